This design comes from an exercise in tuning for small area and few clock cycles per item on the open sky130 flow, not from production work. At most, simulation tests tie the RTL to the original design; equivalence was not proved. Runs are listed by start time; runs that overlapped did not see each other's results, and the first one shown may already differ from the original design. Some runs may be left out. An edit can pass the tests and still lose a function that they never use. Function not checked in runs 1 to 7: the RTL went through the layout flow alone.

==> flow/design.v <==
module ascon_enc(
	input [127:0] i_data,
	input [127:0] i_n,
	input [127:0] i_k,
	input clk,
	input i_rst,
	input i_start,
	input [15:0] i_a_len,
	input [15:0] i_m_len,
	output reg o_nxt_data,
	output reg o_c,
	output reg [127:0]o_data,
	output reg o_fin
	);
	reg [319:0] data,data_nxt;
	reg [3:0] ctr,ctr_nxt; 
	reg [15:0] b_ctr,b_ctr_nxt;  
	wire [319:0] p_out;
	reg [319:0] p_in;
	reg [7:0] p_c;
	reg [3:0] state, state_nxt;
	reg [127:0] key,key_nxt;
	reg [15:0] a_len,a_len_nxt,m_len,m_len_nxt;
	localparam IV = 64'h80800c0800000000;
	localparam P_A = 12;
	localparam P_B = 8;
	localparam S_IDLE = 0;
	localparam S_INIT = 1;
	localparam S_AD1 = 2;
	localparam S_P1 = 3;
	localparam S_F = 4;
	localparam S_FIN = 5;
	permutation p(p_in,p_out,p_c);
	always @(*) begin
		if((state==S_F)||(state==S_INIT)) begin
			case(ctr)
				1 : p_c = 8'hf0;
				2 : p_c = 8'he1;
				3 : p_c = 8'hd2;
				4 : p_c = 8'hc3;
				5 : p_c = 8'hb4;
				6 : p_c = 8'ha5;
				7 : p_c = 8'h96;
				8 : p_c = 8'h87;
				9 : p_c = 8'h78;
				10: p_c = 8'h69;
				11: p_c = 8'h5a;
				12: p_c = 8'h4b;
				default: p_c = 0;
			endcase
		end
		else begin
			case(ctr)
				1 : p_c = 8'hb4;
				2 : p_c = 8'ha5;
				3 : p_c = 8'h96;
				4 : p_c = 8'h87;
				5 : p_c = 8'h78;
				6 : p_c = 8'h69;
				7 : p_c = 8'h5a;
				8 : p_c = 8'h4b;
				default: p_c = 0;
			endcase
		end
	end
	always @(*) begin
		state_nxt = state;
		data_nxt = data;
		ctr_nxt = ctr;
		b_ctr_nxt = b_ctr;
		key_nxt = key;
		a_len_nxt = a_len;
		m_len_nxt = m_len;
		o_nxt_data = 0;
		o_data = 0;
		o_c = 0;
		o_fin = 0;
		p_in = 0;
		case(state)
			S_IDLE: begin
				if(i_start) begin
					state_nxt = S_INIT;
					data_nxt = {IV,i_k,i_n};
					ctr_nxt = 1;
					key_nxt = i_k;
					a_len_nxt = i_a_len;
					m_len_nxt = i_m_len;
				end
			end
			S_INIT: begin
				if(ctr<P_A) begin
					p_in = data;
					data_nxt = p_out; 
					ctr_nxt = ctr + 1;
				end
				else begin
					p_in = data;
					data_nxt = p_out ^ {192'd0,key};
					state_nxt = S_AD1;
					ctr_nxt = 1;
					b_ctr_nxt = 1;
					o_nxt_data = 1;
				end
			end
			S_AD1: begin
				if(ctr<P_B) begin
					p_in = (ctr==1)? {data[319:192]^i_data,data[191:0]}:data;
					data_nxt = p_out; 
					ctr_nxt = ctr + 1;
				end
				else begin
					p_in = data;
					ctr_nxt = 1;
					o_nxt_data = 1;
					if(b_ctr==a_len) begin
						data_nxt = p_out ^ 320'd1;
						b_ctr_nxt = 1;
						state_nxt = S_P1;
					end 
					else begin
						data_nxt = p_out;
						b_ctr_nxt = b_ctr + 1;
					end
				end
			end
			S_P1: begin
				if(ctr<P_B) begin
					o_data = (ctr==1)? data[319:192]^i_data:0;
					o_c = (ctr==1)? 1:0;
					p_in = (ctr==1)? {data[319:192]^i_data,data[191:0]}:data;
					data_nxt = p_out; 
					ctr_nxt = ctr + 1;
				end
				else begin
					p_in = data;
					if(b_ctr==m_len) begin
						o_c = 1;
						o_data = data[319:192]^i_data;
						data_nxt = {data[319:192]^i_data,data[191:0]};
						b_ctr_nxt = 0;
						ctr_nxt = 1;
						state_nxt = S_F;
					end
					else if(b_ctr==m_len-1) begin
						data_nxt = p_out;
						b_ctr_nxt = b_ctr + 1;
						o_nxt_data = 1;
					end 
					else begin
						data_nxt = p_out;
						b_ctr_nxt = b_ctr + 1;
						ctr_nxt = 1;
						o_nxt_data = 1;
					end
				end
			end
			S_F: begin
				if(ctr<P_A) begin
					p_in = (ctr==1)? data^{128'd0,key,64'd0}:data;
					data_nxt = p_out; 
					ctr_nxt = ctr + 1;
				end
				else begin
					p_in = data;
					data_nxt = p_out^{192'd0,key};
					state_nxt = S_FIN;
					ctr_nxt = 0;
				end
			end
			S_FIN: begin
				o_data = data[127:0];
				o_fin = 1;
				state_nxt = S_IDLE;
			end
		endcase
	end
	always @(posedge clk or negedge i_rst) begin
		if(~i_rst) begin
			state <= S_IDLE;
			data <= 320'd0;
			ctr <= 0; 
			b_ctr <= 0; 
			key <= 0;
			a_len <= 0;
			m_len <= 0;
		end 
		else begin
			state <= state_nxt;
			data <= data_nxt;
			ctr <= ctr_nxt;
			b_ctr <= b_ctr_nxt; 
			key <= key_nxt;
			a_len <= a_len_nxt;
			m_len <= m_len_nxt;
		end
	end
endmodule
module permutation(in,out,round_c);  
	input [319:0] in;
	input [7:0] round_c;
	output [319:0] out;
	reg [63:0] x  [0:4];
	reg [63:0] x1 [0:4];
	reg [63:0] x2 [0:4];
	reg [63:0] x3 [0:4];
	reg [63:0] x4 [0:4];
	integer i; 
	assign out = {x4[0],x4[1],x4[2],x4[3],x4[4]};
	always@(*) begin
		x[0] = in[319:256];
		x[1] = in[255:192];
		x[2] = in[191:128]^{56'b0,round_c};
		x[3] = in[127:64];
		x[4] = in[63:0];
		x1[0] = x[0] ^ x[4];
		x1[1] = x[1];
		x1[2] = x[2] ^ x[1];
		x1[3] = x[3];
		x1[4] = x[4] ^ x[3];
		x2[0] = x1[0] ^ (~x1[1]&x1[2]);
		x2[1] = x1[1] ^ (~x1[2]&x1[3]);
		x2[2] = x1[2] ^ (~x1[3]&x1[4]);
		x2[3] = x1[3] ^ (~x1[4]&x1[0]);
		x2[4] = x1[4] ^ (~x1[0]&x1[1]);
		x3[0] = x2[0] ^ x2[4];
		x3[1] = x2[1] ^ x2[0];
		x3[2] = ~x2[2];
		x3[3] = x2[3] ^ x2[2];
		x3[4] = x2[4];
		x4[0] = x3[0] ^ {x3[0][18:0],x3[0][63:19]} ^ {x3[0][27:0],x3[0][63:28]};
		x4[1] = x3[1] ^ {x3[1][60:0],x3[1][63:61]} ^ {x3[1][38:0],x3[1][63:39]};
		x4[2] = x3[2] ^ {x3[2][ 1:0],x3[2][63: 1]} ^ {x3[2][ 5:0],x3[2][63: 6]};
		x4[3] = x3[3] ^ {x3[3][ 9:0],x3[3][63:10]} ^ {x3[3][16:0],x3[3][63:17]};
		x4[4] = x3[4] ^ {x3[4][ 6:0],x3[4][63: 7]} ^ {x3[4][40:0],x3[4][63:41]};
	end
endmodule
==> flow/run.sh <==
#!/bin/bash
# synth_recipe.tcl (not shown) runs the flow's synth.tcl, then flattens the netlist and writes it again
# the make line also repeats each setting of config.mk as NAME=value (left out here)
make -C /OpenROAD-flow-scripts/flow DESIGN_CONFIG=/design/flow/config.mk WORK_HOME=/design/flow/orfs CLKGATE_MAP_FILE= SYNTH_SCRIPT=/design/flow/synth_recipe.tcl finish
==> flow/config.mk <==
export PLATFORM = sky130hd
export DESIGN_NAME = ascon_enc
export DESIGN_NICKNAME = ascon_enc
export VERILOG_FILES = /design/flow/design.v
export SDC_FILE = /design/flow/constraint.sdc
export NUM_CORES = 4
export LEC_CHECK = 0
export CAP_MARGIN = 40
export CORE_MARGIN = 2
export CORE_UTILIZATION = 40
export SLEW_MARGIN = 40
==> flow/constraint.sdc <==
create_clock -name core_clock -period 10.0 [get_ports {clk}]
set_input_delay 2.0000 -clock core_clock [delete_from_list [all_inputs] [get_ports {clk}]]
set_output_delay 2.0000 -clock core_clock [all_outputs]
set_load 0.01 [all_outputs]
==> run_results.csv, run 1 <==
group,metric,value,unit
outcome,status,"no timing/DRC/antenna violations",
cts,clockBufferDepth,3,
finish,layout_commonest_cell,"nand2_1",
routing,wl_met3,63400,um
cts,clkTransAtPathRegs,0.06,ns
routing,routed.top_layer,"met5",
timing,setup_viol,0,
routing,wl,397000,um
global_routing,overflow,0,
routing,vias,63900,
cts,postCtsSetupRepairBufs,0,
setup_path,path_class,"reg -> out",
die,die_area,0.146,mm^2
die,start_util,40.3,%
timing,slew_headroom,30.4,%
setup_path,reg2reg_depth,14,
synthesis,yosysSeqAreaShare,22.0,%
setup_path,cp-start-kind,"flip-flop",
synthesis,yosysWarnings,7,
global_routing,antenna_found_initial,57,
timing,maxSlewViolCount,0,
hold_path,min_from,"data[143]$_DFFE_PN0P_",
synthesis,synth_nets,7551,
timing,fmax,0.130,GHz
synthesis,synthTopCellsByArea,"dfrtp_1 22%, xnor2_1 8.9%, xnor3_1 7.8%",
synthesis,synth_edf_count,0,
routing,drc,0,
die,floorplan.die.height,382,um
global_routing,grt_max_degree,143,
placed_design,hpwl,300000,um
global_routing,grtUsageTotal,52.6,%
finish,area.growth.synth_to_final,19.6,%
hold_path,min_to,"data[143]$_DFFE_PN0P_",
setup_path,critPathMostFrequentCell,"buf_4",
setup_path,cp_data_arrival_time,5.72,ns
cts,hold_buffers,0,
cts,insertion_delay,0.73,ns
cts,cts_sinks,503,
routing,viasPerCell,6.96,
routing,firstDrtPassIters,8,
timing,finClkSkew,0.0397,ns
setup_path,endpoint_kind,"output port",
cts,postCtsResizedCells,0,
cts,cts_made_buffers,74,
die,io_pins,550,
setup_path,crit_chain,"inv_1 > ha_4 > buf_4 > nor3b_4 > buf_12 > a31oi_4 > buf_4 > o21ai_0 > clkdlybuf4s50_1",
setup_path,slowest_stage,"o21ai_0",
placed_design,gp_congestion,1.13,
setup_path,worst_r2r_endpoint,"data[201]$_DFFE_PN0P_",
synthesis,synthCells,6994,
die,die_w,382,um
synthesis,synth_area_per_cell,8.16,um^2
setup_path,max_stage_delay,0.87,ns
job,maxCapViolations,0,
setup_path,worstPathRequired,8.00,ns
cts,htree_num_levels,3,
timing,tns,0,ns
routing,wl_per_cell,43.3,um
cts,clockRootBuffer,"clkbuf_16",
synthesis,synth_seq_cells,503,
synthesis,yosys.area.top_type_share,22.0,%
synthesis,yosys.cell_types.count,91,
setup_path,path_max_fanout,142,
global_routing,grt_pass1_vias,57500,
placed_design,place_area,0.0652,mm^2
finish,drive_above_1_share,8.67,%
die,num_rows,138,
timing,worst_pin_slew,1.04,ns
hold_path,whs_path_depth,2,
hold_path,hold_path.class,"reg -> reg",
finish,mostFrequentLayoutCells,"1010 x nand2_1, 548 x clkdlybuf4s50_1, 547 x o21ai_0",
routing,drt-initial-drc-count,10600,
setup_path,r2r_start,"ctr[1]$_DFFE_PN0P_",
timing,finalHoldViolations,0,
timing,rsz0062_at_grt,"false",
setup_path,ff2ff_setup_slack,3.43,ns
synthesis,syn_area,0.0571,mm^2
finish,nets,7747,
synthesis,synthArstFlopShare,100,%
synthesis,yosys.area.top_type,"dfrtp_1",
timing,fin_crit_sh,77.2,%
synthesis,synthFlopType,"dfrtp_1",
routing,ant_nets,0,
routing,wl_met1,149000,um
die,core-area,0.142,mm^2
timing,period_minus_slack,7.72,ns
cts,cts_tree,"yes",
global_routing,grt_pass1_wl,522000,um
routing,wl_met2,151000,um
finish,fin_area,0.0683,mm^2
placed_design,port_buffers,549,
worst max path at each step:
stage                             startpoint          end  depth (start not counted)
after detailed placement  ctr[1]$_DFFE_PN0P_   o_data[81]                          9
after floorplan           ctr[1]$_DFFE_PN0P_  o_data[100]                         13
final                     ctr[1]$_DFFE_PN0P_   o_data[81]                          9
after global placement    ctr[1]$_DFFE_PN0P_   o_data[29]                          9
after CTS                 ctr[1]$_DFFE_PN0P_   o_data[81]                          9
after global routing      ctr[1]$_DFFE_PN0P_   o_data[81]                          9
kinds of logic after synthesis:
group / after synthesis / share of synthesized area (%)
buffers and inverters: 804 / 5.70
adders and majority gates: 202 / 4.15
DFF: 503 / 22.0
AOI/OAI and AO/OA: 2058 / 23.4
xor gates and xnor gates: 1146 / 23.1
muxes: 131 / 2.38
and+or+nand+nor: 2150 / 19.2
critical path: cells and delay by family, from the launching register on:
family,cells,cell delay [ns]
AOI/OAI and AO/OA,2,1.06
adders and majority gates,1,0.53
buffers and inverters,5,2.24
DFF,1,0.40
and+or+nand+nor,1,0.41
metal layers:
layer,vias up,global-route usage [%]
met5,-,1.39
met4,40,36.4
met3,1122,24.3
met2,5475,69.4
met1,31600,66.8
li1,25600,-
Yosys cell counts, types with 24 or more instances:
cell type / n
a211oi_1: 110
a21o_1: 113
a21oi_1: 333
a22o_1: 57
a22oi_1: 39
a31oi_1: 250
a32oi_1: 28
and2_1: 26
and3_1: 49
and4_1: 57
and4bb_1: 24
and4bb_2: 36
buf_1: 70
buf_2: 88
clkbuf_1: 412
dfrtp_1: 503
ha_1: 138
inv_1: 203
maj3_1: 64
mux2_2: 38
mux2i_1: 93
nand2_1: 1015
nand3_1: 122
nand4_1: 29
nor2_1: 268
nor2b_1: 53
nor3_1: 40
nor3b_1: 97
nor4_1: 35
nor4b_1: 25
o211ai_1: 161
o21a_1: 85
o21ai_0: 551
o21bai_1: 38
o221ai_1: 105
o22ai_1: 50
or3_1: 146
xnor2_1: 578
xnor2_2: 31
xnor3_1: 198
xor2_1: 325
area by class of cell:
type	instances	area [um^2]
diodes	39	97.6
clock buffers	97	2070
repair buffers	720	7080
fillers	13800	73300
inverters	204	767
flip-flops and latches	503	12600
clock inverters	41	631
multi-input cells	5687	42700
well taps	1890	2360
flip-flops by register name, summed over array words and instances (netlist names):
register,flops
data,320
m_len,16
state,3
a_len,16
b_ctr,16
ctr,4
key,128
metrics by stage:
stage / utilization, % / hold slack, ns / cells / setup slack (ns)
global route: 48.2 / 0.507 / 9159 / 2.48
global placement: 45.5 / 0.480 / 8999 / 3.12
finish: 48.2 / 0.494 / 9181 / 2.28
floorplan: - / 0.460 / 6994 / 5.25
detailed placement: 46.1 / 0.483 / 9000 / 3.38
CTS: 48.0 / 0.497 / 9138 / 2.64
Power of run 1 is not shown: default switching activity piles up to over one toggle a cycle in this logic, so the estimate is an artifact.
==> run 2: changes to the inputs <==
==> flow/design.v (replaced) <==
module ascon_enc(
	input [127:0] i_data,
	input [127:0] i_n,
	input [127:0] i_k,
	input clk,
	input i_rst,
	input i_start,
	input [15:0] i_a_len,
	input [15:0] i_m_len,
	output reg o_nxt_data,
	output reg o_c,
	output reg [127:0] o_data,
	output reg o_fin
	);
	localparam [63:0] IV = 64'h80800c0800000000;
	localparam [2:0] M_IDLE  = 3'd0;
	localparam [2:0] M_INIT  = 3'd1;
	localparam [2:0] M_AD    = 3'd2;
	localparam [2:0] M_PT    = 3'd3;
	localparam [2:0] M_FINAL = 3'd4;
	localparam [2:0] M_FIN   = 3'd5;
	reg [2:0] mode, mode_nxt;
	reg [1:0] grp, grp_nxt;          
	reg [319:0] s;                   
	reg [127:0] key;
	reg [15:0] cnt, cnt_nxt;         
	reg [15:0] mlen;
	wire idle = (mode == M_IDLE);
	wire cnt_one = (cnt == 16'd1);
	wire cnt_two = (cnt == 16'd2);
	reg absorb, key_in, key_out, dom_sep;
	always @(*) begin
		mode_nxt = mode;
		grp_nxt = grp;
		cnt_nxt = cnt;
		absorb = 1'b0;
		key_in = 1'b0;
		key_out = 1'b0;
		dom_sep = 1'b0;
		o_nxt_data = 1'b0;
		o_c = 1'b0;
		o_fin = 1'b0;
		case (mode)
			M_IDLE: begin
				grp_nxt = 2'd0;
				if (i_start) begin
					mode_nxt = M_INIT;
					grp_nxt = 2'd1;
				end
			end
			M_INIT: begin
				if (grp == 2'd1) begin
					grp_nxt = 2'd2;
				end else begin
					key_out = 1'b1;
					o_nxt_data = 1'b1;
					mode_nxt = M_AD;
					grp_nxt = 2'd1;
				end
			end
			M_AD: begin
				if (grp == 2'd1) begin
					absorb = 1'b1;
					grp_nxt = 2'd2;
				end else begin
					o_nxt_data = 1'b1;
					grp_nxt = 2'd1;
					if (cnt_one) begin
						dom_sep = 1'b1;
						mode_nxt = M_PT;
						cnt_nxt = mlen;
					end else begin
						cnt_nxt = cnt - 16'd1;
					end
				end
			end
			M_PT: begin
				if (grp == 2'd1) begin
					absorb = 1'b1;
					o_c = 1'b1;
					grp_nxt = 2'd2;
				end else begin
					o_nxt_data = 1'b1;
					cnt_nxt = cnt - 16'd1;
					if (cnt_two) begin
						mode_nxt = M_FINAL;
						grp_nxt = 2'd0;
					end else begin
						grp_nxt = 2'd1;
					end
				end
			end
			M_FINAL: begin
				if (grp == 2'd0) begin
					absorb = 1'b1;
					o_c = 1'b1;
					key_in = 1'b1;
					grp_nxt = 2'd1;
				end else if (grp == 2'd1) begin
					grp_nxt = 2'd2;
				end else begin
					key_out = 1'b1;
					mode_nxt = M_FIN;
					grp_nxt = 2'd0;
				end
			end
			M_FIN: begin
				o_fin = 1'b1;
				mode_nxt = M_IDLE;
				grp_nxt = 2'd0;
			end
			default: begin
				mode_nxt = M_IDLE;
				grp_nxt = 2'd0;
			end
		endcase
	end
	wire [127:0] c_blk = s[319:192] ^ i_data;
	wire [319:0] p_in = idle ? {IV, i_k, i_n} :
		{absorb ? c_blk : s[319:192],
		 s[191:64] ^ (key_in ? key : 128'd0),
		 s[63:0]};
	wire [319:0] p_out;
	ascon_round4 perm (.i_s(p_in), .i_grp(grp), .o_s(p_out));
	always @(*) begin
		if (o_fin) o_data = s[127:0];
		else o_data = c_blk;
	end
	always @(posedge clk) begin
		s <= p_out ^ {192'd0, key_out ? key : 128'd0} ^ {319'd0, dom_sep};
		if (idle) begin
			key <= i_k;
			mlen <= i_m_len;
		end
		cnt <= idle ? i_a_len : cnt_nxt;
	end
	always @(posedge clk or negedge i_rst) begin
		if (~i_rst) begin
			mode <= M_IDLE;
			grp <= 2'd0;
		end else begin
			mode <= mode_nxt;
			grp <= grp_nxt;
		end
	end
endmodule
module ascon_round4(
	input [319:0] i_s,
	input [1:0] i_grp,
	output [319:0] o_s
	);
	reg [31:0] rc;
	always @(*) begin
		case (i_grp)
			2'd0: rc = 32'hf0e1d2c3;
			2'd1: rc = 32'hb4a59687;
			default: rc = 32'h78695a4b;
		endcase
	end
	wire [319:0] s1, s2, s3;
	ascon_round r0 (.i_s(i_s), .i_c(rc[31:24]), .o_s(s1));
	ascon_round r1 (.i_s(s1),  .i_c(rc[23:16]), .o_s(s2));
	ascon_round r2 (.i_s(s2),  .i_c(rc[15:8]),  .o_s(s3));
	ascon_round r3 (.i_s(s3),  .i_c(rc[7:0]),   .o_s(o_s));
endmodule
module ascon_round(
	input [319:0] i_s,
	input [7:0] i_c,
	output [319:0] o_s
	);
	wire [63:0] x0 = i_s[319:256];
	wire [63:0] x1 = i_s[255:192];
	wire [63:0] x2 = i_s[191:128] ^ {56'd0, i_c};
	wire [63:0] x3 = i_s[127:64];
	wire [63:0] x4 = i_s[63:0];
	wire [63:0] a0 = x0 ^ x4;
	wire [63:0] a2 = x2 ^ x1;
	wire [63:0] a4 = x4 ^ x3;
	wire [63:0] b0 = a0 ^ (~x1 & a2);
	wire [63:0] b1 = x1 ^ (~a2 & x3);
	wire [63:0] b2 = a2 ^ (~x3 & a4);
	wire [63:0] b3 = x3 ^ (~a4 & a0);
	wire [63:0] b4 = a4 ^ (~a0 & x1);
	wire [63:0] t0 = b0 ^ b4;
	wire [63:0] t1 = b1 ^ b0;
	wire [63:0] t2 = ~b2;
	wire [63:0] t3 = b3 ^ b2;
	wire [63:0] t4 = b4;
	assign o_s[319:256] = t0 ^ {t0[18:0], t0[63:19]} ^ {t0[27:0], t0[63:28]};
	assign o_s[255:192] = t1 ^ {t1[60:0], t1[63:61]} ^ {t1[38:0], t1[63:39]};
	assign o_s[191:128] = t2 ^ {t2[ 1:0], t2[63: 1]} ^ {t2[ 5:0], t2[63: 6]};
	assign o_s[127:64]  = t3 ^ {t3[ 9:0], t3[63:10]} ^ {t3[16:0], t3[63:17]};
	assign o_s[63:0]    = t4 ^ {t4[ 6:0], t4[63: 7]} ^ {t4[40:0], t4[63:41]};
endmodule
==> run 2 against run 1 <==
Net effect:
- the layout now fails its checks (negative setup slack)
- largest cell class unchanged
- worst setup slack got worse by 2.6 ns
- sequential share of layout area is 9.5 points lower
- cell area is 86% higher
- register-to-register slack lost 3.7 ns
- critical path depth increased by 24
- via count is 57% higher
- highest routed layer unchanged
- maximum frequency down 25%
- count of clock-buffer cells in the layout shrank 28
- final cell count grew 73%
- die area up 60%
==> run_results.csv, run 2 <==
group,metric,value,unit
timing,slew_headroom,30.4,%
die,num_rows,175,
setup_path,r2r_start,"mode[2]$_DFFE_PN0P_",
synthesis,synth_nets,10500,
setup_path,cp_num_cells,33,
setup_path,crit_end,"s[66]$_DFF_P_",
routing,drc,0,
die,core-area,0.228,mm^2
timing,fmax,0.0970,GHz
synthesis,synth_seq_cells,485,
finish,largest_reg_flops,320,
setup_path,path_class,"in -> reg",
die,io_pins,550,
routing,viasPerCell,6.33,
timing,worst_pin_slew,1.04,ns
synthesis,yosysSeqAreaShare,12.3,%
finish,area.growth.synth_to_final,38.1,%
global_routing,antenna_found_initial,70,
setup_path,slowest_stage,"or4b_2",
setup_path,worst_r2r_endpoint,"s[66]$_DFF_P_",
routing,ant_nets,0,
setup_path,max_stage_delay,0.58,ns
cts,htree_num_levels,2,
cts,clockBufferDepth,3,
synthesis,synthFlopType,"dfxtp_1",
setup_path,critPathMostFrequentCell,"xnor2_1",
synthesis,synthTopCellsByCount,"2670 x xnor2_1, 1115 x xor2_1, 735 x nand2_1, 515 x ha_1",
setup_path,worstSetupStartpoint,"i_k[76]",
cts,cts_sinks,485,
cts,cts_made_buffers,53,
synthesis,synth_area_per_cell,9.60,um^2
timing,maxSlewViolCount,0,
placed_design,gp_congestion,1.28,
routing,vias,101000,
synthesis,yosysWarnings,2,
finish,top_regs,"s: 320 flops, key: 128 flops",
timing,setup_ws,-0.313,ns
setup_path,critPathBufInv,8,
cts,postCtsSetupRepairBufs,0,
die,floorplan.die.height,483,um
die,start_util,40.3,%
setup_path,endpoint_kind,"flip-flop",
cts,clockRootBuffer,"clkbuf_16",
finish,layout_commonest_cell,"buf_4",
finish,max_flop_register,"s",
placed_design,dp_slack,-0.933,ns
global_routing,grt_pass1_vias,94100,
cts,hold_buffers,0,
setup_path,path_max_fanout,3,
outcome,violations,"negative setup slack",
cts,cts_tree,"yes",
global_routing,grt_pass1_wl,922000,um
finish,drive_above_1_share,27.9,%
placed_design,hpwl,626000,um
setup_path,cp_data_arrival_time,10.88,ns
routing,firstDrtPassIters,12,
finish,nets,13700,
hold_path,hold_path.class,"reg -> reg",
global_routing,overflow,0,
routing,wl_per_cell,45.9,um
setup_path,critPathTopFamily,"XOR/XNOR gates",
setup_path,cp-start-kind,"input pin",
timing,finalHoldViolations,0,
timing,setup_viol,71,
global_routing,grtUsageTotal,60.0,%
synthesis,yosys.area.top_type,"xnor2_1",
finish,mostFrequentLayoutCells,"2661 x buf_4, 2606 x xnor2_1, 1106 x xor2_1",
outcome,status,"finished with violations",
setup_path,worstPathRequired,10.57,ns
synthesis,yosys.area.top_type_share,25.4,%
timing,fin_crit_sh,103,%
synthesis,synthTopCellsByArea,"xnor2_1 25%, xor2_1 11%, xnor3_1 9.9%",
die,die_area,0.234,mm^2
die,die_w,483,um
setup_path,ff2ff_setup_slack,-0.29,ns
synthesis,syn_area,0.0919,mm^2
synthesis,synthArstFlopShare,1.03,%
global_routing,grt_max_degree,139,
setup_path,reg2reg_depth,31,
routing,drt-initial-drc-count,17900,
job,maxCapViolations,0,
cts,insertion_delay,0.70,ns
cts,clkTransAtPathRegs,0.08,ns
synthesis,synthCells,9575,
placed_design,port_buffers,549,
synthesis,synth_edf_count,160,
synthesis,yosysMostFrequentCell,"xnor2_1",
timing,period_minus_slack,10.31,ns
timing,finClkSkew,0.0573,ns
routing,wl,730000,um
synthesis,yosys.cell_types.count,113,
-- run 2: repair_timing --
action                     4_1_cts  5_1_grt
gates resized for setup         11       39
setup endpoints to repair       40      153
pin swaps                        1        2
-- run 2: worst min path at each step --
stage	start	endpoint	slack, ns	depth (start not counted)
2_1_floorplan	key[123]$_DFFE_PP_	s[123]$_DFF_P_	0.53	2
3_3_place_gp	key[74]$_DFFE_PP_	s[74]$_DFF_P_	0.58	2
3_5_place_dp	key[74]$_DFFE_PP_	s[74]$_DFF_P_	0.57	2
4_1_cts	key[74]$_DFFE_PP_	s[74]$_DFF_P_	0.61	2
5_1_grt	key[109]$_DFFE_PP_	s[109]$_DFF_P_	0.63	2
6_report	key[109]$_DFFE_PP_	s[109]$_DFF_P_	0.62	2
-- run 2: cell type report --
| cell class | count | area, um^2 |
|---|---|---|
| Fill cell | 20400 | 101000 |
| Multi-Input combinational cell | 8363 | 78100 |
| Timing Repair Buffer | 3445 | 30100 |
| Sequential cell | 485 | 11400 |
| Tap cell | 3009 | 3760 |
| Inverter | 411 | 1560 |
| Clock buffer | 69 | 1500 |
| Clock inverter | 30 | 358 |
| Antenna cell | 73 | 183 |
-- run 2: per-layer routing --
metal	part of all wire, %	global-route usage [%]
met4	14	66.2
met1	32	62.5
met2	36	77.0
met3	17	37.4
met5	0.22	4.76
-- run 2: kinds of logic after synthesis --
family,count (synthesis),synth area share [%]
multiplexers,220,2.44
buffers and inverters,727,3.63
XOR/XNOR,4580,54.0
AO/OA/AOI/OAI,1110,8.84
adder cells (fa/ha/maj),684,8.86
AND/OR/NAND/NOR,1769,9.92
flip-flops,485,12.3
-- run 2: worst register-to-register path: cells and delay by family, from the launching register on --
kind,cells,cell delay (ns)
DFF,1,0.64
and+or+nand+nor,4,1.51
xor gates and xnor gates,16,4.97
buffers and inverters,8,1.84
adders and majority gates,3,1.18
-- run 2: through the flow --
step / hold WS (ns) / cell area [um^2] / setup TNS, ns / std cells / utilization (%)
finish: 0.625 / 127000 / -6.04 / 15900 / 55.7
global route: 0.632 / 127000 / -0.149 / 15800 / 55.6
CTS: 0.609 / 126000 / 0 / 15800 / 55.3
detailed placement: 0.572 / 124000 / -109.73 / 15700 / 54.5
global placement: 0.583 / 124000 / -128.41 / 15700 / 54.3
floorplan: 0.534 / 91900 / 0 / 9575 / -
Power of run 2 is left out for the same reason.
==> run 3: changes to the inputs <==
--- a/flow/design.v
+++ b/flow/design.v
@@ -23,20 +23,20 @@
 	reg [1:0] grp, grp_nxt;          
 	reg [319:0] s;                   
 	reg [127:0] key;
+	reg [127:0] blk;                 
 	reg [15:0] cnt, cnt_nxt;         
 	reg [15:0] mlen;
-	wire idle = (mode == M_IDLE);
+	reg idle;        
+	reg absorb;      
+	reg key_in;      
+	reg key_out;     
+	reg dom_sep;     
 	wire cnt_one = (cnt == 16'd1);
 	wire cnt_two = (cnt == 16'd2);
-	reg absorb, key_in, key_out, dom_sep;
 	always @(*) begin
 		mode_nxt = mode;
 		grp_nxt = grp;
 		cnt_nxt = cnt;
-		absorb = 1'b0;
-		key_in = 1'b0;
-		key_out = 1'b0;
-		dom_sep = 1'b0;
 		o_nxt_data = 1'b0;
 		o_c = 1'b0;
 		o_fin = 1'b0;
@@ -45,28 +45,26 @@
 				grp_nxt = 2'd0;
 				if (i_start) begin
 					mode_nxt = M_INIT;
-					grp_nxt = 2'd1;
 				end
 			end
 			M_INIT: begin
-				if (grp == 2'd1) begin
+				if (grp == 2'd0) begin
+					grp_nxt = 2'd1;
+				end else if (grp == 2'd1) begin
+					o_nxt_data = 1'b1;
 					grp_nxt = 2'd2;
 				end else begin
-					key_out = 1'b1;
-					o_nxt_data = 1'b1;
 					mode_nxt = M_AD;
 					grp_nxt = 2'd1;
 				end
 			end
 			M_AD: begin
 				if (grp == 2'd1) begin
-					absorb = 1'b1;
+					o_nxt_data = 1'b1;
 					grp_nxt = 2'd2;
 				end else begin
-					o_nxt_data = 1'b1;
 					grp_nxt = 2'd1;
 					if (cnt_one) begin
-						dom_sep = 1'b1;
 						mode_nxt = M_PT;
 						cnt_nxt = mlen;
 					end else begin
@@ -76,14 +74,13 @@
 			end
 			M_PT: begin
 				if (grp == 2'd1) begin
-					absorb = 1'b1;
 					o_c = 1'b1;
+					o_nxt_data = 1'b1;
 					grp_nxt = 2'd2;
 				end else begin
-					o_nxt_data = 1'b1;
 					cnt_nxt = cnt - 16'd1;
 					if (cnt_two) begin
-						mode_nxt = M_FINAL;
+							mode_nxt = M_FINAL;
 						grp_nxt = 2'd0;
 					end else begin
 						grp_nxt = 2'd1;
@@ -92,14 +89,11 @@
 			end
 			M_FINAL: begin
 				if (grp == 2'd0) begin
-					absorb = 1'b1;
 					o_c = 1'b1;
-					key_in = 1'b1;
 					grp_nxt = 2'd1;
 				end else if (grp == 2'd1) begin
 					grp_nxt = 2'd2;
 				end else begin
-					key_out = 1'b1;
 					mode_nxt = M_FIN;
 					grp_nxt = 2'd0;
 				end
@@ -115,19 +109,19 @@
 			end
 		endcase
 	end
-	wire [127:0] c_blk = s[319:192] ^ i_data;
-	wire [319:0] p_in = idle ? {IV, i_k, i_n} :
-		{absorb ? c_blk : s[319:192],
-		 s[191:64] ^ (key_in ? key : 128'd0),
-		 s[63:0]};
+	wire [319:0] p_in = {s[319:192] ^ (blk & {128{absorb}}), s[191:0]};
 	wire [319:0] p_out;
 	ascon_round4 perm (.i_s(p_in), .i_grp(grp), .o_s(p_out));
 	always @(*) begin
 		if (o_fin) o_data = s[127:0];
-		else o_data = c_blk;
+		else o_data = p_in[319:192];
 	end
+	wire [319:0] kmask = {128'd0,
+		key & {128{key_in}}, 64'd0} ^ {192'd0, key & {128{key_out}}};
 	always @(posedge clk) begin
-		s <= p_out ^ {192'd0, key_out ? key : 128'd0} ^ {319'd0, dom_sep};
+		if (idle) s <= {IV, i_k, i_n};
+		else s <= p_out ^ kmask ^ {319'd0, dom_sep};
+		blk <= i_data;
 		if (idle) begin
 			key <= i_k;
 			mlen <= i_m_len;
@@ -138,9 +132,19 @@
 		if (~i_rst) begin
 			mode <= M_IDLE;
 			grp <= 2'd0;
+			idle <= 1'b1;
+			absorb <= 1'b0;
+			key_in <= 1'b0;
+			key_out <= 1'b0;
+			dom_sep <= 1'b0;
 		end else begin
 			mode <= mode_nxt;
 			grp <= grp_nxt;
+			idle <= (mode_nxt == M_IDLE);
+			absorb <= (mode == M_INIT || mode == M_AD || mode == M_PT) && grp == 2'd2;
+			key_in <= (mode == M_PT) && grp == 2'd1 && cnt_two;
+			key_out <= (mode == M_INIT || mode == M_FINAL) && grp == 2'd1;
+			dom_sep <= (mode == M_AD) && grp == 2'd1 && cnt_one;
 		end
 	end
 endmodule
--- a/flow/config.mk
+++ b/flow/config.mk
@@ -8,4 +8,5 @@
 export CAP_MARGIN = 40
 export CORE_MARGIN = 2
 export CORE_UTILIZATION = 40
+export GPL_TIMING_DRIVEN = 0
 export SLEW_MARGIN = 40
==> run 3 against run 2 <==
Net effect:
- count of clock-buffer cells in the layout increased by 17
- the layout still fails its checks (negative setup slack)
- non-clock buffer count fell by 2581
- maximum frequency decreased by 2.1%
- via count fell by 18%
- critical path type is now reg -> reg
- final cell count decreased by 18%
- critical path depth down 6
==> run_results.csv, run 3 <==
group,metric,value,unit
outcome,status,"finished with violations",
outcome,violations,"negative setup slack",
global_routing,grtUsageTotal,56.6,%
global_routing,overflow,0,
cts,cts_made_buffers,67,
timing,timing.hold.ws,0.514,ns
cts,clockRootBuffer,"clkbuf_16",
placed_design,dp_slack,-1.78,ns
placed_design,port_buffers,549,
job,maxCapViolations,0,
die,die_w,485,um
finish,nets,10800,
global_routing,grt_pass1_wl,840000,um
timing,tns,-56.84,ns
synthesis,synthCells,9095,
routing,drc,0,
finish,top_regs,"s: 320 flops, blk: 128 flops, key: 128 flops",
synthesis,yosysSeqAreaShare,15.1,%
routing,drt-initial-drc-count,14900,
global_routing,grt_pass1_vias,76700,
cts,insertion_delay,0.75,ns
finish,mostFrequentLayoutCells,"1627 x xnor2_1, 863 x xor2_1, 749 x xnor2_2",
setup_path,worstPathRequired,10.53,ns
synthesis,synthTopCellsByCount,"2359 x xnor2_1, 1135 x xor2_1, 734 x nand2_1, 511 x ha_1, 493 x xnor3_1",
cts,htree_num_levels,3,
setup_path,path_class,"reg -> reg",
timing,slew_headroom,26.4,%
routing,ant_nets,0,
synthesis,synthArstFlopShare,1.62,%
finish,post-route-util,51.6,%
cts,cts_sinks,618,
setup_path,path_max_fanout,10,
finish,regArea,0.0140,mm^2
setup_path,ff2ff_setup_slack,-0.53,ns
hold_path,whs_path_depth,1,
setup_path,endpoint_kind,"flip-flop",
synthesis,synthTopCellsByArea,"xnor2_1 22%, xnor3_1 12%, xor2_1 11%",
die,floorplan.die.height,485,um
die,num_rows,176,
hold_path,min_from,"grp[0]$_DFF_PN0_",
synthesis,yosys.area.top_type_share,22.3,%
synthesis,synth_seq_cells,618,
timing,finalHoldViolations,0,
global_routing,antenna_found_initial,58,
synthesis,synth_area_per_cell,10.2,um^2
routing,firstDrtPassIters,9,
placed_design,gp_congestion,1.21,
routing,wl,688000,um
die,die_area,0.235,mm^2
finish,area.growth.synth_to_final,28.3,%
timing,setup_viol,250,
timing,period_minus_slack,10.53,ns
finish,layout_commonest_cell,"xnor2_1",
die,io_pins,550,
placed_design,hpwl,605000,um
setup_path,cp-start-kind,"flip-flop",
finish,nFillCells,20500,
finish,drive_above_1_share,20.5,%
timing,rsz0062_at_grt,"true",
finish,multiInputGateArea,0.0888,mm^2
synthesis,syn_area,0.0926,mm^2
synthesis,synth_nets,10000,
synthesis,yosysWarnings,2,
synthesis,yosys.area.top_type,"xnor2_1",
die,start_util,40.2,%
timing,setup_ws,-0.532,ns
timing,worst_pin_slew,1.10,ns
routing,vias,82800,
synthesis,synthFlopType,"dfxtp_1",
timing,fin_crit_sh,105,%
hold_path,min_to,"absorb$_DFF_PN0_",
cts,clockBufferDepth,3,
finish,max_flop_register,"s",
cts,cts_tree,"yes",
setup_path,r2r_start,"absorb$_DFF_PN0_",
timing,maxSlewViolCount,0,
die,core-area,0.230,mm^2
hold_path,hold_path.class,"reg -> reg",
global_routing,grt_max_degree,42,
setup_path,reg2reg_depth,27,
timing,finClkSkew,0.0572,ns
cts,clkTransAtPathRegs,0.07,ns
finish,largest_reg_flops,320,
synthesis,yosysMostFrequentCell,"xnor2_1",
timing,fmax,0.0950,GHz
synthesis,synth_edf_count,160,
setup_path,worst_r2r_endpoint,"s[211]$_DFF_P_",
synthesis,yosys.cell_types.count,97,
setup_path,cp_data_arrival_time,11.06,ns
routing,viasPerCell,6.38,
routing,wl_per_cell,53.0,um
==> run 3: changes by cell type after synthesis, sizes merged, moves of 56 or more <==
| cell | before | now |
|---|---|---|
| xnor2 | 2914 | 2635 |
| nand2b | 124 | 61 |
| nor2 | 313 | 423 |
| dfxtp | 320 | 448 |
| and4 | 58 | 2 |
| mux2 | 29 | 165 |
| a31oi | 103 | 9 |
| buf | 185 | 51 |
| o211ai | 112 | 23 |
| a211oi | 72 | 12 |
| nor2b | 142 | 81 |
| xnor3 | 408 | 501 |
==> run 3: layer usage <==
metal  global-route usage [%]  wire length (um)  vias up
li1                         -                 -    31600
met1                     64.3            238000    41200
met2                     73.3            254000     7918
met3                     32.1            113000     2125
met4                     52.0             81000       40
met5                     3.86              2250        -
==> run 3: worst max-delay path: stages, from the launching register on <==
cell,delay [ns]
dfrtp_1,0.56
buf_6,0.28
buf_6,0.31
buf_6,0.30
buf_6,0.26
buf_6,0.30
a21boi_0,0.17
nor2_1,0.24
ha_1,0.33
xnor2_4,0.27
xnor2_4,0.58
xnor3_1,0.69
ha_1,0.40
xor2_1,0.21
xnor2_4,0.52
xor3_1,0.68
xor2_1,0.36
xor2_1,0.56
xor2_2,0.41
xnor2_1,0.26
xor2_1,0.39
inv_1,0.15
ha_1,0.25
xor2_1,0.18
xnor2_1,0.69
xnor2_1,0.18
xnor2_1,0.16
o21ai_1,0.57
==> run 3: cell families after synthesis <==
kind of cell,count (synthesis),synth area share [%]
flops,618,15.1
mux,396,4.51
fa+ha+maj,724,9.21
xor+xnor,4498,55.7
simple gates,1681,8.47
compound gates,653,4.51
buf+inv,525,2.43
==> run 3: per-stage QoR <==
step                instance area, um^2  cells
finish                           119000  13000
global route                     119000  13000
detailed placement               108000  12800
CTS                              116000  12900
floorplan                         92600   9095
global placement                 102000  12700
==> run 3: area by class of cell <==
cell class	count	share of cell area, %
diodes	32	0.0674
well taps	3026	3.19
multi-input cells	7952	74.7
inverters	367	1.16
clock inverters	36	0.434
clock buffers	86	1.55
plain buffers	157	0.790
flip-flops and latches	618	11.8
repair buffers	707	6.30
==> run 3: what timing repair did <==
| action | in CTS | in global routing |
|---|---|---|
| setup buffers | 32 | 46 |
| pin swaps | 28 | 43 |
| endpoints found under the hold margin | 0 | 0 |
| cloned | 0 | 0 |
| endpoints found under the setup margin | 320 | 235 |
| gates resized for setup | 586 | 246 |
| hold buffers | 0 | 0 |
==> run 3: worst max path at each step <==
stage | startpoint | to | slack [ns] | cells after the start
after floorplan | absorb$_DFF_PN0_ | s[14]$_DFF_P_ | 2.77 | 29
after global placement | absorb$_DFF_PN0_ | s[89]$_DFF_P_ | -4.72 | 28
after detailed placement | absorb$_DFF_PN0_ | s[79]$_DFF_P_ | -1.78 | 28
after CTS | absorb$_DFF_PN0_ | s[92]$_DFF_P_ | -0.03 | 29
after global routing | absorb$_DFF_PN0_ | s[27]$_DFF_P_ | -0.07 | 31
final | absorb$_DFF_PN0_ | s[211]$_DFF_P_ | -0.53 | 27
Power of run 3 is left out for the same reason.
==> run 4: changes to the inputs <==
--- a/flow/design.v
+++ b/flow/design.v
@@ -27,7 +27,6 @@
 	reg [15:0] cnt, cnt_nxt;         
 	reg [15:0] mlen;
 	reg idle;        
-	reg absorb;      
 	reg key_in;      
 	reg key_out;     
 	reg dom_sep;     
@@ -109,7 +108,8 @@
 			end
 		endcase
 	end
-	wire [319:0] p_in = {s[319:192] ^ (blk & {128{absorb}}), s[191:0]};
+	wire [319:0] p_in = {s[319:192] ^ blk, s[191:0]};
+	wire absorb_nxt = (mode == M_INIT || mode == M_AD || mode == M_PT) && grp == 2'd2;
 	wire [319:0] p_out;
 	ascon_round4 perm (.i_s(p_in), .i_grp(grp), .o_s(p_out));
 	always @(*) begin
@@ -121,7 +121,7 @@
 	always @(posedge clk) begin
 		if (idle) s <= {IV, i_k, i_n};
 		else s <= p_out ^ kmask ^ {319'd0, dom_sep};
-		blk <= i_data;
+		blk <= i_data & {128{absorb_nxt}};
 		if (idle) begin
 			key <= i_k;
 			mlen <= i_m_len;
@@ -133,7 +133,6 @@
 			mode <= M_IDLE;
 			grp <= 2'd0;
 			idle <= 1'b1;
-			absorb <= 1'b0;
 			key_in <= 1'b0;
 			key_out <= 1'b0;
 			dom_sep <= 1'b0;
@@ -141,7 +140,6 @@
 			mode <= mode_nxt;
 			grp <= grp_nxt;
 			idle <= (mode_nxt == M_IDLE);
-			absorb <= (mode == M_INIT || mode == M_AD || mode == M_PT) && grp == 2'd2;
 			key_in <= (mode == M_PT) && grp == 2'd1 && cnt_two;
 			key_out <= (mode == M_INIT || mode == M_FINAL) && grp == 2'd1;
 			dom_sep <= (mode == M_AD) && grp == 2'd1 && cnt_one;
==> flow/flow/run.sh (new file) <==
#!/bin/bash
# Standard ORFS layout (standard.sh), except that synthesis maps cells with an
# area-oriented ABC script and without full-adder extraction.
set -euo pipefail
here=$(pwd)
sed -e "s#SYNTH_SCRIPT=[^ ]*#SYNTH_SCRIPT=$here/flow/synth_area.tcl ADDER_MAP_FILE=#" standard.sh > flow_standard.sh
bash flow_standard.sh > flow_make.log 2>&1
==> flow/flow/abc_nf.script (new file) <==
strash
&get -n
&st
&dch
&nf -R 1000
&put
==> flow/flow/synth_area.tcl (new file) <==
# The standard synthesis (synth_recipe.tcl), with ABC's cell mapping done by
# an area-oriented script (abc_nf.script) instead of ORFS's speed script.
set ::area_abc_script [file join [file dirname [file normalize [info script]]] abc_nf.script]
proc abc {args} {
  set i [lsearch -exact $args -script]
  if { $i >= 0 } { lset args [expr { $i + 1 }] $::area_abc_script }
  set i [lsearch -exact $args -D]
  if { $i >= 0 } { lset args [expr { $i + 1 }] 10000 }
  yosys abc {*}$args
}
source [file join [file dirname [file dirname [file normalize [info script]]]] synth_recipe.tcl]
==> flow/standard.sh (new file) <==
#!/bin/bash
# synth_recipe.tcl (not shown) runs the flow's synth.tcl, then flattens the netlist and writes it again
# the make line also repeats each setting of config.mk as NAME=value (left out here)
make -C /OpenROAD-flow-scripts/flow DESIGN_CONFIG=/design/flow/config.mk WORK_HOME=/design/flow/orfs CLKGATE_MAP_FILE= SYNTH_SCRIPT=/design/flow/synth_recipe.tcl "${@:-finish}"
==> flow/config.mk (replaced) <==
export PLATFORM = sky130hd
export DESIGN_NAME = ascon_enc
export DESIGN_NICKNAME = ascon_enc
export VERILOG_FILES = /design/flow/design.v
export SDC_FILE = /design/flow/constraint.sdc
export NUM_CORES = 4
export LEC_CHECK = 0
export CAP_MARGIN = 20
export CORE_MARGIN = 2
export CORE_UTILIZATION = 50
export GPL_TIMING_DRIVEN = 0
export SLEW_MARGIN = 20
removed: flow/run.sh
==> run 4 against run 3 <==
Net effect:
- the flow now stops in global routing
- synthesized cell count is 2.4% lower
- synthesized area is 19% lower
==> run_results.csv, run 4 <==
group,metric,value,unit
die,floorplan.die.height,390,um
placed_design,gp_congestion,1.33,
global_routing,grt_pass1_vias,81100,
outcome,lastStage,"global routing",
synthesis,synthTopCellsByArea,"xnor2_1 42%, xor2_1 19%, dfxtp_1 12%",
cts,htree_num_levels,3,
global_routing,grtUsageTotal,75.0,%
outcome,run.stop_error,"[ERROR GRT-0116] Global routing finished with congestion. Check the congestion regions in the DRC Viewer.",
synthesis,syn_area,0.0746,mm^2
synthesis,synthFlopType,"dfxtp_1",
placed_design,hpwl,442000,um
cts,postCtsSetupRepairBufs,0,
placed_design,port_buffers,549,
outcome,status,"aborted with a tool error",
cts,cts_made_buffers,70,
synthesis,yosysWarnings,2,
die,num_rows,141,
synthesis,synth_edf_count,160,
die,io_pins,550,
synthesis,yosysSeqAreaShare,18.8,%
cts,clockRootBuffer,"clkbuf_16",
synthesis,yosys.cell_types.count,33,
die,start_util,50.4,%
synthesis,synthCells,8873,
placed_design,place_area,0.0872,mm^2
synthesis,yosys.area.top_type,"xnor2_1",
cts,cts_sinks,617,
synthesis,synth_area_per_cell,8.41,um^2
synthesis,synth_nets,9292,
synthesis,yosysMostFrequentCell,"xnor2_1",
synthesis,synth_seq_cells,617,
die,die_w,390,um
synthesis,synthArstFlopShare,1.46,%
cts,clockBufferDepth,3,
global_routing,grt_max_degree,102,
cts,hold_buffers,0,
global_routing,grt_pass1_wl,787000,um
global_routing,overflow,372,
synthesis,yosys.area.top_type_share,42.3,%
synthesis,synthTopCellsByCount,"3605 x xnor2_1, 1621 x xor2_1, 1228 x nand2_1, 540 x nor2_1, 476 x o21ai_0",
==> run 4: timing repair <==
item                       4_1_cts
gates cloned                     0
gates resized for setup        199
setup endpoints to repair      277
hold endpoints to repair         0
==> run 4: stage by stage <==
stage	worst slack [ns]	instances	utilization, %	hold WS, ns	setup TNS (ns)
after global placement	-5.92	11400	55.8	0.598	-1717.82
after CTS	0.00102	11600	61.7	0.648	0
after floorplan	2.45	8873	-	0.566	0
after detailed placement	-1.92	11500	59.0	0.625	-158.34
==> run 4: cell families after synthesis <==
kind of cell	after synthesis	synth area share, %
XOR/XNOR	5226	61.4
AND/OR/NAND/NOR	2133	11.9
flip-flops	617	18.8
AO/OA/AOI/OAI	584	3.96
multiplexers	244	3.29
adder cells (fa/ha/maj)	39	0.523
buffers and inverters	30	0.151
==> run 4: worst max-delay path by stage <==
| stage | start | endpoint | slack [ns] |
|---|---|---|---|
| floorplan | mode[0]$_DFF_PN0_ | o_data[0] | 2.45 |
| global placement | grp[1]$_DFF_PN0_ | s[297]$_SDFF_PP0_ | -5.92 |
| detailed placement | grp[1]$_DFF_PN0_ | s[284]$_SDFF_PP0_ | -1.92 |
| CTS | s[282]$_SDFF_PP0_ | s[280]$_SDFF_PP0_ | 0.001 |
==> run 4: layer usage <==
metal | GRT usage, % | GRT overflow
met4 | 68.9 | 153
met5 | 35.1 | 0
met1 | 78.0 | 0
met3 | 62.0 | 2
met2 | 88.3 | 217
==> run 5: changes to the inputs <==
--- a/flow/config.mk
+++ b/flow/config.mk
@@ -7,6 +7,7 @@
 export LEC_CHECK = 0
 export CAP_MARGIN = 20
 export CORE_MARGIN = 2
-export CORE_UTILIZATION = 50
+export CORE_UTILIZATION = 40
 export GPL_TIMING_DRIVEN = 0
+export SETUP_SLACK_MARGIN = 0.4
 export SLEW_MARGIN = 20
==> run 5 against run 4 <==
Net effect:
- now fails the layout checks on max-capacitance violations, max-slew violations, negative setup slack
- synthesized cell count unchanged
- synthesized area unchanged
==> run_results.csv, run 5 <==
group,metric,value,unit
synthesis,yosys.area.top_type,"xnor2_1",
finish,max_flop_register,"s",
synthesis,yosys.area.top_type_share,42.3,%
routing,wl,568000,um
routing,drt-initial-drc-count,12500,
synthesis,synthTopCellsByArea,"xnor2_1 42%, xor2_1 19%, dfxtp_1 12%",
cts,cts_tree,"yes",
timing,period_minus_slack,10.25,ns
timing,fin_crit_sh,102,%
hold_path,hold_path.class,"reg -> reg",
routing,firstDrtPassIters,9,
outcome,violations,"max-capacitance violations, max-slew violations, negative setup slack",
global_routing,grt_max_degree,99,
setup_path,cp_data_arrival_time,10.79,ns
placed_design,gp_congestion,1.21,
timing,slew_headroom,-2.08,%
timing,worst_pin_slew,1.52,ns
synthesis,yosysMostFrequentCell,"xnor2_1",
die,die_area,0.190,mm^2
global_routing,grt_pass1_vias,69200,
setup_path,reg2reg_depth,22,
finish,multiInputGateArea,0.0694,mm^2
outcome,status,"finished with violations",
timing,setup_ws,-0.245,ns
job,maxCapViolations,1,
global_routing,grt_pass1_wl,706000,um
die,num_rows,158,
hold_path,whs_path_depth,2,
setup_path,worst_r2r_endpoint,"s[146]$_DFF_P_",
finish,regArea,0.0140,mm^2
die,floorplan.die.height,436,um
die,die_w,436,um
cts,cts_sinks,617,
synthesis,synthTopCellsByCount,"3605 x xnor2_1, 1621 x xor2_1, 1228 x nand2_1, 540 x nor2_1, 476 x o21ai_0",
timing,setup_viol,30,
routing,wl_per_cell,46.1,um
finish,final_cells,12300,
global_routing,overflow,0,
finish,largest_reg_flops,320,
synthesis,yosysWarnings,2,
die,core-area,0.185,mm^2
finish,area.growth.synth_to_final,31.3,%
cts,insertion_delay,0.77,ns
routing,drc,0,
timing,finalHoldViolations,0,
timing,maxSlewViolCount,4,
synthesis,yosysSeqAreaShare,18.8,%
placed_design,hpwl,494000,um
setup_path,path_class,"reg -> reg",
cts,cts_made_buffers,71,
finish,nets,10200,
global_routing,grtUsageTotal,57.5,%
finish,layout_commonest_cell,"xnor2_1",
cts,htree_num_levels,3,
routing,vias,75100,
synthesis,synthArstFlopShare,1.46,%
setup_path,endpoint_kind,"flip-flop",
timing,finClkSkew,0.0577,ns
setup_path,worstPathRequired,10.54,ns
setup_path,path_max_fanout,4,
setup_path,ff2ff_setup_slack,-0.25,ns
synthesis,synthFlopType,"dfxtp_1",
placed_design,port_buffers,549,
finish,top_regs,"s: 320 flops, blk: 128 flops, key: 128 flops",
synthesis,synth_nets,9292,
synthesis,synthCells,8873,
cts,hold_buffers,0,
routing,viasPerCell,6.09,
hold_path,min_from,"mlen[5]$_DFFE_PP_",
hold_path,min_to,"cnt[5]$_DFFE_PP_",
finish,drive_above_1_share,14.2,%
global_routing,antenna_found_initial,51,
setup_path,r2r_start,"s[260]$_SDFF_PP0_",
synthesis,yosys.cell_types.count,33,
setup_path,cp-start-kind,"flip-flop",
synthesis,synth_seq_cells,617,
synthesis,synth_area_per_cell,8.41,um^2
synthesis,syn_area,0.0746,mm^2
placed_design,dp_cells,12100,
die,start_util,40.2,%
timing,fmax,0.0976,GHz
routing,ant_nets,0,
finish,nFillCells,17000,
synthesis,synth_edf_count,160,
cts,clockBufferDepth,3,
finish,post-route-util,52.8,%
timing,rsz0062_at_grt,"true",
cts,clkTransAtPathRegs,0.07,ns
timing,timing.hold.ws,0.640,ns
cts,clockRootBuffer,"clkbuf_16",
die,io_pins,550,
finish,mostFrequentLayoutCells,"2856 x xnor2_1, 1394 x xor2_1, 1227 x nand2_1",
run 5: layout make-up:
class,count,area share (%)
Multi-Input combinational cell,8226,70.8
Sequential cell,617,14.3
Timing Repair Buffer,796,8.94
Tap cell,2480,3.17
Clock buffer,102,2.08
Clock inverter,30,0.454
Inverter,30,0.120
Antenna cell,37,0.0946
run 5: worst max path at each step:
stage                                  from                 to  slack (ns)  depth (start not counted)
after global routing        blk[72]$_DFF_P_     s[229]$_DFF_P_        0.22                         26
after floorplan           mode[0]$_DFF_PN0_          o_data[0]        2.45                          4
after detailed placement   grp[1]$_DFF_PN0_  s[294]$_SDFF_PP0_       -2.45                         26
after global placement     grp[1]$_DFF_PN0_  s[290]$_SDFF_PP0_       -6.14                         24
after CTS                  grp[1]$_DFF_PN0_  s[294]$_SDFF_PP0_        0.26                         26
final                     s[260]$_SDFF_PP0_     s[146]$_DFF_P_       -0.25                         22
run 5: repair_timing:
| action | 4_1_cts | 5_1_grt |
|---|---|---|
| resized for setup | 445 | 211 |
| setup endpoints to repair | 319 | 201 |
| buffers inserted | 1 | 11 |
| pin swaps | 1 | 6 |
run 5: per-stage QoR:
step | setup TNS (ns) | setup WS [ns] | area, um^2
2_1_floorplan | 0 | 2.45 | 74600
3_3_place_gp | -1905.52 | -6.14 | 83200
3_5_place_dp | -257.94 | -2.45 | 90000
4_1_cts | 0 | 0.259 | 95800
5_1_grt | 0 | 0.220 | 97900
6_report | -1.81 | -0.245 | 97900
run 5: worst max-delay path, cell delays in order, from the launching register on:
cell and delay [ns]:
dfxtp_1 0.42, xor2_1 0.55, xnor2_1 0.24, nand2_1 0.14
xor2_2 0.62, xnor2_1 0.39, xnor2_1 0.24, xnor2_1 0.37
xnor2_1 0.22, nand2_1 0.14, xnor2_2 0.31, xnor2_1 1.11
xnor2_1 0.34, xor2_1 0.25, xnor2_1 0.47, xor2_2 0.81
xor2_1 0.17, xnor2_1 0.78, xor2_1 0.36, xor2_2 0.61
xnor2_1 0.44, xnor2_1 0.23, o21ai_0 0.75
run 5: logic make-up (layout without fill, tap and decap cells):
logic type               Yosys count  in the layout  synth area share [%]
buffers and inverters             30            958                 0.151
multiplexers                     244            244                  3.29
flip-flops                       617            617                  18.8
XOR/XNOR                        5226           5226                  61.4
AO/OA/AOI/OAI                    584            584                  3.96
adder cells (fa/ha/maj)           39             39                 0.523
other                              0             37                     0
AND/OR/NAND/NOR                 2133           2133                  11.9
run 5: metal layers:
metal  part of all wire (%)  wire [um]  track usage (%)  up-vias
li1                       -          -                -    29500
met1                     34     195000             64.8    36600
met2                     37     212000             75.9     6930
met3                     15      87600             28.8     2059
met4                     13      73100             58.3       20
met5                   0.11        640             2.02        -
Power of run 5 is left out for the same reason.
==> run 6: changes to the inputs <==
==> flow/design.v (replaced) <==
module ascon_enc(
	input [127:0] i_data,
	input [127:0] i_n,
	input [127:0] i_k,
	input clk,
	input i_rst,
	input i_start,
	input [15:0] i_a_len,
	input [15:0] i_m_len,
	output reg o_nxt_data,
	output reg o_c,
	output reg [127:0] o_data,
	output reg o_fin
	);
	localparam [63:0] IV = 64'h80800c0800000000;
	localparam [2:0] M_IDLE  = 3'd0;
	localparam [2:0] M_INIT  = 3'd1;
	localparam [2:0] M_AD    = 3'd2;
	localparam [2:0] M_PT    = 3'd3;
	localparam [2:0] M_FINAL = 3'd4;
	reg [2:0] mode, mode_nxt;
	reg [2:0] ph, ph_nxt;            
	reg [319:0] s;                   
	reg [127:0] key;
	reg [15:0] cnt, cnt_nxt;         
	reg [15:0] mlen;
	reg absorb;                      
	wire idle = (mode == M_IDLE);
	wire cnt_one = (cnt == 16'd1);
	wire cnt_two = (cnt == 16'd2);
	reg key_in, key_out, dom_sep;
	always @(*) begin
		mode_nxt = mode;
		ph_nxt = ph;
		cnt_nxt = cnt;
		key_in = 1'b0;
		key_out = 1'b0;
		dom_sep = 1'b0;
		o_nxt_data = 1'b0;
		o_c = 1'b0;
		o_fin = 1'b0;
		case (mode)
			M_IDLE: begin
				ph_nxt = 3'd0;
				if (i_start) begin
					mode_nxt = M_INIT;
					ph_nxt = 3'd1;
				end
			end
			M_INIT: begin
				ph_nxt = ph + 3'd1;
				if (ph == 3'd4) o_nxt_data = 1'b1;
				if (ph == 3'd5) begin
					key_out = 1'b1;
					mode_nxt = M_AD;
					ph_nxt = 3'd2;
				end
			end
			M_AD: begin
				ph_nxt = ph + 3'd1;
				if (ph == 3'd4) o_nxt_data = 1'b1;
				if (ph == 3'd5) begin
					ph_nxt = 3'd2;
					if (cnt_one) begin
						dom_sep = 1'b1;
						mode_nxt = M_PT;
						cnt_nxt = mlen;
					end else begin
						cnt_nxt = cnt - 16'd1;
					end
				end
			end
			M_PT: begin
				ph_nxt = ph + 3'd1;
				if (ph == 3'd2) o_c = 1'b1;
				if (ph == 3'd4) o_nxt_data = 1'b1;
				if (ph == 3'd5) begin
					cnt_nxt = cnt - 16'd1;
					if (cnt_two) begin
						key_in = 1'b1;
						mode_nxt = M_FINAL;
						ph_nxt = 3'd0;
					end else begin
						ph_nxt = 3'd2;
					end
				end
			end
			M_FINAL: begin
				ph_nxt = ph + 3'd1;
				if (ph == 3'd0) o_c = 1'b1;
				if (ph == 3'd5) begin
					key_out = 1'b1;
					o_fin = 1'b1;
					mode_nxt = M_IDLE;
					ph_nxt = 3'd0;
				end
			end
			default: begin
				mode_nxt = M_IDLE;
				ph_nxt = 3'd0;
			end
		endcase
	end
	wire [319:0] p_out;
	wire [319:0] p_in = idle ? {IV, i_k, i_n} : s;
	ascon_round2 perm (.i_s(p_in), .i_ph(ph), .o_s(p_out));
	wire [319:0] mask = {i_data & {128{absorb}},
		key & {128{key_in}}, 64'd0}
		^ {192'd0, key & {128{key_out}}}
		^ {319'd0, dom_sep};
	wire [319:0] s_nxt = p_out ^ mask;
	always @(*) begin
		if (o_fin) o_data = s_nxt[127:0];
		else o_data = s[319:192];
	end
	always @(posedge clk) begin
		s <= s_nxt;
		if (idle) begin
			key <= i_k;
			mlen <= i_m_len;
		end
		cnt <= idle ? i_a_len : cnt_nxt;
	end
	always @(posedge clk or negedge i_rst) begin
		if (~i_rst) begin
			mode <= M_IDLE;
			ph <= 3'd0;
			absorb <= 1'b0;
		end else begin
			mode <= mode_nxt;
			ph <= ph_nxt;
			absorb <= o_nxt_data;
		end
	end
endmodule
module ascon_round2(
	input [319:0] i_s,
	input [2:0] i_ph,
	output [319:0] o_s
	);
	reg [15:0] rc;
	always @(*) begin
		case (i_ph)
			3'd0: rc = 16'hf0e1;
			3'd1: rc = 16'hd2c3;
			3'd2: rc = 16'hb4a5;
			3'd3: rc = 16'h9687;
			3'd4: rc = 16'h7869;
			default: rc = 16'h5a4b;
		endcase
	end
	wire [319:0] s1;
	ascon_round r0 (.i_s(i_s), .i_c(rc[15:8]), .o_s(s1));
	ascon_round r1 (.i_s(s1),  .i_c(rc[7:0]),  .o_s(o_s));
endmodule
module ascon_round(
	input [319:0] i_s,
	input [7:0] i_c,
	output [319:0] o_s
	);
	wire [63:0] x0 = i_s[319:256];
	wire [63:0] x1 = i_s[255:192];
	wire [63:0] x2 = i_s[191:128] ^ {56'd0, i_c};
	wire [63:0] x3 = i_s[127:64];
	wire [63:0] x4 = i_s[63:0];
	wire [63:0] a0 = x0 ^ x4;
	wire [63:0] a2 = x2 ^ x1;
	wire [63:0] a4 = x4 ^ x3;
	wire [63:0] b0 = a0 ^ (~x1 & a2);
	wire [63:0] b1 = x1 ^ (~a2 & x3);
	wire [63:0] b2 = a2 ^ (~x3 & a4);
	wire [63:0] b3 = x3 ^ (~a4 & a0);
	wire [63:0] b4 = a4 ^ (~a0 & x1);
	wire [63:0] t0 = b0 ^ b4;
	wire [63:0] t1 = b1 ^ b0;
	wire [63:0] t2 = ~b2;
	wire [63:0] t3 = b3 ^ b2;
	wire [63:0] t4 = b4;
	assign o_s[319:256] = t0 ^ {t0[18:0], t0[63:19]} ^ {t0[27:0], t0[63:28]};
	assign o_s[255:192] = t1 ^ {t1[60:0], t1[63:61]} ^ {t1[38:0], t1[63:39]};
	assign o_s[191:128] = t2 ^ {t2[ 1:0], t2[63: 1]} ^ {t2[ 5:0], t2[63: 6]};
	assign o_s[127:64]  = t3 ^ {t3[ 9:0], t3[63:10]} ^ {t3[16:0], t3[63:17]};
	assign o_s[63:0]    = t4 ^ {t4[ 6:0], t4[63: 7]} ^ {t4[40:0], t4[63:41]};
endmodule
==> flow/flow/run.sh (replaced) <==
#!/bin/bash
# Standard ORFS layout (standard.sh), except that synthesis maps cells with an
# area-oriented ABC script and without full-adder extraction, and the port
# buffers are the smallest buffer cell.
set -euo pipefail
here=$(pwd)
sed -e "s#SYNTH_SCRIPT=[^ ]*#SYNTH_SCRIPT=$here/flow/synth_area.tcl ADDER_MAP_FILE= 'BUFFER_PORTS_ARGS=-buffer_cell sky130_fd_sc_hd__buf_1'#" standard.sh > flow_standard.sh
bash flow_standard.sh > flow_make.log 2>&1
==> flow/config.mk (replaced) <==
export PLATFORM = sky130hd
export DESIGN_NAME = ascon_enc
export DESIGN_NICKNAME = ascon_enc
export VERILOG_FILES = /design/flow/design.v
export SDC_FILE = /design/flow/constraint.sdc
export NUM_CORES = 4
export LEC_CHECK = 0
export CAP_MARGIN = 25
export CORE_MARGIN = 2
export CORE_UTILIZATION = 55
export GPL_TIMING_DRIVEN = 0
export SLEW_MARGIN = 25
==> run 6 against run 5 <==
Net effect:
- fails the layout checks on negative setup slack
- maximum frequency up 0.22%
- sequential share of layout area up 6.2 points
- register-to-register slack better by 1.8 ns
- sequential cell count down 130
- critical path type is now reg -> out
- largest cell class unchanged
==> run_results.csv, run 6 <==
group,metric,value,unit
global_routing,antenna_found_initial,17,
finish,max_flop_register,"s",
timing,period_minus_slack,10.22,ns
synthesis,synth-compound-area-share,3.49,%
synthesis,synthFlopType,"dfxtp_1",
synthesis,yosys.area.top_type_share,36.1,%
setup_path,cp_data_arrival_time,8.22,ns
routing,ant_nets,0,
finish,nets,6168,
synthesis,synth.area.mux_share,9.85,%
timing,setup_viol,34,
setup_path,max_stage_delay,0.78,ns
finish,final_cells,6886,
synthesis,yosysWarnings,2,
synthesis,yosysSeqAreaShare,24.7,%
hold_path,min_from,"key[27]$_DFFE_PP_",
synthesis,yosys.cell_types.count,37,
cts,cts_tree,"yes",
die,core-area,0.0833,mm^2
setup_path,crit_chain,"nor2_2 > nand2_8 > clkinv_16 > buf_16 > mux2i_1 > xor2_1 > nor2_1 > xnor2_1 > xor2_2 > xnor2_1 > xnor2_1 > nor2_1 > xnor2_2 > xnor2_1 > xnor2_1 > xnor2_1 > mux2_1 > buf_1",
cts,clockBufferDepth,3,
die,die_area,0.0861,mm^2
cts,clkTransAtPathRegs,0.07,ns
setup_path,worst_r2r_endpoint,"s[295]$_DFF_P_",
cts,insertion_delay,0.69,ns
timing,worst_pin_slew,1.40,ns
routing,viasPerCell,6.46,
hold_path,min_to,"s[27]$_DFF_P_",
placed_design,hpwl,221000,um
timing,finalHoldViolations,0,
cts,cts_sinks,487,
setup_path,r2r_start,"mode[0]$_DFFE_PN0P_",
outcome,status,"finished with violations",
setup_path,path_class,"reg -> out",
die,die_w,293,um
global_routing,grtUsageTotal,59.5,%
global_routing,grt_pass1_vias,41300,
timing,fin_crit_sh,102,%
finish,drive_above_1_share,9.16,%
setup_path,endpoint_kind,"output port",
synthesis,yosysMostFrequentCell,"xnor2_1",
timing,setup_ws,-0.223,ns
synthesis,synthCells,5046,
synthesis,yosys.area_share.adder,0.174,%
finish,mostFrequentLayoutCells,"1647 x xnor2_1, 755 x xor2_1, 622 x nand2_1",
setup_path,slowest_stage,"xor2_2",
routing,drt-initial-drc-count,6959,
routing,vias,44500,
synthesis,synth_edf_count,160,
synthesis,yosys.area_share.simple,9.59,%
synthesis,synthArstFlopShare,1.44,%
setup_path,cp-start-kind,"flip-flop",
routing,firstDrtPassIters,6,
finish,layout_commonest_cell,"xnor2_1",
setup_path,path_max_fanout,92,
global_routing,overflow,0,
global_routing,grt_max_degree,128,
placed_design,gp_congestion,1.20,
die,floorplan.die.height,293,um
placed_design,port_buffers,549,
timing,slew_headroom,6.28,%
timing,maxSlewViolCount,0,
placed_design,dp_cells,6769,
timing,fmax,0.0978,GHz
setup_path,worstPathRequired,8.00,ns
synthesis,synth_top_family_by_area,"XOR/XNOR gates",
finish,area.growth.synth_to_final,20.4,%
cts,clockRootBuffer,"clkbuf_16",
hold_path,whs_path_depth,2,
timing,finClkSkew,0.0543,ns
routing,wl,267000,um
die,start_util,55.3,%
die,num_rows,106,
synthesis,synth_seq_cells,487,
synthesis,synth_area_per_cell,9.13,um^2
job,maxCapViolations,0,
synthesis,synthTopCellsByCount,"1897 x xnor2_1, 832 x xor2_1, 623 x nand2_1, 320 x dfxtp_1, 310 x nor2_1",
synthesis,synthTopCellsByArea,"xnor2_1 36%, xor2_1 16%, dfxtp_1 14%",
outcome,violations,"negative setup slack",
cts,htree_num_levels,2,
cts,cts_made_buffers,55,
setup_path,critPathMostFrequentCell,"xnor2_1",
routing,drc,0,
setup_path,ff2ff_setup_slack,1.53,ns
die,io_pins,550,
global_routing,grt_pass1_wl,344000,um
routing,wl_per_cell,38.8,um
synthesis,syn_area,0.0461,mm^2
synthesis,synth-xor-area-share,51.9,%
synthesis,yosys.area.top_type,"xnor2_1",
finish,top_regs,"s: 320 flops, key: 128 flops",
hold_path,hold_path.class,"reg -> reg",
synthesis,synth_nets,5465,
finish,largest_reg_flops,320,
setup_path,reg2reg_depth,17,
[run 6: cell count changes in the layout (fill, tap and decap cells not counted), moves of 127 or more]
| cell | before | now |
|---|---|---|
| xnor2_1 | 2856 | 1647 |
| xor2_1 | 1394 | 755 |
| nand2_1 | 1227 | 622 |
| buf_1 | 0 | 549 |
| clkdlybuf4s50_1 | 549 | 0 |
| xnor2_2 | 679 | 229 |
| o21ai_0 | 417 | 75 |
| nor2_1 | 538 | 308 |
| dfxtp_1 | 448 | 320 |
| and2_0 | 138 | 11 |
[run 6: cell families after synthesis]
logic type | Yosys count
AO/OA/AOI/OAI | 270
buffers and inverters | 36
XOR/XNOR | 2729
AND/OR/NAND/NOR | 1079
adder cells (fa/ha/maj) | 8
flip-flops | 487
multiplexers | 437
[run 6: routing by layer]
| layer | GRT usage, % | share of wire, % | up-vias | wire [um] |
|---|---|---|---|---|
| met5 | 0 | 0.018 | - | 47 |
| met4 | 55.7 | 12 | 8 | 32900 |
| met3 | 22.4 | 15 | 1381 | 40200 |
| met2 | 83.1 | 39 | 4332 | 104000 |
| met1 | 69.9 | 34 | 21100 | 90200 |
| li1 | - | - | 17700 | - |
[run 6: area by class of cell]
cell class / count / area (um^2)
Clock buffer: 80 / 1600
Sequential cell: 487 / 11400
Antenna cell: 10 / 25.0
Multi-Input combinational cell: 4523 / 37400
Tap cell: 1080 / 1350
Timing Repair Buffer: 645 / 3240
Fill cell: 6309 / 27800
Timing Repair inverter: 1 / 16.3
Inverter: 36 / 161
Clock inverter: 24 / 224
[run 6: metrics by stage]
step	setup TNS (ns)	setup slack (ns)	cell area [um^2]	hold slack [ns]	util (%)
CTS	0	0.0246	55000	0.594	66.0
global placement	-1511.78	-6.29	49500	0.561	59.4
floorplan	0	0.119	46100	0.532	-
global route	-0.106	-0.0573	55400	0.631	66.6
detailed placement	-13.75	-1.08	52400	0.581	62.9
finish	-2.49	-0.223	55500	0.605	66.6
[run 6: worst max-delay path by stage]
stage                        startpoint          end  slack, ns  cells after the start
floorplan           mode[1]$_DFFE_PN0P_  o_data[116]       0.12                     17
global placement        ph[2]$_DFF_PN0_   o_data[31]      -6.29                      7
detailed placement  mode[0]$_DFFE_PN0P_   o_data[23]      -1.08                     20
CTS                 mode[0]$_DFFE_PN0P_  o_data[127]       0.02                     18
global route        mode[0]$_DFFE_PN0P_  o_data[101]      -0.06                     18
finish              mode[0]$_DFFE_PN0P_   o_data[27]      -0.22                     18
[run 6: worst max-delay path, delay by kind of cell (launching register included)]
family                 cells  cell delay (ns)
XOR/XNOR                   9             3.99
buffers and inverters      3             1.06
multiplexers               2             0.79
AND/OR/NAND/NOR            4             1.09
flip-flops                 1             0.43
[run 6: what timing repair did]
action / 4_1_cts / 5_1_grt
resized for setup: 95 / 38
setup buffers: 0 / 0
cloned: 2 / 1
hold buffers: 0 / 0
setup endpoints to repair: 128 / 75
Power of run 6 is left out for the same reason.
==> run 7: changes to the inputs <==
--- a/flow/config.mk
+++ b/flow/config.mk
@@ -5,8 +5,9 @@
 export SDC_FILE = /design/flow/constraint.sdc
 export NUM_CORES = 4
 export LEC_CHECK = 0
-export CAP_MARGIN = 25
+export CAP_MARGIN = 20
 export CORE_MARGIN = 2
 export CORE_UTILIZATION = 55
+export CTS_BUF_LIST = sky130_fd_sc_hd__clkbuf_8
 export GPL_TIMING_DRIVEN = 0
-export SLEW_MARGIN = 25
+export SLEW_MARGIN = 20
==> run 7 against run 6 <==
Net effect:
- fails the layout checks on max-capacitance violations, max-slew violations, negative setup slack
- hold slack better by 0.0042 ns
- critical path depth down 1
- clock skew up 0.043 ns
- first-iteration DRC count up 6.7%
- die area unchanged
- core utilization about the same
- synthesized cell count unchanged
- global-route usage down 0.11 points
- final cell count up 1.1%
- register-to-register slack better by 0.16 ns
- critical path type unchanged
==> run_results.csv, run 7 <==
group,metric,value,unit
routing,wl,267000,um
timing,fin_crit_sh,104,%
timing,tns,-1.81,ns
synthesis,synthTopCellsByArea,"xnor2_1 36%, xor2_1 16%, dfxtp_1 14%",
die,floorplan.die.height,293,um
placed_design,place_area,0.0520,mm^2
global_routing,grt_pass1_wl,343000,um
finish,largest_reg_flops,320,
timing,period_minus_slack,10.39,ns
setup_path,path_class,"reg -> out",
synthesis,yosysMostFrequentCell,"xnor2_1",
global_routing,antenna_found_initial,18,
cts,cts_made_buffers,89,
synthesis,synth_edf_count,160,
timing,maxSlewViolCount,4,
setup_path,worstPathRequired,8.00,ns
placed_design,hpwl,220000,um
setup_path,worstSetupStartpoint,"mode[0]$_DFFE_PN0P_",
hold_path,min_from,"key[24]$_DFFE_PP_",
hold_path,whs_path_depth,2,
cts,postCtsSetupRepairBufs,0,
finish,multiInputGateArea,0.0373,mm^2
timing,worst_pin_slew,1.50,ns
routing,viasPerCell,6.43,
synthesis,synthTopCellsByCount,"1897 x xnor2_1, 832 x xor2_1, 623 x nand2_1, 320 x dfxtp_1, 310 x nor2_1",
cts,cts_sinks,487,
synthesis,yosys.area.top_type,"xnor2_1",
cts,clockBufferDepth,3,
setup_path,endpoint_kind,"output port",
finish,area.growth.synth_to_final,20.4,%
cts,clockRootBuffer,"clkbuf_8",
synthesis,synthFlopType,"dfxtp_1",
global_routing,overflow,0,
die,die_area,0.0861,mm^2
global_routing,grtUsageTotal,59.4,%
synthesis,yosys.cell_types.count,37,
job,maxCapViolations,1,
timing,fmax,0.0963,GHz
routing,wl_per_cell,38.3,um
setup_path,cp-start-kind,"flip-flop",
setup_path,critPathMostFrequentCell,"xnor2_1",
timing,finalHoldViolations,0,
die,core-area,0.0833,mm^2
setup_path,crit_chain,"nor2_2 > nand2_8 > clkinv_16 > buf_16 > mux2i_1 > xnor2_1 > xnor2_1 > xor2_2 > xnor2_1 > xnor2_2 > xor2_1 > xnor2_2 > xor2_2 > xor2_1 > xnor2_1 > mux2_1 > buf_1",
timing,finClkSkew,0.0968,ns
synthesis,syn_area,0.0461,mm^2
die,start_util,55.3,%
hold_path,hold_path.class,"reg -> reg",
finish,drive_above_1_share,9.45,%
finish,layout_commonest_cell,"xnor2_1",
finish,post-route-util,66.6,%
finish,max_flop_register,"s",
setup_path,ff2ff_setup_slack,1.69,ns
routing,firstDrtPassIters,6,
placed_design,gp_congestion,1.20,
synthesis,synth_area_per_cell,9.13,um^2
die,die_w,293,um
synthesis,synthCells,5046,
setup_path,slowest_stage,"xor2_2",
outcome,status,"finished with violations",
timing,setup_ws,-0.385,ns
cts,clkTransAtPathRegs,0.06,ns
setup_path,cp_data_arrival_time,8.39,ns
finish,regArea,0.0114,mm^2
cts,insertion_delay,0.87,ns
finish,nets,6204,
setup_path,r2r_start,"mode[0]$_DFFE_PN0P_",
global_routing,grt_max_degree,135,
cts,cts_tree,"yes",
setup_path,max_stage_delay,0.82,ns
hold_path,min_to,"s[24]$_DFF_P_",
synthesis,yosysSeqAreaShare,24.7,%
finish,nFillCells,6289,
placed_design,port_buffers,549,
placed_design,dp_slack,-0.958,ns
die,num_rows,106,
synthesis,synthArstFlopShare,1.44,%
setup_path,path_max_fanout,67,
synthesis,yosys.area.top_type_share,36.1,%
global_routing,grt_pass1_vias,41400,
outcome,violations,"max-capacitance violations, max-slew violations, negative setup slack",
finish,top_regs,"s: 320 flops, key: 128 flops",
finish,mostFrequentLayoutCells,"1667 x xnor2_1, 759 x xor2_1, 622 x nand2_1",
synthesis,synth_nets,5465,
routing,drt-initial-drc-count,7425,
synthesis,yosysWarnings,2,
cts,htree_num_levels,3,
finish,fin_area,0.0555,mm^2
routing,drc,0,
routing,vias,44800,
routing,ant_nets,0,
timing,slew_headroom,-0.891,%
setup_path,reg2reg_depth,17,
synthesis,synth_seq_cells,487,
timing,setup_viol,26,
setup_path,worst_r2r_endpoint,"s[295]$_DFF_P_",
die,io_pins,550,
[run 7: cell counts after synthesis]
Identical to the previous run, type by type.
[run 7: area by class of cell]
cell class / instances / share of cell area [%]
Clock inverter: 55 / 0.706
Multi-Input combinational cell: 4523 / 67.2
Tap cell: 1080 / 2.44
Sequential cell: 487 / 20.5
Antenna cell: 23 / 0.104
Timing Repair inverter: 2 / 0.0496
Timing Repair Buffer: 646 / 5.88
Inverter: 36 / 0.291
Clock buffer: 111 / 2.75
[run 7: worst max-delay path by stage]
stage / to / cells after the start
global route: o_data[92] / 17
floorplan: o_data[116] / 17
global placement: o_data[31] / 7
CTS: o_data[84] / 18
finish: o_data[92] / 17
detailed placement: o_data[23] / 20
[run 7: cells by family after synthesis]
kind of cell    share of synthesized area, %
buf+inv                                0.293
mux                                     9.85
flops                                   24.7
simple gates                            9.59
xor+xnor                                51.9
fa+ha+maj                              0.174
compound gates                          3.49
[run 7: metrics by stage]
| step | hold WS, ns | instances |
|---|---|---|
| after detailed placement | 0.575 | 6771 |
| after CTS | 0.607 | 6938 |
| final | 0.609 | 6963 |
| after global routing | 0.635 | 6947 |
| after floorplan | 0.532 | 5046 |
| after global placement | 0.561 | 6675 |
[run 7: worst max-delay path, delay by kind of cell (launching register included)]
family,cells,cell delay [ns]
flops,1,0.43
buf+inv,3,0.93
xor+xnor,10,4.40
mux,2,0.78
simple gates,2,0.84
[run 7: timing repair]
item                       4_1_cts  5_1_grt
cloned                           2        2
hold buffers                     0        0
gates resized for setup        114       53
setup endpoints to repair      128      103
[run 7: routing by layer]
metal	vias to the layer above	global-route usage, %	wire length, um
li1	17800	-	-
met1	21400	69.2	90200
met5	-	0	61
met2	4308	81.8	103000
met3	1318	23.4	40000
met4	10	57.5	33400
Power of run 7 is left out for the same reason.
==> run 8: changes to the inputs <==
--- a/flow/design.v
+++ b/flow/design.v
@@ -25,7 +25,7 @@
 	reg [15:0] cnt, cnt_nxt;         
 	reg [15:0] mlen;
 	reg absorb;                      
-	wire idle = (mode == M_IDLE);
+	reg idle;                        
 	wire cnt_one = (cnt == 16'd1);
 	wire cnt_two = (cnt == 16'd2);
 	reg key_in, key_out, dom_sep;
@@ -126,10 +126,12 @@
 			mode <= M_IDLE;
 			ph <= 3'd0;
 			absorb <= 1'b0;
+			idle <= 1'b1;
 		end else begin
 			mode <= mode_nxt;
 			ph <= ph_nxt;
 			absorb <= o_nxt_data;
+			idle <= (mode_nxt == M_IDLE);
 		end
 	end
 endmodule
==> flow/config.mk (replaced) <==
export PLATFORM = sky130hd
export DESIGN_NAME = ascon_enc
export DESIGN_NICKNAME = ascon_enc
export VERILOG_FILES = /design/flow/design.v
export SDC_FILE = /design/flow/constraint.sdc
export NUM_CORES = 4
export LEC_CHECK = 0
export CAP_MARGIN = 30
export CORE_MARGIN = 2
export CORE_UTILIZATION = 40
export GPL_TIMING_DRIVEN = 0
export SETUP_SLACK_MARGIN = 0.3
export SLEW_MARGIN = 30
==> run 8 against run 7 <==
Net effect:
- final cell count increased by 8.7%
- register-to-register slack improved by 0.40 ns
- core utilization decreased by 16 points
- maximum frequency increased by 5.6%
- cell area increased by 4.9%
- worst setup slack improved by 0.55 ns
- synthesized cell count increased by 3.7%
- largest cell class unchanged
- global-route usage decreased by 15 points
- die area increased by 37%
- now clean on timing, DRC and antenna
- hold slack got worse by 0.037 ns
- non-clock buffer count increased by 48
- count of clock-buffer cells in the layout decreased by 37
- highest routed layer unchanged
==> run_results.csv, run 8 <==
group,metric,value,unit
global_routing,grt_pass1_vias,39600,
setup_path,endpoint_kind,"output port",
timing,slew_headroom,19.7,%
finish,mostFrequentLayoutCells,"1592 x xnor2_1, 706 x nand2_1, 692 x xor2_1",
timing,fin_crit_sh,98.4,%
finish,area.growth.synth_to_final,26.0,%
cts,htree_num_levels,2,
setup_path,worstPathRequired,8.00,ns
die,num_rows,124,
setup_path,critPathBufInv,7,
finish,largest_reg_flops,320,
setup_path,path_max_fanout,52,
routing,wl,271000,um
setup_path,max_stage_delay,0.80,ns
finish,final_cells,7570,
placed_design,hpwl,235000,um
cts,insertion_delay,0.69,ns
routing,wl_per_cell,35.8,um
synthesis,synthFlopType,"dfxtp_1",
cts,clockBufferDepth,3,
synthesis,yosys.area.top_type,"xnor2_1",
routing,ant_nets,0,
synthesis,yosysMostFrequentCell,"xnor2_1",
cts,clockRootBuffer,"clkbuf_16",
job,maxCapViolations,0,
finish,drive_above_1_share,11.7,%
setup_path,path_class,"reg -> out",
synthesis,synth_seq_cells,488,
synthesis,synthTopCellsByArea,"xnor2_1 36%, xor2_1 15%, dfxtp_1 14%",
cts,cts_sinks,488,
setup_path,slowest_stage,"dfstp_4",
synthesis,synthCells,5235,
finish,nets,6409,
synthesis,yosysWarnings,2,
setup_path,critPathMostFrequentCell,"buf_16",
timing,worst_pin_slew,1.20,ns
synthesis,yosys.area.top_type_share,35.9,%
routing,firstDrtPassIters,6,
timing,rsz0062_at_grt,"true",
synthesis,synth_edf_count,160,
synthesis,synthArstFlopShare,1.64,%
cts,cts_made_buffers,59,
synthesis,synthTopCellsByCount,"1891 x xnor2_1, 816 x xor2_1, 707 x nand2_1, 466 x nor2_1, 320 x dfxtp_1",
setup_path,cp_data_arrival_time,7.84,ns
timing,setup_ws,0.165,ns
die,die_w,344,um
global_routing,overflow,0,
cts,cts_tree,"yes",
routing,viasPerCell,5.56,
die,start_util,40.3,%
finish,top_regs,"s: 320 flops, key: 128 flops",
setup_path,crit_chain,"buf_12 > buf_16 > buf_16 > buf_16 > buf_16 > buf_12 > mux2i_1 > xor2_1 > xnor2_4 > xor2_4 > xor2_1 > xnor2_2 > nor2_1 > xor2_4 > a21oi_4 > xnor2_2 > xnor2_1 > nor2_1 > nor2_1 > buf_1",
placed_design,port_buffers,549,
outcome,status,"no timing/DRC/antenna violations",
timing,period_minus_slack,9.84,ns
global_routing,grt_pass1_wl,349000,um
timing,fmax,0.102,GHz
die,die_area,0.118,mm^2
global_routing,grt_max_degree,68,
timing,finClkSkew,0.0273,ns
placed_design,dp_cells,7405,
synthesis,synth_nets,5654,
placed_design,gp_congestion,1.10,
die,core-area,0.115,mm^2
global_routing,grtUsageTotal,44.6,%
cts,clkTransAtPathRegs,0.06,ns
synthesis,yosysSeqAreaShare,24.7,%
finish,max_flop_register,"s",
synthesis,yosys.cell_types.count,38,
finish,layout_commonest_cell,"xnor2_1",
die,io_pins,550,
setup_path,critPathTopFamily,"XOR/XNOR gates",
synthesis,synth_area_per_cell,8.82,um^2
hold_path,hold_path.class,"reg -> reg",
placed_design,dp_slack,-0.0348,ns
die,floorplan.die.height,344,um
timing,maxSlewViolCount,0,
timing,setup_viol,0,
finish,nFillCells,11000,
routing,drt-initial-drc-count,4874,
routing,drc,0,
global_routing,antenna_found_initial,8,
timing,finalHoldViolations,0,
synthesis,syn_area,0.0462,mm^2
routing,vias,42100,
setup_path,cp-start-kind,"flip-flop",
[run 8: changes by cell type in the layout (fill, tap and decap cells not counted), sizes merged, moves of 50 or more]
cell / delta
buf: +50
mux2: -83
nand2: +84
nand2b: +65
nor2: +156
o21ai: +64
[run 8: what timing repair did]
action,CTS,global route
setup endpoints to repair,102,99
pin swaps,4,20
gates resized for setup,111,80
hold buffers,0,0
buffers inserted,6,30
[run 8: metal layers]
layer	GRT usage (%)	wire, um	vias up
met4	29.8	22500	6
li1	-	-	18200
met2	66.7	114000	2446
met3	9.50	27100	603
met1	57.8	108000	20800
met5	0	44	-
[run 8: logic make-up after synthesis]
group | after synthesis | share of synthesized area, %
AO/OA/AOI/OAI | 277 | 3.47
adder cells (fa/ha/maj) | 4 | 0.0867
buffers and inverters | 13 | 0.106
XOR/XNOR | 2707 | 51.3
multiplexers | 357 | 7.86
flip-flops | 488 | 24.7
AND/OR/NAND/NOR | 1389 | 12.4
[run 8: cell type report]
type                            instances  area, um^2  area share (%)
Multi-Input combinational cell       4734       38800            66.7
Sequential cell                       488       11400            19.6
Timing Repair Buffer                  694        3940            6.77
Tap cell                             1512        1890            3.25
Clock buffer                           74        1590            2.74
Clock inverter                         38         408           0.701
Inverter                               13        53.8          0.0925
Antenna cell                           17        42.5          0.0731
[run 8: worst reg2reg max path, delay by kind of cell (launching register included)]
family | cells | cell delay (ns)
muxes | 1 | 0.29
xor gates and xnor gates | 9 | 4.48
and+or+nand+nor | 3 | 0.32
DFF | 1 | 0.80
buffers and inverters | 5 | 1.59
AOI/OAI and AO/OA | 1 | 0.21
[run 8: per-stage QoR]
stage               hold slack [ns]  util, %  cell area (um^2)  setup TNS, ns
floorplan                     0.535        -             46200              0
CTS                           0.573     49.9             57100              0
finish                        0.572     50.8             58200              0
global route                  0.595     50.8             58200              0
global placement              0.562     43.8             50100       -1865.49
detailed placement            0.559     47.3             54100        -0.0348
[run 8: final timing paths]
| check | from | endpoint | slack, ns | cells after the start |
|---|---|---|---|---|
| min in group asynchronous | i_rst | absorb$_DFF_PN0_ | 1.24 | 1 |
| min reg2reg | key[90]$_DFFE_PP_ | s[154]$_DFF_P_ | 0.57 | 2 |
| min | key[90]$_DFFE_PP_ | s[154]$_DFF_P_ | 0.57 | 2 |
| max reg2reg | idle$_DFF_PN1_ | s[301]$_DFF_P_ | 2.09 | 19 |
| max in group asynchronous | i_rst | absorb$_DFF_PN0_ | 8.39 | 1 |
| max | idle$_DFF_PN1_ | o_data[121] | 0.16 | 20 |
Testbench counts for the RTL of run 8, summed over its fixed seeds: cycles 9,824, messages 256.
Power of run 8 is left out for the same reason.
==> run 9: changes to the inputs <==
--- a/flow/design.v
+++ b/flow/design.v
@@ -18,6 +18,7 @@
 	localparam [2:0] M_AD    = 3'd2;
 	localparam [2:0] M_PT    = 3'd3;
 	localparam [2:0] M_FINAL = 3'd4;
+	localparam [2:0] M_FIN   = 3'd5;
 	reg [2:0] mode, mode_nxt;
 	reg [2:0] ph, ph_nxt;            
 	reg [319:0] s;                   
@@ -25,7 +26,7 @@
 	reg [15:0] cnt, cnt_nxt;         
 	reg [15:0] mlen;
 	reg absorb;                      
-	reg idle;                        
+	wire idle = (mode == M_IDLE);
 	wire cnt_one = (cnt == 16'd1);
 	wire cnt_two = (cnt == 16'd2);
 	reg key_in, key_out, dom_sep;
@@ -42,10 +43,7 @@
 		case (mode)
 			M_IDLE: begin
 				ph_nxt = 3'd0;
-				if (i_start) begin
-					mode_nxt = M_INIT;
-					ph_nxt = 3'd1;
-				end
+				if (i_start) mode_nxt = M_INIT;
 			end
 			M_INIT: begin
 				ph_nxt = ph + 3'd1;
@@ -90,10 +88,14 @@
 				if (ph == 3'd0) o_c = 1'b1;
 				if (ph == 3'd5) begin
 					key_out = 1'b1;
-					o_fin = 1'b1;
-					mode_nxt = M_IDLE;
+					mode_nxt = M_FIN;
 					ph_nxt = 3'd0;
 				end
+			end
+			M_FIN: begin
+				o_fin = 1'b1;
+				mode_nxt = M_IDLE;
+				ph_nxt = 3'd0;
 			end
 			default: begin
 				mode_nxt = M_IDLE;
@@ -102,19 +104,18 @@
 		endcase
 	end
 	wire [319:0] p_out;
-	wire [319:0] p_in = idle ? {IV, i_k, i_n} : s;
-	ascon_round2 perm (.i_s(p_in), .i_ph(ph), .o_s(p_out));
+	ascon_round2 perm (.i_s(s), .i_ph(ph), .o_s(p_out));
 	wire [319:0] mask = {i_data & {128{absorb}},
 		key & {128{key_in}}, 64'd0}
 		^ {192'd0, key & {128{key_out}}}
 		^ {319'd0, dom_sep};
-	wire [319:0] s_nxt = p_out ^ mask;
 	always @(*) begin
-		if (o_fin) o_data = s_nxt[127:0];
+		if (o_fin) o_data = s[127:0];
 		else o_data = s[319:192];
 	end
 	always @(posedge clk) begin
-		s <= s_nxt;
+		if (idle) s <= {IV, i_k, i_n};
+		else s <= p_out ^ mask;
 		if (idle) begin
 			key <= i_k;
 			mlen <= i_m_len;
@@ -126,12 +127,10 @@
 			mode <= M_IDLE;
 			ph <= 3'd0;
 			absorb <= 1'b0;
-			idle <= 1'b1;
 		end else begin
 			mode <= mode_nxt;
 			ph <= ph_nxt;
 			absorb <= o_nxt_data;
-			idle <= (mode_nxt == M_IDLE);
 		end
 	end
 endmodule
--- a/flow/config.mk
+++ b/flow/config.mk
@@ -9,5 +9,4 @@
 export CORE_MARGIN = 2
 export CORE_UTILIZATION = 40
 export GPL_TIMING_DRIVEN = 0
-export SETUP_SLACK_MARGIN = 0.3
 export SLEW_MARGIN = 30
==> run 9 against run 8 <==
Net effect:
- sequential cell count decreased by 1
- die area is 1.3% lower
- routed wire length is 1.8% higher
- non-clock buffer count fell by 9
- worst setup slack better by 3.3 ns
- still clean
- hold slack better by 0.022 ns
==> run_results.csv, run 9 <==
group,metric,value,unit
die,start_util,40.4,%
timing,setup_ws,3.51,ns
synthesis,synthArstFlopShare,1.44,%
synthesis,yosys.area.top_type,"xnor2_1",
timing,finalHoldViolations,0,
timing,worst_pin_slew,1.21,ns
setup_path,path_max_fanout,10,
finish,area.growth.synth_to_final,23.0,%
global_routing,overflow,0,
timing,period_minus_slack,6.49,ns
synthesis,yosysMostFrequentCell,"xnor2_1",
timing,timing.hold.ws,0.594,ns
outcome,status,"no timing/DRC/antenna violations",
synthesis,synth_seq_cells,487,
global_routing,grtUsageTotal,45.9,%
finish,largest_reg_flops,320,
finish,top_regs,"s: 320 flops, key: 128 flops",
cts,htree_num_levels,2,
timing,maxSlewViolCount,0,
hold_path,hold_path.class,"reg -> reg",
cts,cts_made_buffers,60,
synthesis,yosys.cell_types.count,34,
timing,slew_headroom,18.5,%
setup_path,slowest_stage,"a21oi_1",
die,num_rows,123,
synthesis,synth_edf_count,160,
global_routing,grt_pass1_wl,355000,um
setup_path,max_stage_delay,0.79,ns
setup_path,worst_r2r_endpoint,"s[278]$_SDFF_PP0_",
setup_path,path_class,"reg -> reg",
timing,finClkSkew,0.0441,ns
die,die_w,342,um
placed_design,hpwl,240000,um
finish,max_flop_register,"s",
routing,viasPerCell,5.67,
placed_design,dp_slack,3.70,ns
finish,nFillCells,11100,
timing,rsz0062_at_grt,"false",
synthesis,yosys.area.top_type_share,33.8,%
global_routing,grt_max_degree,67,
synthesis,synthTopCellsByArea,"xnor2_1 34%, xor2_1 16%, dfxtp_1 14%",
synthesis,syn_area,0.0456,mm^2
synthesis,synthTopCellsByCount,"1758 x xnor2_1, 846 x xor2_1, 484 x nor2_1, 449 x nand2_1, 410 x a21oi_1",
routing,vias,42800,
timing,fmax,0.154,GHz
job,maxCapViolations,0,
routing,ant_nets,0,
cts,cts_tree,"yes",
synthesis,yosysSeqAreaShare,25.0,%
cts,postCtsSetupRepairBufs,0,
finish,drive_above_1_share,9.86,%
setup_path,worstSetupStartpoint,"ph[2]$_DFF_PN0_",
die,core-area,0.113,mm^2
cts,hold_buffers,0,
routing,drc,0,
setup_path,r2r_start,"ph[2]$_DFF_PN0_",
setup_path,cp_data_arrival_time,7.01,ns
routing,wl,276000,um
synthesis,yosysWarnings,2,
die,io_pins,550,
cts,clockRootBuffer,"clkbuf_16",
finish,nets,6413,
hold_path,whs_path_depth,1,
routing,drt-initial-drc-count,5393,
synthesis,synthFlopType,"dfxtp_1",
timing,fin_crit_sh,64.9,%
setup_path,reg2reg_depth,13,
setup_path,worstPathRequired,10.52,ns
hold_path,min_to,"absorb$_DFF_PN0_",
placed_design,port_buffers,549,
setup_path,endpoint_kind,"flip-flop",
routing,wl_per_cell,36.5,um
setup_path,crit_chain,"a21oi_1 > xor2_1 > nor2b_1 > xnor2_1 > xor2_1 > xnor2_1 > xnor2_1 > nor2b_1 > xnor2_2 > xnor2_1 > xor2_1 > o21ai_0 > a21oi_1",
routing,firstDrtPassIters,6,
setup_path,ff2ff_setup_slack,3.51,ns
hold_path,min_from,"ph[1]$_DFF_PN0_",
synthesis,synth_area_per_cell,8.69,um^2
die,floorplan.die.height,342,um
cts,postCtsResizedCells,0,
global_routing,antenna_found_initial,16,
cts,cts_sinks,487,
finish,mostFrequentLayoutCells,"1477 x xnor2_1, 786 x xor2_1, 549 x buf_1",
timing,setup_viol,0,
synthesis,synthCells,5247,
cts,insertion_delay,0.72,ns
die,die_area,0.117,mm^2
finish,layout_commonest_cell,"xnor2_1",
setup_path,critPathMostFrequentCell,"xnor2_1",
cts,clockBufferDepth,3,
setup_path,cp-start-kind,"flip-flop",
cts,clkTransAtPathRegs,0.06,ns
synthesis,synth_nets,5666,
global_routing,grt_pass1_vias,39500,
placed_design,gp_congestion,1.11,
[run 9: cell count changes in the layout (fill, tap and decap cells not counted), sizes merged, moves of 12 or more]
cell,change
a21oi,+375
nand2,-258
mux2i,-233
xnor2,-133
nor2b,+102
mux2,+87
nand2b,-64
nor3,+58
o21ai,+47
xor2,+30
nor2,+18
o22ai,-13
nand3,-12
[run 9: cell families (layout without fill, tap and decap cells)]
family | count (synthesis) | count (layout) | synth area share [%]
other | 0 | 10 | 0
adders and majority gates | 13 | 13 | 0.285
AOI/OAI and AO/OA | 681 | 681 | 7.89
buffers and inverters | 11 | 810 | 0.0905
xor gates and xnor gates | 2604 | 2604 | 50.0
DFF | 487 | 487 | 25.0
and+or+nand+nor | 1240 | 1240 | 11.7
muxes | 211 | 211 | 5.00
[run 9: routing by layer]
metal  wire (um)  up-vias  share of wire (%)  GRT usage [%]
met5          53        -              0.019              0
met1      111000    21100                 40           59.9
met2      116000     2597                 42           68.0
met4       22400        8                8.1           31.1
li1            -    18600                  -              -
met3       26800      572                9.7           9.41
[run 9: worst max path at each step]
stage / endpoint / depth (start not counted)
2_1_floorplan: cnt[1]$_DFFE_PP_ / 4
6_report: s[278]$_SDFF_PP0_ / 13
4_1_cts: s[278]$_SDFF_PP0_ / 13
3_3_place_gp: s[41]$_DFF_P_ / 4
3_5_place_dp: s[278]$_SDFF_PP0_ / 13
5_1_grt: s[294]$_SDFF_PP0_ / 13
[run 9: area by class of cell]
type,count,area (um^2),share of cell area [%]
multi-input cells,4749,36900,65.8
clock inverters,43,453,0.807
well taps,1500,1880,3.35
diodes,10,25.0,0.0446
clock buffers,71,1580,2.82
flip-flops and latches,487,11400,20.3
inverters,11,46.3,0.0825
repair buffers,685,3820,6.82
[run 9: metrics by stage]
stage	setup TNS, ns	std cells	cell area [um^2]	util [%]
after floorplan	0	5247	45600	-
after global placement	-1430.46	7296	49500	43.9
after detailed placement	0	7432	54000	47.9
after CTS	0	7546	56000	49.7
after global routing	0	7548	56100	49.7
final	0	7556	56100	49.7
[run 9: worst max-delay path: cells and delay by family (launching register included)]
kind | cells | cell delay [ns]
xor gates and xnor gates | 8 | 3.78
DFF | 1 | 0.63
and+or+nand+nor | 2 | 0.34
AOI/OAI and AO/OA | 3 | 1.55
Testbench counts for the RTL of run 9, summed over its fixed seeds: cycles 10,336, messages 256.
Power of run 9 is left out for the same reason.
==> run 10: changes to the inputs <==
--- a/flow/design.v
+++ b/flow/design.v
@@ -26,6 +26,7 @@
 	reg [15:0] cnt, cnt_nxt;         
 	reg [15:0] mlen;
 	reg absorb;                      
+	reg [23:0] rc;                   
 	wire idle = (mode == M_IDLE);
 	wire cnt_one = (cnt == 16'd1);
 	wire cnt_two = (cnt == 16'd2);
@@ -46,51 +47,75 @@
 				if (i_start) mode_nxt = M_INIT;
 			end
 			M_INIT: begin
-				ph_nxt = ph + 3'd1;
-				if (ph == 3'd4) o_nxt_data = 1'b1;
-				if (ph == 3'd5) begin
-					key_out = 1'b1;
-					mode_nxt = M_AD;
-					ph_nxt = 3'd2;
-				end
+				case (ph)
+					3'd0: ph_nxt = 3'd1;
+					3'd1: ph_nxt = 3'd2;
+					3'd2: begin
+						o_nxt_data = 1'b1;
+						ph_nxt = 3'd3;
+					end
+					default: begin
+						key_out = 1'b1;
+						mode_nxt = M_AD;
+						ph_nxt = 3'd4;
+					end
+				endcase
 			end
 			M_AD: begin
-				ph_nxt = ph + 3'd1;
-				if (ph == 3'd4) o_nxt_data = 1'b1;
-				if (ph == 3'd5) begin
-					ph_nxt = 3'd2;
-					if (cnt_one) begin
-						dom_sep = 1'b1;
-						mode_nxt = M_PT;
-						cnt_nxt = mlen;
-					end else begin
+				case (ph)
+					3'd4: ph_nxt = 3'd2;
+					3'd2: begin
+						o_nxt_data = 1'b1;
+						ph_nxt = 3'd3;
+					end
+					default: begin
+						ph_nxt = 3'd4;
+						if (cnt_one) begin
+							dom_sep = 1'b1;
+							mode_nxt = M_PT;
+							cnt_nxt = mlen;
+						end else begin
+							cnt_nxt = cnt - 16'd1;
+						end
+					end
+				endcase
+			end
+			M_PT: begin
+				case (ph)
+					3'd4: begin
+						o_c = 1'b1;
+						ph_nxt = 3'd2;
+					end
+					3'd2: begin
+						o_nxt_data = 1'b1;
+						ph_nxt = 3'd3;
+					end
+					default: begin
 						cnt_nxt = cnt - 16'd1;
-					end
-				end
-			end
-			M_PT: begin
-				ph_nxt = ph + 3'd1;
-				if (ph == 3'd2) o_c = 1'b1;
-				if (ph == 3'd4) o_nxt_data = 1'b1;
-				if (ph == 3'd5) begin
-					cnt_nxt = cnt - 16'd1;
-					if (cnt_two) begin
-						key_in = 1'b1;
-						mode_nxt = M_FINAL;
+						if (cnt_two) begin
+							key_in = 1'b1;
+							mode_nxt = M_FINAL;
+							ph_nxt = 3'd0;
+						end else begin
+							ph_nxt = 3'd4;
+						end
+					end
+				endcase
+			end
+			M_FINAL: begin
+				case (ph)
+					3'd0: begin
+						o_c = 1'b1;
+						ph_nxt = 3'd1;
+					end
+					3'd1: ph_nxt = 3'd2;
+					3'd2: ph_nxt = 3'd3;
+					default: begin
+						key_out = 1'b1;
+						mode_nxt = M_FIN;
 						ph_nxt = 3'd0;
-					end else begin
-						ph_nxt = 3'd2;
-					end
-				end
-			end
-			M_FINAL: begin
-				ph_nxt = ph + 3'd1;
-				if (ph == 3'd0) o_c = 1'b1;
-				if (ph == 3'd5) begin
-					key_out = 1'b1;
-					mode_nxt = M_FIN;
-					ph_nxt = 3'd0;
-				end
+					end
+				endcase
 			end
 			M_FIN: begin
 				o_fin = 1'b1;
@@ -104,7 +129,16 @@
 		endcase
 	end
 	wire [319:0] p_out;
-	ascon_round2 perm (.i_s(s), .i_ph(ph), .o_s(p_out));
+	ascon_round3 perm (.i_s(s), .i_rc(rc), .i_two(ph == 3'd4), .o_s(p_out));
+	function [23:0] phase_rc(input [2:0] p);
+		case (p)
+			3'd0: phase_rc = 24'hf0e1d2;
+			3'd1: phase_rc = 24'hc3b4a5;
+			3'd2: phase_rc = 24'h968778;
+			3'd3: phase_rc = 24'h695a4b;
+			default: phase_rc = 24'h00b4a5;
+		endcase
+	endfunction
 	wire [319:0] mask = {i_data & {128{absorb}},
 		key & {128{key_in}}, 64'd0}
 		^ {192'd0, key & {128{key_out}}}
@@ -127,32 +161,26 @@
 			mode <= M_IDLE;
 			ph <= 3'd0;
 			absorb <= 1'b0;
+			rc <= 24'hf0e1d2;
 		end else begin
 			mode <= mode_nxt;
 			ph <= ph_nxt;
 			absorb <= o_nxt_data;
+			rc <= phase_rc(ph_nxt);
 		end
 	end
 endmodule
-module ascon_round2(
+module ascon_round3(
 	input [319:0] i_s,
-	input [2:0] i_ph,
+	input [23:0] i_rc,
+	input i_two,
 	output [319:0] o_s
 	);
-	reg [15:0] rc;
-	always @(*) begin
-		case (i_ph)
-			3'd0: rc = 16'hf0e1;
-			3'd1: rc = 16'hd2c3;
-			3'd2: rc = 16'hb4a5;
-			3'd3: rc = 16'h9687;
-			3'd4: rc = 16'h7869;
-			default: rc = 16'h5a4b;
-		endcase
-	end
-	wire [319:0] s1;
-	ascon_round r0 (.i_s(i_s), .i_c(rc[15:8]), .o_s(s1));
-	ascon_round r1 (.i_s(s1),  .i_c(rc[7:0]),  .o_s(o_s));
+	wire [319:0] s1, s1m, s2;
+	ascon_round r0 (.i_s(i_s), .i_c(i_rc[23:16]), .o_s(s1));
+	assign s1m = i_two ? i_s : s1;
+	ascon_round r1 (.i_s(s1m), .i_c(i_rc[15:8]), .o_s(s2));
+	ascon_round r2 (.i_s(s2),  .i_c(i_rc[7:0]),  .o_s(o_s));
 endmodule
 module ascon_round(
 	input [319:0] i_s,
==> run 10 against run 9 <==
Net effect:
- still clean
- routed wire length rose by 76%
- via count rose by 53%
- register-to-register slack got worse by 3.0 ns
==> run_results.csv, run 10 <==
group,metric,value,unit
outcome,status,"no timing/DRC/antenna violations",
die,die_w,396,um
synthesis,synth-compound-area-share,8.79,%
setup_path,critPathMostFrequentCell,"xnor2_1",
timing,finClkSkew,0.0407,ns
synthesis,yosys.area_share.adder,0.163,%
setup_path,max_stage_delay,1.07,ns
finish,layout_commonest_cell,"xnor2_1",
routing,vias,65700,
cts,postCtsResizedCells,0,
synthesis,synth_edf_count,160,
synthesis,syn_area,0.0613,mm^2
synthesis,yosys.area_share.simple,12.6,%
cts,clockRootBuffer,"clkbuf_16",
setup_path,critPathBufInv,1,
setup_path,path_class,"reg -> reg",
finish,drive_above_1_share,10.3,%
timing,worst_pin_slew,1.28,ns
setup_path,worst_r2r_endpoint,"s[231]$_DFF_P_",
synthesis,yosys.area.top_type_share,37.8,%
finish,nets,8698,
cts,cts_tree,"yes",
timing,rsz0062_at_grt,"false",
synthesis,yosysMostFrequentCell,"xnor2_1",
setup_path,ff2ff_setup_slack,0.46,ns
routing,drt-initial-drc-count,12300,
synthesis,synthFlopType,"dfxtp_1",
placed_design,hpwl,422000,um
synthesis,synth_area_per_cell,8.20,um^2
cts,clockBufferDepth,3,
finish,nFillCells,14700,
global_routing,overflow,0,
synthesis,synth_seq_cells,502,
placed_design,port_buffers,549,
hold_path,hold_path.class,"reg -> reg",
routing,viasPerCell,6.28,
cts,clkTransAtPathRegs,0.06,ns
setup_path,worstSetupStartpoint,"s[58]$_DFF_P_",
cts,insertion_delay,0.76,ns
die,start_util,40.3,%
synthesis,synth.area.mux_share,3.97,%
synthesis,synth-xor-area-share,55.1,%
cts,postCtsSetupRepairBufs,0,
setup_path,cp_num_cells,20,
synthesis,synth_nets,7893,
timing,maxSlewViolCount,0,
synthesis,yosysWarnings,1,
setup_path,r2r_start,"s[58]$_DFF_P_",
timing,slew_headroom,13.8,%
synthesis,synthTopCellsByCount,"2647 x xnor2_1, 1208 x xor2_1, 765 x nand2_1, 669 x nor2_1, 547 x a21oi_1",
synthesis,yosys.cell_types.count,38,
routing,wl_per_cell,46.3,um
routing,wl,484000,um
setup_path,reg2reg_depth,20,
setup_path,endpoint_kind,"flip-flop",
routing,ant_nets,0,
global_routing,grt_pass1_vias,58300,
routing,drc,0,
cts,hold_buffers,0,
setup_path,cp-start-kind,"flip-flop",
die,io_pins,550,
die,num_rows,143,
finish,mostFrequentLayoutCells,"2278 x xnor2_1, 1064 x xor2_1, 764 x nand2_1",
cts,cts_made_buffers,71,
global_routing,grtUsageTotal,59.7,%
timing,setup_viol,0,
synthesis,synthCells,7474,
finish,area.growth.synth_to_final,23.1,%
setup_path,slowest_stage,"dfxtp_1",
finish,top_regs,"s: 320 flops, key: 128 flops",
global_routing,grt_pass1_wl,600000,um
die,die_area,0.156,mm^2
finish,largest_reg_flops,320,
timing,fin_crit_sh,95.4,%
setup_path,crit_chain,"o21ai_0 > xnor2_1 > xnor2_1 > xor2_1 > xnor2_1 > nand2_1 > o21ai_0 > xor2_1 > nor2_1 > xnor2_2 > xor2_2 > xnor2_1 > xnor2_2 > xnor2_1 > xnor2_1 > xnor2_2 > buf_6 > xnor2_1 > xnor2_1 > a21oi_2",
synthesis,yosys.area.top_type,"xnor2_1",
timing,period_minus_slack,9.54,ns
finish,post-route-util,49.6,%
finish,max_flop_register,"s",
setup_path,crit_end,"s[231]$_DFF_P_",
setup_path,critPathTopFamily,"XOR/XNOR gates",
synthesis,yosysSeqAreaShare,19.2,%
global_routing,antenna_found_initial,57,
timing,finalHoldViolations,0,
hold_path,min_from,"mlen[8]$_DFFE_PP_",
setup_path,path_max_fanout,6,
setup_path,cp_data_arrival_time,10.08,ns
cts,cts_sinks,502,
synthesis,synthTopCellsByArea,"xnor2_1 38%, xor2_1 17%, dfxtp_1 10%",
global_routing,grt_max_degree,124,
die,core-area,0.152,mm^2
job,maxCapViolations,0,
synthesis,synth_top_family_by_area,"XOR/XNOR gates",
routing,firstDrtPassIters,14,
cts,htree_num_levels,3,
setup_path,worstPathRequired,10.54,ns
synthesis,synthArstFlopShare,4.38,%
timing,fmax,0.105,GHz
die,floorplan.die.height,396,um
placed_design,gp_congestion,1.22,
## run 10: changes by cell type in the layout (fill, tap and decap cells not counted), sizes merged, moves of 47 or more
| cell | before | now |
|---|---|---|
| xor2 | 846 | 1208 |
| nor2 | 484 | 669 |
| diode | 10 | 96 |
| nand2b | 46 | 111 |
| a21oi | 410 | 547 |
| xnor2 | 1758 | 2647 |
| buf | 685 | 732 |
| nand2 | 449 | 765 |
| o21ai | 192 | 388 |
## run 10: worst min path at each step
stage / depth (start not counted) / end
after floorplan: 2 / cnt[13]$_DFFE_PP_
after global placement: 2 / cnt[6]$_DFFE_PP_
after detailed placement: 2 / cnt[12]$_DFFE_PP_
after CTS: 2 / cnt[10]$_DFFE_PP_
after global routing: 2 / cnt[4]$_DFFE_PP_
final: 2 / cnt[8]$_DFFE_PP_
## run 10: stage by stage
step / instances / setup TNS, ns / setup WS, ns / area (um^2) / hold WS [ns]
floorplan: 7474 / 0 / 0.628 / 61300 / 0.576
global placement: 10100 / -3076.87 / -9.55 / 65900 / 0.608
detailed placement: 10200 / 0 / 1.19 / 72500 / 0.621
CTS: 10400 / 0 / 1.12 / 74900 / 0.642
global route: 10400 / 0 / 0.981 / 75400 / 0.669
finish: 10500 / 0 / 0.463 / 75500 / 0.644
## run 10: per-layer routing
layer	part of all wire, %	global-route usage [%]
met1	34	67.2
met2	36	75.1
met3	17	35.8
met4	13	58.5
met5	0.039	2.09
## run 10: cell type report
type / count / area, um^2 / share of cell area (%)
multi-input cells: 6934 / 53700 / 71.2
flip-flops and latches: 502 / 11800 / 15.6
repair buffers: 732 / 4650 / 6.17
well taps: 2030 / 2540 / 3.36
clock buffers: 99 / 2000 / 2.65
clock inverters: 28 / 393 / 0.520
diodes: 96 / 240 / 0.318
inverters: 38 / 148 / 0.196
## run 10: worst min-delay path, stage by stage (launching register included)
cell	delay (ns)
edfxtp_1	0.32
a21oi_1	0.06
a21oi_1	0.14
## run 10: logic make-up (layout without fill, tap and decap cells)
kind of cell | count (synthesis) | count (layout)
compound gates | 1030 | 1030
other cells | 0 | 96
flops | 502 | 502
simple gates | 1810 | 1810
mux | 228 | 228
buf+inv | 38 | 897
xor+xnor | 3856 | 3856
fa+ha+maj | 10 | 10
Testbench counts for the RTL of run 10, summed over its fixed seeds: cycles 7,624, messages 256.
Power of run 10 is left out for the same reason.
==> run 11: changes to the inputs <==
==> flow/design.v (replaced) <==
module ascon_enc(
	input [127:0] i_data,
	input [127:0] i_n,
	input [127:0] i_k,
	input clk,
	input i_rst,
	input i_start,
	input [15:0] i_a_len,
	input [15:0] i_m_len,
	output reg o_nxt_data,
	output reg o_c,
	output reg [127:0] o_data,
	output reg o_fin
	);
	localparam [63:0] IV = 64'h80800c0800000000;
	localparam [2:0] M_IDLE  = 3'd0;
	localparam [2:0] M_INIT  = 3'd1;
	localparam [2:0] M_AD    = 3'd2;
	localparam [2:0] M_PT    = 3'd3;
	localparam [2:0] M_FINAL = 3'd4;
	reg [2:0] mode, mode_nxt;
	reg [2:0] ph, ph_nxt;            
	reg [319:0] s;                   
	reg [127:0] key;
	reg [15:0] cnt, cnt_nxt;         
	reg [15:0] mlen;
	reg absorb;                      
	wire idle = (mode == M_IDLE);
	wire cnt_one = (cnt == 16'd1);
	wire cnt_two = (cnt == 16'd2);
	reg key_in, key_out, dom_sep;
	always @(*) begin
		mode_nxt = mode;
		ph_nxt = ph;
		cnt_nxt = cnt;
		key_in = 1'b0;
		key_out = 1'b0;
		dom_sep = 1'b0;
		o_nxt_data = 1'b0;
		o_c = 1'b0;
		o_fin = 1'b0;
		case (mode)
			M_IDLE: begin
				ph_nxt = 3'd0;
				if (i_start) mode_nxt = M_INIT;
			end
			M_INIT: begin
				ph_nxt = ph + 3'd1;
				if (ph == 3'd4) o_nxt_data = 1'b1;
				if (ph == 3'd5) begin
					key_out = 1'b1;
					mode_nxt = M_AD;
					ph_nxt = 3'd2;
				end
			end
			M_AD: begin
				ph_nxt = ph + 3'd1;
				if (ph == 3'd4) o_nxt_data = 1'b1;
				if (ph == 3'd5) begin
					ph_nxt = 3'd2;
					if (cnt_one) begin
						dom_sep = 1'b1;
						mode_nxt = M_PT;
						cnt_nxt = mlen;
					end else begin
						cnt_nxt = cnt - 16'd1;
					end
				end
			end
			M_PT: begin
				ph_nxt = ph + 3'd1;
				if (ph == 3'd2) o_c = 1'b1;
				if (ph == 3'd4) o_nxt_data = 1'b1;
				if (ph == 3'd5) begin
					cnt_nxt = cnt - 16'd1;
					if (cnt_two) begin
						key_in = 1'b1;
						mode_nxt = M_FINAL;
						ph_nxt = 3'd0;
					end else begin
						ph_nxt = 3'd2;
					end
				end
			end
			M_FINAL: begin
				ph_nxt = ph + 3'd1;
				if (ph == 3'd0) o_c = 1'b1;
				if (ph == 3'd5) begin
					key_out = 1'b1;
					o_fin = 1'b1;
					mode_nxt = M_IDLE;
					ph_nxt = 3'd0;
				end
			end
			default: begin
				mode_nxt = M_IDLE;
				ph_nxt = 3'd0;
			end
		endcase
	end
	wire [319:0] p_out;
	ascon_round2 perm (.i_s(s), .i_ph(ph), .o_s(p_out));
	wire [319:0] mask = {i_data & {128{absorb}},
		key & {128{key_in}}, 64'd0}
		^ {192'd0, key & {128{key_out}}}
		^ {319'd0, dom_sep};
	wire [319:0] s_nxt = p_out ^ mask;
	always @(*) begin
		if (o_fin) o_data = s_nxt[127:0];
		else o_data = s[319:192];
	end
	always @(posedge clk) begin
		if (idle) s <= {IV, i_k, i_n};
		else s <= s_nxt;
		if (idle) begin
			key <= i_k;
			mlen <= i_m_len;
		end
		cnt <= idle ? i_a_len : cnt_nxt;
	end
	always @(posedge clk or negedge i_rst) begin
		if (~i_rst) begin
			mode <= M_IDLE;
			ph <= 3'd0;
			absorb <= 1'b0;
		end else begin
			mode <= mode_nxt;
			ph <= ph_nxt;
			absorb <= o_nxt_data;
		end
	end
endmodule
module ascon_round2(
	input [319:0] i_s,
	input [2:0] i_ph,
	output [319:0] o_s
	);
	reg [15:0] rc;
	always @(*) begin
		case (i_ph)
			3'd0: rc = 16'hf0e1;
			3'd1: rc = 16'hd2c3;
			3'd2: rc = 16'hb4a5;
			3'd3: rc = 16'h9687;
			3'd4: rc = 16'h7869;
			default: rc = 16'h5a4b;
		endcase
	end
	wire [319:0] s1;
	ascon_round r0 (.i_s(i_s), .i_c(rc[15:8]), .o_s(s1));
	ascon_round r1 (.i_s(s1),  .i_c(rc[7:0]),  .o_s(o_s));
endmodule
module ascon_round(
	input [319:0] i_s,
	input [7:0] i_c,
	output [319:0] o_s
	);
	wire [63:0] x0 = i_s[319:256];
	wire [63:0] x1 = i_s[255:192];
	wire [63:0] x2 = i_s[191:128] ^ {56'd0, i_c};
	wire [63:0] x3 = i_s[127:64];
	wire [63:0] x4 = i_s[63:0];
	wire [63:0] a0 = x0 ^ x4;
	wire [63:0] a2 = x2 ^ x1;
	wire [63:0] a4 = x4 ^ x3;
	wire [63:0] b0 = a0 ^ (~x1 & a2);
	wire [63:0] b1 = x1 ^ (~a2 & x3);
	wire [63:0] b2 = a2 ^ (~x3 & a4);
	wire [63:0] b3 = x3 ^ (~a4 & a0);
	wire [63:0] b4 = a4 ^ (~a0 & x1);
	wire [63:0] t0 = b0 ^ b4;
	wire [63:0] t1 = b1 ^ b0;
	wire [63:0] t2 = ~b2;
	wire [63:0] t3 = b3 ^ b2;
	wire [63:0] t4 = b4;
	assign o_s[319:256] = t0 ^ {t0[18:0], t0[63:19]} ^ {t0[27:0], t0[63:28]};
	assign o_s[255:192] = t1 ^ {t1[60:0], t1[63:61]} ^ {t1[38:0], t1[63:39]};
	assign o_s[191:128] = t2 ^ {t2[ 1:0], t2[63: 1]} ^ {t2[ 5:0], t2[63: 6]};
	assign o_s[127:64]  = t3 ^ {t3[ 9:0], t3[63:10]} ^ {t3[16:0], t3[63:17]};
	assign o_s[63:0]    = t4 ^ {t4[ 6:0], t4[63: 7]} ^ {t4[40:0], t4[63:41]};
endmodule
==> run 11 against run 10 <==
Net effect:
- non-clock buffer count fell by 62
- highest routed layer unchanged
- count of clock-buffer cells in the layout fell by 21
- critical path depth down 7
- global-route usage decreased by 13 points
==> run_results.csv, run 11 <==
group,metric,value,unit
routing,viasPerCell,5.67,
die,io_pins,550,
routing,vias,43200,
cts,cts_sinks,487,
timing,fmax,0.112,GHz
cts,cts_tree,"yes",
synthesis,syn_area,0.0455,mm^2
timing,setup_viol,0,
synthesis,yosys.cell_types.count,37,
setup_path,cp_data_arrival_time,6.92,ns
global_routing,busiest_layer,"met2",
routing,wl,279000,um
finish,final_cells,7618,
routing,drt-initial-drc-count,5758,
placed_design,gp_congestion,1.09,
timing,fin_crit_sh,89.2,%
synthesis,synth-compound-area-share,7.74,%
synthesis,synth_edf_count,160,
timing,tns,0,ns
timing,worst_pin_slew,1.27,ns
global_routing,grt_pass1_wl,359000,um
synthesis,synth.area.mux_share,3.43,%
setup_path,worstSetupStartpoint,"ph[2]$_DFF_PN0_",
cts,hold_buffers,0,
timing,rsz0062_at_grt,"false",
synthesis,synthArstFlopShare,1.44,%
synthesis,synth_nets,5752,
global_routing,grt_max_degree,81,
placed_design,dp_cells,7502,
finish,layout_commonest_cell,"xnor2_1",
synthesis,yosys.area.top_type,"xnor2_1",
global_routing,use_met1,60.5,%
placed_design,hpwl,244000,um
timing,slew_headroom,14.8,%
synthesis,synthTopCellsByCount,"1837 x xnor2_1, 801 x xor2_1, 662 x nor2_1, 437 x nand2_1, 425 x a21oi_1",
synthesis,yosys.area_share.adder,0.176,%
finish,fin_area,0.0558,mm^2
job,maxCapViolations,0,
finish,nets,6483,
setup_path,endpoint_kind,"output port",
finish,largest_reg_flops,320,
global_routing,met3_usage,8.78,%
cts,htree_num_levels,2,
global_routing,antenna_found_initial,7,
setup_path,ff2ff_setup_slack,3.45,ns
placed_design,place_area,0.0536,mm^2
cts,clkTransAtPathRegs,0.06,ns
global_routing,grtUsageTotal,46.5,%
global_routing,grt_pass1_vias,39800,
routing,drc,0,
setup_path,max_stage_delay,1.00,ns
synthesis,synth_seq_cells,487,
synthesis,synthTopCellsByArea,"xnor2_1 35%, xor2_1 15%, dfxtp_1 14%",
setup_path,critPathTopFamily,"XOR/XNOR gates",
synthesis,yosys.area.top_type_share,35.4,%
setup_path,cp-start-kind,"flip-flop",
setup_path,r2r_start,"ph[2]$_DFF_PN0_",
cts,postCtsResizedCells,0,
setup_path,slowest_stage,"a21oi_1",
finish,drive_above_1_share,9.32,%
finish,nFillCells,11100,
setup_path,critPathMostFrequentCell,"xnor2_1",
synthesis,yosys.area_share.simple,12.8,%
cts,postCtsSetupRepairBufs,0,
finish,max_flop_register,"s",
die,floorplan.die.height,341,um
die,die_w,341,um
synthesis,yosysSeqAreaShare,25.0,%
timing,finClkSkew,0.0329,ns
die,num_rows,123,
synthesis,synth-xor-area-share,50.8,%
timing,maxSlewViolCount,0,
finish,mostFrequentLayoutCells,"1573 x xnor2_1, 734 x xor2_1, 660 x nor2_1",
finish,area.growth.synth_to_final,22.5,%
die,core-area,0.113,mm^2
global_routing,grtUsageMet2,69.8,%
synthesis,yosysMostFrequentCell,"xnor2_1",
setup_path,crit_chain,"a21oi_1 > xnor2_1 > xor2_1 > xnor2_1 > xnor2_1 > nor2_1 > xnor2_1 > xor2_1 > xor2_1 > xnor2_1 > xnor2_1 > mux2_1 > buf_1",
synthesis,synthFlopType,"dfxtp_1",
global_routing,overflow,0,
hold_path,hold_path.class,"reg -> reg",
synthesis,synth_top_family_by_area,"XOR/XNOR gates",
die,die_area,0.116,mm^2
setup_path,critPathBufInv,1,
setup_path,worstPathRequired,8.00,ns
finish,top_regs,"s: 320 flops, key: 128 flops",
routing,wl_per_cell,36.6,um
timing,finalHoldViolations,0,
setup_path,path_max_fanout,11,
die,start_util,40.4,%
setup_path,path_class,"reg -> out",
outcome,status,"no timing/DRC/antenna violations",
placed_design,port_buffers,549,
cts,clockRootBuffer,"clkbuf_16",
timing,period_minus_slack,8.92,ns
synthesis,synth_area_per_cell,8.53,um^2
routing,firstDrtPassIters,5,
cts,cts_made_buffers,59,
cts,insertion_delay,0.71,ns
synthesis,synthCells,5333,
synthesis,yosysWarnings,2,
hold_path,min_from,"mode[2]$_DFFE_PN0P_",
routing,ant_nets,0,
cts,clockBufferDepth,3,
==> run 11: cell types whose count changed after synthesis, moves of 21 or more <==
| cell | before | now |
|---|---|---|
| xor2_1 | 1208 | 801 |
| nor3_1 | 32 | 53 |
| mux2_1 | 123 | 56 |
| xnor2_1 | 2647 | 1837 |
| clkinv_1 | 38 | 10 |
| nor2b_1 | 208 | 165 |
| nand2b_1 | 111 | 38 |
| o21ai_0 | 388 | 160 |
| nand2_1 | 765 | 437 |
| a21oi_1 | 547 | 425 |
==> run 11: metrics by stage <==
step | hold WS (ns) | utilization, % | setup slack, ns
4_1_cts | 0.558 | 49.4 | 1.33
2_1_floorplan | 0.526 | - | 0.353
6_report | 0.561 | 49.5 | 1.08
3_5_place_dp | 0.541 | 47.6 | 2.10
3_3_place_gp | 0.561 | 43.9 | -9.12
5_1_grt | 0.615 | 49.5 | 1.24
==> run 11: kinds of logic after synthesis <==
group / Yosys count
adder cells (fa/ha/maj): 8
XOR/XNOR: 2638
flip-flops: 487
buffers and inverters: 10
AND/OR/NAND/NOR: 1378
multiplexers: 149
AO/OA/AOI/OAI: 663
==> run 11: path summary, 6_finish.rpt <==
kind	endpoint	depth (start not counted)
min in group asynchronous	mode[1]$_DFFE_PN0P_	1
min reg2reg	absorb$_DFF_PN0_	1
max	o_data[116]	13
max reg2reg	s[297]$_SDFF_PP0_	12
min	absorb$_DFF_PN0_	1
max in group asynchronous	absorb$_DFF_PN0_	1
==> run 11: final cells by class <==
cell class,count,area [um^2],share of cell area [%]
Antenna cell,3,7.51,0.0135
Sequential cell,487,11400,20.4
Clock inverter,34,397,0.711
Inverter,10,42.5,0.0763
Timing Repair Buffer,670,3700,6.63
Tap cell,1500,1880,3.37
Clock buffer,78,1660,2.98
Multi-Input combinational cell,4836,36700,65.8
==> run 11: layer usage <==
layer / routed length, um / vias up / part of all wire, %
li1: - / 18700 / -
met1: 110000 / 21200 / 40
met2: 118000 / 2806 / 42
met3: 27700 / 528 / 9.9
met4: 22700 / 4 / 8.2
met5: 25 / - / 0.0090
Testbench counts for the RTL of run 11, summed over its fixed seeds: cycles 10,080, messages 256.
Power of run 11 is left out for the same reason.
==> run 12: changes to the inputs <==
--- a/flow/config.mk
+++ b/flow/config.mk
@@ -9,4 +9,5 @@
 export CORE_MARGIN = 2
 export CORE_UTILIZATION = 40
 export GPL_TIMING_DRIVEN = 0
+export PLACE_DENSITY = 0.8
 export SLEW_MARGIN = 30
==> run 12 against run 11 <==
Net effect:
- hold slack better by 0.0028 ns
- routed wire length increased by 4.0%
- sequential cell count did not move
- first-iteration DRC count rose by 12%
- critical path type unchanged
- register-to-register slack worse by 0.16 ns
- critical endpoint is now o_data[77]
- core utilization is 0.39 points higher
- cell area rose by 0.79%
- clock skew barely moved
- sequential share of layout area decreased by 0.16 points
- maximum frequency is 1.6% lower
==> run_results.csv, run 12 <==
group,metric,value,unit
timing,finClkSkew,0.0324,ns
routing,firstDrtPassIters,8,
routing,drc,0,
setup_path,path_class,"reg -> out",
synthesis,synth_seq_cells,487,
synthesis,syn_area,0.0455,mm^2
synthesis,yosys.area.top_type_share,35.4,%
placed_design,hpwl,253000,um
synthesis,synthTopCellsByCount,"1837 x xnor2_1, 801 x xor2_1, 662 x nor2_1, 437 x nand2_1, 425 x a21oi_1",
hold_path,min_to,"absorb$_DFF_PN0_",
placed_design,port_buffers,549,
die,die_w,341,um
finish,top_regs,"s: 320 flops, key: 128 flops",
synthesis,synthCells,5333,
global_routing,grtUsageTotal,48.2,%
routing,wl_per_cell,37.9,um
finish,largest_reg_flops,320,
finish,area.growth.synth_to_final,23.5,%
die,num_rows,123,
timing,fin_crit_sh,90.7,%
synthesis,synthFlopType,"dfxtp_1",
synthesis,synth_edf_count,160,
timing,maxSlewViolCount,0,
timing,timing.hold.ws,0.564,ns
routing,vias,44400,
routing,ant_nets,0,
global_routing,grt_max_degree,68,
hold_path,min_from,"mode[2]$_DFFE_PN0P_",
synthesis,synthArstFlopShare,1.44,%
hold_path,whs_path_depth,1,
die,die_area,0.116,mm^2
setup_path,reg2reg_depth,12,
placed_design,gp_congestion,1.12,
synthesis,synth_nets,5752,
cts,insertion_delay,0.71,ns
cts,cts_tree,"yes",
die,core-area,0.113,mm^2
cts,postCtsSetupRepairBufs,0,
finish,layout_commonest_cell,"xnor2_1",
timing,worst_pin_slew,1.30,ns
hold_path,hold_path.class,"reg -> reg",
outcome,status,"no timing/DRC/antenna violations",
timing,slew_headroom,12.8,%
routing,drt-initial-drc-count,6475,
die,start_util,40.4,%
finish,nets,6502,
timing,fmax,0.110,GHz
cts,hold_buffers,0,
cts,postCtsResizedCells,0,
synthesis,yosys.cell_types.count,37,
setup_path,worst_r2r_endpoint,"s[297]$_SDFF_PP0_",
global_routing,overflow,0,
cts,htree_num_levels,2,
synthesis,yosysWarnings,2,
setup_path,path_max_fanout,11,
routing,viasPerCell,5.81,
cts,cts_made_buffers,59,
synthesis,synthTopCellsByArea,"xnor2_1 35%, xor2_1 15%, dfxtp_1 14%",
synthesis,synth_area_per_cell,8.53,um^2
setup_path,ff2ff_setup_slack,3.29,ns
synthesis,yosysMostFrequentCell,"xnor2_1",
finish,mostFrequentLayoutCells,"1555 x xnor2_1, 720 x xor2_1, 660 x nor2_1",
cts,clockBufferDepth,3,
finish,drive_above_1_share,10.0,%
routing,wl,290000,um
synthesis,yosysSeqAreaShare,25.0,%
synthesis,yosys.area.top_type,"xnor2_1",
cts,clkTransAtPathRegs,0.06,ns
global_routing,grt_pass1_wl,372000,um
die,io_pins,550,
setup_path,worstPathRequired,8.00,ns
timing,setup_viol,0,
timing,period_minus_slack,9.07,ns
job,maxCapViolations,0,
die,floorplan.die.height,341,um
global_routing,grt_pass1_vias,41200,
setup_path,cp_data_arrival_time,7.07,ns
timing,rsz0062_at_grt,"false",
finish,max_flop_register,"s",
setup_path,endpoint_kind,"output port",
setup_path,r2r_start,"ph[2]$_DFF_PN0_",
setup_path,cp-start-kind,"flip-flop",
cts,cts_sinks,487,
timing,finalHoldViolations,0,
finish,nFillCells,10600,
global_routing,antenna_found_initial,10,
cts,clockRootBuffer,"clkbuf_16",
run 12: cell counts after synthesis:
No cell type changed its count.
run 12: how the worst max path moves through the flow:
| stage | slack, ns | startpoint | end | depth (start not counted) |
|---|---|---|---|---|
| detailed placement | 1.91 | ph[2]$_DFF_PN0_ | o_data[77] | 13 |
| floorplan | 0.35 | mode[0]$_DFFE_PN0P_ | key[0]$_DFFE_PP_ | 2 |
| global route | 0.95 | ph[2]$_DFF_PN0_ | o_data[77] | 13 |
| CTS | 1.10 | ph[2]$_DFF_PN0_ | o_data[77] | 13 |
| global placement | -10.98 | cnt[4]$_DFFE_PP_ | o_data[64] | 8 |
| finish | 0.93 | ph[2]$_DFF_PN0_ | o_data[77] | 13 |
run 12: logic make-up (layout without fill, tap and decap cells):
family                     after synthesis  in the layout  share of synthesized area (%)
DFF                                    487            487                           25.0
AOI/OAI and AO/OA                      663            663                           7.74
adders and majority gates                8              8                          0.176
buffers and inverters                   10            810                         0.0825
muxes                                  149            149                           3.43
xor gates and xnor gates              2638           2638                           50.8
and+or+nand+nor                       1378           1378                           12.8
other                                    0              4                              0
run 12: cell type report:
| cell class | instances | area, um^2 | area share [%] |
|---|---|---|---|
| Sequential cell | 487 | 11400 | 20.3 |
| Antenna cell | 4 | 10.0 | 0.0178 |
| Clock inverter | 22 | 241 | 0.430 |
| Multi-Input combinational cell | 4836 | 37000 | 65.8 |
| Tap cell | 1500 | 1880 | 3.34 |
| Timing Repair Buffer | 689 | 3910 | 6.96 |
| Clock buffer | 89 | 1750 | 3.12 |
| Inverter | 10 | 42.5 | 0.0757 |
run 12: critical path: stages (launching register included):
cell	delay [ns]
dfrtp_1	0.61
a21oi_1	0.94
xnor2_1	0.31
nor2_1	0.20
xnor2_1	0.17
xnor2_1	0.82
xnor2_1	0.37
xor2_1	0.36
xor2_2	0.65
mux2i_1	0.52
xnor2_1	0.70
xor2_1	0.18
mux2_1	0.38
buf_1	0.15
run 12: metrics by stage:
stage                     worst slack (ns)  area [um^2]  setup TNS (ns)  utilization (%)  instances
final                                0.933        56200               0             49.9       7637
after global routing                 0.948        56200               0             49.9       7633
after CTS                             1.10        56100               0             49.8       7633
after detailed placement              1.91        54100               0             48.0       7522
after global placement              -10.98        49400        -2254.83             43.9       7382
after floorplan                      0.353        45500               0                -       5333
run 12: per-layer routing:
metal / up-vias / share of wire (%) / global-route usage, % / wire length (um)
met3: 738 / 11 / 12.1 / 32900
met4: 10 / 9.3 / 36.8 / 26900
met2: 3249 / 42 / 71.2 / 121000
met5: - / 0.024 / 0 / 71
li1: 18800 / - / - / -
met1: 21600 / 38 / 60.4 / 109000
Power of run 12 is left out for the same reason.
==> run 13: changes to the inputs <==
--- a/flow/design.v
+++ b/flow/design.v
@@ -25,7 +25,7 @@
 	reg [15:0] cnt, cnt_nxt;         
 	reg [15:0] mlen;
 	reg absorb;                      
-	wire idle = (mode == M_IDLE);
+	reg idle;                        
 	wire cnt_one = (cnt == 16'd1);
 	wire cnt_two = (cnt == 16'd2);
 	reg key_in, key_out, dom_sep;
@@ -42,7 +42,10 @@
 		case (mode)
 			M_IDLE: begin
 				ph_nxt = 3'd0;
-				if (i_start) mode_nxt = M_INIT;
+				if (i_start) begin
+					mode_nxt = M_INIT;
+					ph_nxt = 3'd1;
+				end
 			end
 			M_INIT: begin
 				ph_nxt = ph + 3'd1;
@@ -99,7 +102,8 @@
 		endcase
 	end
 	wire [319:0] p_out;
-	ascon_round2 perm (.i_s(s), .i_ph(ph), .o_s(p_out));
+	wire [319:0] p_in = idle ? {IV, i_k, i_n} : s;
+	ascon_round2 perm (.i_s(p_in), .i_ph(ph), .o_s(p_out));
 	wire [319:0] mask = {i_data & {128{absorb}},
 		key & {128{key_in}}, 64'd0}
 		^ {192'd0, key & {128{key_out}}}
@@ -110,8 +114,7 @@
 		else o_data = s[319:192];
 	end
 	always @(posedge clk) begin
-		if (idle) s <= {IV, i_k, i_n};
-		else s <= s_nxt;
+		s <= s_nxt;
 		if (idle) begin
 			key <= i_k;
 			mlen <= i_m_len;
@@ -123,10 +126,12 @@
 			mode <= M_IDLE;
 			ph <= 3'd0;
 			absorb <= 1'b0;
+			idle <= 1'b1;
 		end else begin
 			mode <= mode_nxt;
 			ph <= ph_nxt;
 			absorb <= o_nxt_data;
+			idle <= (mode_nxt == M_IDLE);
 		end
 	end
 endmodule
--- a/flow/config.mk
+++ b/flow/config.mk
@@ -9,5 +9,5 @@
 export CORE_MARGIN = 2
 export CORE_UTILIZATION = 40
 export GPL_TIMING_DRIVEN = 0
-export PLACE_DENSITY = 0.8
+export SETUP_SLACK_MARGIN = 0.15
 export SLEW_MARGIN = 30
==> run 13 against run 12 <==
Net effect:
- die area rose by 1.5%
- final cell count decreased by 1.3%
- still clean on timing, DRC and antenna
- clock skew down 0.0057 ns
- global-route usage down 3.7 points
- sequential share of layout area fell by 0.42 points
- cell area is 2.4% higher
- count of clock-buffer cells in the layout decreased by 15
- critical path depth rose by 8
- register-to-register slack worse by 1.4 ns
- synthesized cell count shrank 1.8%
- routed wire length fell by 6.7%
==> run_results.csv, run 13 <==
group,metric,value,unit
synthesis,synth_area_per_cell,8.82,um^2
cts,cts_made_buffers,59,
finish,area.growth.synth_to_final,24.5,%
timing,timing.hold.ws,0.570,ns
die,num_rows,124,
global_routing,antenna_found_initial,12,
synthesis,synth.area.mux_share,7.86,%
setup_path,critPathTopFamily,"XOR/XNOR gates",
synthesis,yosysWarnings,2,
timing,setup_viol,0,
synthesis,synthFlopType,"dfxtp_1",
die,io_pins,550,
global_routing,grt_pass1_wl,348000,um
cts,htree_num_levels,2,
hold_path,hold_path.class,"reg -> reg",
synthesis,synth-xor-area-share,51.3,%
setup_path,max_stage_delay,0.81,ns
routing,ant_nets,0,
finish,nets,6379,
synthesis,yosys.cell_types.count,38,
synthesis,syn_area,0.0462,mm^2
job,maxCapViolations,0,
cts,clkTransAtPathRegs,0.06,ns
finish,largest_reg_flops,320,
synthesis,yosys.area_share.adder,0.0867,%
outcome,status,"no timing/DRC/antenna violations",
timing,finClkSkew,0.0268,ns
timing,fmax,0.101,GHz
finish,drive_above_1_share,10.7,%
synthesis,synth-compound-area-share,3.47,%
cts,cts_sinks,488,
timing,maxSlewViolCount,0,
die,start_util,40.3,%
finish,final_cells,7534,
cts,clockBufferDepth,3,
routing,firstDrtPassIters,5,
placed_design,hpwl,235000,um
timing,period_minus_slack,9.85,ns
die,floorplan.die.height,344,um
die,die_area,0.118,mm^2
finish,top_regs,"s: 320 flops, key: 128 flops",
finish,post-route-util,50.2,%
setup_path,path_class,"reg -> out",
synthesis,yosysMostFrequentCell,"xnor2_1",
cts,insertion_delay,0.69,ns
global_routing,grtUsageTotal,44.6,%
synthesis,synthTopCellsByArea,"xnor2_1 36%, xor2_1 15%, dfxtp_1 14%",
synthesis,synth_top_family_by_area,"XOR/XNOR gates",
synthesis,yosysSeqAreaShare,24.7,%
finish,fin_area,0.0575,mm^2
setup_path,crit_chain,"buf_12 > buf_16 > buf_16 > buf_16 > buf_16 > mux2_1 > nand2_1 > o21ai_0 > nor2_1 > xnor2_2 > xor2_2 > xnor2_1 > xnor2_1 > xnor2_1 > nor2_1 > xnor2_2 > xnor2_1 > xnor2_1 > nand2_1 > nand2_1 > buf_1",
finish,layout_commonest_cell,"xnor2_1",
global_routing,grt_max_degree,68,
routing,wl_per_cell,35.9,um
setup_path,cp_data_arrival_time,7.85,ns
synthesis,synthTopCellsByCount,"1891 x xnor2_1, 816 x xor2_1, 707 x nand2_1, 466 x nor2_1, 320 x dfxtp_1",
cts,cts_tree,"yes",
timing,finalHoldViolations,0,
finish,mostFrequentLayoutCells,"1608 x xnor2_1, 706 x nand2_1, 699 x xor2_1",
synthesis,synth_edf_count,160,
cts,clockRootBuffer,"clkbuf_16",
placed_design,gp_congestion,1.10,
placed_design,port_buffers,549,
global_routing,grt_pass1_vias,39500,
routing,drt-initial-drc-count,4888,
synthesis,synth_nets,5654,
synthesis,yosys.area.top_type_share,35.9,%
die,die_w,344,um
finish,max_flop_register,"s",
synthesis,synthArstFlopShare,1.64,%
synthesis,synthCells,5235,
timing,slew_headroom,17.0,%
synthesis,yosys.area_share.simple,12.4,%
synthesis,yosys.area.top_type,"xnor2_1",
timing,fin_crit_sh,98.5,%
timing,worst_pin_slew,1.24,ns
setup_path,endpoint_kind,"output port",
die,core-area,0.115,mm^2
setup_path,critPathBufInv,6,
cts,hold_buffers,0,
global_routing,overflow,0,
setup_path,critPathMostFrequentCell,"xnor2_1",
setup_path,cp-start-kind,"flip-flop",
routing,vias,41800,
synthesis,synth_seq_cells,488,
setup_path,slowest_stage,"dfstp_4",
timing,rsz0062_at_grt,"true",
setup_path,path_max_fanout,52,
placed_design,place_area,0.0541,mm^2
routing,drc,0,
routing,wl,270000,um
placed_design,dp_cells,7405,
routing,viasPerCell,5.55,
setup_path,worstPathRequired,8.00,ns
==> run 13: cell count changes after synthesis, moves of 15 or more <==
cell	change
a21oi_1	-390
nand2_1	+270
mux2i_1	+217
nor2_1	-196
nor2b_1	-96
nand2b_1	+72
xnor2_1	+54
nor3_1	-49
o21ai_0	-15
xor2_1	+15
==> run 13: routing by layer <==
metal	up-vias	global-route usage, %	part of all wire [%]
met2	2405	66.1	42
met5	-	0	0.029
met4	12	31.0	8.8
met1	20600	57.6	40
met3	630	9.78	9.7
li1	18200	-	-
==> run 13: worst min-delay path, stage by stage, from the launching register on <==
cell      delay (ns)
edfxtp_1        0.34
nand2_1         0.06
xnor2_1         0.12
==> run 13: kinds of logic (layout without fill, tap and decap cells) <==
family                     Yosys count  after routing
DFF                                488            488
xor gates and xnor gates          2707           2707
other                                0             11
muxes                              357            357
and+or+nand+nor                   1389           1389
AOI/OAI and AO/OA                  277            277
buffers and inverters               13            789
adders and majority gates            4              4
==> run 13: final timing paths <==
check | from | slack (ns) | depth (start not counted) | to
setup / recovery | idle$_DFF_PN1_ | 0.15 | 21 | o_data[50]
hold / removal | key[90]$_DFFE_PP_ | 0.57 | 2 | s[154]$_DFF_P_
setup reg to reg | idle$_DFF_PN1_ | 1.92 | 18 | s[301]$_DFF_P_
hold reg to reg | key[90]$_DFFE_PP_ | 0.57 | 2 | s[154]$_DFF_P_
max in group asynchronous | i_rst | 8.40 | 1 | absorb$_DFF_PN0_
min in group asynchronous | i_rst | 1.24 | 1 | absorb$_DFF_PN0_
==> run 13: area by class of cell <==
type                    count  area (um^2)
fillers                 11000        57000
multi-input cells        4734        38500
flip-flops and latches    488        11400
repair buffers            664         3650
well taps                1512         1890
clock buffers              74         1590
clock inverters            38          408
inverters                  13         53.8
diodes                     11         27.5
==> run 13: through the flow <==
step	setup TNS [ns]	setup WS, ns
5_1_grt	0	0.00489
6_report	0	0.146
4_1_cts	0	0.141
3_5_place_dp	-0.0348	-0.0348
2_1_floorplan	0	0.440
3_3_place_gp	-1865.49	-7.65
==> run 13: what timing repair did <==
item	in CTS	in global routing
buffers inserted	3	3
resized for setup	74	69
setup endpoints to repair	89	66
pin swaps	2	7
Testbench counts for the RTL of run 13, summed over its fixed seeds: cycles 9,824, messages 256.
Power of run 13 is left out for the same reason.
==> run 14: changes to the inputs <==
--- a/flow/config.mk
+++ b/flow/config.mk
@@ -8,6 +8,5 @@
 export CAP_MARGIN = 30
 export CORE_MARGIN = 2
 export CORE_UTILIZATION = 40
-export GPL_TIMING_DRIVEN = 0
-export SETUP_SLACK_MARGIN = 0.15
+export SETUP_SLACK_MARGIN = 0.1
 export SLEW_MARGIN = 30
==> run 14 against run 13 <==
Net effect:
- global-route usage rose by 2.2 points
- maximum frequency rose by 0.83%
- synthesized cell count did not move
- core utilization fell by 0.71 points
- final cell count rose by 4.1%
- first-iteration DRC count rose by 18%
- sequential share of layout area rose by 0.28 points
- hold slack improved by 0.022 ns
- critical path type unchanged
- largest cell class unchanged
==> run_results.csv, run 14 <==
group,metric,value,unit
placed_design,place_area,0.0546,mm^2
finish,top_regs,"s: 320 flops, key: 128 flops",
timing,finalHoldViolations,0,
cts,cts_made_buffers,59,
routing,wl_per_cell,36.3,um
cts,cts_tree,"yes",
finish,fin_area,0.0567,mm^2
synthesis,yosys.cell_types.count,38,
timing,worst_pin_slew,1.20,ns
die,floorplan.die.height,344,um
die,die_w,344,um
die,num_rows,124,
finish,nets,6686,
cts,hold_buffers,0,
synthesis,synthTopCellsByCount,"1891 x xnor2_1, 816 x xor2_1, 707 x nand2_1, 466 x nor2_1, 320 x dfxtp_1",
setup_path,slowest_stage,"dfstp_4",
hold_path,hold_path.class,"reg -> reg",
timing,rsz0062_at_grt,"false",
synthesis,synth_area_per_cell,8.82,um^2
routing,ant_nets,0,
timing,fin_crit_sh,97.7,%
cts,clkTransAtPathRegs,0.07,ns
finish,largest_reg_flops,320,
synthesis,yosys.area.top_type,"xnor2_1",
routing,firstDrtPassIters,6,
global_routing,antenna_found_initial,12,
timing,slew_headroom,19.7,%
setup_path,critPathMostFrequentCell,"xnor2_1",
finish,mostFrequentLayoutCells,"1786 x xnor2_1, 785 x xor2_1, 706 x nand2_1",
cts,clockBufferDepth,3,
placed_design,hpwl,247000,um
cts,htree_num_levels,2,
finish,max_flop_register,"s",
timing,maxSlewViolCount,0,
cts,cts_sinks,488,
timing,fmax,0.102,GHz
setup_path,path_class,"reg -> out",
cts,clockRootBuffer,"clkbuf_16",
routing,vias,43500,
setup_path,cp-start-kind,"flip-flop",
routing,wl,285000,um
synthesis,yosysMostFrequentCell,"xnor2_1",
job,maxCapViolations,0,
placed_design,port_buffers,549,
setup_path,path_max_fanout,47,
timing,finClkSkew,0.0380,ns
setup_path,endpoint_kind,"output port",
synthesis,synthFlopType,"dfxtp_1",
finish,area.growth.synth_to_final,22.8,%
global_routing,grt_pass1_vias,40700,
synthesis,syn_area,0.0462,mm^2
timing,period_minus_slack,9.77,ns
global_routing,grt_max_degree,65,
cts,postCtsResizedCells,0,
outcome,status,"no timing/DRC/antenna violations",
setup_path,cp_data_arrival_time,7.77,ns
finish,layout_commonest_cell,"xnor2_1",
setup_path,max_stage_delay,1.23,ns
timing,setup_viol,0,
cts,insertion_delay,0.70,ns
routing,drc,0,
synthesis,synth_edf_count,160,
setup_path,crit_chain,"buf_12 > mux2i_1 > xnor2_1 > xnor2_2 > xor2_1 > xnor2_1 > xnor2_1 > nor2_1 > xnor2_1 > xnor2_1 > xnor2_1 > xnor2_1 > xnor2_1 > nor2_1 > nor2_1 > buf_1",
routing,drt-initial-drc-count,5765,
global_routing,grtUsageTotal,46.8,%
synthesis,yosys.area.top_type_share,35.9,%
placed_design,gp_congestion,1.13,
synthesis,yosysWarnings,2,
synthesis,synthCells,5235,
cts,postCtsSetupRepairBufs,0,
synthesis,yosysSeqAreaShare,24.7,%
routing,viasPerCell,5.55,
die,io_pins,550,
die,core-area,0.115,mm^2
synthesis,synthArstFlopShare,1.64,%
finish,drive_above_1_share,10.6,%
global_routing,grt_pass1_wl,365000,um
setup_path,worstPathRequired,8.00,ns
die,die_area,0.118,mm^2
synthesis,synth_nets,5654,
synthesis,synth_seq_cells,488,
die,start_util,40.3,%
synthesis,synthTopCellsByArea,"xnor2_1 36%, xor2_1 15%, dfxtp_1 14%",
global_routing,overflow,0,
[run 14: worst paths after layout]
check / start / endpoint / slack [ns] / depth (start not counted)
max in group asynchronous: i_rst / absorb$_DFF_PN0_ / 8.36 / 1
worst max register to register: idle$_DFF_PN1_ / s[286]$_DFF_P_ / 2.54 / 17
min in group asynchronous: i_rst / absorb$_DFF_PN0_ / 1.27 / 1
worst min-delay path: key[67]$_DFFE_PP_ / s[131]$_DFF_P_ / 0.59 / 2
worst min register to register: key[67]$_DFFE_PP_ / s[131]$_DFF_P_ / 0.59 / 2
worst max-delay path: idle$_DFF_PN1_ / o_data[76] / 0.23 / 16
[run 14: cells by family (layout without fill, tap and decap cells)]
| logic type | Yosys count | in the layout | synth area share (%) |
|---|---|---|---|
| AOI/OAI and AO/OA | 277 | 277 | 3.47 |
| xor gates and xnor gates | 2707 | 2707 | 51.3 |
| adders and majority gates | 4 | 4 | 0.0867 |
| buffers and inverters | 13 | 1096 | 0.106 |
| DFF | 488 | 488 | 24.7 |
| muxes | 357 | 357 | 7.86 |
| other | 0 | 16 | 0 |
| and+or+nand+nor | 1389 | 1389 | 12.4 |
[run 14: per-layer routing]
layer	track usage (%)	wire (um)
met4	33.2	24200
met1	61.6	114000
met5	0	44
met2	68.7	118000
met3	8.91	28400
[run 14: cell type report]
| class | count | area, um^2 |
|---|---|---|
| sequential | 488 | 11400 |
| clock inverter | 39 | 395 |
| timing repair buffer | 971 | 5360 |
| clock buffer | 73 | 1600 |
| tap | 1512 | 1890 |
| inverter | 13 | 51.3 |
| fill | 11200 | 57800 |
| multi-input combinational | 4734 | 36000 |
| antenna | 16 | 40.0 |
[run 14: critical path, delay by kind of cell (launching register included)]
kind | cells | cell delay, ns
flip-flops | 1 | 1.23
multiplexers | 1 | 0.42
buffers and inverters | 2 | 0.46
XOR/XNOR | 10 | 4.53
AND/OR/NAND/NOR | 3 | 0.29
[run 14: per-stage QoR]
| stage | util (%) | TNS (ns) | setup WS, ns | instances | hold WS (ns) |
|---|---|---|---|---|---|
| 4_1_cts | 49.5 | 0 | 0.494 | 7830 | 0.574 |
| 5_1_grt | 49.5 | 0 | 0.289 | 7840 | 0.606 |
| 3_3_place_gp | 47.2 | -0.732 | -0.359 | 7712 | 0.587 |
| 2_1_floorplan | - | 0 | 0.440 | 5235 | 0.535 |
| 6_report | 49.5 | 0 | 0.227 | 7846 | 0.592 |
| 3_5_place_dp | 47.7 | 0 | 0.807 | 7718 | 0.595 |
Power of run 14 is left out for the same reason.
==> run 15: changes to the inputs <==
==> flow/design.v (replaced) <==
module ascon_enc(
	input [127:0] i_data,
	input [127:0] i_n,
	input [127:0] i_k,
	input clk,
	input i_rst,
	input i_start,
	input [15:0] i_a_len,
	input [15:0] i_m_len,
	output reg o_nxt_data,
	output reg o_c,
	output reg [127:0] o_data,
	output reg o_fin
	);
	localparam [63:0] IV = 64'h80800c0800000000;
	localparam [2:0] M_IDLE  = 3'd0;
	localparam [2:0] M_INIT  = 3'd1;
	localparam [2:0] M_AD    = 3'd2;
	localparam [2:0] M_PT    = 3'd3;
	localparam [2:0] M_FINAL = 3'd4;
	localparam [2:0] M_FIN   = 3'd5;
	reg [2:0] mode, mode_nxt;
	reg [1:0] ph, ph_nxt;            
	reg [319:0] s;                   
	reg [127:0] key;
	reg [15:0] cnt, cnt_nxt;         
	reg [15:0] mlen;
	reg absorb;                      
	reg [31:0] rc;                   
	wire idle = (mode == M_IDLE);
	wire cnt_one = (cnt == 16'd1);
	wire cnt_two = (cnt == 16'd2);
	reg key_in, key_out, dom_sep;
	always @(*) begin
		mode_nxt = mode;
		ph_nxt = ph;
		cnt_nxt = cnt;
		key_in = 1'b0;
		key_out = 1'b0;
		dom_sep = 1'b0;
		o_nxt_data = 1'b0;
		o_c = 1'b0;
		o_fin = 1'b0;
		case (mode)
			M_IDLE: begin
				ph_nxt = 2'd0;
				if (i_start) mode_nxt = M_INIT;
			end
			M_INIT: begin
				case (ph)
					2'd0: ph_nxt = 2'd1;
					2'd1: begin
						o_nxt_data = 1'b1;
						ph_nxt = 2'd2;
					end
					default: begin
						key_out = 1'b1;
						mode_nxt = M_AD;
						ph_nxt = 2'd1;
					end
				endcase
			end
			M_AD: begin
				if (ph == 2'd1) begin
					o_nxt_data = 1'b1;
					ph_nxt = 2'd2;
				end else begin
					ph_nxt = 2'd1;
					if (cnt_one) begin
						dom_sep = 1'b1;
						mode_nxt = M_PT;
						cnt_nxt = mlen;
					end else begin
						cnt_nxt = cnt - 16'd1;
					end
				end
			end
			M_PT: begin
				if (ph == 2'd1) begin
					o_c = 1'b1;
					o_nxt_data = 1'b1;
					ph_nxt = 2'd2;
				end else begin
					cnt_nxt = cnt - 16'd1;
					if (cnt_two) begin
						key_in = 1'b1;
						mode_nxt = M_FINAL;
						ph_nxt = 2'd0;
					end else begin
						ph_nxt = 2'd1;
					end
				end
			end
			M_FINAL: begin
				case (ph)
					2'd0: begin
						o_c = 1'b1;
						ph_nxt = 2'd1;
					end
					2'd1: ph_nxt = 2'd2;
					default: begin
						key_out = 1'b1;
						mode_nxt = M_FIN;
						ph_nxt = 2'd0;
					end
				endcase
			end
			M_FIN: begin
				o_fin = 1'b1;
				mode_nxt = M_IDLE;
				ph_nxt = 2'd0;
			end
			default: begin
				mode_nxt = M_IDLE;
				ph_nxt = 2'd0;
			end
		endcase
	end
	wire [319:0] p_out;
	ascon_round4 perm (.i_s(s), .i_rc(rc), .o_s(p_out));
	function [31:0] group_rc(input [1:0] g);
		case (g)
			2'd0: group_rc = 32'hf0e1d2c3;
			2'd1: group_rc = 32'hb4a59687;
			default: group_rc = 32'h78695a4b;
		endcase
	endfunction
	wire [319:0] mask = {i_data & {128{absorb}},
		key & {128{key_in}}, 64'd0}
		^ {192'd0, key & {128{key_out}}}
		^ {319'd0, dom_sep};
	always @(*) begin
		if (o_fin) o_data = s[127:0];
		else o_data = s[319:192];
	end
	always @(posedge clk) begin
		if (idle) s <= {IV, i_k, i_n};
		else s <= p_out ^ mask;
		if (idle) begin
			key <= i_k;
			mlen <= i_m_len;
		end
		cnt <= idle ? i_a_len : cnt_nxt;
	end
	always @(posedge clk or negedge i_rst) begin
		if (~i_rst) begin
			mode <= M_IDLE;
			ph <= 2'd0;
			absorb <= 1'b0;
			rc <= 32'hf0e1d2c3;
		end else begin
			mode <= mode_nxt;
			ph <= ph_nxt;
			absorb <= o_nxt_data;
			rc <= group_rc(ph_nxt);
		end
	end
endmodule
module ascon_round4(
	input [319:0] i_s,
	input [31:0] i_rc,
	output [319:0] o_s
	);
	wire [319:0] s1, s2, s3;
	ascon_round r0 (.i_s(i_s), .i_c(i_rc[31:24]), .o_s(s1));
	ascon_round r1 (.i_s(s1),  .i_c(i_rc[23:16]), .o_s(s2));
	ascon_round r2 (.i_s(s2),  .i_c(i_rc[15:8]),  .o_s(s3));
	ascon_round r3 (.i_s(s3),  .i_c(i_rc[7:0]),   .o_s(o_s));
endmodule
module ascon_round(
	input [319:0] i_s,
	input [7:0] i_c,
	output [319:0] o_s
	);
	wire [63:0] x0 = i_s[319:256];
	wire [63:0] x1 = i_s[255:192];
	wire [63:0] x2 = i_s[191:128] ^ {56'd0, i_c};
	wire [63:0] x3 = i_s[127:64];
	wire [63:0] x4 = i_s[63:0];
	wire [63:0] a0 = x0 ^ x4;
	wire [63:0] a2 = x2 ^ x1;
	wire [63:0] a4 = x4 ^ x3;
	wire [63:0] b0 = a0 ^ (~x1 & a2);
	wire [63:0] b1 = x1 ^ (~a2 & x3);
	wire [63:0] b2 = a2 ^ (~x3 & a4);
	wire [63:0] b3 = x3 ^ (~a4 & a0);
	wire [63:0] b4 = a4 ^ (~a0 & x1);
	wire [63:0] t0 = b0 ^ b4;
	wire [63:0] t1 = b1 ^ b0;
	wire [63:0] t2 = ~b2;
	wire [63:0] t3 = b3 ^ b2;
	wire [63:0] t4 = b4;
	assign o_s[319:256] = t0 ^ {t0[18:0], t0[63:19]} ^ {t0[27:0], t0[63:28]};
	assign o_s[255:192] = t1 ^ {t1[60:0], t1[63:61]} ^ {t1[38:0], t1[63:39]};
	assign o_s[191:128] = t2 ^ {t2[ 1:0], t2[63: 1]} ^ {t2[ 5:0], t2[63: 6]};
	assign o_s[127:64]  = t3 ^ {t3[ 9:0], t3[63:10]} ^ {t3[16:0], t3[63:17]};
	assign o_s[63:0]    = t4 ^ {t4[ 6:0], t4[63: 7]} ^ {t4[40:0], t4[63:41]};
endmodule
--- a/flow/config.mk
+++ b/flow/config.mk
@@ -8,5 +8,5 @@
 export CAP_MARGIN = 30
 export CORE_MARGIN = 2
 export CORE_UTILIZATION = 40
-export SETUP_SLACK_MARGIN = 0.1
+export SETUP_SLACK_MARGIN = 0.4
 export SLEW_MARGIN = 30
==> run 15 against run 14 <==
Net effect:
- clock skew is 0.034 ns higher
- final cell count is 68% higher
- cell area increased by 64%
- hold slack improved by 0.025 ns
- core utilization grew 3.5 points
- highest routed layer unchanged
- now fails the layout checks on negative setup slack
- worst setup slack worse by 0.47 ns
- count of clock-buffer cells in the layout increased by 4
==> run_results.csv, run 15 <==
group,metric,value,unit
timing,timing.hold.ws,0.617,ns
setup_path,slowest_stage,"xor2_2",
setup_path,worstPathRequired,10.59,ns
synthesis,yosysWarnings,1,
timing,fmax,0.0976,GHz
setup_path,worst_r2r_endpoint,"s[122]$_DFF_P_",
timing,rsz0062_at_grt,"true",
setup_path,ff2ff_setup_slack,-0.24,ns
timing,worst_pin_slew,1.26,ns
die,die_area,0.180,mm^2
synthesis,syn_area,0.0708,mm^2
setup_path,reg2reg_depth,28,
cts,hold_buffers,0,
cts,clkTransAtPathRegs,0.06,ns
placed_design,dp_slack,0.393,ns
outcome,violations,"negative setup slack",
hold_path,whs_path_depth,2,
die,num_rows,154,
setup_path,endpoint_kind,"flip-flop",
finish,drive_above_1_share,18.9,%
timing,setup_ws,-0.245,ns
cts,cts_tree,"yes",
routing,drt-initial-drc-count,16200,
cts,cts_made_buffers,58,
cts,clockRootBuffer,"clkbuf_16",
synthesis,yosysSeqAreaShare,16.2,%
finish,nFillCells,16800,
global_routing,grt_pass1_wl,740000,um
routing,vias,82000,
synthesis,yosysMostFrequentCell,"xnor2_1",
die,start_util,40.2,%
setup_path,max_stage_delay,0.93,ns
timing,finalHoldViolations,0,
global_routing,grt_pass1_vias,74800,
cts,cts_sinks,490,
cts,insertion_delay,0.76,ns
hold_path,min_from,"mlen[14]$_DFFE_PP_",
synthesis,yosys.area.top_type_share,44.2,%
hold_path,min_to,"cnt[14]$_DFFE_PP_",
cts,htree_num_levels,2,
synthesis,synthFlopType,"dfxtp_1",
routing,firstDrtPassIters,13,
timing,setup_viol,3,
finish,nets,11200,
synthesis,synth_nets,8829,
timing,finClkSkew,0.0720,ns
synthesis,synthTopCellsByCount,"3570 x xnor2_1, 1426 x xor2_1, 769 x nor2_1, 620 x nand2_1, 465 x a21oi_1",
timing,tns,-0.377,ns
setup_path,cp-start-kind,"flip-flop",
global_routing,overflow,0,
finish,top_regs,"s: 320 flops, key: 128 flops",
die,core-area,0.176,mm^2
global_routing,grtUsageTotal,63.0,%
synthesis,yosys.area.top_type,"xnor2_1",
synthesis,synth_edf_count,160,
timing,maxSlewViolCount,0,
synthesis,synthCells,8410,
finish,mostFrequentLayoutCells,"3419 x xnor2_1, 1701 x buf_4, 1396 x xor2_1",
setup_path,path_class,"reg -> reg",
synthesis,synth_area_per_cell,8.41,um^2
setup_path,path_max_fanout,4,
outcome,status,"finished with violations",
routing,wl,591000,um
hold_path,hold_path.class,"reg -> reg",
timing,slew_headroom,15.9,%
die,floorplan.die.height,425,um
routing,drc,0,
synthesis,synthArstFlopShare,2.04,%
routing,wl_per_cell,44.8,um
routing,viasPerCell,6.21,
synthesis,synthTopCellsByArea,"xnor2_1 44%, xor2_1 18%, dfxtp_1 9.1%",
finish,area.growth.synth_to_final,31.9,%
placed_design,gp_congestion,1.29,
finish,layout_commonest_cell,"xnor2_1",
finish,post-route-util,53.0,%
job,maxCapViolations,0,
synthesis,synth_seq_cells,490,
finish,max_flop_register,"s",
timing,period_minus_slack,10.24,ns
setup_path,r2r_start,"s[294]$_SDFF_PP0_",
timing,fin_crit_sh,102,%
die,io_pins,550,
global_routing,grt_max_degree,179,
finish,largest_reg_flops,320,
die,die_w,425,um
setup_path,critPathMostFrequentCell,"xnor2_1",
global_routing,antenna_found_initial,52,
routing,ant_nets,0,
placed_design,port_buffers,549,
setup_path,cp_data_arrival_time,10.83,ns
synthesis,yosys.cell_types.count,39,
placed_design,hpwl,507000,um
cts,clockBufferDepth,3,
## run 15: worst max-delay path by stage
stage / depth (start not counted) / slack (ns) / start / endpoint
3_3_place_gp: 31 / 0.23 / s[295]$_SDFF_PP0_ / s[302]$_SDFF_PP0_
6_report: 28 / -0.24 / s[294]$_SDFF_PP0_ / s[122]$_DFF_P_
3_5_place_dp: 26 / 0.39 / s[297]$_SDFF_PP0_ / s[314]$_SDFF_PP0_
2_1_floorplan: 5 / 0.53 / mode[2]$_DFFE_PN0P_ / cnt[11]$_DFFE_PP_
4_1_cts: 26 / 0.46 / s[297]$_SDFF_PP0_ / s[314]$_SDFF_PP0_
5_1_grt: 28 / 0.31 / s[294]$_SDFF_PP0_ / s[301]$_SDFF_PP0_
## run 15: timing repair
action	in CTS	in global routing
resized for setup	1	5
endpoints found under the setup margin	1	2
gates cloned	0	0
buffers inserted	0	0
pin swaps	0	0
hold endpoints to repair	0	0
## run 15: cell families (layout without fill, tap and decap cells)
kind of cell	Yosys count	after routing	synth area share, %
compound gates	764	764	5.72
flops	490	490	16.2
xor+xnor	4996	4996	61.8
mux	334	334	4.94
other cells	0	47	0
fa+ha+maj	54	54	0.764
buf+inv	57	2464	0.302
simple gates	1715	1715	10.2
## run 15: layout make-up
type / instances / area [um^2] / area share, %
Antenna cell: 47 / 118 / 0.126
Clock inverter: 30 / 359 / 0.385
Clock buffer: 77 / 1660 / 1.77
Timing Repair Buffer: 2300 / 15800 / 16.9
Multi-Input combinational cell: 7863 / 60800 / 65.1
Tap cell: 2340 / 2930 / 3.14
Inverter: 57 / 221 / 0.237
Sequential cell: 490 / 11500 / 12.3
## run 15: critical path: cells and delay by family (launching register included)
family | cells | cell delay (ns)
xor gates and xnor gates | 19 | 7.04
buffers and inverters | 5 | 1.17
DFF | 1 | 0.87
AOI/OAI and AO/OA | 2 | 0.70
and+or+nand+nor | 2 | 0.23
## run 15: metal layers
layer,GRT usage (%),share of wire [%]
met1,65.7,32
met2,80.0,36
met3,41.0,18
met4,67.6,14
met5,6.19,0.19
## run 15: metrics by stage
| stage | instances | cell area [um^2] |
|---|---|---|
| 2_1_floorplan | 8410 | 70800 |
| 3_3_place_gp | 13000 | 90100 |
| 3_5_place_dp | 13000 | 90500 |
| 4_1_cts | 13100 | 92500 |
| 5_1_grt | 13200 | 93300 |
| 6_report | 13200 | 93300 |
Testbench counts for the RTL of run 15, summed over its fixed seeds: cycles 5,424, messages 256.
Power of run 15 is left out for the same reason.
==> run 16: changes to the inputs <==
--- a/flow/config.mk
+++ b/flow/config.mk
@@ -8,5 +8,5 @@
 export CAP_MARGIN = 30
 export CORE_MARGIN = 2
 export CORE_UTILIZATION = 40
-export SETUP_SLACK_MARGIN = 0.4
+export SETUP_SLACK_MARGIN = 1.5
 export SLEW_MARGIN = 30
==> run 16 against run 15 <==
Net effect:
- fails the layout checks on max-capacitance violations, max-slew violations
- hold slack worse by 0.016 ns
- worst setup slack better by 0.83 ns
- critical path depth is 3 lower
- sequential cell count stayed put
- non-clock buffer count is 55 lower
- register-to-register slack better by 0.83 ns
- routed wire length is 1.4% lower
- cell area is 0.74% higher
- clock skew is 0.0077 ns higher
- core utilization is 0.39 points higher
- synthesized area stayed put
- sequential share of layout area is 0.087 points lower
==> run_results.csv, run 16 <==
group,metric,value,unit
cts,cts_made_buffers,60,
setup_path,worstPathRequired,10.74,ns
die,die_area,0.180,mm^2
synthesis,yosys.area.top_type,"xnor2_1",
finish,area.growth.synth_to_final,32.8,%
placed_design,place_area,0.0899,mm^2
synthesis,yosysMostFrequentCell,"xnor2_1",
hold_path,whs_path_depth,2,
die,io_pins,550,
timing,fmax,0.106,GHz
global_routing,grt_max_degree,169,
synthesis,synth_top_family_by_area,"XOR/XNOR gates",
placed_design,gp_congestion,1.28,
setup_path,max_stage_delay,1.76,ns
synthesis,synthCells,8410,
finish,largest_reg_flops,320,
setup_path,r2r_start,"s[55]$_DFF_P_",
timing,maxSlewViolCount,4,
finish,nFillCells,16900,
synthesis,synthTopCellsByArea,"xnor2_1 44%, xor2_1 18%, dfxtp_1 9.1%",
synthesis,synth_nets,8829,
synthesis,synth-xor-area-share,61.8,%
routing,viasPerCell,6.18,
setup_path,slowest_stage,"xnor2_1",
job,maxCapViolations,1,
die,num_rows,154,
global_routing,grt_pass1_vias,74200,
setup_path,cp-start-kind,"flip-flop",
setup_path,critPathMostFrequentCell,"xnor2_1",
die,core-area,0.176,mm^2
synthesis,yosys.area_share.simple,10.2,%
hold_path,hold_path.class,"reg -> reg",
synthesis,synthArstFlopShare,2.04,%
setup_path,critPathTopFamily,"XOR/XNOR gates",
routing,firstDrtPassIters,10,
global_routing,overflow,0,
cts,cts_tree,"yes",
synthesis,yosys.cell_types.count,39,
setup_path,ff2ff_setup_slack,0.58,ns
timing,period_minus_slack,9.42,ns
cts,insertion_delay,0.80,ns
synthesis,synth_edf_count,160,
finish,top_regs,"s: 320 flops, key: 128 flops",
timing,tns,0,ns
synthesis,yosysWarnings,1,
timing,slew_headroom,-55.2,%
synthesis,yosys.area_share.adder,0.764,%
setup_path,path_max_fanout,5,
cts,cts_sinks,490,
cts,htree_num_levels,2,
placed_design,port_buffers,549,
finish,layout_commonest_cell,"xnor2_1",
cts,clkTransAtPathRegs,0.07,ns
synthesis,synth_seq_cells,490,
die,die_w,425,um
timing,finClkSkew,0.0797,ns
outcome,violations,"max-capacitance violations, max-slew violations",
synthesis,syn_area,0.0708,mm^2
global_routing,grtUsageTotal,62.0,%
synthesis,synth_area_per_cell,8.41,um^2
finish,nets,11100,
routing,wl_per_cell,44.3,um
synthesis,synth-compound-area-share,5.72,%
finish,final_cells,13200,
routing,ant_nets,0,
finish,mostFrequentLayoutCells,"3324 x xnor2_1, 1659 x buf_4, 1357 x xor2_1",
die,floorplan.die.height,425,um
routing,vias,81400,
setup_path,cp_data_arrival_time,10.16,ns
cts,clockBufferDepth,3,
synthesis,synth.area.mux_share,4.94,%
synthesis,yosys.area.top_type_share,44.2,%
global_routing,antenna_found_initial,55,
hold_path,min_from,"mlen[6]$_DFFE_PP_",
timing,fin_crit_sh,94.2,%
cts,clockRootBuffer,"clkbuf_16",
synthesis,yosysSeqAreaShare,16.2,%
outcome,status,"finished with violations",
routing,drt-initial-drc-count,15500,
timing,worst_pin_slew,2.31,ns
setup_path,endpoint_kind,"flip-flop",
setup_path,worst_r2r_endpoint,"s[149]$_DFF_P_",
setup_path,path_class,"reg -> reg",
hold_path,min_to,"cnt[6]$_DFFE_PP_",
timing,setup_viol,0,
global_routing,grt_pass1_wl,729000,um
timing,finalHoldViolations,0,
routing,wl,583000,um
placed_design,dp_cells,13000,
finish,fin_area,0.0940,mm^2
cts,hold_buffers,0,
setup_path,reg2reg_depth,25,
setup_path,critPathBufInv,5,
finish,drive_above_1_share,19.8,%
synthesis,synthTopCellsByCount,"3570 x xnor2_1, 1426 x xor2_1, 769 x nor2_1, 620 x nand2_1, 465 x a21oi_1",
die,start_util,40.2,%
finish,max_flop_register,"s",
placed_design,hpwl,501000,um
synthesis,synthFlopType,"dfxtp_1",
timing,rsz0062_at_grt,"true",
routing,drc,0,
[run 16: how the worst max path moves through the flow]
| stage | slack (ns) | start | endpoint | depth (start not counted) |
|---|---|---|---|---|
| floorplan | 0.63 | mode[2]$_DFFE_PN0P_ | cnt[11]$_DFFE_PP_ | 5 |
| global placement | -0.02 | s[37]$_DFF_P_ | s[267]$_SDFF_PP0_ | 27 |
| detailed placement | 0.53 | s[37]$_DFF_P_ | s[267]$_SDFF_PP0_ | 27 |
| CTS | 1.40 | s[205]$_DFF_P_ | s[267]$_SDFF_PP0_ | 27 |
| global route | 1.16 | s[55]$_DFF_P_ | s[149]$_DFF_P_ | 25 |
| finish | 0.58 | s[55]$_DFF_P_ | s[149]$_DFF_P_ | 25 |
[run 16: worst reg2reg max path: cells and delay by family, from the launching register on]
family | cells | cell delay, ns
DFF | 1 | 0.54
AOI/OAI and AO/OA | 1 | 0.64
xor gates and xnor gates | 17 | 6.80
buffers and inverters | 5 | 1.04
and+or+nand+nor | 2 | 0.34
[run 16: stage by stage]
step                util (%)  hold WS [ns]  setup slack [ns]
CTS                     52.4         0.600              1.40
detailed placement      51.1         0.585             0.530
global placement        50.9         0.564           -0.0164
finish                  53.4         0.601             0.584
floorplan                  -         0.549             0.633
global route            53.4         0.644              1.16
[run 16: kinds of logic after synthesis]
family / Yosys count
XOR/XNOR: 4996
AND/OR/NAND/NOR: 1715
AO/OA/AOI/OAI: 764
flip-flops: 490
multiplexers: 334
buffers and inverters: 57
adder cells (fa/ha/maj): 54
[run 16: layer usage]
layer,track usage [%],vias to the layer above,share of wire [%]
met5,7.33,-,0.26
met4,65.6,40,14
met3,38.0,2956,18
met2,79.1,8539,36
met1,66.0,38500,32
li1,-,31500,-
[run 16: repair_timing]
item,CTS,global route
pin swaps,0,2
setup endpoints to repair,127,188
resized for setup,47,139
setup buffers,0,6
[run 16: area by class of cell]
class                           instances  area (um^2)  area share, %
Sequential cell                       490        11500           12.2
Clock inverter                         28          352          0.374
Inverter                               57          221          0.236
Tap cell                             2340         2930           3.12
Multi-Input combinational cell       7863        62000           66.0
Timing Repair Buffer                 2245        15200           16.2
Clock buffer                           82         1660           1.76
Antenna cell                           67          168          0.178
Power of run 16 is left out for the same reason.
==> run 17: changes to the inputs <==
--- a/flow/config.mk
+++ b/flow/config.mk
@@ -8,5 +8,6 @@
 export CAP_MARGIN = 30
 export CORE_MARGIN = 2
 export CORE_UTILIZATION = 40
-export SETUP_SLACK_MARGIN = 1.5
+export PLACE_DENSITY = 0.7
+export SETUP_SLACK_MARGIN = 1.0
 export SLEW_MARGIN = 30
==> run 17 against run 16 <==
Net effect:
- now clean on timing, DRC and antenna
- worst setup slack lost 0.015 ns
- via count is essentially flat
- synthesized area is the same
- register-to-register slack lost 0.02 ns
- synthesized cell count is the same
- global-route usage grew 0.46 points
- critical path type unchanged
- non-clock buffer count shrank 34
- critical path depth shrank 1
==> run_results.csv, run 17 <==
group,metric,value,unit
outcome,status,"no timing/DRC/antenna violations",
synthesis,yosys.area.top_type_share,44.2,%
routing,vias,81400,
synthesis,synthFlopType,"dfxtp_1",
job,maxCapViolations,0,
die,core-area,0.176,mm^2
die,die_w,425,um
placed_design,dp_slack,0.589,ns
synthesis,syn_area,0.0708,mm^2
hold_path,hold_path.class,"reg -> reg",
routing,firstDrtPassIters,11,
global_routing,grt_pass1_vias,73300,
synthesis,synth_area_per_cell,8.41,um^2
cts,clkTransAtPathRegs,0.07,ns
synthesis,yosys.cell_types.count,39,
timing,fmax,0.106,GHz
synthesis,synth.area.mux_share,4.94,%
timing,finalHoldViolations,0,
synthesis,synth_edf_count,160,
finish,drive_above_1_share,19.1,%
synthesis,synthTopCellsByCount,"3570 x xnor2_1, 1426 x xor2_1, 769 x nor2_1, 620 x nand2_1, 465 x a21oi_1",
finish,top_regs,"s: 320 flops, key: 128 flops",
global_routing,grtUsageTotal,62.4,%
setup_path,worstPathRequired,10.57,ns
synthesis,synthTopCellsByArea,"xnor2_1 44%, xor2_1 18%, dfxtp_1 9.1%",
global_routing,grt_pass1_wl,734000,um
cts,clockBufferDepth,3,
timing,setup_viol,0,
synthesis,yosys.area.top_type,"xnor2_1",
die,num_rows,154,
cts,cts_tree,"yes",
routing,wl_per_cell,44.5,um
placed_design,hpwl,499000,um
setup_path,path_class,"reg -> reg",
timing,maxSlewViolCount,0,
hold_path,min_from,"mlen[2]$_DFFE_PP_",
finish,area.growth.synth_to_final,32.1,%
timing,setup_ws,0.569,ns
finish,largest_reg_flops,320,
synthesis,yosys.area_share.adder,0.764,%
setup_path,cp_data_arrival_time,10.00,ns
timing,slew_headroom,17.3,%
timing,period_minus_slack,9.43,ns
timing,worst_pin_slew,1.23,ns
synthesis,synthCells,8410,
global_routing,overflow,0,
placed_design,gp_congestion,1.30,
timing,rsz0062_at_grt,"false",
setup_path,endpoint_kind,"flip-flop",
cts,postCtsSetupRepairBufs,0,
finish,nets,11100,
synthesis,yosysMostFrequentCell,"xnor2_1",
setup_path,path_max_fanout,5,
cts,clockRootBuffer,"clkbuf_16",
timing,fin_crit_sh,94.3,%
timing,finClkSkew,0.0775,ns
routing,drc,0,
synthesis,yosysSeqAreaShare,16.2,%
placed_design,place_area,0.0903,mm^2
finish,mostFrequentLayoutCells,"3355 x xnor2_1, 1601 x buf_4, 1367 x xor2_1",
synthesis,synth_top_family_by_area,"XOR/XNOR gates",
finish,max_flop_register,"s",
global_routing,grt_max_degree,189,
finish,fin_area,0.0934,mm^2
synthesis,synth_seq_cells,490,
synthesis,synth_nets,8829,
setup_path,cp-start-kind,"flip-flop",
finish,nFillCells,17000,
routing,ant_nets,0,
cts,htree_num_levels,2,
synthesis,yosys.area_share.simple,10.2,%
routing,viasPerCell,6.22,
setup_path,r2r_start,"s[68]$_DFF_P_",
synthesis,synth-compound-area-share,5.72,%
finish,layout_commonest_cell,"xnor2_1",
synthesis,synthArstFlopShare,2.04,%
setup_path,worstSetupStartpoint,"s[68]$_DFF_P_",
routing,wl,583000,um
cts,cts_made_buffers,55,
die,start_util,40.2,%
cts,cts_sinks,490,
synthesis,synth-xor-area-share,61.8,%
global_routing,antenna_found_initial,41,
die,die_area,0.180,mm^2
placed_design,port_buffers,549,
synthesis,yosysWarnings,1,
cts,insertion_delay,0.74,ns
die,floorplan.die.height,425,um
die,io_pins,550,
routing,drt-initial-drc-count,16700,
-- run 17: cell counts after synthesis --
No cell type changed its count.
-- run 17: cell type report --
| class | instances | area [um^2] | area share (%) |
|---|---|---|---|
| multi-input cells | 7863 | 61600 | 65.9 |
| clock buffers | 78 | 1610 | 1.72 |
| inverters | 57 | 221 | 0.237 |
| flip-flops and latches | 490 | 11500 | 12.3 |
| clock inverters | 26 | 315 | 0.337 |
| well taps | 2340 | 2930 | 3.13 |
| repair buffers | 2211 | 15300 | 16.3 |
| diodes | 26 | 65.1 | 0.0696 |
-- run 17: through the flow --
stage | util, % | instances | hold slack [ns] | setup TNS (ns)
6_report | 53.1 | 13100 | 0.614 | 0
5_1_grt | 53.1 | 13100 | 0.649 | 0
4_1_cts | 52.5 | 13100 | 0.601 | 0
3_5_place_dp | 51.4 | 13000 | 0.585 | 0
3_3_place_gp | 51.1 | 13000 | 0.575 | -0.0743
2_1_floorplan | - | 8410 | 0.549 | 0
-- run 17: metal layers --
layer,vias to the layer above,part of all wire (%),global-route usage [%]
met5,-,0.36,7.59
met4,46,14,64.6
met3,2954,18,40.7
met2,8458,35,79.0
met1,38600,33,66.1
li1,31300,-,-
-- run 17: logic make-up (layout without fill, tap and decap cells) --
family                   after synthesis  count (layout)
AO/OA/AOI/OAI                        764             764
AND/OR/NAND/NOR                     1715            1715
buffers and inverters                 57            2372
XOR/XNOR                            4996            4996
adder cells (fa/ha/maj)               54              54
flip-flops                           490             490
multiplexers                         334             334
other                                  0              26
-- run 17: final timing paths --
kind,to,slack (ns),cells after the start
hold reg to reg,cnt[2]$_DFFE_PP_,0.61,2
min in group asynchronous,rc[26]$_DFF_PN0_,1.33,1
max in group asynchronous,absorb$_DFF_PN0_,8.11,1
setup / recovery,s[112]$_DFF_P_,0.57,24
setup reg to reg,s[112]$_DFF_P_,0.57,24
hold / removal,cnt[2]$_DFFE_PP_,0.61,2
-- run 17: what timing repair did --
action / in CTS / in global routing
hold buffers: 0 / 0
hold endpoints to repair: 0 / 0
gates resized for setup: 8 / 54
setup endpoints to repair: 9 / 118
-- run 17: critical path, stage by stage, from the launching register on --
cell and delay (ns):
dfxtp_1 0.66, nor2_1 0.13, xnor2_1 0.15, buf_4 0.20, xnor2_1 0.74, xor2_1 0.23
xnor2_1 0.81, mux2i_1 0.50, xor2_4 0.67, xnor2_1 0.16, xnor2_1 0.67, xor2_1 0.22
xnor2_2 0.45, xnor2_1 0.25, xnor2_1 0.19, xnor2_1 0.52, nand2_1 0.14, xnor2_1 0.98
buf_4 0.30, xor2_1 0.40, buf_4 0.23, xnor2_1 0.13, xnor2_1 0.15, xor2_1 0.21
a21oi_1 0.09
Power of run 17 is left out for the same reason.
==> run 18: changes to the inputs <==
==> flow/config.mk (replaced) <==
export PLATFORM = sky130hd
export DESIGN_NAME = ascon_enc
export DESIGN_NICKNAME = ascon_enc
export VERILOG_FILES = /design/flow/design.v
export SDC_FILE = /design/flow/constraint.sdc
export NUM_CORES = 4
export LEC_CHECK = 0
export CAP_MARGIN = 50
export CORE_MARGIN = 2
export CORE_UTILIZATION = 40
export SETUP_SLACK_MARGIN = 1.5
export SLEW_MARGIN = 30
==> run 18 against run 17 <==
Net effect:
- still clean
- sequential cell count stayed put
- first-iteration DRC count is 0.12% higher
- die area stayed put
- cell area is 2.2% higher
- register-to-register slack better by 0.51 ns
- via count is 3.0% higher
- count of clock-buffer cells in the layout is 8 higher
- critical path depth is 8 higher
- hold slack worse by 0.0023 ns
- critical path type unchanged
==> run_results.csv, run 18 <==
group,metric,value,unit
finish,multiInputGateArea,0.0606,mm^2
synthesis,yosys.area.top_type,"xnor2_1",
synthesis,synth_nets,8829,
timing,maxSlewViolCount,0,
setup_path,ff2ff_setup_slack,1.08,ns
timing,setup_viol,0,
die,floorplan.die.height,425,um
setup_path,critPathMostFrequentCell,"xnor2_1",
finish,fin_area,0.0955,mm^2
setup_path,path_max_fanout,4,
finish,mostFrequentLayoutCells,"3429 x xnor2_1, 1789 x buf_4, 1393 x xor2_1",
global_routing,grtUsageTotal,62.4,%
routing,viasPerCell,6.19,
setup_path,cp-start-kind,"flip-flop",
timing,rsz0062_at_grt,"true",
timing,worst_pin_slew,0.999,ns
synthesis,yosysSeqAreaShare,16.2,%
cts,cts_tree,"yes",
finish,largest_reg_flops,320,
cts,hold_buffers,0,
timing,period_minus_slack,8.92,ns
finish,drive_above_1_share,21.3,%
synthesis,synthCells,8410,
outcome,status,"no timing/DRC/antenna violations",
synthesis,synth_seq_cells,490,
routing,wl_per_cell,43.2,um
die,die_w,425,um
synthesis,synthFlopType,"dfxtp_1",
synthesis,synthArstFlopShare,2.04,%
placed_design,gp_congestion,1.28,
cts,clockRootBuffer,"clkbuf_16",
routing,drt-initial-drc-count,16700,
synthesis,yosys.cell_types.count,39,
setup_path,slowest_stage,"dfxtp_1",
global_routing,grt_pass1_vias,76700,
finish,max_flop_register,"s",
synthesis,synthTopCellsByArea,"xnor2_1 44%, xor2_1 18%, dfxtp_1 9.1%",
cts,clockBufferDepth,3,
global_routing,overflow,0,
setup_path,worstSetupStartpoint,"s[287]$_SDFF_PP0_",
global_routing,grt_max_degree,169,
placed_design,dp_cells,13300,
synthesis,synthTopCellsByCount,"3570 x xnor2_1, 1426 x xor2_1, 769 x nor2_1, 620 x nand2_1, 465 x a21oi_1",
setup_path,endpoint_kind,"flip-flop",
hold_path,min_from,"mode[0]$_DFFE_PN0P_",
die,io_pins,550,
cts,clkTransAtPathRegs,0.07,ns
job,maxCapViolations,0,
routing,wl,585000,um
die,num_rows,154,
timing,slew_headroom,33.4,%
routing,firstDrtPassIters,10,
finish,area.growth.synth_to_final,34.9,%
placed_design,place_area,0.0918,mm^2
setup_path,worstPathRequired,10.61,ns
finish,final_cells,13500,
global_routing,antenna_found_initial,48,
timing,fmax,0.112,GHz
global_routing,grt_pass1_wl,745000,um
cts,cts_sinks,490,
placed_design,hpwl,502000,um
finish,regArea,0.0115,mm^2
timing,finalHoldViolations,0,
cts,postCtsSetupRepairBufs,0,
routing,ant_nets,0,
die,core-area,0.176,mm^2
setup_path,r2r_start,"s[287]$_SDFF_PP0_",
die,start_util,40.2,%
die,die_area,0.180,mm^2
synthesis,yosysWarnings,1,
finish,top_regs,"s: 320 flops, key: 128 flops",
synthesis,syn_area,0.0708,mm^2
cts,cts_made_buffers,61,
setup_path,max_stage_delay,0.69,ns
finish,layout_commonest_cell,"xnor2_1",
synthesis,synth_edf_count,160,
cts,htree_num_levels,2,
placed_design,port_buffers,549,
cts,insertion_delay,0.78,ns
timing,timing.hold.ws,0.612,ns
synthesis,synth_area_per_cell,8.41,um^2
routing,vias,83800,
synthesis,yosys.area.top_type_share,44.2,%
setup_path,path_class,"reg -> reg",
finish,nets,11500,
setup_path,cp_data_arrival_time,9.53,ns
synthesis,yosysMostFrequentCell,"xnor2_1",
hold_path,hold_path.class,"reg -> reg",
finish,nFillCells,16700,
timing,finClkSkew,0.0784,ns
routing,drc,0,
timing,fin_crit_sh,89.2,%
run 18: changes by cell type in the layout (fill, tap and decap cells not counted), moves of 6 or more:
cell       before   now
diode_2        26    61
buf_2           0   170
buf_4        1601  1789
xor2_2         56    30
clkbuf_4        0    44
bufinv_16       4    10
buf_12         53    31
xor2_1       1367  1393
xnor2_4        31    11
buf_6           5    22
buf_16          0     7
xnor2_1      3355  3429
xnor2_2       184   130
clkbuf_8        8    16
run 18: critical path: cells and delay by family (launching register included):
kind	cells	cell delay (ns)
xor gates and xnor gates	19	5.15
buffers and inverters	9	1.86
AOI/OAI and AO/OA	2	0.79
DFF	1	0.69
and+or+nand+nor	2	0.23
run 18: logic make-up (layout without fill, tap and decap cells):
| logic type | after synthesis | after routing | synth area share (%) |
|---|---|---|---|
| AND/OR/NAND/NOR | 1715 | 1715 | 10.2 |
| XOR/XNOR | 4996 | 4996 | 61.8 |
| buffers and inverters | 57 | 2791 | 0.302 |
| flip-flops | 490 | 490 | 16.2 |
| AO/OA/AOI/OAI | 764 | 764 | 5.72 |
| multiplexers | 334 | 334 | 4.94 |
| adder cells (fa/ha/maj) | 54 | 54 | 0.764 |
| other | 0 | 61 | 0 |
run 18: what timing repair did:
item                       in CTS  in global routing
pin swaps                       0                  0
gates resized for setup         4                 33
gates cloned                    0                  0
setup endpoints to repair      15                 65
run 18: per-layer routing:
layer | vias to the layer above | share of wire [%] | routed length [um] | global-route usage [%]
met5 | - | 0.17 | 1010 | 5.42
met1 | 39600 | 33 | 192000 | 66.9
met4 | 34 | 14 | 79300 | 63.2
met2 | 8838 | 36 | 210000 | 80.2
li1 | 32200 | - | - | -
met3 | 3119 | 18 | 102000 | 39.0
run 18: area by class of cell:
cell class / instances / share of cell area [%]
clock inverters: 30 / 0.506
flip-flops and latches: 490 / 12.0
diodes: 61 / 0.160
clock buffers: 86 / 1.86
multi-input cells: 7863 / 63.5
inverters: 57 / 0.232
well taps: 2340 / 3.07
repair buffers: 2618 / 18.7
run 18: worst paths after layout:
path / to / depth (start not counted)
worst max register to register: s[207]$_DFF_P_ / 32
worst min-delay path: mode[0]$_DFFE_PN0P_ / 1
min in group asynchronous: absorb$_DFF_PN0_ / 2
worst min register to register: mode[0]$_DFFE_PN0P_ / 1
worst max-delay path: s[207]$_DFF_P_ / 32
max in group asynchronous: rc[30]$_DFF_PN1_ / 2
run 18: through the flow:
stage | util, % | TNS, ns | setup slack [ns]
2_1_floorplan | - | 0 | 0.633
3_3_place_gp | 50.9 | -0.0164 | -0.0164
3_5_place_dp | 52.2 | 0 | 1.18
4_1_cts | 53.5 | 0 | 1.50
5_1_grt | 54.2 | 0 | 1.31
6_report | 54.3 | 0 | 1.08
Power of run 18 is left out for the same reason.
==> run 19: changes to the inputs <==
--- a/flow/config.mk
+++ b/flow/config.mk
@@ -5,8 +5,10 @@
 export SDC_FILE = /design/flow/constraint.sdc
 export NUM_CORES = 4
 export LEC_CHECK = 0
-export CAP_MARGIN = 50
+export CAP_MARGIN = 40
 export CORE_MARGIN = 2
 export CORE_UTILIZATION = 40
-export SETUP_SLACK_MARGIN = 1.5
+export GPL_TIMING_DRIVEN = 0
+export PLACE_DENSITY = 0.7
+export SETUP_SLACK_MARGIN = 1.2
 export SLEW_MARGIN = 30
==> run 19 against run 18 <==
Net effect:
- highest routed layer unchanged
- clock skew down 0.0090 ns
- cell area down 2.5%
- maximum frequency down 6.4%
- count of clock-buffer cells in the layout down 13
- global-route usage down 1.0 points
- synthesized cell count unchanged
- non-clock buffer count down 1480
- synthesized area unchanged
- sequential cell count unchanged
- largest cell class unchanged
- die area unchanged
- still clean on timing, DRC and antenna
==> run_results.csv, run 19 <==
group,metric,value,unit
synthesis,yosys.area_share.adder,0.764,%
cts,cts_tree,"yes",
outcome,status,"no timing/DRC/antenna violations",
finish,nets,10000,
placed_design,dp_cells,11800,
synthesis,synthTopCellsByCount,"3570 x xnor2_1, 1426 x xor2_1, 769 x nor2_1, 620 x nand2_1, 465 x a21oi_1",
die,start_util,40.2,%
setup_path,max_stage_delay,0.70,ns
synthesis,yosys.area.top_type,"xnor2_1",
routing,drc,0,
synthesis,synthArstFlopShare,2.04,%
synthesis,synth-compound-area-share,5.72,%
job,maxCapViolations,0,
routing,viasPerCell,6.35,
die,core-area,0.176,mm^2
setup_path,endpoint_kind,"flip-flop",
finish,max_flop_register,"s",
global_routing,grt_max_degree,75,
synthesis,synthFlopType,"dfxtp_1",
global_routing,grt_pass1_wl,709000,um
synthesis,synth-xor-area-share,61.8,%
synthesis,synthTopCellsByArea,"xnor2_1 44%, xor2_1 18%, dfxtp_1 9.1%",
timing,period_minus_slack,9.54,ns
cts,htree_num_levels,2,
cts,clkTransAtPathRegs,0.07,ns
synthesis,yosys.area.top_type_share,44.2,%
setup_path,slowest_stage,"xor2_4",
finish,mostFrequentLayoutCells,"2855 x xnor2_1, 1209 x xor2_1, 769 x nor2_1",
global_routing,overflow,0,
finish,final_cells,12000,
die,io_pins,550,
timing,fmax,0.105,GHz
synthesis,synth_nets,8829,
hold_path,hold_path.class,"reg -> reg",
routing,wl_per_cell,47.9,um
finish,top_regs,"s: 320 flops, key: 128 flops",
setup_path,critPathTopFamily,"XOR/XNOR gates",
placed_design,port_buffers,549,
global_routing,grt_pass1_vias,67700,
die,die_w,425,um
timing,setup_viol,0,
die,floorplan.die.height,425,um
placed_design,hpwl,496000,um
routing,firstDrtPassIters,10,
cts,cts_made_buffers,57,
die,die_area,0.180,mm^2
finish,largest_reg_flops,320,
placed_design,gp_congestion,1.24,
synthesis,synthCells,8410,
routing,vias,76400,
global_routing,grtUsageTotal,61.4,%
timing,worst_pin_slew,1.10,ns
timing,fin_crit_sh,95.4,%
timing,slew_headroom,26.1,%
synthesis,yosys.cell_types.count,39,
synthesis,yosysWarnings,1,
synthesis,syn_area,0.0708,mm^2
synthesis,synth.area.mux_share,4.94,%
setup_path,critPathBufInv,1,
finish,drive_above_1_share,17.4,%
synthesis,yosysMostFrequentCell,"xnor2_1",
cts,clockRootBuffer,"clkbuf_16",
routing,drt-initial-drc-count,14000,
synthesis,synth_edf_count,160,
cts,insertion_delay,0.75,ns
cts,hold_buffers,0,
setup_path,path_max_fanout,4,
synthesis,yosys.area_share.simple,10.2,%
timing,maxSlewViolCount,0,
finish,post-route-util,52.9,%
synthesis,yosysSeqAreaShare,16.2,%
synthesis,synth_seq_cells,490,
timing,finClkSkew,0.0694,ns
global_routing,antenna_found_initial,51,
setup_path,cp-start-kind,"flip-flop",
synthesis,synth_area_per_cell,8.41,um^2
timing,finalHoldViolations,0,
finish,area.growth.synth_to_final,31.6,%
timing,rsz0062_at_grt,"true",
routing,wl,576000,um
setup_path,path_class,"reg -> reg",
die,num_rows,154,
routing,ant_nets,0,
finish,layout_commonest_cell,"xnor2_1",
setup_path,worstPathRequired,10.56,ns
synthesis,synth_top_family_by_area,"XOR/XNOR gates",
setup_path,cp_data_arrival_time,10.10,ns
setup_path,critPathMostFrequentCell,"xnor2_1",
cts,cts_sinks,490,
cts,clockBufferDepth,3,
run 19: cell count changes in the layout (fill, tap and decap cells not counted), sizes merged:
cell | previous run | this run
buf | 2571 | 1117
clkbuf | 133 | 94
diode | 61 | 42
bufinv | 10 | 7
inv | 3 | 4
clkinv | 72 | 77
clkinvlp | 2 | 3
run 19: worst register-to-register path, delay by kind of cell, from the launching register on:
family,cells,cell delay (ns)
DFF,1,0.67
xor gates and xnor gates,18,7.09
and+or+nand+nor,4,0.61
buffers and inverters,1,0.23
AOI/OAI and AO/OA,2,0.74
run 19: final cells by class:
cell class | instances | area, um^2
inverters | 57 | 219
multi-input cells | 7863 | 68600
well taps | 2340 | 2930
clock inverters | 34 | 414
flip-flops and latches | 490 | 11500
fillers | 16500 | 82800
diodes | 42 | 105
repair buffers | 1138 | 7770
clock buffers | 73 | 1570
run 19: final timing paths:
path / end / slack, ns / startpoint / cells past startpoint
max in group asynchronous: rc[26]$_DFF_PN0_ / 8.35 / i_rst / 1
worst min-delay path: cnt[6]$_DFFE_PP_ / 0.60 / mlen[6]$_DFFE_PP_ / 2
min in group asynchronous: mode[0]$_DFFE_PN0P_ / 1.23 / i_rst / 1
worst min register to register: cnt[6]$_DFFE_PP_ / 0.60 / mlen[6]$_DFFE_PP_ / 2
worst max-delay path: s[297]$_SDFF_PP0_ / 0.46 / s[43]$_DFF_P_ / 25
worst max register to register: s[297]$_SDFF_PP0_ / 0.46 / s[43]$_DFF_P_ / 25
run 19: kinds of logic after synthesis:
kind of cell | count (synthesis)
flip-flops | 490
adder cells (fa/ha/maj) | 54
XOR/XNOR | 4996
AND/OR/NAND/NOR | 1715
buffers and inverters | 57
AO/OA/AOI/OAI | 764
multiplexers | 334
run 19: repair_timing:
item,CTS,global route
buffers inserted,3,31
hold endpoints to repair,0,0
gates cloned,0,0
pin swaps,3,31
setup endpoints to repair,248,198
resized for setup,266,244
run 19: per-stage QoR:
stage                     instance area, um^2  hold slack [ns]  TNS [ns]  worst slack (ns)
final                                   93100            0.601         0             0.464
after global routing                    93000            0.656         0             0.866
after CTS                               89400            0.601         0              1.06
after detailed placement                85200            0.587     -1.53            -0.320
after global placement                  75700            0.574  -2081.24             -5.53
after floorplan                         70800            0.549         0             0.633
run 19: metal layers:
layer | share of wire [%] | GRT usage (%)
met2 | 36 | 78.1
met3 | 17 | 37.9
met4 | 13 | 63.9
met1 | 33 | 66.3
met5 | 0.21 | 3.44
Power of run 19 is left out for the same reason.
==> run 20: changes to the inputs <==
==> flow/config.mk (replaced) <==
export PLATFORM = sky130hd
export DESIGN_NAME = ascon_enc
export DESIGN_NICKNAME = ascon_enc
export VERILOG_FILES = /design/flow/design.v
export SDC_FILE = /design/flow/constraint.sdc
export NUM_CORES = 4
export LEC_CHECK = 0
export CAP_MARGIN = 30
export CORE_MARGIN = 2
export CORE_UTILIZATION = 40
export PLACE_DENSITY = 0.8
export SETUP_SLACK_MARGIN = 1.0
export SLEW_MARGIN = 30
==> run 20 against run 19 <==
Net effect:
- via count grew 5.7%
- first-iteration DRC count increased by 14%
- global-route usage is 2.7 points higher
- highest routed layer unchanged
- still clean on timing, DRC and antenna
- critical endpoint is now s[287]$_SDFF_PP0_
==> run_results.csv, run 20 <==
group,metric,value,unit
routing,firstDrtPassIters,10,
synthesis,synthFlopType,"dfxtp_1",
cts,insertion_delay,0.74,ns
synthesis,yosys.cell_types.count,39,
routing,drt-initial-drc-count,15900,
setup_path,slowest_stage,"dfxtp_1",
global_routing,grt_pass1_vias,70900,
synthesis,synth_edf_count,160,
setup_path,worstPathRequired,10.55,ns
setup_path,critPathMostFrequentCell,"xnor2_1",
job,maxCapViolations,0,
timing,tns,0,ns
cts,clockBufferDepth,3,
routing,drc,0,
global_routing,grt_pass1_wl,745000,um
synthesis,synthCells,8410,
placed_design,gp_congestion,1.29,
finish,max_flop_register,"s",
cts,cts_sinks,490,
finish,nets,11200,
cts,htree_num_levels,2,
timing,setup_viol,0,
routing,viasPerCell,6.12,
timing,period_minus_slack,9.54,ns
setup_path,path_class,"reg -> reg",
synthesis,synthTopCellsByCount,"3570 x xnor2_1, 1426 x xor2_1, 769 x nor2_1, 620 x nand2_1, 465 x a21oi_1",
synthesis,yosys.area.top_type,"xnor2_1",
die,io_pins,550,
synthesis,yosysSeqAreaShare,16.2,%
setup_path,path_max_fanout,5,
timing,fin_crit_sh,95.4,%
cts,hold_buffers,0,
routing,ant_nets,0,
timing,rsz0062_at_grt,"true",
finish,mostFrequentLayoutCells,"3405 x xnor2_1, 1704 x buf_4, 1391 x xor2_1",
placed_design,dp_slack,1.03,ns
cts,clockRootBuffer,"clkbuf_16",
die,start_util,40.2,%
setup_path,cp-start-kind,"flip-flop",
synthesis,synth_seq_cells,490,
finish,largest_reg_flops,320,
setup_path,cp_data_arrival_time,10.08,ns
timing,slew_headroom,20.1,%
synthesis,synth_area_per_cell,8.41,um^2
routing,wl,601000,um
die,die_area,0.180,mm^2
die,die_w,425,um
timing,fmax,0.105,GHz
timing,setup_ws,0.462,ns
synthesis,synthArstFlopShare,2.04,%
finish,layout_commonest_cell,"xnor2_1",
cts,cts_tree,"yes",
finish,top_regs,"s: 320 flops, key: 128 flops",
placed_design,hpwl,519000,um
placed_design,port_buffers,549,
synthesis,yosys.area.top_type_share,44.2,%
cts,clkTransAtPathRegs,0.07,ns
timing,finClkSkew,0.112,ns
cts,postCtsSetupRepairBufs,0,
synthesis,syn_area,0.0708,mm^2
finish,post-route-util,53.4,%
finish,final_cells,13200,
global_routing,antenna_found_initial,42,
timing,maxSlewViolCount,0,
finish,area.growth.synth_to_final,32.7,%
finish,drive_above_1_share,19.3,%
die,core-area,0.176,mm^2
global_routing,grt_max_degree,129,
synthesis,synthTopCellsByArea,"xnor2_1 44%, xor2_1 18%, dfxtp_1 9.1%",
global_routing,overflow,0,
hold_path,hold_path.class,"reg -> reg",
cts,cts_made_buffers,59,
synthesis,synth_nets,8829,
timing,worst_pin_slew,1.19,ns
setup_path,max_stage_delay,0.93,ns
global_routing,grtUsageTotal,64.1,%
setup_path,ff2ff_setup_slack,0.46,ns
placed_design,dp_cells,13100,
routing,vias,80800,
setup_path,critPathTopFamily,"XOR/XNOR gates",
setup_path,endpoint_kind,"flip-flop",
synthesis,yosysMostFrequentCell,"xnor2_1",
timing,finalHoldViolations,0,
synthesis,yosysWarnings,1,
setup_path,critPathBufInv,6,
die,num_rows,154,
outcome,status,"no timing/DRC/antenna violations",
die,floorplan.die.height,425,um
routing,wl_per_cell,45.5,um
==> run 20: per-layer routing <==
| layer | wire length (um) | GRT usage, % | part of all wire, % |
|---|---|---|---|
| met4 | 82200 | 66.2 | 14 |
| met3 | 108000 | 42.2 | 18 |
| met1 | 198000 | 68.5 | 33 |
| met2 | 211000 | 80.4 | 35 |
| met5 | 1550 | 6.06 | 0.26 |
==> run 20: final timing paths <==
path,start,end,cells after the start
setup / recovery,s[61]$_DFF_P_,s[287]$_SDFF_PP0_,29
hold / removal,mlen[6]$_DFFE_PP_,cnt[6]$_DFFE_PP_,2
setup reg to reg,s[61]$_DFF_P_,s[287]$_SDFF_PP0_,29
hold reg to reg,mlen[6]$_DFFE_PP_,cnt[6]$_DFFE_PP_,2
max in group asynchronous,i_rst,rc[23]$_DFF_PN1_,1
min in group asynchronous,i_rst,mode[1]$_DFFE_PN0P_,1
==> run 20: per-stage QoR <==
step | cell area, um^2 | hold WS, ns
3_3_place_gp | 90600 | 0.571
6_report | 93900 | 0.628
4_1_cts | 93100 | 0.624
2_1_floorplan | 70800 | 0.549
5_1_grt | 93800 | 0.653
3_5_place_dp | 91000 | 0.610
==> run 20: area by class of cell <==
cell class                      instances  area (um^2)
Fill cell                           17300        82100
Multi-Input combinational cell       7863        61100
Timing Repair Buffer                 2310        16000
Sequential cell                       490        11500
Tap cell                             2340         2930
Clock buffer                           81         1750
Clock inverter                         31          357
Inverter                               57          221
Antenna cell                           32         80.1
==> run 20: what timing repair did <==
item,CTS,global route
resized for setup,0,14
hold endpoints to repair,0,0
endpoints found under the setup margin,0,21
==> run 20: cells by family (layout without fill, tap and decap cells) <==
group	Yosys count	count (layout)	share of synthesized area, %
flops	490	490	16.2
xor+xnor	4996	4996	61.8
other cells	0	32	0
simple gates	1715	1715	10.2
compound gates	764	764	5.72
fa+ha+maj	54	54	0.764
mux	334	334	4.94
buf+inv	57	2479	0.302
==> run 20: worst register-to-register path: cells and delay by family, from the launching register on <==
family / cells / cell delay [ns]
compound gates: 3 / 0.90
xor+xnor: 18 / 6.09
buf+inv: 6 / 1.08
flops: 1 / 0.93
simple gates: 2 / 0.32
Power of run 20 is left out for the same reason.

## afterwards: timing with drivers on the ports
No port has a modelled driver above. Below, the same layouts with a new extraction and two added sets of constraints.
Step 1 (the two cells are an assumption about what drives the block):
set clk [get_ports {clk}]
set_driving_cell -lib_cell sky130_fd_sc_hd__clkbuf_16 $clk
set_driving_cell -lib_cell sky130_fd_sc_hd__buf_2 [delete_from_list [all_inputs] $clk]
Step 2 adds t to the input delays and takes it off the output delays; t is the mean of the earliest and latest rising clock arrival at the registers after step 1. Input paths then give back, and output paths get back, about the clock's delay inside the block.
Slacks: ideal ports / drivers / drivers and shift; pairs: ideal ports / drivers.
| run | shift t [ns] | setup slack, ns | hold slack, ns | worst setup path at the end | worst register clock-pin slew, ns |
|---|---|---|---|---|---|
| run 1 | 0.802 | 2.281 / 2.187 / 2.989 | 0.494 / 0.494 / 0.494 | register to output | 0.07 / 0.07 |
| run 2 | 0.758 | -0.313 / -0.288 / -1.013 | 0.625 / 0.625 / 0.625 | input to register | 0.08 / 0.08 |
| run 3 | 0.804 | -0.532 / -0.532 / -0.532 | 0.514 / 0.514 / 0.514 | register to register | 0.09 / 0.09 |
| run 5 | 0.820 | -0.245 / -0.245 / -0.245 | 0.640 / 0.640 / 0.640 | register to register | 0.09 / 0.09 |
| run 6 | 0.738 | -0.223 / -0.300 / 0.350 | 0.605 / 0.605 / 0.605 | input to output | 0.09 / 0.09 |
| run 7 | 0.901 | -0.385 / -0.463 / 0.438 | 0.609 / 0.609 / 0.609 | register to output | 0.08 / 0.08 |
| run 8 | 0.754 | 0.165 / 0.089 / 0.717 | 0.572 / 0.572 / 0.572 | input to output | 0.08 / 0.08 |
| run 9 | 0.780 | 3.508 / 3.508 / 3.508 | 0.594 / 0.594 / 0.594 | register to register | 0.08 / 0.08 |
| run 10 | 0.830 | 0.463 / 0.463 / 0.463 | 0.644 / 0.644 / 0.644 | register to register | 0.08 / 0.08 |
| run 11 | 0.778 | 1.079 / 0.994 / 1.773 | 0.561 / 0.561 / 0.561 | register to output | 0.08 / 0.08 |
| run 12 | 0.774 | 0.933 / 0.854 / 1.627 | 0.564 / 0.564 / 0.564 | register to output | 0.08 / 0.08 |
| run 13 | 0.758 | 0.146 / 0.069 / 0.752 | 0.570 / 0.570 / 0.570 | input to output | 0.08 / 0.08 |
| run 14 | 0.764 | 0.227 / 0.141 / 0.496 | 0.592 / 0.592 / 0.592 | input to output | 0.07 / 0.07 |
| run 15 | 0.816 | -0.245 / -0.245 / -0.245 | 0.617 / 0.617 / 0.617 | register to register | 0.07 / 0.07 |
| run 16 | 0.855 | 0.584 / 0.584 / 0.584 | 0.601 / 0.601 / 0.601 | register to register | 0.08 / 0.08 |
| run 17 | 0.825 | 0.569 / 0.569 / 0.569 | 0.614 / 0.614 / 0.614 | register to register | 0.08 / 0.08 |
| run 18 | 0.840 | 1.079 / 1.079 / 1.079 | 0.612 / 0.612 / 0.612 | register to register | 0.07 / 0.07 |
| run 19 | 0.820 | 0.464 / 0.464 / 0.464 | 0.601 / 0.601 / 0.601 | register to register | 0.07 / 0.07 |
| run 20 | 0.779 | 0.462 / 0.462 / 0.462 | 0.628 / 0.628 / 0.628 | register to register | 0.08 / 0.08 |
For run 2, which loses most, drivers alone change the setup slack by +0.025 ns; drivers and shift together by -0.700 ns.
